Context: an optimization exercise on an open-source flow, tuned for small area. The choices shown serve that exercise and are no tape-out recipe.
At most, simulation tests tie the RTL to the original design; equivalence was not proved.
Order is by start time. A run may have started before the one above it ended, and the first run may already hold edits.
The series may have gaps, and a smaller design here may also do less where the tests do not look.
Only the layout flow was run in runs 4 to 6, 10 and 11; the RTL was not checked for function there.

### design/flow/config.mk
export PLATFORM = sky130hd
export DESIGN_NAME = synthesizer
export DESIGN_NICKNAME = synthesizer
export VERILOG_FILES = /design/flow/design.v
export SDC_FILE = /design/flow/constraint.sdc
export NUM_CORES = 4
export LEC_CHECK = 0
export CAP_MARGIN = 20
export CORE_MARGIN = 2
export CORE_UTILIZATION = 40
export PLACE_DENSITY = 0.6
export SLEW_MARGIN = 20
### design/flow/run.sh
#!/bin/bash
# synth_recipe.tcl (not shown) runs the flow's synth.tcl, then flattens the netlist and writes it again
# the make line also repeats each setting of config.mk as NAME=value (left out here)
make -C /OpenROAD-flow-scripts/flow DESIGN_CONFIG=/design/flow/config.mk WORK_HOME=/design/flow/orfs CLKGATE_MAP_FILE= SYNTH_SCRIPT=/design/flow/synth_recipe.tcl finish
### design/flow/design.v
`timescale 1ns / 1ps
module display(freq, anode, segOut);
    input [11:0] freq;
    output [3:0] anode;      
    output [6:0] segOut;     
    wire [3:0] anode;
    reg [6:0] segOut;
    assign anode = 4'b1110;
    always @(*) begin
        case (freq)                      
            523 : segOut = 7'b1000110;  
            494 : segOut = 7'b0000011;  
            440 : segOut = 7'b0001000;  
            392 : segOut = 7'b0010000;  
            349 : segOut = 7'b0001110;  
            330 : segOut = 7'b0000110;  
            294 : segOut = 7'b0100001;  
            262 : segOut = 7'b1000110;  
            247 : segOut = 7'b0000011;  
            220 : segOut = 7'b0001000;  
            196 : segOut = 7'b0010000;  
            175 : segOut = 7'b0001110;  
            165 : segOut = 7'b0000110;  
            147 : segOut = 7'b0100001;  
            131 : segOut = 7'b1000110;  
            default : segOut = 7'b0111111;
        endcase
    end
endmodule
`timescale 1ns / 1ps
module osc_square(freq, clk, rst, sig);
    input [11:0] freq;
    input clk;           
    input rst;
    output [15:0] sig;   
    reg [15:0] sig;
    reg [31:0] cycleCount;       
    reg [31:0] sigHalfPeriod;
    always @(posedge clk)
    begin
        if (rst) begin
            sig <= 16'b0000111111111111;
            cycleCount <= 0;
        end
        else if (cycleCount >= sigHalfPeriod) begin
            sig <= ~sig;
            cycleCount <= 0;
        end
        else begin
            cycleCount <= cycleCount + 1;
        end
    end
    always @(*)
    begin
        sigHalfPeriod = 1000000 / (freq * 2);
    end
endmodule
`timescale 1ns / 1ps
module osc_tri_saw(freq, clk, rst, sig_saw, sig_tri);
    input [11:0] freq;
    input clk;   
    input rst;
    output [15:0] sig_saw;
    output [15:0] sig_tri;
    reg [15:0] sig_saw;
    reg [15:0] sig_tri;
    reg [15:0] sig_temp;
    reg [31:0] cycleCount;   
    reg [31:0] sigPeriod;
    wire [15:0] amplitude = 16'b0001111111111111;
    reg [15:0] X;
    reg [35:0] AmulC;
    reg [31:0] cc;
    always @(posedge clk)
    begin
        if (rst) begin
            sig_saw <= 16'b0000000000000000;
            sig_tri <= 16'b0000000000000000;
            cycleCount <= 0;
        end
        else begin
            cc = cycleCount;
            if (cc >= sigPeriod) begin
                cc = 0;
            end
            if ((cc << 1) < sigPeriod) begin
                X = 0;
            end
            else begin
                X = amplitude;
            end
            AmulC = amplitude * cc;
            sig_temp = (AmulC / sigPeriod) - X;
            sig_saw <= sig_temp;
            if (sig_temp[15] == 1) begin
                sig_temp = ~sig_temp + 1;
            end
            sig_temp = sig_temp - (amplitude >> 2);
            sig_tri <= sig_temp << 2;
            cycleCount <= cc + 1;
        end
    end
    always @(*)
    begin
        sigPeriod = 1000000 / freq;
    end
endmodule
`timescale 1ns / 1ps
module osc_sine(freq, clk, rst, sin);
    input [11:0] freq;
    input clk;           
    input rst;
    output [15:0] sin;   
    reg [15:0] sin;
    integer sin_curr;
    integer cos_curr;
    integer sin_last;
    integer cos_last;
    integer denom;
    always @(posedge clk)
    begin
        if (rst) begin
            sin <= 0;
            sin_last <= 0;
            cos_last <= 32'b00111111111111110000000000000000;
            denom <= 159154 / 440;
        end
        else begin
            sin_curr = (cos_last / denom);
            sin_curr = sin_last + sin_curr;
            cos_curr = (sin_last / denom);
            cos_curr = cos_last - cos_curr;
            sin <= sin_curr[31:16];
            if (sin_curr[31] == 0 && sin_last[31] == 1) begin
                sin_last <= 0;
                cos_last <= 32'b00111111111111110000000000000000;
                denom <= 159154 / freq;
            end
            else begin
                sin_last <= sin_curr;
                cos_last <= cos_curr;
            end
        end
    end
endmodule
`timescale 1ns / 1ps
module sig_adder(clk, rst, sw, sig_square, sig_saw, sig_tri, sig_sine, sig);
    input clk;                   
    input rst;
    input [4:0] sw;              
    input [15:0] sig_square;
    input [15:0] sig_saw;
    input [15:0] sig_tri;
    input [15:0] sig_sine;
    output reg [15:0] sig;       
    reg [15:0] sig_temp;
    reg [15:0] sig_noise;
    reg [15:0] noise_next;
    always @(posedge clk)
    begin
        if (rst) begin
            sig <= 0;
            sig_noise <= 773;
        end
        else begin
            sig_temp = 0;
            noise_next = sig_noise;
            if (sw[0] == 1) begin
                sig_temp = sig_temp + sig_square;
            end
            if (sw[1] == 1) begin
                sig_temp = sig_temp + sig_saw;
            end
            if (sw[2] == 1) begin
                sig_temp = sig_temp + sig_tri;
            end
            if (sw[3] == 1) begin
                sig_temp = sig_temp + sig_sine;
            end
            if (sw[4] == 1) begin
                noise_next = { sig_noise[14:0], sig_noise[15] ^ sig_noise[14] ^ sig_noise[12] ^ sig_noise[3] };
                sig_temp = sig_temp + noise_next;
            end
            sig_noise <= noise_next;
            sig <= sig_temp;
        end
    end
endmodule
`timescale 1ns / 1ps
module synthesizer(clk, rst, sw, freq, sig, seg);
    input clk;           
    input rst;           
    input [4:0] sw;      
    input [11:0] freq;   
    output [15:0] sig;   
    output [6:0] seg;    
    wire [15:0] sig_square;  
    wire [15:0] sig_saw;     
    wire [15:0] sig_tri;     
    wire [15:0] sig_sine;    
    display disp_ (
        .freq   (freq),
        .segOut (seg),
        .anode  ()
    );
    osc_square squosc_ (
        .freq   (freq),
        .clk    (clk),
        .rst    (rst),
        .sig    (sig_square)
    );
    osc_tri_saw trisawsc_ (
        .freq   (freq),
        .clk    (clk),
        .rst    (rst),
        .sig_saw    (sig_saw),
        .sig_tri    (sig_tri)
    );
    osc_sine sinesc_ (
        .freq   (freq),
        .clk    (clk),
        .rst    (rst),
        .sin    (sig_sine)
    );
    sig_adder sigadd_ (
        .sw (sw),
        .sig_saw    (sig_saw),
        .sig_tri    (sig_tri),
        .sig_square (sig_square),
        .sig_sine   (sig_sine),
        .clk    (clk),
        .rst    (rst),
        .sig    (sig)
    );
endmodule
### design/flow/constraint.sdc
create_clock -name core_clock -period 500.0 [get_ports {clk}]
set_input_delay 100.0000 -clock core_clock [delete_from_list [all_inputs] [get_ports {clk}]]
set_output_delay 100.0000 -clock core_clock [all_outputs]
set_load 0.01 [all_outputs]
==> results of run 1 <==
[sequential cells by signal, summed over array words and instances (netlist names)]
register              count
trisawsc_.cycleCount     32
trisawsc_.sig_saw        16
squosc_.cycleCount       32
sinesc_.denom            32
sigadd_.sig_noise        16
sigadd_.sig              16
sinesc_.cos_last         32
sinesc_.sin              16
trisawsc_.sig_tri        14
sinesc_.sin_last         32
squosc_.sig              16
[layout make-up]
type,count,area share [%]
Clock inverter,19,0.146
Tap cell,5220,3.91
Clock buffer,49,0.624
Antenna cell,4,0.00600
Sequential cell,254,3.05
Multi-Input combinational cell,20100,88.1
Inverter,1110,2.52
Timing Repair Buffer,330,1.59
[stage by stage]
step	hold slack (ns)	instances	util, %
2_1_floorplan	0.437	22100	-
3_3_place_gp	0.464	27000	42.1
3_5_place_dp	0.472	27000	42.1
4_1_cts	0.482	27000	42.5
5_1_grt	0.488	27000	42.5
6_report	0.487	27000	42.5
[cells by family after synthesis]
family / count (synthesis) / synth area share (%)
AOI/OAI and AO/OA: 6980 / 30.1
xor gates and xnor gates: 1114 / 6.22
adders and majority gates: 3018 / 24.9
buffers and inverters: 1759 / 4.39
DFF: 254 / 3.21
muxes: 850 / 5.94
other: 1 / 0.00237
and+or+nand+nor: 8097 / 25.2
[placed cells by master, fill, tap and decap left out, types with 483 or more instances in the layout]
master,count
xnor2_1,701
o31ai_1,839
a21oi_1,1454
nand2_1,1583
inv_1,1052
nor2_1,2148
mux2_2,675
nor3_1,1621
o21a_1,1624
nand2b_1,483
a21o_1,547
ha_1,2791
o21ai_0,1031
[layer usage]
layer	vias up	global-route usage, %	part of all wire, %
li1	82000	-	-
met1	75800	33.3	47
met2	3502	41.9	45
met3	671	1.56	4.0
met4	0	8.65	4.0
met5	-	0	0
==> key figures, run 1 <==
Clocking
  – Clock Path Buffers: 3
  – Clk slew on worst S/H paths: 0.06 ns
  – Setup Fix Bufs, Post-CTS: 0
  – Clock Sinks: about 250
  – Clock latency (worst-skew pair): 0.67 ns
  – CTS resizes: 0
  – Root buf cell: clkbuf_16
  – TritonCTS Buffers: 38
  – Hold buffer count at cts: 0
  – TritonCTS clock tree: done
  – H-tree levels: 2

Routing
  – Detailed-router iteration count before antenna repair: 6
  – Average wire per standard cell: 19.2 µm
  – Via-to-Cell Ratio: ~6.0
  – Routed Wire Length: 520 mm
  – Routed Antenna Nets: 0
  – DR iter-0 viols: 10900
  – DRC: 0
  – DR vias: between 150k and 200k

Place
  – Placed cell areas: roughly 170000 µm²
  – Global placement routability congestion: 0.946
  – Post-DP HPWL: 419 mm
  – Dpl ws: 155.81 ns
  – Port buffer count: 41

Run
  – Maxcap violations: 0

Hold path
  – Hold_sp: squosc_.cycleCount[0]
  – Worst hold path type: register to register
  – Worst Hold Depth: 1
  – Hold Path End: squosc_.cycleCount[0]

Setup path
  – Crit Path Max Fanout: between 50 and 60
  – Delay-heaviest family, CP: compound AO/OA/AOI/OAI gates
  – Slowest stage delay, CP: around 0.85 ns
  – CP Buf/Inv Count: 67
  – Critical path endpoint: trisawsc_.sig_tri[15]
  – R2r setup slk: roughly 350 ns
  – Levels on crit path: between 900 and 1000
  – Worst Reg2Reg Path Length in Cells: between 700 and 800
  – Worst Path Required: roughly 500 ns
  – Slowest-stage cell, CP: o211ai_1
  – Type of origin of the critical path: input port
  – CP most frequent cell: o21a_1
  – Worst reg2reg endpoint: trisawsc_.sig_tri[15]
  – Worst Path Arrival: 347.96 ns
  – RR Startpoint: trisawsc_.cycleCount[1]
  – Critical path class: input port to register
  – Worst setup EP type: register
  – Critical path origin: freq[11]

Floorplan
  – IO Count: 42
  – DIE WIDTH: around 630 µm
  – Die Footprint: 401000 µm²
  – Die height: 633 µm
  – Core region area: roughly 400000 µm²
  – # rows: between 200 and 250
  – Initial Utilization: around two fifths

Timing
  – Final TNS setup: 0 ns
  – RSZ-0062 raised after global routing: false
  – Hold Vio Cnt, Final: 0
  – Final worst path period share: around 69%
  – Setup ws final: between 150 and 200 ns
  – Worst slew margin: about 25%
  – Final min period: roughly 350 ns
  – Peak Freq: ~2.9 MHz
  – Final Skew: ~0.040 ns
  – Final setup viols: 0
  – Final slew viol count: 0
  – Worst-Margin Slew: about 1.1 ns

Synth
  – Ys flop type: dfxtp_1
  – Post-synth top cells: ha_1, nor2_1, nor3_1
  – Mean Syn Cell Area: 7.17 µm²
  – Yosys reg bits: between 200 and 300
  – Synthesized Nets: between 20000 and 30000
  – Post-synth cell types: ~170
  – EDFF count, synth: 0
  – Register area share after synthesis: 3.21%
  – Post-Syn Area: around 160000 µm²
  – Synth area leader: ha_1
  – Yosys warns: 5
  – Post-synth top area share: between 20% and 30%
  – Synth Instances: 22100
  – Fraction of registers with async set or reset after synthesis: 0%
  – Ranking of synthesized cells by area: ha_1, o21a_1, nor3_1, nor2_1, mux2_2
  – Count leader, synth: ha_1

GRT
  – Initial antenna violation count: 7
  – Largest net degree at the start of global routing: 64
  – Global-route wire length before repair: between 800 and 900 mm
  – GRT Overall Usage: between 20 and 25%
  – Grt ovf: 0
  – Vias in the first global route: 150000

Final layout
  – Reg area: 5090 µm²
  – Nets: around 25000
  – Fin area: between 150000 and 200000 µm²
  – Share of layout cells above drive strength 1: around 7.8%
  – Multi-input logic area: approximately 150000 µm²
  – Fillcell total: around 41000
  – Area grow syn2layout: 5.50%

Outcome
  – Outcome: no timing/DRC/antenna violations
Power of run 1 is not shown: the default activity estimate is doubtful for this run.
==> run 2: changes to the inputs <==
==> design/flow/design.v (replaced) <==
`timescale 1ns / 1ps
module note_key(freq, key);
    input [11:0] freq;
    output [4:0] key;
    assign key = {freq[5:3], freq[1:0]};
endmodule
module display(freq, segOut);
    input [11:0] freq;
    output reg [6:0] segOut;
    wire [4:0] key;
    note_key nk (.freq(freq), .key(key));
    always @(*) begin
        case (key)
            5'b00111, 5'b00011, 5'b00010 : segOut = 7'b1000110;  
            5'b10110, 5'b11011           : segOut = 7'b0000011;  
            5'b11100, 5'b01100           : segOut = 7'b0001000;  
            5'b00100, 5'b00000           : segOut = 7'b0010000;  
            5'b01101, 5'b10111           : segOut = 7'b0001110;  
            5'b00110, 5'b10001           : segOut = 7'b0000110;  
            5'b10010, 5'b01011           : segOut = 7'b0100001;  
            default                      : segOut = 7'b0111111;
        endcase
    end
endmodule
module note_consts(key, period, half, denom, denom_m1);
    input [4:0] key;
    output reg [12:0] period;
    output reg [11:0] half;
    output reg [10:0] denom;
    output [10:0] denom_m1;
    assign denom_m1 = denom - 1'b1;
    always @(*) begin
        case (key)
            5'b00011 : begin period = 7633; half = 3816; denom = 1214; end  
            5'b01011 : begin period = 6802; half = 3401; denom = 1082; end  
            5'b10001 : begin period = 6060; half = 3030; denom =  964; end  
            5'b10111 : begin period = 5714; half = 2857; denom =  909; end  
            5'b00000 : begin period = 5102; half = 2551; denom =  812; end  
            5'b01100 : begin period = 4545; half = 2272; denom =  723; end  
            5'b11011 : begin period = 4048; half = 2024; denom =  644; end  
            5'b00010 : begin period = 3816; half = 1908; denom =  607; end  
            5'b10010 : begin period = 3401; half = 1700; denom =  541; end  
            5'b00110 : begin period = 3030; half = 1515; denom =  482; end  
            5'b01101 : begin period = 2865; half = 1432; denom =  456; end  
            5'b00100 : begin period = 2551; half = 1275; denom =  406; end  
            5'b11100 : begin period = 2272; half = 1136; denom =  361; end  
            5'b10110 : begin period = 2024; half = 1012; denom =  322; end  
            default  : begin period = 1912; half =  956; denom =  304; end  
        endcase
    end
endmodule
`timescale 1ns / 1ps
module osc_square(freq, clk, rst, sq);
    input [11:0] freq;
    input clk;
    input rst;
    output reg sq;           
    reg [11:0] cycleCount;
    wire [4:0] key;
    wire [11:0] half;
    note_key nk (.freq(freq), .key(key));
    note_consts nc (.key(key), .period(), .half(half), .denom(), .denom_m1());
    wire reached;            
    add_rc #(12) cmp (.a(cycleCount), .b(~half), .ci(1'b1), .s(), .co(reached));
    wire [11:0] cnt1;
    inc_rc #(12) inc (.a(cycleCount), .ci(1'b1), .s(cnt1), .co());
    always @(posedge clk) begin
        if (rst) begin
            sq <= 1'b1;
            cycleCount <= 0;
        end else if (reached) begin
            sq <= ~sq;
            cycleCount <= 0;
        end else begin
            cycleCount <= cnt1;
        end
    end
endmodule
`timescale 1ns / 1ps
module osc_tri_saw(freq, clk, rst, sig_saw, sig_tri, valid);
    input [11:0] freq;
    input clk;
    input rst;
    output [15:0] sig_saw;
    output [15:0] sig_tri;
    output valid;
    reg [12:0] cc;
    reg [4:0] ckey;
    wire [4:0] key;
    wire [12:0] pnow, period;
    note_key nk (.freq(freq), .key(key));
    note_consts ncn (.key(key), .period(pnow), .half(), .denom(), .denom_m1());
    note_consts ncc (.key(ckey), .period(period), .half(), .denom(), .denom_m1());
    wire [12:0] cnext;
    wire wrap;
    inc_rc #(13) inc (.a(cc), .ci(1'b1), .s(cnext), .co());
    add_rc #(13) cmp (.a(cnext), .b(~pnow), .ci(1'b1), .s(), .co(wrap));
    always @(posedge clk) begin
        if (rst) begin
            cc <= 13'h1fff;
        end else begin
            cc <= wrap ? 13'd0 : cnext;
        end
        ckey <= key;
    end
    assign valid = ~&cc;
    wire [12:0] cinv = ~cc;
    wire [12:0] hi, lo;
    wire nz;
    inc_rc #(13) neg (.a(cinv), .ci(1'b1), .s(lo), .co());      
    add_rc #(13) dec (.a(cc), .b(13'h1fff), .ci(1'b0), .s(hi), .co(nz));   
    wire [12:0] np = ~period;
    wire [12:0] r [0:13];
    wire [12:0] q;
    assign r[13] = nz ? hi : 13'd0;
    genvar i;
    generate
        for (i = 12; i >= 0; i = i - 1) begin : st_
            div_step #(14, 13) ds (.a({r[i+1], lo[i]}), .nb({1'b1, np}), .q(q[i]), .r(r[i]));
        end
    endgenerate
    wire X;
    add_rc #(14) cmpx (.a({cc, 1'b0}), .b({1'b1, np}), .ci(1'b1), .s(), .co(X));
    wire [12:0] q1;
    inc_rc #(13) incq (.a(q), .ci(1'b1), .s(q1), .co());
    assign sig_saw = X ? {3'b111, q1} : {3'b000, q};
    wire [12:0] mag = q ^ {13{X}};
    wire [13:0] t;
    add_rc #(14) tadd (.a({1'b0, mag}), .b(14'h3801), .ci(1'b0), .s(t), .co());
    assign sig_tri = {t, 2'b00};
endmodule
`timescale 1ns / 1ps
module osc_sine(freq, clk, rst, sin);
    input [11:0] freq;
    input clk;
    input rst;
    output [15:0] sin;
    reg [31:0] s, c;
    reg [4:0] dkey;
    reg restart;
    wire [4:0] key;
    wire [10:0] d, dm1;
    note_key nk (.freq(freq), .key(key));
    note_consts nc (.key(dkey), .period(), .half(), .denom(d), .denom_m1(dm1));
    wire [31:0] se = restart ? 32'd0 : s;
    wire [31:0] ce = restart ? 32'h3FFF0000 : c;
    wire ss = se[31];
    wire cs = ce[31];
    wire [30:0] ys = se[30:0] ^ {31{ss}};
    wire [30:0] yc = ce[30:0] ^ {31{cs}};
    wire [21:0] qs, qc;
    wire es, ec;
    sdiv dvs (.y(ys), .d(d), .dm1(dm1), .q(qs), .e(es));
    sdiv dvc (.y(yc), .d(d), .dm1(dm1), .q(qc), .e(ec));
    wire sci = cs & ~ec;
    wire cci = ~ss | es;
    wire [31:0] sn, cn;
    add_rc #(32) adds (.a(se), .b({{10{cs}}, qc ^ {22{cs}}}), .ci(sci), .s(sn), .co());
    add_rc #(32) addc (.a(ce), .b({{10{~ss}}, qs ^ {22{~ss}}}), .ci(cci), .s(cn), .co());
    wire crossing = ~sn[31] & ss;
    always @(posedge clk) begin
        if (rst) begin
            s[31:16] <= 16'd0;
            restart <= 1'b1;
            dkey <= 5'b11100;    
        end else begin
            s[31:16] <= sn[31:16];
            restart <= crossing;
            if (crossing) dkey <= key;
        end
        s[15:0] <= sn[15:0];
        c <= cn;
    end
    assign sin = s[31:16];
endmodule
module sdiv(y, d, dm1, q, e);
    input [30:0] y;
    input [10:0] d, dm1;
    output [21:0] q;
    output e;
    wire [10:0] r [0:22];
    assign r[22] = {2'b00, y[30:22]};
    genvar i;
    generate
        for (i = 21; i >= 0; i = i - 1) begin : st_
            div_step #(12, 11) ds (.a({r[i+1], y[i]}), .nb({1'b1, ~d}), .q(q[i]), .r(r[i]));
        end
    endgenerate
    assign e = (r[0] == dm1);
endmodule
`timescale 1ns / 1ps
module sig_adder(clk, rst, sw, sq, sig_saw, sig_tri, saw_valid, sig_sine, sig);
    input clk;
    input rst;
    input [4:0] sw;
    input sq;
    input [15:0] sig_saw;
    input [15:0] sig_tri;
    input saw_valid;
    input [15:0] sig_sine;
    output reg [15:0] sig;
    reg [15:0] sig_noise;
    wire [15:0] noise_next = { sig_noise[14:0], sig_noise[15] ^ sig_noise[14] ^ sig_noise[12] ^ sig_noise[3] };
    wire [15:0] a = sw[0] ? (sq ? 16'h0FFF : 16'hF000) : 16'd0;
    wire [15:0] b = (sw[1] & saw_valid) ? sig_saw : 16'd0;
    wire [15:0] c = (sw[2] & saw_valid) ? sig_tri : 16'd0;
    wire [15:0] d = sw[3] ? sig_sine : 16'd0;
    wire [15:0] e = sw[4] ? noise_next : 16'd0;
    wire [15:0] s1 = a ^ b ^ c;
    wire [15:0] c1 = {(a[14:0] & b[14:0]) | (a[14:0] & c[14:0]) | (b[14:0] & c[14:0]), 1'b0};
    wire [15:0] s2 = s1 ^ c1 ^ d;
    wire [15:0] c2 = {(s1[14:0] & c1[14:0]) | (s1[14:0] & d[14:0]) | (c1[14:0] & d[14:0]), 1'b0};
    wire [15:0] s3 = s2 ^ c2 ^ e;
    wire [15:0] c3 = {(s2[14:0] & c2[14:0]) | (s2[14:0] & e[14:0]) | (c2[14:0] & e[14:0]), 1'b0};
    wire [15:0] sum;
    add_rc #(16) fin (.a(s3), .b(c3), .ci(1'b0), .s(sum), .co());
    always @(posedge clk) begin
        if (rst) begin
            sig <= 0;
            sig_noise <= 773;
        end else begin
            sig <= sum;
            if (sw[4]) sig_noise <= noise_next;
        end
    end
endmodule
`timescale 1ns / 1ps
module synthesizer(clk, rst, sw, freq, sig, seg);
    input clk;           
    input rst;           
    input [4:0] sw;      
    input [11:0] freq;   
    output [15:0] sig;   
    output [6:0] seg;    
    wire sq;
    wire [15:0] sig_saw, sig_tri, sig_sine;
    wire saw_valid;
    display disp_ (.freq(freq), .segOut(seg));
    osc_square squosc_ (.freq(freq), .clk(clk), .rst(rst), .sq(sq));
    osc_tri_saw trisawsc_ (.freq(freq), .clk(clk), .rst(rst),
                           .sig_saw(sig_saw), .sig_tri(sig_tri), .valid(saw_valid));
    osc_sine sinesc_ (.freq(freq), .clk(clk), .rst(rst), .sin(sig_sine));
    sig_adder sigadd_ (.clk(clk), .rst(rst), .sw(sw), .sq(sq), .sig_saw(sig_saw),
                       .sig_tri(sig_tri), .saw_valid(saw_valid), .sig_sine(sig_sine), .sig(sig));
endmodule
module add_rc #(parameter W = 8) (a, b, ci, s, co);
    input [W-1:0] a, b;
    input ci;
    output [W-1:0] s;
    output co;
    wire [W:0] c;
    assign c[0] = ci;
    genvar i;
    generate
        for (i = 0; i < W; i = i + 1) begin : bit_
            assign s[i] = a[i] ^ b[i] ^ c[i];
            assign c[i+1] = (a[i] & b[i]) | (c[i] & (a[i] ^ b[i]));
        end
    endgenerate
    assign co = c[W];
endmodule
module inc_rc #(parameter W = 8) (a, ci, s, co);
    input [W-1:0] a;
    input ci;
    output [W-1:0] s;
    output co;
    wire [W:0] c;
    assign c[0] = ci;
    genvar i;
    generate
        for (i = 0; i < W; i = i + 1) begin : bit_
            assign s[i] = a[i] ^ c[i];
            assign c[i+1] = a[i] & c[i];
        end
    endgenerate
    assign co = c[W];
endmodule
module div_step #(parameter W = 8, parameter R = 8) (a, nb, q, r);
    input [W-1:0] a, nb;
    output q;
    output [R-1:0] r;
    wire [W-1:0] d;
    add_rc #(W) sub (.a(a), .b(nb), .ci(1'b1), .s(d), .co(q));
    assign r = q ? d[R-1:0] : a[R-1:0];
endmodule
==> run 2 against run 1 <==
Fmax up 72%; design area fell by 78%; register-to-register slack improved by 21 ns; critical endpoint is now seg[4]; sequential share of layout area is 5.2 points higher; first-iteration DRC count is 90% lower; largest cell class unchanged; synthesized cell count down 85%; wire length is 85% lower; cell count fell by 83%; synthesized area down 78%; utilization up 0.52 points; worst hold slack lost 0.021 ns; still clean.
==> key figures, run 2 <==
Outcome
  – Outcome: no timing/DRC/antenna violations (unchanged)

Synth
  – Count leader, synth: fa_1 (was ha_1)
  – Post-synth top area share: 40.0% (was 22.1%)
  – Yosys reg bits: 152 (was 254)
  – Mean Syn Cell Area: 10.3 µm² (was 7.17 µm²)
  – Ranking of synthesized cells by area: fa_1, mux2_2, dfxtp_1, ha_1, nand2_1 (was ha_1, o21a_1, nor3_1, nor2_1, mux2_2)
  – EDFF count, synth: 0 (unchanged)
  – Synthesized Nets: 4276 (was 25100)
  – Post-synth top cells: fa_1, mux2_2, nand2_1 (was ha_1, nor2_1, nor3_1)
  – Post-Syn Area: 34900 µm² (was 158000 µm²)
  – Register area share after synthesis: 8.72% (was 3.21%)
  – Yosys warns: 7 (was 5)
  – Ys flop type: dfxtp_1 (unchanged)
  – Post-synth cell types: 107 (was 167)
  – Synth Instances: 3379 (was 22100)
  – Synth area leader: fa_1 (was ha_1)
  – Fraction of registers with async set or reset after synthesis: 0% (unchanged)

GRT
  – Grt ovf: 0 (unchanged)
  – GRT Overall Usage: 18.5% (was 24.8%)
  – Largest net degree at the start of global routing: 66 (was 64)
  – Global-route wire length before repair: 136 mm (was 822 mm)
  – Vias in the first global route: 25700 (was 150000)
  – Initial antenna violation count: 0 (was 7)

Timing
  – Worst slew margin: 33.5% (was 25.0%)
  – Final slew viol count: 0 (unchanged)
  – Worst-Margin Slew: 0.998 ns (was 1.12 ns)
  – Final setup viols: 0 (unchanged)
  – Final TNS setup: 0 ns (unchanged)
  – Final min period: 202.44 ns (was 347.47 ns)
  – Hold Vio Cnt, Final: 0 (unchanged)
  – RSZ-0062 raised after global routing: false (unchanged)
  – Final Skew: 0.0146 ns (was 0.0402 ns)
  – Peak Freq: 4.94 MHz (was 2.88 MHz)
  – Final worst path period share: 40.5% (was 69.5%)

Final layout
  – Most frequent cells in the layout: fa_1, mux2_2, nand2_1 (was ha_1, nor2_1, o21a_1)
  – Largest regs: sinesc_.c: 32 flops, sinesc_.s: 32 flops
  – Area grow syn2layout: 6.72% (was 5.50%)
  – Nets: 4270 (was 24800)
  – Share of layout cells above drive strength 1: 17.0% (was 7.76%)
  – Ant diodes: 0 (was 4)
  – Fillcell total: 8331 (was 40900)
  – Most common cell after layout, fill and taps aside: fa_1 (was ha_1)

Routing
  – DR iter-0 viols: 1145 (was 10900)
  – DR vias: 24300 (was 162000)
  – Detailed-router iteration count before antenna repair: 5 (was 6)
  – Routed Antenna Nets: 0 (unchanged)
  – Average wire per standard cell: 17.3 µm (was 19.2 µm)
  – DRC: 0 (unchanged)
  – Routed Wire Length: 78.5 mm (was 520 mm)
  – Via-to-Cell Ratio: 5.36 (was 5.99)

Floorplan
  – DIE WIDTH: 299 µm (was 633 µm)
  – Initial Utilization: 40.3% (was 40.2%)
  – IO Count: 42 (unchanged)
  – Die Footprint: 89600 µm² (was 401000 µm²)
  – Core region area: 86600 µm² (was 393000 µm²)
  – Die height: 299 µm (was 633 µm)
  – # rows: 108 (was 230)

Place
  – Post-DP HPWL: 64.4 mm (was 419 mm)
  – Global placement routability congestion: 0.838 (was 0.946)
  – Port buffer count: 34 (was 41)

Clocking
  – TritonCTS clock tree: done (unchanged)
  – Clock Sinks: 152 (was 254)
  – H-tree levels: 4 (was 2)
  – Clk slew on worst S/H paths: 0.06 ns (about the same)
  – Clock Path Buffers: 2 (was 3)
  – Hold buffer count at cts: 0 (unchanged)
  – CTS resizes: 0 (unchanged)
  – TritonCTS Buffers: 17 (was 38)
  – Root buf cell: clkbuf_16 (unchanged)
  – Clock latency (worst-skew pair): 0.48 ns (was 0.67 ns)
  – Setup Fix Bufs, Post-CTS: 0 (unchanged)

Setup path
  – Worst Path Arrival: 102.44 ns (was 347.96 ns)
  – Slowest stage delay, CP: 0.62 ns (was 0.85 ns)
  – Critical path class: input port to output port (was input port to register)
  – Worst setup EP type: output port (was register)
  – Crit Path Max Fanout: 8 (was 57)
  – Slowest-stage cell, CP: clkdlybuf4s50_1 (was o211ai_1)
  – CP Cell Sequence: clkdlybuf4s50_1 > inv_1 > ha_1 > nand2_1 > and2_1 > nand2_1 > a31oi_1 > clkdlybuf4s50_1
  – Type of origin of the critical path: input port (unchanged)
  – Worst Path Required: 400.00 ns (was 500.49 ns)

Hold path
  – Worst hold path type: register to register (unchanged)

Run
  – Maxcap violations: 0 (unchanged)
## run 2: changes by cell type after synthesis, moves of 437 or more
cell	delta
ha_1	-2613
o21a_1	-1608
nand2_1	-1266
inv_1	-779
xnor2_1	-623
a21oi_1	-1373
nand2b_1	-437
o31ai_1	-827
o21ai_0	-960
a21o_1	-527
nor3_1	-1607
fa_1	+473
nor2_1	-1969
## run 2: final timing paths
kind	to	slack [ns]	start	cells after the start
worst max register to register	sinesc_.dvc.d[9]	369.54	sinesc_.c[31]	353
worst min register to register	squosc_.cycleCount[0]	0.47	squosc_.cycleCount[0]	1
worst min-delay path	squosc_.cycleCount[0]	0.47	squosc_.cycleCount[0]	1
worst max-delay path	seg[4]	297.56	freq[1]	8
## run 2: area by class of cell
| cell class | instances | area [µm²] | share of cell area, % |
|---|---|---|---|
| multi-input cells | 2791 | 30100 | 80.9 |
| well taps | 1155 | 1450 | 3.88 |
| inverters | 298 | 1120 | 3.01 |
| flip-flops and latches | 152 | 3060 | 8.22 |
| clock inverters | 14 | 126 | 0.339 |
| repair buffers | 113 | 928 | 2.49 |
| clock buffers | 18 | 439 | 1.18 |
## run 2: cell families (layout without fill, tap and decap cells)
| logic type | count (synthesis) | after routing | synth area share [%] |
|---|---|---|---|
| AO/OA/AOI/OAI | 508 | 508 | 10.8 |
| AND/OR/NAND/NOR | 816 | 816 | 11.1 |
| buffers and inverters | 436 | 443 | 5.02 |
| adder cells (fa/ha/maj) | 878 | 878 | 46.5 |
| XOR/XNOR | 159 | 159 | 4.01 |
| flip-flops | 152 | 152 | 8.72 |
| multiplexers | 430 | 430 | 13.8 |
## run 2: worst max-delay path, delay by kind of cell
family	cells	cell delay [ns]
buffers and inverters	3	1.42
and+or+nand+nor	3	0.45
adders and majority gates	1	0.35
AOI/OAI and AO/OA	1	0.22
## run 2: metal layers
metal / wire length (µm) / GRT usage [%] / part of all wire [%]
met2: 38300 / 31.1 / 49
met3: 1870 / 1.66 / 2.4
met5: 0 / 0 / 0
met1: 36900 / 26.0 / 47
met4: 1390 / 4.20 / 1.8
## run 2: per-stage QoR
step | hold WS, ns | instance area (µm²) | cells | utilization [%] | setup slack, ns
2_1_floorplan | 0.428 | 34900 | 3379 | - | 298.51
3_3_place_gp | 0.441 | 36700 | 4509 | 42.3 | 297.57
3_5_place_dp | 0.449 | 36700 | 4509 | 42.3 | 297.61
4_1_cts | 0.463 | 37200 | 4541 | 43.0 | 297.59
5_1_grt | 0.476 | 37200 | 4541 | 43.0 | 297.43
6_report | 0.466 | 37200 | 4541 | 43.0 | 297.56
Power of run 2 is not shown: default switching activity piles up to over one toggle a cycle in this logic, so the estimate is an artifact.
==> run 3: changes to the inputs <==
--- a/design/flow/design.v
+++ b/design/flow/design.v
@@ -6,48 +6,137 @@
 endmodule
 module display(freq, segOut);
     input [11:0] freq;
-    output reg [6:0] segOut;
+    output [6:0] segOut;
     wire [4:0] key;
     note_key nk (.freq(freq), .key(key));
-    always @(*) begin
-        case (key)
-            5'b00111, 5'b00011, 5'b00010 : segOut = 7'b1000110;  
-            5'b10110, 5'b11011           : segOut = 7'b0000011;  
-            5'b11100, 5'b01100           : segOut = 7'b0001000;  
-            5'b00100, 5'b00000           : segOut = 7'b0010000;  
-            5'b01101, 5'b10111           : segOut = 7'b0001110;  
-            5'b00110, 5'b10001           : segOut = 7'b0000110;  
-            5'b10010, 5'b01011           : segOut = 7'b0100001;  
-            default                      : segOut = 7'b0111111;
-        endcase
-    end
+    seg_table st (.key(key), .seg(segOut));
 endmodule
-module note_consts(key, period, half, denom, denom_m1);
+module seg_table(key, seg);
     input [4:0] key;
-    output reg [12:0] period;
-    output reg [11:0] half;
-    output reg [10:0] denom;
-    output [10:0] denom_m1;
-    assign denom_m1 = denom - 1'b1;
-    always @(*) begin
-        case (key)
-            5'b00011 : begin period = 7633; half = 3816; denom = 1214; end  
-            5'b01011 : begin period = 6802; half = 3401; denom = 1082; end  
-            5'b10001 : begin period = 6060; half = 3030; denom =  964; end  
-            5'b10111 : begin period = 5714; half = 2857; denom =  909; end  
-            5'b00000 : begin period = 5102; half = 2551; denom =  812; end  
-            5'b01100 : begin period = 4545; half = 2272; denom =  723; end  
-            5'b11011 : begin period = 4048; half = 2024; denom =  644; end  
-            5'b00010 : begin period = 3816; half = 1908; denom =  607; end  
-            5'b10010 : begin period = 3401; half = 1700; denom =  541; end  
-            5'b00110 : begin period = 3030; half = 1515; denom =  482; end  
-            5'b01101 : begin period = 2865; half = 1432; denom =  456; end  
-            5'b00100 : begin period = 2551; half = 1275; denom =  406; end  
-            5'b11100 : begin period = 2272; half = 1136; denom =  361; end  
-            5'b10110 : begin period = 2024; half = 1012; denom =  322; end  
-            default  : begin period = 1912; half =  956; denom =  304; end  
-        endcase
-    end
+    output [6:0] seg;
+    assign seg[0] = (key[1] & key[3]) | (~key[0] & ~key[3] & key[4]);
+    assign seg[1] = (key[0] & ~key[1]) | (key[1] & key[2]) | (key[1] & ~key[3] & ~key[4]) | (key[0] & key[4]);
+    assign seg[2] = (key[0] & ~key[1]) | (key[0] & key[2]) | (key[1] & ~key[3] & ~key[4]);
+    assign seg[3] = (key[0] & key[2] & key[4]) | (key[2] & key[3]);
+    assign seg[4] = (~key[0] & ~key[1] & ~key[3]);
+    assign seg[5] = (key[1] & key[3] & ~key[4]) | (~key[0] & ~key[2] & key[4]);
+    assign seg[6] = (key[1] & ~key[2] & ~key[3] & ~key[4]) | (key[0] & ~key[3] & ~key[4]);
+endmodule
+module half_table(key, half);
+    input [4:0] key;
+    output [11:0] half;
+    assign half[0] = (key[1] & key[3] & ~key[4]) | (key[0] & key[2] & key[4]) | (~key[1] & ~key[3] & ~key[4]) | (~key[0] & key[1] & key[2] & ~key[4]);
+    assign half[1] = (~key[0] & key[1] & key[2] & ~key[4]) | (~key[1] & ~key[3]);
+    assign half[2] = (~key[0] & ~key[2]) | (~key[0] & ~key[3] & key[4]) | (~key[1] & ~key[2]) | (key[0] & key[1] & key[2] & ~key[4]);
+    assign half[3] = (key[2] & ~key[3] & ~key[4]) | (key[0] & key[3]) | (key[0] & key[1]);
+    assign half[4] = (~key[0] & ~key[2] & ~key[4]) | (~key[0] & key[2] & key[4]) | (key[0] & key[2] & ~key[4]) | (~key[1] & ~key[3]);
+    assign half[5] = (~key[3] & ~key[4]) | (~key[0]) | (key[1] & key[4]);
+    assign half[6] = (~key[0] & key[2]) | (key[0] & ~key[2]) | (~key[0] & ~key[4]);
+    assign half[7] = (~key[0] & key[1] & key[2]) | (~key[1] & ~key[4]) | (key[0] & ~key[3] & ~key[4]) | (~key[2] & key[4]);
+    assign half[8] = (key[0] & ~key[1]) | (key[1] & key[3]) | (~key[0] & ~key[2] & ~key[4]) | (key[1] & key[2]);
+    assign half[9] = (key[1] & ~key[2] & ~key[3]) | (key[1] & key[4]) | (key[0] & ~key[3]);
+    assign half[10] = (key[3] & key[4]) | (key[0] & key[3]) | (~key[0] & key[2] & ~key[3] & ~key[4]) | (key[1] & ~key[2]);
+    assign half[11] = (key[0] & key[2] & key[4]) | (~key[1] & ~key[2]) | (~key[0] & key[3] & ~key[4]) | (key[0] & ~key[2] & ~key[4]);
+endmodule
+module period_table(key, period);
+    input [4:0] key;
+    output [12:0] period;
+    assign period[0] = (key[0] & ~key[2] & ~key[3] & ~key[4]) | (~key[1] & key[2] & ~key[4]) | (~key[0] & ~key[2] & key[4]);
+    assign period[1] = (key[1] & key[3] & ~key[4]) | (key[0] & key[2] & key[4]) | (~key[1] & ~key[3] & ~key[4]) | (~key[0] & key[1] & key[2] & ~key[4]);
+    assign period[2] = (~key[0] & key[1] & key[2] & ~key[4]) | (~key[1] & ~key[3]);
+    assign period[3] = (~key[0] & ~key[2]) | (~key[0] & ~key[3] & key[4]) | (~key[1] & ~key[2]) | (key[0] & key[1] & key[2] & ~key[4]);
+    assign period[4] = (key[2] & ~key[3] & ~key[4]) | (key[0] & key[3]) | (key[0] & key[1]);
+    assign period[5] = (~key[0] & ~key[2] & ~key[4]) | (~key[0] & key[2] & key[4]) | (key[0] & key[2] & ~key[4]) | (~key[1] & ~key[3]);
+    assign period[6] = (~key[3] & ~key[4]) | (~key[0]) | (key[1] & key[4]);
+    assign period[7] = (~key[0] & key[2]) | (key[0] & ~key[2]) | (~key[0] & ~key[4]);
+    assign period[8] = (~key[0] & key[1] & key[2]) | (~key[1] & ~key[4]) | (key[0] & ~key[3] & ~key[4]) | (~key[2] & key[4]);
+    assign period[9] = (key[0] & ~key[1]) | (key[1] & key[3]) | (~key[0] & ~key[2] & ~key[4]) | (key[1] & key[2]);
+    assign period[10] = (key[1] & ~key[2] & ~key[3]) | (key[1] & key[4]) | (key[0] & ~key[3]);
+    assign period[11] = (key[3] & key[4]) | (key[0] & key[3]) | (~key[0] & key[2] & ~key[3] & ~key[4]) | (key[1] & ~key[2]);
+    assign period[12] = (key[0] & key[2] & key[4]) | (~key[1] & ~key[2]) | (~key[0] & key[3] & ~key[4]) | (key[0] & ~key[2] & ~key[4]);
+endmodule
+module sine_consts(key, d, c1, c3, t1, t2, t3);
+    input [4:0] key;
+    output [10:0] d;
+    output [22:0] c1;
+    output [6:0] c3;
+    output [10:0] t1;
+    output [10:0] t2;
+    output [10:0] t3;
+    assign d[0] = (key[0] & key[2] & key[4]) | (~key[0] & key[3]) | (~key[0] & key[1] & ~key[2]);
+    assign d[1] = (~key[0] & key[1] & key[2]) | (~key[0] & key[2] & ~key[4]) | (key[1] & ~key[2] & ~key[4]);
+    assign d[2] = (~key[2] & ~key[3]) | (~key[1] & ~key[3]) | (key[0] & key[4]);
+    assign d[3] = (key[0] & key[2] & key[4]) | (key[0] & ~key[1] & key[2]) | (key[2] & key[3] & key[4]) | (~key[2] & ~key[4]) | (~key[0] & ~key[2]);
+    assign d[4] = (~key[0] & key[1] & ~key[2]) | (~key[0] & ~key[1] & key[2] & ~key[4]) | (key[0] & key[1] & ~key[4]);
+    assign d[5] = (key[2] & key[3] & key[4]) | (~key[1] & ~key[2] & ~key[4]) | (key[0] & ~key[2] & ~key[4]) | (key[1] & key[2] & ~key[4]);
+    assign d[6] = (key[0] & ~key[1]) | (~key[0] & key[1] & key[2]) | (key[2] & key[3]) | (~key[0] & key[1] & ~key[4]);
+    assign d[7] = (key[0] & ~key[1]) | (key[0] & key[4]) | (key[0] & ~key[2] & ~key[3]) | (~key[0] & key[2] & ~key[4]);
+    assign d[8] = (key[0] & ~key[1]) | (key[2] & key[4]) | (key[2] & ~key[3]) | (~key[1] & ~key[2]);
+    assign d[9] = (key[0] & key[4]) | (~key[0] & ~key[2]) | (~key[0] & key[3] & ~key[4]);
+    assign d[10] = (key[0] & ~key[2] & ~key[4]);
+    assign c1[0] = (key[1] & key[3]) | (key[3] & ~key[4]) | (~key[1] & ~key[2] & ~key[4]) | (key[0] & key[2] & ~key[4]);
+    assign c1[1] = (key[1] & key[3]) | (key[1] & key[4]) | (~key[1] & key[2] & ~key[3]);
+    assign c1[2] = (key[3] & key[4]) | (~key[1] & ~key[2]) | (~key[0] & key[3]) | (key[0] & ~key[3] & ~key[4]) | (~key[0] & key[4]);
+    assign c1[3] = (key[0] & ~key[1]) | (key[2] & key[4]) | (key[1] & ~key[2] & ~key[3] & ~key[4]) | (key[3] & key[4]) | (~key[0] & key[2] & ~key[3]);
+    assign c1[4] = (key[3] & key[4]) | (~key[0] & key[1] & key[2]) | (key[0] & ~key[4]) | (~key[2] & ~key[4]);
+    assign c1[5] = (~key[3] & key[4]) | (~key[1] & key[2] & ~key[4]) | (key[0]) | (key[1] & ~key[2]);
+    assign c1[6] = (key[2] & key[3]) | (key[1] & key[4]) | (~key[0] & key[1]);
+    assign c1[7] = (key[2] & key[4]) | (key[0] & ~key[2] & ~key[3]) | (~key[0] & key[3]);
+    assign c1[8] = (key[0] & key[2] & key[4]) | (~key[0] & ~key[2] & ~key[4]) | (key[0] & ~key[1] & key[2]) | (key[2] & key[3] & key[4]) | (~key[0] & key[1] & ~key[4]);
+    assign c1[9] = (key[0] & ~key[2] & ~key[3]) | (~key[1] & key[2] & ~key[3]);
+    assign c1[10] = (key[1] & ~key[4]) | (key[0] & key[2]) | (~key[1] & ~key[2]);
+    assign c1[11] = (key[0] & ~key[1]) | (~key[2] & ~key[3]) | (~key[0] & ~key[4]);
+    assign c1[12] = (key[1] & ~key[2] & ~key[3] & ~key[4]) | (key[0] & ~key[2] & key[4]) | (~key[0] & key[2] & ~key[3] & ~key[4]);
+    assign c1[13] = (key[3]) | (~key[0] & key[1] & key[2]) | (key[1] & ~key[4]) | (~key[1] & ~key[2]);
+    assign c1[14] = (key[0] & ~key[1]) | (key[2] & ~key[3] & ~key[4]) | (key[3] & key[4]) | (~key[0] & key[1]) | (key[0] & ~key[3] & ~key[4]);
+    assign c1[15] = (key[0] & ~key[1]) | (~key[0] & key[1] & key[2]) | (key[0] & key[2] & ~key[4]) | (~key[0] & key[3] & ~key[4]) | (~key[0] & key[1] & ~key[4]);
+    assign c1[16] = (key[3] & key[4]) | (key[0] & ~key[4]) | (key[1] & key[2] & ~key[4]);
+    assign c1[17] = (key[2] & ~key[3] & key[4]) | (key[3] & ~key[4]) | (~key[0] & key[1] & ~key[2]);
+    assign c1[18] = (~key[0] & ~key[2] & key[4]) | (~key[1] & ~key[2] & ~key[4]) | (~key[0] & key[3]) | (key[0] & key[1] & ~key[4]);
+    assign c1[19] = (key[3] & key[4]) | (key[1] & ~key[2]) | (~key[1] & key[2] & ~key[3]);
+    assign c1[20] = (~key[3] & key[4]) | (~key[2] & key[4]) | (~key[0] & ~key[2]) | (~key[0] & key[3] & ~key[4]) | (key[0] & key[1] & key[2]);
+    assign c1[21] = (key[0] & ~key[1] & key[2]) | (key[2] & ~key[3] & ~key[4]) | (~key[0] & key[2] & key[4]);
+    assign c1[22] = 1'b0;
+    assign c3[0] = (key[0] & ~key[1]) | (key[0] & key[2] & key[4]) | (~key[0] & key[1] & key[2] & ~key[4]);
+    assign c3[1] = (~key[0] & ~key[2] & key[4]) | (~key[1] & ~key[2] & ~key[4]) | (key[2] & key[3]) | (key[0] & key[2] & ~key[4]);
+    assign c3[2] = (~key[0] & key[1] & ~key[2]) | (key[3] & key[4]) | (key[0] & key[1] & key[2] & ~key[4]);
+    assign c3[3] = (key[0] & ~key[1] & ~key[4]) | (~key[0] & key[1] & key[2] & ~key[4]);
+    assign c3[4] = (key[2] & key[3] & key[4]) | (~key[1] & key[2] & ~key[3]);
+    assign c3[5] = (~key[0] & key[1] & key[2] & key[4]) | (key[0] & key[1] & key[2] & ~key[4]);
+    assign c3[6] = 1'b0;
+    assign t1[0] = (~key[0] & key[3] & ~key[4]);
+    assign t1[1] = (key[1] & key[3] & ~key[4]) | (key[0] & key[2] & key[4]) | (~key[0] & ~key[2] & key[4]);
+    assign t1[2] = (key[2] & key[4]) | (~key[0] & ~key[1] & ~key[3]) | (key[3] & key[4]);
+    assign t1[3] = (key[0] & ~key[1] & ~key[4]) | (key[1] & ~key[2] & ~key[3] & ~key[4]) | (key[0] & key[2] & key[4]);
+    assign t1[4] = (~key[2] & ~key[3] & key[4]) | (key[1] & ~key[4]) | (key[0] & key[2]);
+    assign t1[5] = (~key[0] & ~key[1] & ~key[3]) | (key[1] & ~key[2] & ~key[3]) | (key[0] & key[3] & ~key[4]);
+    assign t1[6] = (~key[1]) | (~key[0] & ~key[2]) | (~key[0] & ~key[4]) | (~key[2] & ~key[4]);
+    assign t1[7] = (key[3] & key[4]) | (~key[0] & key[2] & key[4]);
+    assign t1[8] = (key[0] & key[2] & ~key[3] & ~key[4]) | (~key[0] & ~key[1] & ~key[4]);
+    assign t1[9] = 1'b0;
+    assign t1[10] = 1'b0;
+    assign t2[0] = (key[1] & key[3]) | (~key[1] & ~key[2] & ~key[4]) | (key[0] & key[2]);
+    assign t2[1] = (key[0] & key[2] & key[4]) | (key[1] & ~key[2] & key[4]) | (~key[0] & key[1] & ~key[4]) | (~key[0] & key[3]);
+    assign t2[2] = (~key[0] & key[2] & ~key[4]) | (key[3] & key[4]) | (~key[0] & ~key[1]) | (key[0] & ~key[3] & ~key[4]);
+    assign t2[3] = (key[1] & ~key[2] & ~key[3] & ~key[4]) | (key[3] & key[4]) | (~key[0] & key[1] & key[2]);
+    assign t2[4] = (key[2] & key[4]) | (key[1] & key[3] & ~key[4]) | (~key[0] & key[2] & ~key[3]) | (~key[0] & key[1] & ~key[4]);
+    assign t2[5] = (key[0] & ~key[1]) | (key[0] & key[2] & key[4]) | (~key[2] & ~key[3] & key[4]) | (~key[1] & key[4]) | (key[0] & ~key[2] & ~key[4]) | (~key[1] & key[2] & ~key[3]);
+    assign t2[6] = (~key[0] & key[2]) | (~key[3] & key[4]) | (~key[1]) | (key[0] & ~key[2] & ~key[4]);
+    assign t2[7] = (~key[0] & key[2] & ~key[4]) | (~key[0] & ~key[2] & key[4]) | (key[2] & key[3]);
+    assign t2[8] = (~key[1] & ~key[2]) | (key[0] & key[1] & key[2]);
+    assign t2[9] = (key[1] & key[3] & key[4]) | (key[0] & ~key[2] & ~key[3] & ~key[4]) | (~key[0] & key[3] & ~key[4]);
+    assign t2[10] = 1'b0;
+    assign t3[0] = (key[0] & ~key[1]) | (key[3] & ~key[4]) | (~key[0] & key[1] & key[2]) | (key[2] & ~key[4]);
+    assign t3[1] = (~key[3] & key[4]) | (key[2] & key[3] & ~key[4]) | (~key[0] & key[1]);
+    assign t3[2] = (key[1] & key[3]) | (~key[0] & ~key[2]) | (~key[0] & key[3] & ~key[4]) | (key[0] & key[4]);
+    assign t3[3] = (key[0] & ~key[2] & ~key[3]) | (~key[0] & key[1] & key[2] & ~key[4]) | (key[3] & key[4]) | (~key[0] & key[3]);
+    assign t3[4] = (key[0] & ~key[2] & ~key[3]) | (key[3] & ~key[4]) | (~key[0] & key[2] & ~key[3]);
+    assign t3[5] = (~key[1] & key[4]) | (~key[0] & key[4]) | (~key[0] & key[1] & ~key[2]);
+    assign t3[6] = (key[1] & ~key[2] & ~key[3] & ~key[4]) | (key[0] & ~key[3] & ~key[4]) | (~key[0] & key[3] & ~key[4]);
+    assign t3[7] = (key[0] & ~key[3] & key[4]) | (key[1] & ~key[2] & ~key[3]) | (key[0] & key[3] & ~key[4]);
+    assign t3[8] = (key[1] & key[3] & ~key[4]) | (key[0] & key[2] & key[4]) | (key[2] & key[3] & key[4]) | (~key[0] & ~key[2] & key[4]) | (~key[0] & key[1] & ~key[4]);
+    assign t3[9] = (key[0] & ~key[2] & ~key[4]) | (~key[0] & key[3] & ~key[4]);
+    assign t3[10] = 1'b0;
 endmodule
 `timescale 1ns / 1ps
 module osc_square(freq, clk, rst, sq);
@@ -59,7 +148,7 @@
     wire [4:0] key;
     wire [11:0] half;
     note_key nk (.freq(freq), .key(key));
-    note_consts nc (.key(key), .period(), .half(half), .denom(), .denom_m1());
+    half_table ht (.key(key), .half(half));
     wire reached;            
     add_rc #(12) cmp (.a(cycleCount), .b(~half), .ci(1'b1), .s(), .co(reached));
     wire [11:0] cnt1;
@@ -89,8 +178,8 @@
     wire [4:0] key;
     wire [12:0] pnow, period;
     note_key nk (.freq(freq), .key(key));
-    note_consts ncn (.key(key), .period(pnow), .half(), .denom(), .denom_m1());
-    note_consts ncc (.key(ckey), .period(period), .half(), .denom(), .denom_m1());
+    period_table ptn (.key(key), .period(pnow));
+    period_table ptc (.key(ckey), .period(period));
     wire [12:0] cnext;
     wire wrap;
     inc_rc #(13) inc (.a(cc), .ci(1'b1), .s(cnext), .co());
@@ -135,59 +224,95 @@
     input clk;
     input rst;
     output [15:0] sin;
-    reg [31:0] s, c;
+    reg [31:0] s;
+    reg [22:0] C1;
+    reg [14:0] S2;
+    reg [6:0] S3, C3;
+    reg [10:0] r1, r2, r3, t1, t2, t3;
     reg [4:0] dkey;
     reg restart;
     wire [4:0] key;
-    wire [10:0] d, dm1;
     note_key nk (.freq(freq), .key(key));
-    note_consts nc (.key(dkey), .period(), .half(), .denom(d), .denom_m1(dm1));
-    wire [31:0] se = restart ? 32'd0 : s;
-    wire [31:0] ce = restart ? 32'h3FFF0000 : c;
-    wire ss = se[31];
-    wire cs = ce[31];
-    wire [30:0] ys = se[30:0] ^ {31{ss}};
-    wire [30:0] yc = ce[30:0] ^ {31{cs}};
-    wire [21:0] qs, qc;
-    wire es, ec;
-    sdiv dvs (.y(ys), .d(d), .dm1(dm1), .q(qs), .e(es));
-    sdiv dvc (.y(yc), .d(d), .dm1(dm1), .q(qc), .e(ec));
-    wire sci = cs & ~ec;
-    wire cci = ~ss | es;
-    wire [31:0] sn, cn;
-    add_rc #(32) adds (.a(se), .b({{10{cs}}, qc ^ {22{cs}}}), .ci(sci), .s(sn), .co());
-    add_rc #(32) addc (.a(ce), .b({{10{~ss}}, qs ^ {22{~ss}}}), .ci(cci), .s(cn), .co());
-    wire crossing = ~sn[31] & ss;
+    wire [10:0] d;
+    wire [22:0] C1_0;
+    wire [6:0] C3_0;
+    wire [10:0] t1_0, t2_0, t3_0;
+    sine_consts sc (.key(dkey), .d(d), .c1(C1_0), .c3(C3_0), .t1(t1_0), .t2(t2_0), .t3(t3_0));
+    wire [31:0] se  = restart ? 32'd0 : s;
+    wire [14:0] S2e = restart ? 15'd0 : S2;
+    wire [6:0]  S3e = restart ? 7'd0  : S3;
+    wire [10:0] r1e = restart ? 11'd0 : r1;
+    wire [10:0] r2e = restart ? 11'd0 : r2;
+    wire [10:0] r3e = restart ? 11'd0 : r3;
+    wire [22:0] C1e = restart ? C1_0 : C1;
+    wire [6:0]  C3e = restart ? C3_0 : C3;
+    wire [10:0] t1e = restart ? t1_0 : t1;
+    wire [10:0] t2e = restart ? t2_0 : t2;
+    wire [10:0] t3e = restart ? t3_0 : t3;
+    wire [11:0] d12 = {1'b0, d};
+    wire sneg = se[31];
+    wire cneg = C3e[6];
+    wire S3neg = S3e[6];
+    wire dc = cneg & (|t1e);
+    wire ds = sneg & (|r1e);
+    wire [31:0] Sn;
+    add_rc #(32) a_s (.a(se), .b({{9{C1e[22]}}, C1e}), .ci(dc), .s(Sn), .co());
+    wire [11:0] U1, M1;
+    wire g1, g2;
+    add_rc #(11) a_u1 (.a(r1e), .b(t2e), .ci(dc), .s(U1[10:0]), .co(U1[11]));
+    add_rc #(12) a_m1 (.a(U1), .b(~d12), .ci(1'b1), .s(M1), .co(g1));
+    wire [10:0] r1n = g1 ? M1[10:0] : U1[10:0];
+    wire [11:0] U2, M2;
+    add_rc #(11) a_u2 (.a(r2e), .b(t3e), .ci(g1), .s(U2[10:0]), .co(U2[11]));
+    add_rc #(12) a_m2 (.a(U2), .b(~d12), .ci(1'b1), .s(M2), .co(g2));
+    wire [10:0] r2n = g2 ? M2[10:0] : U2[10:0];
+    wire [14:0] S2n;
+    add_rc #(15) a_s2 (.a(S2e), .b({{8{C3e[6]}}, C3e}), .ci(g2), .s(S2n), .co());
+    wire [11:0] V, AV;
+    add_rc #(12) a_v (.a({1'b0, r3e}), .b({{5{C3e[6]}}, C3e}), .ci(g2), .s(V), .co());
+    add_rc #(12) a_av (.a(V), .b(d12 ^ {12{~cneg}}), .ci(~cneg), .s(AV), .co());
+    wire uv = cneg ? V[11] : ~AV[11];
+    wire [10:0] r3n = uv ? AV[10:0] : V[10:0];
+    wire [6:0] S3n;
+    add_rc #(7) a_s3 (.a(S3e), .b({7{uv & cneg}}), .ci(uv & ~cneg), .s(S3n), .co());
+    wire [11:0] B1;
+    wire nb1, nb2;
+    add_rc #(12) a_b1 (.a({1'b0, t1e}), .b(~{1'b0, r2e}), .ci(~ds), .s(B1), .co(nb1));
+    wire [10:0] B1d;
+    add_rc #(11) a_b1d (.a(B1[10:0]), .b(d), .ci(1'b0), .s(B1d), .co());
+    wire [10:0] t1n = nb1 ? B1[10:0] : B1d;
+    wire [22:0] C1n;
+    add_rc #(23) a_c1 (.a(C1e), .b(~{{8{S2e[14]}}, S2e}), .ci(nb1), .s(C1n), .co());
+    wire [11:0] B2;
+    add_rc #(12) a_b2 (.a({1'b0, t2e}), .b(~{1'b0, r3e}), .ci(nb1), .s(B2), .co(nb2));
+    wire [10:0] B2d;
+    add_rc #(11) a_b2d (.a(B2[10:0]), .b(d), .ci(1'b0), .s(B2d), .co());
+    wire [10:0] t2n = nb2 ? B2[10:0] : B2d;
+    wire [11:0] W, AW;
+    add_rc #(12) a_w (.a({1'b0, t3e}), .b(~{{5{S3e[6]}}, S3e}), .ci(nb2), .s(W), .co());
+    add_rc #(12) a_aw (.a(W), .b(d12 ^ {12{S3neg}}), .ci(S3neg), .s(AW), .co());
+    wire uw = S3neg ? ~AW[11] : W[11];
+    wire [10:0] t3n = uw ? AW[10:0] : W[10:0];
+    wire [6:0] C3n;
+    add_rc #(7) a_c3 (.a(C3e), .b({7{uw & ~S3neg}}), .ci(uw & S3neg), .s(C3n), .co());
+    wire crossing = ~Sn[31] & sneg;
     always @(posedge clk) begin
         if (rst) begin
             s[31:16] <= 16'd0;
             restart <= 1'b1;
             dkey <= 5'b11100;    
         end else begin
-            s[31:16] <= sn[31:16];
+            s[31:16] <= Sn[31:16];
             restart <= crossing;
             if (crossing) dkey <= key;
         end
-        s[15:0] <= sn[15:0];
-        c <= cn;
+        s[15:0] <= Sn[15:0];
+        C1 <= C1n; S2 <= S2n; S3 <= S3n; C3 <= C3n;
+        r1 <= r1n; r2 <= r2n; r3 <= r3n;
+        t1 <= t1n; t2 <= t2n; t3 <= t3n;
     end
     assign sin = s[31:16];
 endmodule
-module sdiv(y, d, dm1, q, e);
-    input [30:0] y;
-    input [10:0] d, dm1;
-    output [21:0] q;
-    output e;
-    wire [10:0] r [0:22];
-    assign r[22] = {2'b00, y[30:22]};
-    genvar i;
-    generate
-        for (i = 21; i >= 0; i = i - 1) begin : st_
-            div_step #(12, 11) ds (.a({r[i+1], y[i]}), .nb({1'b1, ~d}), .q(q[i]), .r(r[i]));
-        end
-    endgenerate
-    assign e = (r[0] == dm1);
-endmodule
 `timescale 1ns / 1ps
 module sig_adder(clk, rst, sw, sq, sig_saw, sig_tri, saw_valid, sig_sine, sig);
     input clk;
==> run 3 against run 2 <==
First-iteration DRC count decreased by 3.8%; critical path depth fell by 2; clock skew grew 0.015 ns; design area down 32%; largest cell class unchanged; synthesized cell count is 30% lower; critical endpoint is now seg[5]; non-clock buffer count down 39; cell count shrank 30%; still clean.
==> key figures, run 3 <==
Final layout
  – Fillcell total: 5494 (was 8331)
  – Max FFs per register: 32
  – Layout Utilization: 44.1% (was 43.0%)
  – Nets: 2934 (was 4270)
  – Most common cell after layout, fill and taps aside: fa_1 (unchanged)
  – Ant diodes: 0 (unchanged)
  – Area grow syn2layout: 9.19% (was 6.72%)
  – Largest Register: sinesc_.s
  – Largest regs: sinesc_.s: 32 flops, sinesc_.C1: 23 flops (was sinesc_.c: 32 flops, sinesc_.s: 32 flops)
  – Share of layout cells above drive strength 1: 10.1% (was 17.0%)
  – Most frequent cells in the layout: fa_1, inv_1, nand2_1 (was fa_1, mux2_2, nand2_1)

GRT
  – GRT Overall Usage: 19.4% (was 18.5%)
  – Global-route wire length before repair: 93.5 mm (was 136 mm)
  – Grt ovf: 0 (unchanged)
  – Largest net degree at the start of global routing: 77 (was 66)
  – Vias in the first global route: 17400 (was 25700)
  – Initial antenna violation count: 2 (was 0)

Routing
  – Detailed-router iteration count before antenna repair: 5 (unchanged)
  – Routed Wire Length: 54.9 mm (was 78.5 mm)
  – DRC: 0 (unchanged)
  – DR iter-0 viols: 1102 (was 1145)
  – Routed Antenna Nets: 0 (unchanged)
  – DR vias: 16300 (was 24300)
  – Average wire per standard cell: 17.4 µm (was 17.3 µm)
  – Via-to-Cell Ratio: 5.16 (was 5.36)

Synth
  – Post-Syn Area: 23300 µm² (was 34900 µm²)
  – Post-synth top cells: fa_1, inv_1, nand2_1 (was fa_1, mux2_2, nand2_1)
  – Yosys reg bits: 219 (was 152)
  – Post-synth cell types: 93 (was 107)
  – Ys flop type: dfxtp_1 (unchanged)
  – EDFF count, synth: 0 (unchanged)
  – Synth Instances: 2379 (was 3379)
  – Register area share after synthesis: 18.8% (was 8.72%)
  – Count leader, synth: fa_1 (unchanged)
  – Mean Syn Cell Area: 9.78 µm² (was 10.3 µm²)
  – Ranking of synthesized cells by area: fa_1, dfxtp_1, ha_1, mux2_2, inv_1 (was fa_1, mux2_2, dfxtp_1, ha_1, nand2_1)
  – Fraction of registers with async set or reset after synthesis: 0% (unchanged)
  – Synthesized Nets: 2933 (was 4276)
  – Synth area leader: fa_1 (unchanged)
  – Post-synth top area share: 34.5% (was 40.0%)
  – Yosys warns: 4 (was 7)

Clocking
  – Setup Fix Bufs, Post-CTS: 0 (unchanged)
  – CTS resizes: 0 (unchanged)
  – Hold buffer count at cts: 0 (unchanged)
  – Clk slew on worst S/H paths: 0.06 ns (about the same)
  – H-tree levels: 1 (was 4)
  – Clock latency (worst-skew pair): 0.58 ns (was 0.48 ns)
  – Clock Path Buffers: 3 (was 2)
  – Root buf cell: clkbuf_16 (unchanged)
  – TritonCTS clock tree: done (unchanged)
  – TritonCTS Buffers: 29 (was 17)
  – Clock Sinks: 219 (was 152)

Place
  – Dpl ws: 297.92 ns (was 297.61 ns)
  – Port buffer count: 34 (unchanged)
  – Global placement routability congestion: 0.871 (was 0.838)
  – Post-DP HPWL: 43.5 mm (was 64.4 mm)

Timing
  – Final TNS setup: 0 ns (unchanged)
  – Worst-Margin Slew: 1.02 ns (was 0.998 ns)
  – Final slew viol count: 0 (unchanged)
  – RSZ-0062 raised after global routing: false (unchanged)
  – Worst slew margin: 30.5% (was 33.5%)
  – Hold Vio Cnt, Final: 0 (unchanged)
  – Final setup viols: 0 (unchanged)
  – Final min period: 202.12 ns (was 202.44 ns)
  – Final worst path period share: 40.4% (was 40.5%)
  – Final Skew: 0.0294 ns (was 0.0146 ns)
  – Setup ws final: 297.89 ns (was 297.56 ns)
  – Peak Freq: 4.95 MHz (was 4.94 MHz)

Floorplan
  – IO Count: 42 (unchanged)
  – # rows: 88 (was 108)
  – Core region area: 57600 µm² (was 86600 µm²)
  – Die height: 245 µm (was 299 µm)
  – Initial Utilization: 40.4% (was 40.3%)
  – DIE WIDTH: 245 µm (was 299 µm)
  – Die Footprint: 60100 µm² (was 89600 µm²)

Setup path
  – Type of origin of the critical path: input port (unchanged)
  – Critical path class: input port to output port (unchanged)
  – Worst setup EP type: output port (unchanged)
  – Worst Path Required: 400.00 ns (about the same)
  – Crit Path Max Fanout: 13 (was 8)
  – Worst Path Arrival: 102.11 ns (was 102.44 ns)

Hold path
  – Worst hold path type: register to register (unchanged)

Run
  – Maxcap violations: 0 (unchanged)

Outcome
  – Outcome: no timing/DRC/antenna violations (unchanged)
## run 3: cell types whose count changed after synthesis, sizes merged, moves of 33 or more
cell / change
buf: -33
mux2: -251
mux2i: -39
a21oi: +33
dfxtp: +67
nand2: -97
inv: +34
ha: -47
fa: -296
xor2: -65
## run 3: final timing paths
kind / start / endpoint / slack (ns) / cells past startpoint
hold reg to reg: sigadd_.sig_noise[5] / sigadd_.sig_noise[5] / 0.46 / 2
hold / removal: sigadd_.sig_noise[5] / sigadd_.sig_noise[5] / 0.46 / 2
setup reg to reg: trisawsc_.cc[0] / sigadd_.sig[15] / 420.15 / 271
setup / recovery: freq[0] / seg[5] / 297.89 / 6
## run 3: layout make-up
cell class	instances	area [µm²]	area share [%]
clock inverter	12	130	0.512
multi-input combinational	1721	17200	67.7
tap	765	957	3.77
clock buffer	40	827	3.25
sequential	219	4390	17.3
inverter	335	1260	4.97
timing repair buffer	74	636	2.50
## run 3: critical path: stages
cell	delay [ns]
clkdlybuf4s50_1	0.69
inv_1	0.36
ha_1	0.31
nand2_1	0.08
o31ai_1	0.09
clkdlybuf4s50_1	0.58
## run 3: routing by layer
layer / wire length [µm] / global-route usage [%]
met2: 26900 / 33.1
met4: 1470 / 5.43
met3: 2280 / 2.54
met1: 24200 / 25.8
met5: 25 / 0
## run 3: through the flow
stage,cells,hold WS [ns],area (µm²)
floorplan,2379,0.426,23300
detailed placement,3114,0.455,24500
CTS,3166,0.463,25400
global placement,3114,0.441,24400
global route,3166,0.478,25400
finish,3166,0.462,25400
## run 3: cell families after synthesis
group	synth area share, %
buffers and inverters	7.23
AND/OR/NAND/NOR	12.3
AO/OA/AOI/OAI	10.9
flip-flops	18.8
XOR/XNOR	2.45
multiplexers	6.63
adder cells (fa/ha/maj)	41.7
Power of run 3 is left out for the same reason.
==> run 4: changes to the inputs <==
--- a/design/flow/design.v
+++ b/design/flow/design.v
@@ -166,12 +166,12 @@
     end
 endmodule
 `timescale 1ns / 1ps
-module osc_tri_saw(freq, clk, rst, sig_saw, sig_tri, valid);
+module osc_tri_saw(freq, clk, rst, q, X, valid);
     input [11:0] freq;
     input clk;
     input rst;
-    output [15:0] sig_saw;
-    output [15:0] sig_tri;
+    output [12:0] q;
+    output X;
     output valid;
     reg [12:0] cc;
     reg [4:0] ckey;
@@ -193,30 +193,19 @@
         ckey <= key;
     end
     assign valid = ~&cc;
-    wire [12:0] cinv = ~cc;
-    wire [12:0] hi, lo;
-    wire nz;
-    inc_rc #(13) neg (.a(cinv), .ci(1'b1), .s(lo), .co());      
-    add_rc #(13) dec (.a(cc), .b(13'h1fff), .ci(1'b0), .s(hi), .co(nz));   
+    wire [12:0] lo;
+    wire z;
+    inc_rc #(13) neg (.a(~cc), .ci(1'b1), .s(lo), .co(z));
     wire [12:0] np = ~period;
     wire [12:0] r [0:13];
-    wire [12:0] q;
-    assign r[13] = nz ? hi : 13'd0;
+    assign r[13] = ~lo & {13{~z}};
     genvar i;
     generate
         for (i = 12; i >= 0; i = i - 1) begin : st_
             div_step #(14, 13) ds (.a({r[i+1], lo[i]}), .nb({1'b1, np}), .q(q[i]), .r(r[i]));
         end
     endgenerate
-    wire X;
     add_rc #(14) cmpx (.a({cc, 1'b0}), .b({1'b1, np}), .ci(1'b1), .s(), .co(X));
-    wire [12:0] q1;
-    inc_rc #(13) incq (.a(q), .ci(1'b1), .s(q1), .co());
-    assign sig_saw = X ? {3'b111, q1} : {3'b000, q};
-    wire [12:0] mag = q ^ {13{X}};
-    wire [13:0] t;
-    add_rc #(14) tadd (.a({1'b0, mag}), .b(14'h3801), .ci(1'b0), .s(t), .co());
-    assign sig_tri = {t, 2'b00};
 endmodule
 `timescale 1ns / 1ps
 module osc_sine(freq, clk, rst, sin);
@@ -314,21 +303,25 @@
     assign sin = s[31:16];
 endmodule
 `timescale 1ns / 1ps
-module sig_adder(clk, rst, sw, sq, sig_saw, sig_tri, saw_valid, sig_sine, sig);
+module sig_adder(clk, rst, sw, sq, q, X, saw_valid, sig_sine, sig);
     input clk;
     input rst;
     input [4:0] sw;
     input sq;
-    input [15:0] sig_saw;
-    input [15:0] sig_tri;
+    input [12:0] q;
+    input X;
     input saw_valid;
     input [15:0] sig_sine;
     output reg [15:0] sig;
     reg [15:0] sig_noise;
     wire [15:0] noise_next = { sig_noise[14:0], sig_noise[15] ^ sig_noise[14] ^ sig_noise[12] ^ sig_noise[3] };
-    wire [15:0] a = sw[0] ? (sq ? 16'h0FFF : 16'hF000) : 16'd0;
-    wire [15:0] b = (sw[1] & saw_valid) ? sig_saw : 16'd0;
-    wire [15:0] c = (sw[2] & saw_valid) ? sig_tri : 16'd0;
+    wire v1 = sw[1] & saw_valid;
+    wire v2 = sw[2] & saw_valid;
+    wire xb = X & v1;
+    wire [15:0] a = {{3{xb}}, q & {13{v1}}};
+    wire [15:0] b = {1'b0, (q ^ {13{X}}) & {13{v2}}, 2'b00};
+    wire [15:0] c = v2 ? (sw[0] ? (sq ? 16'hF003 : 16'hD004) : 16'hE004)
+                       : (sw[0] ? (sq ? 16'h0FFF : 16'hF000) : 16'h0000);
     wire [15:0] d = sw[3] ? sig_sine : 16'd0;
     wire [15:0] e = sw[4] ? noise_next : 16'd0;
     wire [15:0] s1 = a ^ b ^ c;
@@ -338,7 +331,7 @@
     wire [15:0] s3 = s2 ^ c2 ^ e;
     wire [15:0] c3 = {(s2[14:0] & c2[14:0]) | (s2[14:0] & e[14:0]) | (c2[14:0] & e[14:0]), 1'b0};
     wire [15:0] sum;
-    add_rc #(16) fin (.a(s3), .b(c3), .ci(1'b0), .s(sum), .co());
+    add_rc #(16) fin (.a(s3), .b(c3), .ci(xb), .s(sum), .co());
     always @(posedge clk) begin
         if (rst) begin
             sig <= 0;
@@ -358,15 +351,16 @@
     output [15:0] sig;   
     output [6:0] seg;    
     wire sq;
-    wire [15:0] sig_saw, sig_tri, sig_sine;
-    wire saw_valid;
+    wire [12:0] saw_q;
+    wire saw_x, saw_valid;
+    wire [15:0] sig_sine;
     display disp_ (.freq(freq), .segOut(seg));
     osc_square squosc_ (.freq(freq), .clk(clk), .rst(rst), .sq(sq));
     osc_tri_saw trisawsc_ (.freq(freq), .clk(clk), .rst(rst),
-                           .sig_saw(sig_saw), .sig_tri(sig_tri), .valid(saw_valid));
+                           .q(saw_q), .X(saw_x), .valid(saw_valid));
     osc_sine sinesc_ (.freq(freq), .clk(clk), .rst(rst), .sin(sig_sine));
-    sig_adder sigadd_ (.clk(clk), .rst(rst), .sw(sw), .sq(sq), .sig_saw(sig_saw),
-                       .sig_tri(sig_tri), .saw_valid(saw_valid), .sig_sine(sig_sine), .sig(sig));
+    sig_adder sigadd_ (.clk(clk), .rst(rst), .sw(sw), .sq(sq), .q(saw_q),
+                       .X(saw_x), .saw_valid(saw_valid), .sig_sine(sig_sine), .sig(sig));
 endmodule
 module add_rc #(parameter W = 8) (a, b, ci, s, co);
     input [W-1:0] a, b;
==> design/flow/config.mk (replaced) <==
export PLATFORM = sky130hd
export DESIGN_NAME = synthesizer
export DESIGN_NICKNAME = synthesizer
export VERILOG_FILES = /design/flow/design.v
export SDC_FILE = /design/flow/constraint.sdc
export NUM_CORES = 4
export LEC_CHECK = 0
export CAP_MARGIN = 5
export CORE_MARGIN = 2
export CORE_UTILIZATION = 60
export CTS_BUF_LIST = sky130_fd_sc_hd__clkbuf_4 sky130_fd_sc_hd__clkbuf_8
export PLACE_DENSITY = 0.75
export SLEW_MARGIN = 5
==> run 4 against run 3 <==
Setup slack worse by 0.15 ns; clock skew rose by 0.024 ns; sequential cell count unchanged; global-route usage up 8.9 points; synthesized area decreased by 2.5%; cell count fell by 9.8%; still clean; critical endpoint unchanged; critical path depth did not move.
==> key figures, run 4 <==
Routing
  – DR iter-0 viols: 920 (was 1102)
  – Detailed-router iteration count before antenna repair: 5 (unchanged)
  – DRC: 0 (unchanged)
  – Routed Wire Length: 51.2 mm (was 54.9 mm)
  – DR vias: 16000 (was 16300)
  – Average wire per standard cell: 17.9 µm (was 17.4 µm)
  – Via-to-Cell Ratio: 5.60 (was 5.16)
  – Routed Antenna Nets: 0 (unchanged)

Synth
  – Yosys warns: 4 (unchanged)
  – Synth Instances: 2306 (was 2379)
  – Post-synth top area share: 35.5% (was 34.5%)
  – Post-synth top cells: fa_1, inv_1, dfxtp_1 (was fa_1, inv_1, nand2_1)
  – EDFF count, synth: 0 (unchanged)
  – Ranking of synthesized cells by area: fa_1, dfxtp_1, ha_1, mux2_2, inv_1 (unchanged)
  – Synthesized Nets: 2840 (was 2933)
  – Post-Syn Area: 22700 µm² (was 23300 µm²)
  – Register area share after synthesis: 19.3% (was 18.8%)
  – Fraction of registers with async set or reset after synthesis: 0% (unchanged)
  – Post-synth cell types: 80 (was 93)
  – Yosys reg bits: 219 (unchanged)
  – Synth area leader: fa_1 (unchanged)
  – Count leader, synth: fa_1 (unchanged)
  – Ys flop type: dfxtp_1 (unchanged)
  – Mean Syn Cell Area: 9.84 µm² (was 9.78 µm²)

Setup path
  – Critical path class: input port to output port (unchanged)
  – Worst Path Required: 400.00 ns (about the same)
  – Worst Path Arrival: 102.27 ns (was 102.11 ns)
  – Type of origin of the critical path: input port (unchanged)
  – Worst setup EP type: output port (unchanged)
  – Crit Path Max Fanout: 12 (was 13)

Final layout
  – Max FFs per register: 32 (unchanged)
  – Most frequent cells in the layout: fa_1, inv_1, dfxtp_1 (was fa_1, inv_1, nand2_1)
  – Largest Register: sinesc_.s (unchanged)
  – Share of layout cells above drive strength 1: 11.2% (was 10.1%)
  – Largest regs: sinesc_.s: 32 flops, sinesc_.C1: 23 flops (unchanged)
  – Area grow syn2layout: 7.44% (was 9.19%)
  – Fillcell total: 3064 (was 5494)
  – Nets: 2847 (was 2934)
  – Post-route insts no fill: 2855 (was 3166)
  – Most common cell after layout, fill and taps aside: fa_1 (unchanged)
  – Ant diodes: 0 (unchanged)

Clocking
  – H-tree levels: 2 (was 1)
  – Clk slew on worst S/H paths: 0.06 ns (about the same)
  – Root buf cell: clkbuf_8 (was clkbuf_16)
  – TritonCTS clock tree: done (unchanged)
  – Hold buffer count at cts: 0 (unchanged)
  – CTS resizes: 0 (unchanged)
  – Clock latency (worst-skew pair): 0.62 ns (was 0.58 ns)
  – Clock Path Buffers: 3 (unchanged)
  – Clock Sinks: 219 (unchanged)
  – TritonCTS Buffers: 41 (was 29)
  – Setup Fix Bufs, Post-CTS: 0 (unchanged)

Outcome
  – Outcome: no timing/DRC/antenna violations (unchanged)

Timing
  – Final Skew: 0.0534 ns (was 0.0294 ns)
  – Peak Freq: 4.94 MHz (was 4.95 MHz)
  – Final setup viols: 0 (unchanged)
  – Final min period: 202.27 ns (was 202.12 ns)
  – Final worst path period share: 40.5% (was 40.4%)
  – Worst slew margin: 19.9% (was 30.5%)
  – Final slew viol count: 0 (unchanged)
  – Worst-Margin Slew: 1.19 ns (was 1.02 ns)
  – Hold Vio Cnt, Final: 0 (unchanged)
  – Final TNS setup: 0 ns (unchanged)
  – RSZ-0062 raised after global routing: false (unchanged)

Floorplan
  – IO Count: 42 (unchanged)
  – DIE WIDTH: 199 µm (was 245 µm)
  – Core region area: 37500 µm² (was 57600 µm²)
  – Die height: 199 µm (was 245 µm)
  – Die Footprint: 39400 µm² (was 60100 µm²)
  – # rows: 71 (was 88)
  – Initial Utilization: 60.6% (was 40.4%)

Place
  – DP Cell Count: 2781 (was 3114)
  – Global placement routability congestion: 0.916 (was 0.871)
  – Post-DP HPWL: 40.3 mm (was 43.5 mm)
  – Port buffer count: 34 (unchanged)

Hold path
  – Worst hold path type: register to register (unchanged)

GRT
  – Vias in the first global route: 17100 (was 17400)
  – Initial antenna violation count: 0 (was 2)
  – Largest net degree at the start of global routing: 69 (was 77)
  – GRT Overall Usage: 28.2% (was 19.4%)
  – Grt ovf: 0 (unchanged)
  – Global-route wire length before repair: 87.4 mm (was 93.5 mm)

Run
  – Maxcap violations: 0 (unchanged)
[run 4: cell count changes in the layout (fill, tap and decap cells not counted), moves of 12 or more]
cell / previous run / this run
a21o_1: 41 / 24
clkbuf_16: 29 / 0
clkbuf_4: 0 / 13
clkbuf_8: 6 / 53
ha_1: 134 / 112
nor2_1: 174 / 154
o21a_1: 17 / 29
o21ai_0: 56 / 69
[run 4: cells by family after synthesis]
logic type               Yosys count  share of synthesized area (%)
flip-flops                       219                           19.3
adder cells (fa/ha/maj)          515                           41.7
XOR/XNOR                          63                           2.43
multiplexers                     146                           7.26
buffers and inverters            431                           7.25
AO/OA/AOI/OAI                    363                           10.4
AND/OR/NAND/NOR                  569                           11.6
[run 4: worst paths after layout]
kind | from | to | slack, ns | depth (start not counted)
hold reg to reg | sigadd_.sig_noise[9] | sigadd_.sig_noise[9] | 0.47 | 1
setup reg to reg | trisawsc_.cc[0] | sigadd_.sig[15] | 419.84 | 266
hold / removal | sigadd_.sig_noise[9] | sigadd_.sig_noise[9] | 0.47 | 1
setup / recovery | freq[0] | seg[5] | 297.73 | 6
[run 4: worst max-delay path, stage by stage]
cell and delay [ns]:
clkdlybuf4s50_1 0.77, clkinv_1 0.40, ha_1 0.37, nand2_1 0.11
o31ai_1 0.11, clkdlybuf4s50_1 0.51
[run 4: metrics by stage]
stage	hold slack [ns]	util (%)	setup slack, ns	area [µm²]
after floorplan	0.432	-	299.04	22700
after global placement	0.443	62.7	297.82	23500
after detailed placement	0.450	62.7	297.81	23500
after CTS	0.467	65.1	297.80	24400
after global routing	0.495	65.1	297.63	24400
final	0.466	65.1	297.73	24400
[run 4: layout make-up]
type / count / area [µm²] / share of cell area [%]
flip-flops and latches: 219 / 4390 / 18.0
clock inverters: 8 / 50.0 / 0.205
well taps: 511 / 639 / 2.62
repair buffers: 65 / 568 / 2.33
inverters: 330 / 1240 / 5.08
clock buffers: 66 / 827 / 3.39
multi-input cells: 1656 / 16700 / 68.4
[run 4: metal layers]
layer	global-route usage, %	part of all wire (%)
met1	37.3	42
met2	47.6	49
met3	3.70	5.1
met4	10.9	3.7
met5	0	0
Power of run 4 is left out for the same reason.
==> run 5: changes to the inputs <==
--- a/design/flow/design.v
+++ b/design/flow/design.v
@@ -55,12 +55,30 @@
     assign period[11] = (key[3] & key[4]) | (key[0] & key[3]) | (~key[0] & key[2] & ~key[3] & ~key[4]) | (key[1] & ~key[2]);
     assign period[12] = (key[0] & key[2] & key[4]) | (~key[1] & ~key[2]) | (~key[0] & key[3] & ~key[4]) | (key[0] & ~key[2] & ~key[4]);
 endmodule
-module sine_consts(key, d, c1, c3, t1, t2, t3);
+module negperiod_table(key, negperiod);
+    input [4:0] key;
+    output [12:0] negperiod;
+    assign negperiod[0] = (key[0] & ~key[2] & ~key[3] & ~key[4]) | (~key[1] & key[2] & ~key[4]) | (~key[0] & ~key[2] & key[4]);
+    assign negperiod[1] = (key[0] & key[2] & key[4]) | (~key[0] & ~key[2] & key[4]) | (key[3] & ~key[4]) | (~key[0] & key[1] & key[2] & ~key[4]) | (~key[1] & ~key[2] & ~key[4]) | (key[0] & ~key[2] & ~key[4]);
+    assign negperiod[2] = (key[0] & ~key[2] & ~key[3]) | (key[0] & key[2] & key[4]) | (~key[0] & ~key[2] & key[4]) | (key[3] & ~key[4]);
+    assign negperiod[3] = (key[2] & ~key[3]) | (key[3] & ~key[4]) | (key[1] & ~key[4]);
+    assign negperiod[4] = (~key[0] & ~key[2]) | (~key[0] & ~key[3] & key[4]) | (~key[0] & key[3] & ~key[4]) | (~key[2] & key[4]);
+    assign negperiod[5] = (key[0] & key[1] & ~key[2]) | (key[0] & key[2] & key[4]) | (~key[0] & ~key[2] & key[4]) | (~key[0] & key[1] & key[2] & ~key[4]) | (~key[0] & key[3]);
+    assign negperiod[6] = (key[0] & ~key[1]) | (key[1] & key[3] & ~key[4]);
+    assign negperiod[7] = (~key[0] & ~key[2] & key[4]) | (key[0] & key[2]);
+    assign negperiod[8] = (key[1] & key[3] & ~key[4]) | (key[0] & key[2] & key[4]) | (key[2] & key[3] & key[4]) | (~key[0] & key[1] & ~key[2] & ~key[4]);
+    assign negperiod[9] = (key[0] & ~key[2] & ~key[3] & ~key[4]) | (~key[0] & ~key[2] & key[4]) | (~key[0] & ~key[1] & key[2]);
+    assign negperiod[10] = (~key[0] & key[2] & ~key[4]) | (key[3] & ~key[4]) | (~key[0] & ~key[1]);
+    assign negperiod[11] = (~key[1] & ~key[2]) | (key[2] & ~key[3] & key[4]) | (~key[0] & key[3] & ~key[4]) | (key[0] & key[1] & key[2]);
+    assign negperiod[12] = (key[0] & ~key[1] & ~key[4]) | (key[2] & ~key[3] & ~key[4]) | (key[3] & key[4]) | (~key[0] & key[1]);
+endmodule
+module sine_consts(key, d, negd, c1, nc3, nt1, t2, t3);
     input [4:0] key;
     output [10:0] d;
+    output [10:0] negd;
     output [22:0] c1;
-    output [6:0] c3;
-    output [10:0] t1;
+    output [6:0] nc3;
+    output [10:0] nt1;
     output [10:0] t2;
     output [10:0] t3;
     assign d[0] = (key[0] & key[2] & key[4]) | (~key[0] & key[3]) | (~key[0] & key[1] & ~key[2]);
@@ -74,6 +92,17 @@
     assign d[8] = (key[0] & ~key[1]) | (key[2] & key[4]) | (key[2] & ~key[3]) | (~key[1] & ~key[2]);
     assign d[9] = (key[0] & key[4]) | (~key[0] & ~key[2]) | (~key[0] & key[3] & ~key[4]);
     assign d[10] = (key[0] & ~key[2] & ~key[4]);
+    assign negd[0] = (key[0] & key[2] & key[4]) | (~key[0] & key[3]) | (~key[0] & key[1] & ~key[2]);
+    assign negd[1] = (key[2] & key[4]) | (~key[0] & key[4]) | (~key[0] & key[2] & ~key[3]) | (key[0] & ~key[2] & ~key[4]);
+    assign negd[2] = (key[1] & key[3]) | (~key[0] & key[1] & key[2]) | (~key[1] & ~key[2]) | (~key[0] & key[3]);
+    assign negd[3] = (~key[1] & key[2] & ~key[4]) | (~key[0] & key[1] & key[2]) | (key[0] & ~key[2] & key[4]);
+    assign negd[4] = (key[0] & ~key[1]) | (key[3] & key[4]) | (~key[1] & ~key[2]) | (key[1] & key[2]);
+    assign negd[5] = (~key[3] & key[4]) | (~key[2] & key[4]) | (~key[1] & key[2] & ~key[4]) | (~key[0] & key[1] & ~key[2]);
+    assign negd[6] = (~key[0] & ~key[1] & ~key[3]) | (~key[0] & ~key[2] & key[4]) | (key[0] & key[1]);
+    assign negd[7] = (key[1] & key[3] & ~key[4]) | (~key[0] & ~key[2]) | (~key[0] & key[4]) | (key[0] & key[1] & key[2] & ~key[4]);
+    assign negd[8] = (~key[0] & key[3] & ~key[4]) | (key[1] & ~key[2]);
+    assign negd[9] = (key[2] & ~key[3] & ~key[4]) | (key[0] & ~key[4]) | (~key[0] & key[2] & key[4]);
+    assign negd[10] = (key[2]) | (~key[0]) | (key[4]);
     assign c1[0] = (key[1] & key[3]) | (key[3] & ~key[4]) | (~key[1] & ~key[2] & ~key[4]) | (key[0] & key[2] & ~key[4]);
     assign c1[1] = (key[1] & key[3]) | (key[1] & key[4]) | (~key[1] & key[2] & ~key[3]);
     assign c1[2] = (key[3] & key[4]) | (~key[1] & ~key[2]) | (~key[0] & key[3]) | (key[0] & ~key[3] & ~key[4]) | (~key[0] & key[4]);
@@ -97,24 +126,24 @@
     assign c1[20] = (~key[3] & key[4]) | (~key[2] & key[4]) | (~key[0] & ~key[2]) | (~key[0] & key[3] & ~key[4]) | (key[0] & key[1] & key[2]);
     assign c1[21] = (key[0] & ~key[1] & key[2]) | (key[2] & ~key[3] & ~key[4]) | (~key[0] & key[2] & key[4]);
     assign c1[22] = 1'b0;
-    assign c3[0] = (key[0] & ~key[1]) | (key[0] & key[2] & key[4]) | (~key[0] & key[1] & key[2] & ~key[4]);
-    assign c3[1] = (~key[0] & ~key[2] & key[4]) | (~key[1] & ~key[2] & ~key[4]) | (key[2] & key[3]) | (key[0] & key[2] & ~key[4]);
-    assign c3[2] = (~key[0] & key[1] & ~key[2]) | (key[3] & key[4]) | (key[0] & key[1] & key[2] & ~key[4]);
-    assign c3[3] = (key[0] & ~key[1] & ~key[4]) | (~key[0] & key[1] & key[2] & ~key[4]);
-    assign c3[4] = (key[2] & key[3] & key[4]) | (~key[1] & key[2] & ~key[3]);
-    assign c3[5] = (~key[0] & key[1] & key[2] & key[4]) | (key[0] & key[1] & key[2] & ~key[4]);
-    assign c3[6] = 1'b0;
-    assign t1[0] = (~key[0] & key[3] & ~key[4]);
-    assign t1[1] = (key[1] & key[3] & ~key[4]) | (key[0] & key[2] & key[4]) | (~key[0] & ~key[2] & key[4]);
-    assign t1[2] = (key[2] & key[4]) | (~key[0] & ~key[1] & ~key[3]) | (key[3] & key[4]);
-    assign t1[3] = (key[0] & ~key[1] & ~key[4]) | (key[1] & ~key[2] & ~key[3] & ~key[4]) | (key[0] & key[2] & key[4]);
-    assign t1[4] = (~key[2] & ~key[3] & key[4]) | (key[1] & ~key[4]) | (key[0] & key[2]);
-    assign t1[5] = (~key[0] & ~key[1] & ~key[3]) | (key[1] & ~key[2] & ~key[3]) | (key[0] & key[3] & ~key[4]);
-    assign t1[6] = (~key[1]) | (~key[0] & ~key[2]) | (~key[0] & ~key[4]) | (~key[2] & ~key[4]);
-    assign t1[7] = (key[3] & key[4]) | (~key[0] & key[2] & key[4]);
-    assign t1[8] = (key[0] & key[2] & ~key[3] & ~key[4]) | (~key[0] & ~key[1] & ~key[4]);
-    assign t1[9] = 1'b0;
-    assign t1[10] = 1'b0;
+    assign nc3[0] = (~key[0] & ~key[1]) | (~key[0] & key[4]) | (key[0] & key[1] & ~key[4]) | (key[1] & ~key[2]);
+    assign nc3[1] = (key[1] & ~key[2] & ~key[4]) | (~key[0] & key[2] & ~key[3]) | (key[0] & key[4]);
+    assign nc3[2] = (~key[0] & key[1] & key[2]) | (~key[1] & ~key[4]) | (key[0] & ~key[3] & key[4]) | (key[0] & ~key[2] & ~key[4]);
+    assign nc3[3] = (key[4]) | (key[0] & key[1]) | (~key[2]) | (~key[0] & ~key[1]);
+    assign nc3[4] = (key[1]) | (key[3] & ~key[4]) | (~key[2]);
+    assign nc3[5] = (key[3]) | (~key[2]) | (~key[0] & ~key[4]) | (key[0] & key[4]);
+    assign nc3[6] = 1'b1;
+    assign nt1[0] = (~key[3]) | (key[4]) | (key[0]);
+    assign nt1[1] = (~key[0] & key[2]) | (~key[3] & ~key[4]) | (key[3] & key[4]) | (~key[1]);
+    assign nt1[2] = (key[3] & ~key[4]) | (~key[2] & ~key[3] & key[4]) | (key[1] & ~key[4]);
+    assign nt1[3] = (~key[0] & key[2]) | (key[1] & key[3]) | (key[2] & ~key[3] & ~key[4]) | (~key[0] & ~key[1]) | (~key[2] & key[4]);
+    assign nt1[4] = (key[3] & key[4]) | (~key[0] & key[2] & key[4]) | (~key[0] & ~key[1]);
+    assign nt1[5] = (~key[0] & key[3]) | (key[1] & key[2]) | (key[0] & key[4]);
+    assign nt1[6] = (key[0] & key[3] & key[4]) | (key[2] & ~key[3] & key[4]) | (key[0] & key[1] & key[2]);
+    assign nt1[7] = (~key[0] & ~key[2]) | (~key[4]) | (key[0] & ~key[3]);
+    assign nt1[8] = (key[0] & ~key[1]) | (key[4]) | (~key[0] & key[1]) | (key[0] & ~key[2]);
+    assign nt1[9] = 1'b1;
+    assign nt1[10] = 1'b1;
     assign t2[0] = (key[1] & key[3]) | (~key[1] & ~key[2] & ~key[4]) | (key[0] & key[2]);
     assign t2[1] = (key[0] & key[2] & key[4]) | (key[1] & ~key[2] & key[4]) | (~key[0] & key[1] & ~key[4]) | (~key[0] & key[3]);
     assign t2[2] = (~key[0] & key[2] & ~key[4]) | (key[3] & key[4]) | (~key[0] & ~key[1]) | (key[0] & ~key[3] & ~key[4]);
@@ -150,7 +179,7 @@
     note_key nk (.freq(freq), .key(key));
     half_table ht (.key(key), .half(half));
     wire reached;            
-    add_rc #(12) cmp (.a(cycleCount), .b(~half), .ci(1'b1), .s(), .co(reached));
+    ge_rc #(12) cmp (.a(cycleCount), .b(half), .ge(reached));
     wire [11:0] cnt1;
     inc_rc #(12) inc (.a(cycleCount), .ci(1'b1), .s(cnt1), .co());
     always @(posedge clk) begin
@@ -176,14 +205,14 @@
     reg [12:0] cc;
     reg [4:0] ckey;
     wire [4:0] key;
-    wire [12:0] pnow, period;
+    wire [12:0] pnow, np;
     note_key nk (.freq(freq), .key(key));
     period_table ptn (.key(key), .period(pnow));
-    period_table ptc (.key(ckey), .period(period));
+    negperiod_table ptc (.key(ckey), .negperiod(np));    
     wire [12:0] cnext;
     wire wrap;
     inc_rc #(13) inc (.a(cc), .ci(1'b1), .s(cnext), .co());
-    add_rc #(13) cmp (.a(cnext), .b(~pnow), .ci(1'b1), .s(), .co(wrap));
+    ge_rc #(13) cmp (.a(cnext), .b(pnow), .ge(wrap));
     always @(posedge clk) begin
         if (rst) begin
             cc <= 13'h1fff;
@@ -196,7 +225,6 @@
     wire [12:0] lo;
     wire z;
     inc_rc #(13) neg (.a(~cc), .ci(1'b1), .s(lo), .co(z));
-    wire [12:0] np = ~period;
     wire [12:0] r [0:13];
     assign r[13] = ~lo & {13{~z}};
     genvar i;
@@ -205,7 +233,7 @@
             div_step #(14, 13) ds (.a({r[i+1], lo[i]}), .nb({1'b1, np}), .q(q[i]), .r(r[i]));
         end
     endgenerate
-    add_rc #(14) cmpx (.a({cc, 1'b0}), .b({1'b1, np}), .ci(1'b1), .s(), .co(X));
+    carry_rc #(14) cmpx (.a({cc, 1'b0}), .b({1'b1, np}), .ci(1'b0), .co(X));
 endmodule
 `timescale 1ns / 1ps
 module osc_sine(freq, clk, rst, sin);
@@ -215,75 +243,76 @@
     output [15:0] sin;
     reg [31:0] s;
     reg [22:0] C1;
-    reg [14:0] S2;
-    reg [6:0] S3, C3;
-    reg [10:0] r1, r2, r3, t1, t2, t3;
+    reg [14:0] nS2;
+    reg [6:0] nS3, nC3;
+    reg [10:0] r1, r2, nr3, nt1, t2, t3;
     reg [4:0] dkey;
     reg restart;
     wire [4:0] key;
     note_key nk (.freq(freq), .key(key));
-    wire [10:0] d;
+    wire [10:0] d, negd;
     wire [22:0] C1_0;
-    wire [6:0] C3_0;
-    wire [10:0] t1_0, t2_0, t3_0;
-    sine_consts sc (.key(dkey), .d(d), .c1(C1_0), .c3(C3_0), .t1(t1_0), .t2(t2_0), .t3(t3_0));
-    wire [31:0] se  = restart ? 32'd0 : s;
-    wire [14:0] S2e = restart ? 15'd0 : S2;
-    wire [6:0]  S3e = restart ? 7'd0  : S3;
-    wire [10:0] r1e = restart ? 11'd0 : r1;
-    wire [10:0] r2e = restart ? 11'd0 : r2;
-    wire [10:0] r3e = restart ? 11'd0 : r3;
-    wire [22:0] C1e = restart ? C1_0 : C1;
-    wire [6:0]  C3e = restart ? C3_0 : C3;
-    wire [10:0] t1e = restart ? t1_0 : t1;
-    wire [10:0] t2e = restart ? t2_0 : t2;
-    wire [10:0] t3e = restart ? t3_0 : t3;
+    wire [6:0] nC3_0;
+    wire [10:0] nt1_0, t2_0, t3_0;
+    sine_consts sc (.key(dkey), .d(d), .negd(negd), .c1(C1_0), .nc3(nC3_0),
+                    .nt1(nt1_0), .t2(t2_0), .t3(t3_0));
+    wire [31:0] se   = restart ? 32'd0 : s;
+    wire [14:0] nS2e = restart ? 15'h7fff : nS2;
+    wire [6:0]  nS3e = restart ? 7'h7f : nS3;
+    wire [10:0] r1e  = restart ? 11'd0 : r1;
+    wire [10:0] r2e  = restart ? 11'd0 : r2;
+    wire [10:0] nr3e = restart ? 11'h7ff : nr3;
+    wire [22:0] C1e  = restart ? C1_0 : C1;
+    wire [6:0]  nC3e = restart ? nC3_0 : nC3;
+    wire [10:0] nt1e = restart ? nt1_0 : nt1;
+    wire [10:0] t2e  = restart ? t2_0 : t2;
+    wire [10:0] t3e  = restart ? t3_0 : t3;
     wire [11:0] d12 = {1'b0, d};
+    wire [11:0] negd12 = {1'b1, negd};       
     wire sneg = se[31];
-    wire cneg = C3e[6];
-    wire S3neg = S3e[6];
-    wire dc = cneg & (|t1e);
+    wire cneg = ~nC3e[6];
+    wire S3neg = ~nS3e[6];
+    wire dc = cneg & ~(&nt1e);
     wire ds = sneg & (|r1e);
     wire [31:0] Sn;
     add_rc #(32) a_s (.a(se), .b({{9{C1e[22]}}, C1e}), .ci(dc), .s(Sn), .co());
-    wire [11:0] U1, M1;
+    wire [11:0] U1, M1, U2, M2;
     wire g1, g2;
     add_rc #(11) a_u1 (.a(r1e), .b(t2e), .ci(dc), .s(U1[10:0]), .co(U1[11]));
-    add_rc #(12) a_m1 (.a(U1), .b(~d12), .ci(1'b1), .s(M1), .co(g1));
+    add_rc #(12) a_m1 (.a(U1), .b(negd12), .ci(1'b0), .s(M1), .co(g1));
     wire [10:0] r1n = g1 ? M1[10:0] : U1[10:0];
-    wire [11:0] U2, M2;
     add_rc #(11) a_u2 (.a(r2e), .b(t3e), .ci(g1), .s(U2[10:0]), .co(U2[11]));
-    add_rc #(12) a_m2 (.a(U2), .b(~d12), .ci(1'b1), .s(M2), .co(g2));
+    add_rc #(12) a_m2 (.a(U2), .b(negd12), .ci(1'b0), .s(M2), .co(g2));
     wire [10:0] r2n = g2 ? M2[10:0] : U2[10:0];
-    wire [14:0] S2n;
-    add_rc #(15) a_s2 (.a(S2e), .b({{8{C3e[6]}}, C3e}), .ci(g2), .s(S2n), .co());
-    wire [11:0] V, AV;
-    add_rc #(12) a_v (.a({1'b0, r3e}), .b({{5{C3e[6]}}, C3e}), .ci(g2), .s(V), .co());
-    add_rc #(12) a_av (.a(V), .b(d12 ^ {12{~cneg}}), .ci(~cneg), .s(AV), .co());
-    wire uv = cneg ? V[11] : ~AV[11];
-    wire [10:0] r3n = uv ? AV[10:0] : V[10:0];
-    wire [6:0] S3n;
-    add_rc #(7) a_s3 (.a(S3e), .b({7{uv & cneg}}), .ci(uv & ~cneg), .s(S3n), .co());
-    wire [11:0] B1;
-    wire nb1, nb2;
-    add_rc #(12) a_b1 (.a({1'b0, t1e}), .b(~{1'b0, r2e}), .ci(~ds), .s(B1), .co(nb1));
-    wire [10:0] B1d;
-    add_rc #(11) a_b1d (.a(B1[10:0]), .b(d), .ci(1'b0), .s(B1d), .co());
-    wire [10:0] t1n = nb1 ? B1[10:0] : B1d;
+    wire [14:0] nS2n;
+    add_rc #(15) a_s2 (.a(nS2e), .b({{8{nC3e[6]}}, nC3e}), .ci(~g2), .s(nS2n), .co());
+    wire [11:0] nV, AV;
+    add_rc #(12) a_v (.a({1'b1, nr3e}), .b({{5{nC3e[6]}}, nC3e}), .ci(~g2), .s(nV), .co());
+    add_rc #(12) a_av (.a(nV), .b(d12 ^ {12{cneg}}), .ci(cneg), .s(AV), .co());
+    wire uv = cneg ? ~nV[11] : AV[11];
+    wire [10:0] nr3n = uv ? AV[10:0] : nV[10:0];
+    wire [6:0] nS3n;
+    add_rc #(7) a_s3 (.a(nS3e), .b({7{uv & ~cneg}}), .ci(uv & cneg), .s(nS3n), .co());
+    wire [11:0] X1, B2;
+    add_rc #(12) a_b1 (.a({1'b1, nt1e}), .b({1'b0, r2e}), .ci(ds), .s(X1), .co());
+    wire b1 = ~X1[11];
+    wire [10:0] X1d;
+    add_rc #(11) a_b1d (.a(X1[10:0]), .b(negd), .ci(1'b0), .s(X1d), .co());
+    wire [10:0] nt1n = b1 ? X1d : X1[10:0];
     wire [22:0] C1n;
-    add_rc #(23) a_c1 (.a(C1e), .b(~{{8{S2e[14]}}, S2e}), .ci(nb1), .s(C1n), .co());
-    wire [11:0] B2;
-    add_rc #(12) a_b2 (.a({1'b0, t2e}), .b(~{1'b0, r3e}), .ci(nb1), .s(B2), .co(nb2));
+    add_rc #(23) a_c1 (.a(C1e), .b({{8{nS2e[14]}}, nS2e}), .ci(~b1), .s(C1n), .co());
+    add_rc #(12) a_b2 (.a({1'b0, t2e}), .b({1'b1, nr3e}), .ci(~b1), .s(B2), .co());
+    wire b2 = B2[11];
     wire [10:0] B2d;
     add_rc #(11) a_b2d (.a(B2[10:0]), .b(d), .ci(1'b0), .s(B2d), .co());
-    wire [10:0] t2n = nb2 ? B2[10:0] : B2d;
+    wire [10:0] t2n = b2 ? B2d : B2[10:0];
     wire [11:0] W, AW;
-    add_rc #(12) a_w (.a({1'b0, t3e}), .b(~{{5{S3e[6]}}, S3e}), .ci(nb2), .s(W), .co());
+    add_rc #(12) a_w (.a({1'b0, t3e}), .b({{5{nS3e[6]}}, nS3e}), .ci(~b2), .s(W), .co());
     add_rc #(12) a_aw (.a(W), .b(d12 ^ {12{S3neg}}), .ci(S3neg), .s(AW), .co());
     wire uw = S3neg ? ~AW[11] : W[11];
     wire [10:0] t3n = uw ? AW[10:0] : W[10:0];
-    wire [6:0] C3n;
-    add_rc #(7) a_c3 (.a(C3e), .b({7{uw & ~S3neg}}), .ci(uw & S3neg), .s(C3n), .co());
+    wire [6:0] nC3n;
+    add_rc #(7) a_c3 (.a(nC3e), .b({7{uw & S3neg}}), .ci(uw & ~S3neg), .s(nC3n), .co());
     wire crossing = ~Sn[31] & sneg;
     always @(posedge clk) begin
         if (rst) begin
@@ -296,9 +325,9 @@
             if (crossing) dkey <= key;
         end
         s[15:0] <= Sn[15:0];
-        C1 <= C1n; S2 <= S2n; S3 <= S3n; C3 <= C3n;
-        r1 <= r1n; r2 <= r2n; r3 <= r3n;
-        t1 <= t1n; t2 <= t2n; t3 <= t3n;
+        C1 <= C1n; nS2 <= nS2n; nS3 <= nS3n; nC3 <= nC3n;
+        r1 <= r1n; r2 <= r2n; nr3 <= nr3n;
+        nt1 <= nt1n; t2 <= t2n; t3 <= t3n;
     end
     assign sin = s[31:16];
 endmodule
@@ -394,11 +423,38 @@
     endgenerate
     assign co = c[W];
 endmodule
+module carry_rc #(parameter W = 8) (a, b, ci, co);
+    input [W-1:0] a, b;
+    input ci;
+    output co;
+    wire [W:0] c;
+    assign c[0] = ci;
+    genvar i;
+    generate
+        for (i = 0; i < W; i = i + 1) begin : bit_
+            assign c[i+1] = (a[i] & b[i]) | (a[i] & c[i]) | (b[i] & c[i]);
+        end
+    endgenerate
+    assign co = c[W];
+endmodule
+module ge_rc #(parameter W = 8) (a, b, ge);
+    input [W-1:0] a, b;
+    output ge;
+    wire [W:0] c;
+    assign c[0] = 1'b1;
+    genvar i;
+    generate
+        for (i = 0; i < W; i = i + 1) begin : bit_
+            assign c[i+1] = (a[i] & ~b[i]) | (a[i] & c[i]) | (~b[i] & c[i]);
+        end
+    endgenerate
+    assign ge = c[W];
+endmodule
 module div_step #(parameter W = 8, parameter R = 8) (a, nb, q, r);
     input [W-1:0] a, nb;
     output q;
     output [R-1:0] r;
     wire [W-1:0] d;
-    add_rc #(W) sub (.a(a), .b(nb), .ci(1'b1), .s(d), .co(q));
+    add_rc #(W) sub (.a(a), .b(nb), .ci(1'b0), .s(d), .co(q));
     assign r = q ? d[R-1:0] : a[R-1:0];
 endmodule
--- a/design/flow/config.mk
+++ b/design/flow/config.mk
@@ -8,6 +8,8 @@
 export CAP_MARGIN = 5
 export CORE_MARGIN = 2
 export CORE_UTILIZATION = 60
-export CTS_BUF_LIST = sky130_fd_sc_hd__clkbuf_4 sky130_fd_sc_hd__clkbuf_8
+export CTS_BUF_LIST = sky130_fd_sc_hd__clkbuf_16
+export CTS_CLUSTER_DIAMETER = 60
+export CTS_CLUSTER_SIZE = 35
 export PLACE_DENSITY = 0.75
 export SLEW_MARGIN = 5
==> run 5 against run 4 <==
Count of clock-buffer cells in the layout fell by 43; first-iteration DRC count rose by 13%; highest routed layer unchanged; still clean; utilization rose by 0.12 points; sequential share of layout area rose by 0.31 points; global-route usage barely moved; die area fell by 0.94%; clock skew fell by 0.011 ns; non-clock buffer count did not move.
==> key figures, run 5 <==
Routing
  – Routed Antenna Nets: 0 (unchanged)
  – DR vias: 15900 (was 16000)
  – Via-to-Cell Ratio: 5.75 (was 5.60)
  – Detailed-router iteration count before antenna repair: 5 (unchanged)
  – Routed Wire Length: 52.1 mm (was 51.2 mm)
  – DRC: 0 (unchanged)
  – DR iter-0 viols: 1035 (was 920)
  – Average wire per standard cell: 18.8 µm (was 17.9 µm)

GRT
  – Initial antenna violation count: 0 (unchanged)
  – Vias in the first global route: 16900 (was 17100)
  – Global-route wire length before repair: 86.6 mm (was 87.4 mm)
  – Grt ovf: 0 (unchanged)
  – Largest net degree at the start of global routing: 71 (was 69)
  – GRT Overall Usage: 28.3% (was 28.2%)

Floorplan
  – # rows: 70 (was 71)
  – Die height: 198 µm (was 199 µm)
  – IO Count: 42 (unchanged)
  – Die Footprint: 39000 µm² (was 39400 µm²)
  – Initial Utilization: 61.1% (was 60.6%)
  – Core region area: 36800 µm² (was 37500 µm²)
  – DIE WIDTH: 198 µm (was 199 µm)

Clocking
  – CTS resizes: 0 (unchanged)
  – Setup Fix Bufs, Post-CTS: 0 (unchanged)
  – Root buf cell: clkbuf_16 (was clkbuf_8)
  – Clock Sinks: 219 (unchanged)
  – Clock latency (worst-skew pair): 0.55 ns (was 0.62 ns)
  – Clock Path Buffers: 3 (unchanged)
  – Clk slew on worst S/H paths: 0.06 ns (about the same)
  – H-tree levels: 1 (was 2)
  – TritonCTS Buffers: 23 (was 41)
  – TritonCTS clock tree: done (unchanged)
  – Hold buffer count at cts: 0 (unchanged)

Synth
  – Post-synth top cells: fa_1, inv_1, nand2_1 (was fa_1, inv_1, dfxtp_1)
  – Register area share after synthesis: 19.5% (was 19.3%)
  – Yosys warns: 4 (unchanged)
  – Yosys reg bits: 219 (unchanged)
  – Synthesized Nets: 2792 (was 2840)
  – Post-synth cell types: 86 (was 80)
  – Synth Instances: 2297 (was 2306)
  – EDFF count, synth: 0 (unchanged)
  – Fraction of registers with async set or reset after synthesis: 0% (unchanged)
  – Mean Syn Cell Area: 9.79 µm² (was 9.84 µm²)
  – Synth area leader: fa_1 (unchanged)
  – Ranking of synthesized cells by area: fa_1, dfxtp_1, mux2_2, inv_1, nand2_1 (was fa_1, dfxtp_1, ha_1, mux2_2, inv_1)
  – Count leader, synth: fa_1 (unchanged)
  – Post-Syn Area: 22500 µm² (was 22700 µm²)
  – Post-synth top area share: 35.9% (was 35.5%)
  – Ys flop type: dfxtp_1 (unchanged)

Timing
  – Worst-Margin Slew: 1.17 ns (was 1.19 ns)
  – Worst slew margin: 20.1% (was 19.9%)
  – Hold_ws: 0.462 ns (was 0.466 ns)
  – RSZ-0062 raised after global routing: false (unchanged)
  – Final worst path period share: 40.4% (was 40.5%)
  – Final min period: 202.08 ns (was 202.27 ns)
  – Final TNS setup: 0 ns (unchanged)
  – Peak Freq: 4.95 MHz (was 4.94 MHz)
  – Final slew viol count: 0 (unchanged)
  – Hold Vio Cnt, Final: 0 (unchanged)
  – Final Skew: 0.0423 ns (was 0.0534 ns)
  – Final setup viols: 0 (unchanged)

Final layout
  – Max FFs per register: 32 (unchanged)
  – Area grow syn2layout: 6.64% (was 7.44%)
  – Most common cell after layout, fill and taps aside: fa_1 (unchanged)
  – Share of layout cells above drive strength 1: 10.3% (was 11.2%)
  – Fillcell total: 2960 (was 3064)
  – Nets: 2779 (was 2847)
  – Reg area: 4390 µm² (unchanged)
  – Most frequent cells in the layout: fa_1, inv_1, nand2_1 (was fa_1, inv_1, dfxtp_1)
  – Largest Register: sinesc_.s (unchanged)
  – Fin area: 24000 µm² (was 24400 µm²)
  – Multi-input logic area: 16600 µm² (was 16700 µm²)
  – Largest regs: sinesc_.s: 32 flops, sinesc_.C1: 23 flops (unchanged)
  – Ant diodes: 0 (unchanged)

Setup path
  – Slowest-stage cell, CP: clkdlybuf4s50_1 (unchanged)
  – Worst setup EP type: output port (unchanged)
  – RR Startpoint: trisawsc_.cc[0] (unchanged)
  – Worst Path Required: 400.00 ns (about the same)
  – CP Cell Sequence: clkdlybuf4s50_1 > inv_1 > ha_1 > nand2_1 > o31ai_1 > clkdlybuf4s50_1 (was clkdlybuf4s50_1 > clkinv_1 > ha_1 > nand2_1 > o31ai_1 > clkdlybuf4s50_1)
  – R2r setup slk: 419.30 ns (was 419.84 ns)
  – Slowest stage delay, CP: 0.82 ns (was 0.77 ns)
  – Critical path class: input port to output port (unchanged)
  – Type of origin of the critical path: input port (unchanged)
  – Worst Reg2Reg Path Length in Cells: 255 (was 266)
  – CP Buf/Inv Count: 3 (unchanged)
  – Delay-heaviest family, CP: buffers and inverters (unchanged)
  – Crit Path Max Fanout: 15 (was 12)
  – CP most frequent cell: clkdlybuf4s50_1 (unchanged)
  – Worst reg2reg endpoint: sigadd_.sig[15] (unchanged)
  – Worst Path Arrival: 102.08 ns (was 102.27 ns)

Hold path
  – Hold Path End: squosc_.cycleCount[0] (was sigadd_.sig_noise[9])
  – Hold_sp: squosc_.cycleCount[0] (was sigadd_.sig_noise[9])
  – Worst Hold Depth: 1 (unchanged)
  – Worst hold path type: register to register (unchanged)

Run
  – Maxcap violations: 0 (unchanged)

Place
  – Post-DP HPWL: 41.1 mm (was 40.3 mm)
  – Placed cell areas: 23200 µm² (was 23500 µm²)
  – Global placement routability congestion: 0.958 (was 0.916)
  – Port buffer count: 34 (unchanged)

Outcome
  – Outcome: no timing/DRC/antenna violations (unchanged)
run 5: how the worst max path moves through the flow:
stage / cells after the start / endpoint / from / slack, ns
finish: 6 / seg[5] / freq[0] / 297.92
global route: 6 / seg[5] / freq[0] / 297.81
CTS: 6 / seg[5] / freq[0] / 297.93
detailed placement: 6 / seg[5] / freq[0] / 297.93
global placement: 6 / seg[5] / freq[0] / 297.92
floorplan: 4 / seg[1] / freq[5] / 299.23
run 5: cells by family (layout without fill, tap and decap cells):
group / after synthesis / after routing / synth area share [%]
xor+xnor: 63 / 63 / 2.45
buf+inv: 389 / 393 / 6.69
mux: 149 / 149 / 7.33
simple gates: 643 / 643 / 13.2
compound gates: 338 / 338 / 9.97
flops: 219 / 219 / 19.5
fa+ha+maj: 496 / 496 / 40.9
run 5: routing by layer:
metal	up-vias	GRT usage [%]	share of wire, %	routed length, µm
met5	-	0	0	0
met4	0	12.2	4.6	2380
met3	133	3.65	5.2	2700
met2	433	49.0	50	26100
met1	7963	35.7	40	20900
li1	7396	-	-	-
run 5: area by class of cell:
class,count,share of cell area [%]
Inverter,286,4.48
Multi-Input combinational cell,1689,69.2
Sequential cell,219,18.3
Timing Repair Buffer,65,2.37
Tap cell,468,2.44
Clock inverter,19,0.793
Clock buffer,23,2.40
run 5: metrics by stage:
stage / cells / utilization [%] / setup slack, ns
finish: 2769 / 65.2 / 297.92
global route: 2769 / 65.2 / 297.81
CTS: 2769 / 65.2 / 297.93
detailed placement: 2727 / 63.1 / 297.93
global placement: 2727 / 63.1 / 297.92
floorplan: 2297 / - / 299.23
Power of run 5 is left out for the same reason.
==> run 6: changes to the inputs <==
--- a/design/flow/config.mk
+++ b/design/flow/config.mk
@@ -9,7 +9,7 @@
 export CORE_MARGIN = 2
 export CORE_UTILIZATION = 60
 export CTS_BUF_LIST = sky130_fd_sc_hd__clkbuf_16
-export CTS_CLUSTER_DIAMETER = 60
-export CTS_CLUSTER_SIZE = 35
+export CTS_CLUSTER_DIAMETER = 100
+export CTS_CLUSTER_SIZE = 28
 export PLACE_DENSITY = 0.75
 export SLEW_MARGIN = 5
==> run 6 against run 5 <==
Register-to-register slack about the same; still clean on timing, DRC and antenna; sequential share of layout area up 0.27 points; largest cell class unchanged; critical path type unchanged; sequential cell count is the same; utilization is 0.95 points lower; first-iteration DRC count grew 0.87%; setup slack lost 0.025 ns; clock skew shrank 0.0060 ns; critical path depth stayed put; synthesized area stayed put; count of clock-buffer cells in the layout down 10; global-route usage decreased by 0.22 points; critical endpoint unchanged.
==> key figures, run 6 <==
Synth
  – Post-synth top cells: fa_1, inv_1, nand2_1 (unchanged)
  – Yosys warns: 4 (unchanged)
  – Ys flop type: dfxtp_1 (unchanged)
  – Ranking of synthesized cells by area: fa_1, dfxtp_1, mux2_2, inv_1, nand2_1 (unchanged)
  – Synthesized Nets: 2792 (unchanged)
  – Post-Syn Area: 22500 µm² (unchanged)
  – Register area share after synthesis: 19.5% (unchanged)
  – Post-synth cell types: 86 (unchanged)
  – Count leader, synth: fa_1 (unchanged)
  – Yosys reg bits: 219 (unchanged)
  – Fraction of registers with async set or reset after synthesis: 0% (unchanged)
  – Mean Syn Cell Area: 9.79 µm² (unchanged)
  – Post-synth top area share: 35.9% (unchanged)
  – EDFF count, synth: 0 (unchanged)
  – Synth Instances: 2297 (unchanged)
  – Synth area leader: fa_1 (unchanged)

Clocking
  – TritonCTS Buffers: 13 (was 23)
  – Clock latency (worst-skew pair): 0.54 ns (was 0.55 ns)
  – Hold buffer count at cts: 0 (unchanged)
  – H-tree levels: 1 (unchanged)
  – TritonCTS clock tree: done (unchanged)
  – Setup Fix Bufs, Post-CTS: 0 (unchanged)
  – Clock Sinks: 219 (unchanged)
  – Root buf cell: clkbuf_16 (unchanged)
  – CTS resizes: 0 (unchanged)
  – Clock Path Buffers: 3 (unchanged)
  – Clk slew on worst S/H paths: 0.12 ns (was 0.06 ns)

Final layout
  – Fin area: 23600 µm² (was 24000 µm²)
  – Share of layout cells above drive strength 1: 9.52% (was 10.3%)
  – Nets: 2769 (was 2779)
  – Largest Register: sinesc_.s (unchanged)
  – Max FFs per register: 32 (unchanged)
  – Area grow syn2layout: 5.09% (was 6.64%)
  – Ant diodes: 0 (unchanged)
  – Largest regs: sinesc_.s: 32 flops, sinesc_.C1: 23 flops (unchanged)
  – Fillcell total: 3035 (was 2960)
  – Most common cell after layout, fill and taps aside: fa_1 (unchanged)
  – Most frequent cells in the layout: fa_1, inv_1, nand2_1 (unchanged)

Floorplan
  – IO Count: 42 (unchanged)
  – Die Footprint: 39000 µm² (unchanged)
  – Die height: 198 µm (unchanged)
  – Initial Utilization: 61.1% (unchanged)
  – DIE WIDTH: 198 µm (unchanged)
  – Core region area: 36800 µm² (unchanged)
  – # rows: 70 (unchanged)

Setup path
  – Critical path origin: freq[0] (unchanged)
  – Crit Path Max Fanout: 15 (unchanged)
  – Type of origin of the critical path: input port (unchanged)
  – Worst Reg2Reg Path Length in Cells: 255 (unchanged)
  – Worst setup EP type: output port (unchanged)
  – Worst Path Required: 400.00 ns (about the same)
  – RR Startpoint: trisawsc_.cc[0] (unchanged)
  – Worst Path Arrival: 102.11 ns (was 102.08 ns)
  – Critical path class: input port to output port (unchanged)
  – R2r setup slk: 419.30 ns (about the same)
  – Worst reg2reg endpoint: sigadd_.sig[15] (unchanged)
  – Critical path endpoint: seg[5] (unchanged)

Run
  – Maxcap violations: 0 (unchanged)

Timing
  – Peak Freq: 4.95 MHz (about the same)
  – RSZ-0062 raised after global routing: false (unchanged)
  – Hold Vio Cnt, Final: 0 (unchanged)
  – Final slew viol count: 0 (unchanged)
  – Final Skew: 0.0363 ns (was 0.0423 ns)
  – Final setup viols: 0 (unchanged)
  – Final worst path period share: 40.4% (about the same)
  – Final min period: 202.11 ns (was 202.08 ns)
  – Worst slew margin: 12.2% (was 20.1%)
  – Final TNS setup: 0 ns (unchanged)
  – Worst-Margin Slew: 1.28 ns (was 1.17 ns)

Place
  – Placed cell areas: 23200 µm² (unchanged)
  – Port buffer count: 34 (unchanged)
  – Post-DP HPWL: 41.1 mm (unchanged)
  – Global placement routability congestion: 0.958 (unchanged)

Routing
  – Via-to-Cell Ratio: 5.75 (about the same)
  – DR vias: 15800 (was 15900)
  – Detailed-router iteration count before antenna repair: 5 (unchanged)
  – Routed Antenna Nets: 0 (unchanged)
  – DRC: 0 (unchanged)
  – Routed Wire Length: 51.4 mm (was 52.1 mm)
  – DR iter-0 viols: 1044 (was 1035)
  – Average wire per standard cell: 18.7 µm (was 18.8 µm)

GRT
  – Grt ovf: 0 (unchanged)
  – GRT Overall Usage: 28.0% (was 28.3%)
  – Vias in the first global route: 16600 (was 16900)
  – Initial antenna violation count: 0 (unchanged)
  – Global-route wire length before repair: 85.8 mm (was 86.6 mm)
  – Largest net degree at the start of global routing: 71 (unchanged)

Hold path
  – Hold_sp: squosc_.cycleCount[0] (unchanged)
  – Worst hold path type: register to register (unchanged)

Outcome
  – Outcome: no timing/DRC/antenna violations (unchanged)
-- run 6: cell types whose count changed in the layout (fill, tap and decap cells not counted), moves of 2 or more --
cell	previous run	this run
clkinv_4	4	0
clkinv_1	6	4
inv_8	3	0
inv_6	4	2
clkbuf_16	23	13
-- run 6: how the worst min path moves through the flow --
stage	endpoint	slack [ns]	depth (start not counted)
6_report	squosc_.cycleCount[0]	0.47	1
3_5_place_dp	sigadd_.sig_noise[8]	0.45	1
2_1_floorplan	squosc_.cycleCount[0]	0.42	1
3_3_place_gp	sigadd_.sig_noise[9]	0.44	1
5_1_grt	sigadd_.sig_noise[0]	0.50	1
4_1_cts	sigadd_.sig_noise[1]	0.47	2
-- run 6: cells by family after synthesis --
| group | share of synthesized area [%] |
|---|---|
| flops | 19.5 |
| fa+ha+maj | 40.9 |
| xor+xnor | 2.45 |
| compound gates | 9.97 |
| simple gates | 13.2 |
| buf+inv | 6.69 |
| mux | 7.33 |
-- run 6: area by class of cell --
type                    count  area, µm²  area share (%)
clock buffers              13        325            1.38
clock inverters             7       91.3           0.387
inverters                 286       1070            4.54
multi-input cells        1689      16600            70.2
flip-flops and latches    219       4390            18.6
well taps                 468        586            2.48
repair buffers             65        568            2.40
-- run 6: per-stage QoR --
step / hold slack, ns / setup WS [ns] / cells / util (%)
6_report: 0.471 / 297.90 / 2747 / 64.2
3_5_place_dp: 0.449 / 297.93 / 2727 / 63.1
2_1_floorplan: 0.421 / 299.23 / 2297 / -
3_3_place_gp: 0.444 / 297.92 / 2727 / 63.1
4_1_cts: 0.474 / 297.93 / 2747 / 64.2
5_1_grt: 0.503 / 297.81 / 2747 / 64.2
-- run 6: critical path, stage by stage --
cell	delay, ns
clkdlybuf4s50_1	0.84
inv_1	0.27
ha_1	0.32
nand2_1	0.08
o31ai_1	0.08
clkdlybuf4s50_1	0.51
-- run 6: routing by layer --
metal | routed length, µm | track usage (%) | part of all wire, % | vias up
met5 | 0 | 0 | 0 | -
met4 | 2460 | 11.6 | 4.8 | 0
met3 | 2580 | 3.52 | 5.0 | 120
met2 | 25600 | 48.3 | 50 | 445
met1 | 20800 | 35.9 | 40 | 7875
li1 | - | - | - | 7350
Power of run 6 is left out for the same reason.
==> run 7: changes to the inputs <==
--- a/design/flow/design.v
+++ b/design/flow/design.v
@@ -72,15 +72,10 @@
     assign negperiod[11] = (~key[1] & ~key[2]) | (key[2] & ~key[3] & key[4]) | (~key[0] & key[3] & ~key[4]) | (key[0] & key[1] & key[2]);
     assign negperiod[12] = (key[0] & ~key[1] & ~key[4]) | (key[2] & ~key[3] & ~key[4]) | (key[3] & key[4]) | (~key[0] & key[1]);
 endmodule
-module sine_consts(key, d, negd, c1, nc3, nt1, t2, t3);
+module sine_d(key, d, negd);
     input [4:0] key;
     output [10:0] d;
     output [10:0] negd;
-    output [22:0] c1;
-    output [6:0] nc3;
-    output [10:0] nt1;
-    output [10:0] t2;
-    output [10:0] t3;
     assign d[0] = (key[0] & key[2] & key[4]) | (~key[0] & key[3]) | (~key[0] & key[1] & ~key[2]);
     assign d[1] = (~key[0] & key[1] & key[2]) | (~key[0] & key[2] & ~key[4]) | (key[1] & ~key[2] & ~key[4]);
     assign d[2] = (~key[2] & ~key[3]) | (~key[1] & ~key[3]) | (key[0] & key[4]);
@@ -103,6 +98,14 @@
     assign negd[8] = (~key[0] & key[3] & ~key[4]) | (key[1] & ~key[2]);
     assign negd[9] = (key[2] & ~key[3] & ~key[4]) | (key[0] & ~key[4]) | (~key[0] & key[2] & key[4]);
     assign negd[10] = (key[2]) | (~key[0]) | (key[4]);
+endmodule
+module sine_c0(key, c1, nc3, nt1, t2, t3);
+    input [4:0] key;
+    output [22:0] c1;
+    output [6:0] nc3;
+    output [10:0] nt1;
+    output [10:0] t2;
+    output [10:0] t3;
     assign c1[0] = (key[1] & key[3]) | (key[3] & ~key[4]) | (~key[1] & ~key[2] & ~key[4]) | (key[0] & key[2] & ~key[4]);
     assign c1[1] = (key[1] & key[3]) | (key[1] & key[4]) | (~key[1] & key[2] & ~key[3]);
     assign c1[2] = (key[3] & key[4]) | (~key[1] & ~key[2]) | (~key[0] & key[3]) | (key[0] & ~key[3] & ~key[4]) | (~key[0] & key[4]);
@@ -250,23 +253,24 @@
     reg restart;
     wire [4:0] key;
     note_key nk (.freq(freq), .key(key));
+    wire [4:0] lkey = rst ? 5'b11100 : key;
     wire [10:0] d, negd;
+    sine_d sd (.key(dkey), .d(d), .negd(negd));
     wire [22:0] C1_0;
     wire [6:0] nC3_0;
     wire [10:0] nt1_0, t2_0, t3_0;
-    sine_consts sc (.key(dkey), .d(d), .negd(negd), .c1(C1_0), .nc3(nC3_0),
-                    .nt1(nt1_0), .t2(t2_0), .t3(t3_0));
-    wire [31:0] se   = restart ? 32'd0 : s;
-    wire [14:0] nS2e = restart ? 15'h7fff : nS2;
-    wire [6:0]  nS3e = restart ? 7'h7f : nS3;
-    wire [10:0] r1e  = restart ? 11'd0 : r1;
-    wire [10:0] r2e  = restart ? 11'd0 : r2;
-    wire [10:0] nr3e = restart ? 11'h7ff : nr3;
-    wire [22:0] C1e  = restart ? C1_0 : C1;
-    wire [6:0]  nC3e = restart ? nC3_0 : nC3;
-    wire [10:0] nt1e = restart ? nt1_0 : nt1;
-    wire [10:0] t2e  = restart ? t2_0 : t2;
-    wire [10:0] t3e  = restart ? t3_0 : t3;
+    sine_c0 sc (.key(lkey), .c1(C1_0), .nc3(nC3_0), .nt1(nt1_0), .t2(t2_0), .t3(t3_0));
+    wire [31:0] se   = {restart ? 16'd0 : s[31:16], s[15:0]};
+    wire [14:0] nS2e = nS2;
+    wire [6:0]  nS3e = nS3;
+    wire [10:0] r1e  = r1;
+    wire [10:0] r2e  = r2;
+    wire [10:0] nr3e = nr3;
+    wire [22:0] C1e  = C1;
+    wire [6:0]  nC3e = nC3;
+    wire [10:0] nt1e = nt1;
+    wire [10:0] t2e  = t2;
+    wire [10:0] t3e  = t3;
     wire [11:0] d12 = {1'b0, d};
     wire [11:0] negd12 = {1'b1, negd};       
     wire sneg = se[31];
@@ -314,20 +318,27 @@
     wire [6:0] nC3n;
     add_rc #(7) a_c3 (.a(nC3e), .b({7{uw & S3neg}}), .ci(uw & ~S3neg), .s(nC3n), .co());
     wire crossing = ~Sn[31] & sneg;
+    wire load = rst | crossing;
     always @(posedge clk) begin
         if (rst) begin
             s[31:16] <= 16'd0;
             restart <= 1'b1;
-            dkey <= 5'b11100;    
         end else begin
             s[31:16] <= Sn[31:16];
             restart <= crossing;
-            if (crossing) dkey <= key;
         end
-        s[15:0] <= Sn[15:0];
-        C1 <= C1n; nS2 <= nS2n; nS3 <= nS3n; nC3 <= nC3n;
-        r1 <= r1n; r2 <= r2n; nr3 <= nr3n;
-        nt1 <= nt1n; t2 <= t2n; t3 <= t3n;
+        if (load) begin
+            dkey <= lkey;
+            s[15:0] <= 16'd0;
+            C1 <= C1_0; nS2 <= 15'h7fff; nS3 <= 7'h7f; nC3 <= nC3_0;
+            r1 <= 11'd0; r2 <= 11'd0; nr3 <= 11'h7ff;
+            nt1 <= nt1_0; t2 <= t2_0; t3 <= t3_0;
+        end else begin
+            s[15:0] <= Sn[15:0];
+            C1 <= C1n; nS2 <= nS2n; nS3 <= nS3n; nC3 <= nC3n;
+            r1 <= r1n; r2 <= r2n; nr3 <= nr3n;
+            nt1 <= nt1n; t2 <= t2n; t3 <= t3n;
+        end
     end
     assign sin = s[31:16];
 endmodule
==> run 7 against run 6 <==
Setup slack worse by 0.34 ns; via count up 0.60%; largest cell class unchanged; synthesized area about the same; worst hold slack about the same; still clean on timing, DRC and antenna.
==> key figures, run 7 <==
Place
  – Dpl ws: 297.64 ns (was 297.93 ns)
  – Global placement routability congestion: 0.927 (was 0.958)
  – DP Cell Count: 2693 (was 2727)
  – Port buffer count: 34 (unchanged)
  – Post-DP HPWL: 42.5 mm (was 41.1 mm)

Synth
  – Post-synth top cells: fa_1, inv_1, dfxtp_1 (was fa_1, inv_1, nand2_1)
  – Ranking of synthesized cells by area: fa_1, dfxtp_1, inv_1, mux2_2, ha_1 (was fa_1, dfxtp_1, mux2_2, inv_1, nand2_1)
  – Ys flop type: dfxtp_1 (unchanged)
  – Count leader, synth: fa_1 (unchanged)
  – Post-synth top area share: 35.9% (about the same)
  – Post-Syn Area: 22500 µm² (about the same)
  – Register area share after synthesis: 19.7% (was 19.5%)
  – Post-synth cell types: 91 (was 86)
  – Synth area leader: fa_1 (unchanged)
  – Yosys reg bits: 219 (unchanged)
  – Synthesized Nets: 2770 (was 2792)
  – Yosys warns: 4 (unchanged)
  – Fraction of registers with async set or reset after synthesis: 0% (unchanged)
  – Mean Syn Cell Area: 9.88 µm² (was 9.79 µm²)
  – EDFF count, synth: 5 (was 0)
  – Synth Instances: 2275 (was 2297)

Timing
  – Hold Vio Cnt, Final: 0 (unchanged)
  – Final setup viols: 0 (unchanged)
  – Final min period: 202.44 ns (was 202.11 ns)
  – Final TNS setup: 0 ns (unchanged)
  – Final slew viol count: 0 (unchanged)
  – Peak Freq: 4.94 MHz (was 4.95 MHz)
  – RSZ-0062 raised after global routing: false (unchanged)
  – Setup ws final: 297.56 ns (was 297.90 ns)
  – Worst-Margin Slew: 1.18 ns (was 1.28 ns)
  – Final Skew: 0.0426 ns (was 0.0363 ns)
  – Final worst path period share: 40.5% (was 40.4%)
  – Worst slew margin: 20.7% (was 12.2%)

Clocking
  – Clk slew on worst S/H paths: 0.09 ns (was 0.12 ns)
  – Clock latency (worst-skew pair): 0.51 ns (was 0.54 ns)
  – CTS resizes: 0 (unchanged)
  – H-tree levels: 1 (unchanged)
  – TritonCTS Buffers: 12 (was 13)
  – TritonCTS clock tree: done (unchanged)
  – Setup Fix Bufs, Post-CTS: 0 (unchanged)
  – Root buf cell: clkbuf_16 (unchanged)
  – Hold buffer count at cts: 0 (unchanged)
  – Clock Path Buffers: 3 (unchanged)
  – Clock Sinks: 219 (unchanged)

Setup path
  – Delay-heaviest family, CP: buffers and inverters (unchanged)
  – Worst Path Required: 400.00 ns (about the same)
  – Crit Path Max Fanout: 47 (was 15)
  – Type of origin of the critical path: input port (unchanged)
  – CP Cell Sequence: clkdlybuf4s50_1 > buf_4 > inv_1 > ha_1 > nand2_1 > o21ai_0 > clkdlybuf4s50_1 (was clkdlybuf4s50_1 > inv_1 > ha_1 > nand2_1 > o31ai_1 > clkdlybuf4s50_1)
  – CP most frequent cell: clkdlybuf4s50_1 (unchanged)
  – CP Buf/Inv Count: 4 (was 3)
  – Worst setup EP type: output port (unchanged)
  – Slowest-stage cell, CP: clkdlybuf4s50_1 (unchanged)
  – Critical path class: input port to output port (unchanged)
  – Slowest stage delay, CP: 0.54 ns (was 0.84 ns)
  – Worst Path Arrival: 102.44 ns (was 102.11 ns)

Final layout
  – Ant diodes: 0 (unchanged)
  – Post-route insts no fill: 2711 (was 2747)
  – Area grow syn2layout: 4.59% (was 5.09%)
  – Most common cell after layout, fill and taps aside: fa_1 (unchanged)
  – Share of layout cells above drive strength 1: 7.89% (was 9.52%)
  – Most frequent cells in the layout: fa_1, inv_1, dfxtp_1 (was fa_1, inv_1, nand2_1)
  – Largest regs: sinesc_.s: 32 flops, sinesc_.C1: 23 flops (unchanged)
  – Largest Register: sinesc_.s (unchanged)
  – Max FFs per register: 32 (unchanged)
  – Nets: 2734 (was 2769)

Routing
  – Average wire per standard cell: 19.9 µm (was 18.7 µm)
  – Via-to-Cell Ratio: 5.86 (was 5.75)
  – DR vias: 15900 (was 15800)
  – Detailed-router iteration count before antenna repair: 5 (unchanged)
  – Routed Wire Length: 53.9 mm (was 51.4 mm)
  – Routed Antenna Nets: 0 (unchanged)
  – DR iter-0 viols: 1198 (was 1044)
  – DRC: 0 (unchanged)

Floorplan
  – Die height: 198 µm (about the same)
  – DIE WIDTH: 198 µm (about the same)
  – Core region area: 36800 µm² (unchanged)
  – # rows: 70 (unchanged)
  – Initial Utilization: 61.1% (about the same)
  – Die Footprint: 39000 µm² (about the same)
  – IO Count: 42 (unchanged)

Hold path
  – Worst hold path type: register to register (unchanged)

GRT
  – Vias in the first global route: 16800 (was 16600)
  – Initial antenna violation count: 0 (unchanged)
  – GRT Overall Usage: 29.3% (was 28.0%)
  – Largest net degree at the start of global routing: 92 (was 71)
  – Grt ovf: 0 (unchanged)
  – Met3 Usage GRT: 2.87% (was 3.52%)
  – Grt met1 use: 38.8% (was 35.9%)
  – M2 GR Usage: 50.3% (was 48.3%)
  – Global-route wire length before repair: 89.8 mm (was 85.8 mm)
  – Most used routing layer: met2 (unchanged)

Run
  – Maxcap violations: 0 (unchanged)

Outcome
  – Outcome: no timing/DRC/antenna violations (unchanged)
## run 7: layout make-up
type / instances / area, µm²
fillers: 2999 / 13300
clock inverters: 6 / 65.1
repair buffers: 64 / 563
flip-flops and latches: 219 / 4430
clock buffers: 12 / 300
multi-input cells: 1658 / 16500
well taps: 468 / 586
inverters: 284 / 1070
## run 7: worst register-to-register path: cells and delay by family (launching register included)
family          cells  cell delay [ns]
fa+ha+maj         174            63.50
mux                13             3.16
compound gates     24             4.95
buf+inv            30             2.48
flops               1             0.46
simple gates       15             3.54
xor+xnor            3             0.56
## run 7: path summary, 6_finish.rpt
kind	from	to	slack, ns	depth (start not counted)
worst min-delay path	sigadd_.sig_noise[8]	sigadd_.sig_noise[8]	0.47	1
worst max-delay path	freq[0]	seg[5]	297.56	7
worst max register to register	trisawsc_.cc[0]	sigadd_.sig[15]	421.25	259
worst min register to register	sigadd_.sig_noise[8]	sigadd_.sig_noise[8]	0.47	1
## run 7: routing by layer
| metal | up-vias | routed length (µm) |
|---|---|---|
| li1 | 7322 | - |
| met1 | 8013 | 22300 |
| met2 | 435 | 26700 |
| met3 | 115 | 2410 |
| met4 | 0 | 2400 |
| met5 | - | 0 |
## run 7: kinds of logic after synthesis
family / count (synthesis) / share of synthesized area [%]
AND/OR/NAND/NOR: 598 / 12.7
buffers and inverters: 398 / 6.93
adder cells (fa/ha/maj): 496 / 40.9
AO/OA/AOI/OAI: 372 / 10.9
multiplexers: 131 / 6.44
flip-flops: 219 / 19.7
XOR/XNOR: 61 / 2.38
## run 7: per-stage QoR
stage                     utilization, %  cell area (µm²)  hold WS, ns
after CTS                           63.9            23500        0.472
final                               63.9            23500        0.472
after floorplan                        -            22500        0.426
after global routing                63.9            23500        0.503
after detailed placement            62.9            23100        0.452
after global placement              62.9            23100        0.441
Power of run 7 is left out for the same reason.
==> run 8: changes to the inputs <==
--- a/design/flow/design.v
+++ b/design/flow/design.v
@@ -355,15 +355,20 @@
     output reg [15:0] sig;
     reg [15:0] sig_noise;
     wire [15:0] noise_next = { sig_noise[14:0], sig_noise[15] ^ sig_noise[14] ^ sig_noise[12] ^ sig_noise[3] };
-    wire v1 = sw[1] & saw_valid;
-    wire v2 = sw[2] & saw_valid;
+    wire on = ~rst;
+    wire v0 = sw[0] & on;
+    wire v1 = sw[1] & saw_valid & on;
+    wire v2 = sw[2] & saw_valid & on;
+    wire v3 = sw[3] & on;
+    wire v4 = sw[4] & on;
     wire xb = X & v1;
-    wire [15:0] a = {{3{xb}}, q & {13{v1}}};
+    wire [15:0] a = {3'b000, q & {13{v1}}};
     wire [15:0] b = {1'b0, (q ^ {13{X}}) & {13{v2}}, 2'b00};
-    wire [15:0] c = v2 ? (sw[0] ? (sq ? 16'hF003 : 16'hD004) : 16'hE004)
-                       : (sw[0] ? (sq ? 16'h0FFF : 16'hF000) : 16'h0000);
-    wire [15:0] d = sw[3] ? sig_sine : 16'd0;
-    wire [15:0] e = sw[4] ? noise_next : 16'd0;
+    wire [15:0] c0 = v2 ? (v0 ? (sq ? 16'hF003 : 16'hD004) : 16'hE004)
+                        : (v0 ? (sq ? 16'h0FFF : 16'hF000) : 16'h0000);
+    wire [15:0] c = {c0[15:13] + {3{xb}}, c0[12:0]};
+    wire [15:0] d = v3 ? sig_sine : 16'd0;
+    wire [15:0] e = v4 ? noise_next : 16'd0;
     wire [15:0] s1 = a ^ b ^ c;
     wire [15:0] c1 = {(a[14:0] & b[14:0]) | (a[14:0] & c[14:0]) | (b[14:0] & c[14:0]), 1'b0};
     wire [15:0] s2 = s1 ^ c1 ^ d;
@@ -373,13 +378,9 @@
     wire [15:0] sum;
     add_rc #(16) fin (.a(s3), .b(c3), .ci(xb), .s(sum), .co());
     always @(posedge clk) begin
-        if (rst) begin
-            sig <= 0;
-            sig_noise <= 773;
-        end else begin
-            sig <= sum;
-            if (sw[4]) sig_noise <= noise_next;
-        end
+        sig <= sum;
+        if (rst) sig_noise <= 773;
+        else if (sw[4]) sig_noise <= noise_next;
     end
 endmodule
 `timescale 1ns / 1ps
==> design/flow/flow/run.sh (new file) <==
#!/bin/bash
bash standard.sh > standard.log 2>&1
==> design/flow/standard.sh (new file) <==
#!/bin/bash
# synth_recipe.tcl (not shown) runs the flow's synth.tcl, then flattens the netlist and writes it again
# the make line also repeats each setting of config.mk as NAME=value (left out here)
make -C /OpenROAD-flow-scripts/flow DESIGN_CONFIG=/design/flow/config.mk WORK_HOME=/design/flow/orfs CLKGATE_MAP_FILE= SYNTH_SCRIPT=/design/flow/synth_recipe.tcl "${@:-finish}"
removed: design/flow/run.sh
==> run 8 against run 7 <==
Global-route usage decreased by 0.49 points; worst hold slack improved by 0.028 ns; register-to-register slack improved by 2.3 ns; count of clock-buffer cells in the layout increased by 1; clock skew increased by 0.024 ns; first-iteration DRC count decreased by 17%; sequential share of layout area decreased by 0.062 points; critical endpoint unchanged.
==> key figures, run 8 <==
GRT
  – Global-route wire length before repair: 88.2 mm (was 89.8 mm)
  – Initial antenna violation count: 1 (was 0)
  – GRT Overall Usage: 28.9% (was 29.3%)
  – Grt ovf: 0 (unchanged)
  – Largest net degree at the start of global routing: 67 (was 92)
  – Vias in the first global route: 16800 (about the same)

Clocking
  – CTS resizes: 0 (unchanged)
  – Root buf cell: clkbuf_16 (unchanged)
  – Clock Sinks: 219 (unchanged)
  – Clock latency (worst-skew pair): 0.52 ns (was 0.51 ns)
  – H-tree levels: 1 (unchanged)
  – Clock Path Buffers: 3 (unchanged)
  – Hold buffer count at cts: 0 (unchanged)
  – TritonCTS Buffers: 13 (was 12)
  – Setup Fix Bufs, Post-CTS: 0 (unchanged)
  – TritonCTS clock tree: done (unchanged)
  – Clk slew on worst S/H paths: 0.10 ns (was 0.09 ns)

Synth
  – Mean Syn Cell Area: 9.96 µm² (was 9.88 µm²)
  – Post-synth top cells: fa_1, inv_1, dfxtp_1 (unchanged)
  – Synthesized Nets: 2745 (was 2770)
  – Synth area leader: fa_1 (unchanged)
  – Yosys reg bits: 219 (unchanged)
  – Fraction of registers with async set or reset after synthesis: 0% (unchanged)
  – Ranking of synthesized cells by area: fa_1, dfxtp_1, inv_1, ha_1, mux2_2 (was fa_1, dfxtp_1, inv_1, mux2_2, ha_1)
  – Post-synth top area share: 35.8% (was 35.9%)
  – Post-synth cell types: 102 (was 91)
  – Ys flop type: dfxtp_1 (unchanged)
  – Post-Syn Area: 22400 µm² (was 22500 µm²)
  – EDFF count, synth: 5 (unchanged)
  – Count leader, synth: fa_1 (unchanged)
  – Synth Instances: 2249 (was 2275)
  – Yosys warns: 4 (unchanged)
  – Register area share after synthesis: 19.8% (was 19.7%)

Setup path
  – Type of origin of the critical path: input port (unchanged)
  – RR Startpoint: trisawsc_.cc[0] (unchanged)
  – Worst Path Arrival: 102.33 ns (was 102.44 ns)
  – Crit Path Max Fanout: 33 (was 47)
  – Critical path class: input port to output port (unchanged)
  – Worst setup EP type: output port (unchanged)
  – Worst Path Required: 400.00 ns (about the same)
  – Critical path origin: freq[0] (unchanged)
  – R2r setup slk: 423.59 ns (was 421.25 ns)

Floorplan
  – DIE WIDTH: 197 µm (was 198 µm)
  – # rows: 70 (unchanged)
  – Core region area: 36700 µm² (was 36800 µm²)
  – IO Count: 42 (unchanged)
  – Die Footprint: 38900 µm² (was 39000 µm²)
  – Die height: 197 µm (was 198 µm)
  – Initial Utilization: 61.0% (was 61.1%)

Timing
  – Final setup viols: 0 (unchanged)
  – Hold Vio Cnt, Final: 0 (unchanged)
  – RSZ-0062 raised after global routing: false (unchanged)
  – Final TNS setup: 0 ns (unchanged)
  – Final slew viol count: 0 (unchanged)
  – Final min period: 202.33 ns (was 202.44 ns)
  – Final worst path period share: 40.5% (about the same)
  – Final Skew: 0.0668 ns (was 0.0426 ns)
  – Worst slew margin: 23.4% (was 20.7%)
  – Peak Freq: 4.94 MHz (about the same)
  – Setup ws final: 297.67 ns (was 297.56 ns)
  – Worst-Margin Slew: 1.14 ns (was 1.18 ns)

Final layout
  – Most common cell after layout, fill and taps aside: fa_1 (unchanged)
  – Most frequent cells in the layout: fa_1, inv_1, dfxtp_1 (unchanged)
  – Nets: 2724 (was 2734)
  – Max FFs per register: 32 (unchanged)
  – Largest regs: sinesc_.s: 32 flops, sinesc_.C1: 23 flops (unchanged)
  – Largest Register: sinesc_.s (unchanged)
  – Fillcell total: 3016 (was 2999)
  – Share of layout cells above drive strength 1: 7.62% (was 7.89%)
  – Area grow syn2layout: 5.25% (was 4.59%)
  – Post-route insts no fill: 2701 (was 2711)

Run
  – Maxcap violations: 0 (unchanged)

Place
  – DP Cell Count: 2681 (was 2693)
  – Global placement routability congestion: 0.938 (was 0.927)
  – Port buffer count: 34 (unchanged)
  – Post-DP HPWL: 42.6 mm (was 42.5 mm)
  – Dpl ws: 297.73 ns (was 297.64 ns)

Routing
  – Average wire per standard cell: 19.6 µm (was 19.9 µm)
  – DR iter-0 viols: 995 (was 1198)
  – DRC: 0 (unchanged)
  – Detailed-router iteration count before antenna repair: 7 (was 5)
  – Via-to-Cell Ratio: 5.83 (was 5.86)
  – Routed Wire Length: 53.0 mm (was 53.9 mm)
  – DR vias: 15700 (was 15900)
  – Routed Antenna Nets: 0 (unchanged)

Outcome
  – Outcome: no timing/DRC/antenna violations (unchanged)

Hold path
  – Worst hold path type: register to register (unchanged)
  – Hold_sp: sigadd_.sig_noise[7] (was sigadd_.sig_noise[8])
==> run 8: per-stage QoR <==
stage	hold slack, ns	util (%)	instance area, µm²
floorplan	0.431	-	22400
global placement	0.473	63.1	23200
detailed placement	0.480	63.1	23200
CTS	0.500	64.2	23600
global route	0.522	64.3	23600
finish	0.499	64.3	23600
==> run 8: kinds of logic after synthesis <==
| family | after synthesis | synth area share, % |
|---|---|---|
| AO/OA/AOI/OAI | 359 | 11.3 |
| XOR/XNOR | 61 | 2.38 |
| adder cells (fa/ha/maj) | 480 | 40.2 |
| buffers and inverters | 388 | 6.69 |
| flip-flops | 219 | 19.8 |
| multiplexers | 142 | 6.94 |
| AND/OR/NAND/NOR | 600 | 12.7 |
==> run 8: worst max-delay path, stage by stage <==
cell and delay (ns):
clkdlybuf4s50_1 0.46, buf_4 0.35, inv_1 0.33, ha_1 0.36, nand2_1 0.08, o21ai_0 0.18
clkdlybuf4s50_1 0.54
==> run 8: layout make-up <==
| class | instances | area, µm² | area share [%] |
|---|---|---|---|
| Multi-Input combinational cell | 1642 | 16500 | 69.9 |
| Sequential cell | 219 | 4430 | 18.8 |
| Inverter | 279 | 1050 | 4.44 |
| Timing Repair Buffer | 73 | 626 | 2.65 |
| Tap cell | 468 | 586 | 2.48 |
| Clock buffer | 13 | 325 | 1.38 |
| Clock inverter | 6 | 81.3 | 0.345 |
| Antenna cell | 1 | 2.50 | 0.0106 |
==> run 8: worst paths after layout <==
| kind | endpoint | depth (start not counted) |
|---|---|---|
| max reg2reg | sigadd_.sig[15] | 252 |
| min | sigadd_.sig_noise[8] | 1 |
| max | seg[5] | 7 |
| min reg2reg | sigadd_.sig_noise[8] | 1 |
==> run 8: layer usage <==
layer | track usage (%) | part of all wire, %
met5 | 0 | 0
met4 | 9.58 | 3.7
met3 | 3.04 | 4.1
met2 | 52.2 | 52
met1 | 36.2 | 40
Power of run 8 is left out for the same reason.
==> run 9: changes to the inputs <==
==> design/flow/flow/run.sh (replaced) <==
#!/bin/bash
# Standard synthesis, then inverters pushed across full adders (flow/fapol.py:
# a full adder with all inputs and outputs inverted is the same adder), then
# the standard layout from the modified netlist.
set -euo pipefail
R=orfs/results/sky130hd/synthesizer/base
bash standard.sh synth > synth.log 2>&1
cp $R/1_2_yosys.v yosys_netlist_orig.v
python3 flow/fapol.py yosys_netlist_orig.v $R/1_2_yosys.v > fapol.log 2>&1
rm -f $R/1_synth.odb $R/1_synth.sdc
touch $R/1_2_yosys.v
bash standard.sh finish > layout.log 2>&1
==> design/flow/flow/fapol.py (new file) <==
#!/usr/bin/env python3
"""Inverter pushing across full adders in a mapped sky130 netlist.

A full adder is self-dual: FA(~a, ~b, ~c) = (~sum, ~cout). Each fa cell
may therefore be "flipped" (fed inverted inputs, giving inverted outputs)
without changing the function. This chooses flips that minimise the number
of nets needing an inverted copy, then rewires the netlist with one shared
inverter per such net. Registers and all other cells are kept as they are.

usage: fapol.py IN.v OUT.v
"""
import re, sys
from collections import defaultdict

src = open(sys.argv[1]).read()
cell_re = re.compile(r'^(\s*)(sky130_fd_sc_hd__\w+)\s+(\S+)\s*\((.*?)\);\n', re.S | re.M)
pin_re = re.compile(r'\.(\w+)\(([^()]*)\)')
OUTS = {'X', 'Y', 'Q', 'Q_N', 'SUM', 'COUT', 'HI', 'LO'}

cells = []
for m in cell_re.finditer(src):
    pins = [(p, n.strip()) for p, n in pin_re.findall(m.group(4))]
    cells.append(dict(type=m.group(2), name=m.group(3), pins=pins, span=m.span()))

mod = re.search(r'module\s+(\w+)\((.*?)\);', src, re.S)
port_nets = set()
for m in re.finditer(r'^\s*output\s+(\[(\d+):(\d+)\]\s*)?(\S+);', src, re.M):
    if m.group(1):
        for i in range(int(m.group(3)), int(m.group(2)) + 1):
            port_nets.add('%s[%d]' % (m.group(4), i))
    else:
        port_nets.add(m.group(4))

def is_inv(c): return re.match(r'sky130_fd_sc_hd__inv_\d+$', c['type']) is not None
def is_fa(c): return c['type'] == 'sky130_fd_sc_hd__fa_1' or re.match(r'sky130_fd_sc_hd__fa_\d+$', c['type'])

driver = {}
for i, c in enumerate(cells):
    for p, n in c['pins']:
        if p in OUTS: driver[n] = (i, p)

# removable inverters: output not a port net
removable = set(i for i, c in enumerate(cells) if is_inv(c) and dict(c['pins'])['Y'] not in port_nets)

memo = {}
def root(n):
    if n in memo: return memo[n]
    d = driver.get(n)
    if d and d[0] in removable:
        r, q = root(dict(cells[d[0]]['pins'])['A'])
        res = (r, q ^ 1)
    else:
        res = (n, 0)
    memo[n] = res
    return res

fas = [i for i, c in enumerate(cells) if is_fa(c)]
fixed = set()
for i in fas:
    for p, n in cells[i]['pins']:
        if p in OUTS and n in port_nets: fixed.add(i)
fa_of_root = {}
for i in fas:
    for p, n in cells[i]['pins']:
        if p in OUTS: fa_of_root[n] = i

# consumers: (cell index, pin, root, parity)
cons = []
for i, c in enumerate(cells):
    if i in removable: continue
    for p, n in c['pins']:
        if p in OUTS: continue
        r, q = root(n)
        cons.append((i, p, r, q))
by_root = defaultdict(list)
for k, (i, p, r, q) in enumerate(cons): by_root[r].append(k)
fa_cons = defaultdict(list)
for k, (i, p, r, q) in enumerate(cons):
    if i in fa_of_root.values() and is_fa(cells[i]): fa_cons[i].append(k)

flip = defaultdict(int)
def pol(r):
    f = fa_of_root.get(r)
    return flip[f] if f is not None else 0
def need(k):
    i, p, r, q = cons[k]
    return q ^ (flip[i] if is_fa(cells[i]) else 0)
def root_cost(r):
    pr = pol(r)
    return 1 if any(need(k) != pr for k in by_root[r]) else 0

def fa_roots(i):
    rs = set()
    for p, n in cells[i]['pins']:
        if p in OUTS: rs.add(n)
        else: rs.add(root(n)[0])
    return rs

total0 = sum(root_cost(r) for r in by_root)
improved = True
it = 0
while improved and it < 50:
    improved = False; it += 1
    for i in fas:
        if i in fixed: continue
        rs = fa_roots(i)
        before = sum(root_cost(r) for r in rs)
        flip[i] ^= 1
        after = sum(root_cost(r) for r in rs)
        if after < before: improved = True
        else: flip[i] ^= 1
# annealing over single flips and over flips of whole runs of adders
# linked by their carries, to get out of local minima
import random
random.seed(1)
nxt = {}
for i in fas:
    co = dict(cells[i]['pins'])['COUT']
    for k in by_root.get(co, []):
        j = cons[k][0]
        if is_fa(cells[j]) and cons[k][1] == 'CIN': nxt[i] = j
groups = []
for i in fas:
    g = [i]; j = i
    for _ in range(40):
        j = nxt.get(j)
        if j is None or j in g: break
        g.append(j); groups.append(list(g))
groups += [[i] for i in fas]
cur = sum(root_cost(r) for r in by_root)
best = cur; bestflip = dict(flip)
T = 1.0
for step in range(200000):
    g = random.choice(groups)
    if any(i in fixed for i in g): continue
    rs = set()
    for i in g: rs |= fa_roots(i)
    before = sum(root_cost(r) for r in rs)
    for i in g: flip[i] ^= 1
    after = sum(root_cost(r) for r in rs)
    dlt = after - before
    if dlt <= 0 or random.random() < pow(2.718, -dlt / T):
        cur += dlt
        if cur < best: best = cur; bestflip = dict(flip)
    else:
        for i in g: flip[i] ^= 1
    T = max(0.05, 1.0 - step / 150000.0)
flip = defaultdict(int, bestflip)
total1 = sum(root_cost(r) for r in by_root)
old_inv = len(removable)
sys.stderr.write("inverters: %d removable before; nets needing inverted copy: %d -> %d; flipped %d of %d fa\n"
                 % (old_inv, total0, total1, sum(flip[i] for i in fas), len(fas)))

# rebuild
newpins = {i: list(c['pins']) for i, c in enumerate(cells)}
inv_net = {}
newcells = []
newwires = []
k = 0
for idx, (i, p, r, q) in enumerate(cons):
    pass
for kk, (i, p, r, q) in enumerate(cons):
    want = need(kk)
    if want == pol(r):
        net = r
    else:
        if r not in inv_net:
            nm = '_fapol_n%d_' % len(inv_net)
            inv_net[r] = nm
            newwires.append(nm)
            newcells.append('  sky130_fd_sc_hd__inv_1 _fapol_i%d_ (\n    .A(%s),\n    .Y(%s)\n  );\n' % (len(inv_net) - 1, r if not r.startswith('\\') else r + ' ', nm))
        net = inv_net[r]
    pins = newpins[i]
    for j, (pp, nn) in enumerate(pins):
        if pp == p and not isinstance(nn, tuple):
            pins[j] = (pp, (net,))
            break

def fmt(n):
    return n + ' ' if n.startswith('\\') else n
out = []
pos = 0
for i, c in enumerate(cells):
    s, e = c['span']
    out.append(src[pos:s]); pos = e
    if i in removable: continue
    body = ',\n'.join('    .%s(%s)' % (p, fmt(n[0]) if isinstance(n, tuple) else fmt(n)) for p, n in newpins[i])
    out.append('  %s %s (\n%s\n  );\n' % (c['type'], c['name'], body))
rest = src[pos:]
ei = rest.rfind('endmodule')
out.append(rest[:ei])
out.extend(newcells)
out.append(rest[ei:])
res = ''.join(out)
# declare new wires after the module header
hdr_end = res.index(';', res.index('module ')) + 1
res = res[:hdr_end] + '\n' + ''.join('  wire %s;\n' % w for w in newwires) + res[hdr_end:]
open(sys.argv[2], 'w').write(res)
sys.stderr.write("inverters now: %d\n" % len(newcells))
==> run 9 against run 8 <==
Still clean; count of clock-buffer cells in the layout stayed put; utilization is 0.58 points lower; critical path depth is 1 lower; cell count is 3.5% lower; clock skew is 0.049 ns lower; global-route usage is 0.083 points higher; wire length is 1.0% lower; setup slack worse by 0.082 ns; synthesized area is 1.6% lower; critical path type unchanged; largest cell class unchanged.
==> key figures, run 9 <==
Floorplan
  – # rows: 70 (unchanged)
  – IO Count: 42 (unchanged)
  – Die Footprint: 38300 µm² (was 38900 µm²)
  – Initial Utilization: 60.5% (was 61.0%)
  – Core region area: 36400 µm² (was 36700 µm²)
  – DIE WIDTH: 196 µm (was 197 µm)
  – Die height: 196 µm (was 197 µm)

Clocking
  – Clock latency (worst-skew pair): 0.49 ns (was 0.52 ns)
  – TritonCTS Buffers: 12 (was 13)
  – Hold buffer count at cts: 0 (unchanged)
  – TritonCTS clock tree: done (unchanged)
  – H-tree levels: 1 (unchanged)
  – Root buf cell: clkbuf_16 (unchanged)
  – Clock Sinks: 219 (unchanged)
  – Clock Path Buffers: 3 (unchanged)
  – CTS resizes: 0 (unchanged)
  – Setup Fix Bufs, Post-CTS: 0 (unchanged)
  – Clk slew on worst S/H paths: 0.09 ns (was 0.10 ns)

Routing
  – Routed Antenna Nets: 0 (unchanged)
  – Detailed-router iteration count before antenna repair: 6 (was 7)
  – DR vias: 15600 (was 15700)
  – DR iter-0 viols: 1202 (was 995)
  – DRC: 0 (unchanged)
  – Average wire per standard cell: 20.1 µm (was 19.6 µm)
  – Routed Wire Length: 52.4 mm (was 53.0 mm)
  – Via-to-Cell Ratio: 5.97 (was 5.83)

Setup path
  – Crit Path Max Fanout: 35 (was 33)
  – Worst Path Required: 400.00 ns (about the same)
  – Critical path class: input port to output port (unchanged)
  – Type of origin of the critical path: input port (unchanged)
  – Worst setup EP type: output port (unchanged)
  – Worst Path Arrival: 102.41 ns (was 102.33 ns)

Final layout
  – Nets: 2630 (was 2724)
  – Ant diodes: 0 (was 1)
  – Share of layout cells above drive strength 1: 7.86% (was 7.62%)
  – Fillcell total: 2909 (was 3016)
  – Largest Register: sinesc_.s (unchanged)
  – Largest regs: sinesc_.s: 32 flops, sinesc_.C1: 23 flops (unchanged)
  – Max FFs per register: 32 (unchanged)
  – Area grow syn2layout: 5.21% (was 5.25%)
  – Most common cell after layout, fill and taps aside: fa_1 (unchanged)
  – Multi-input logic area: 16500 µm² (unchanged)
  – Most frequent cells in the layout: fa_1, dfxtp_1, nor2_1 (was fa_1, inv_1, dfxtp_1)
  – Layout Utilization: 63.7% (was 64.3%)
  – Reg area: 4430 µm² (unchanged)

GRT
  – GRT Overall Usage: 28.9% (about the same)
  – Vias in the first global route: 16400 (was 16800)
  – Grt met1 use: 38.6% (was 36.2%)
  – M2 GR Usage: 50.9% (was 52.2%)
  – Met3 Usage GRT: 2.58% (was 3.04%)
  – Grt ovf: 0 (unchanged)
  – Most used routing layer: met2 (unchanged)
  – Global-route wire length before repair: 87.8 mm (was 88.2 mm)
  – Initial antenna violation count: 0 (was 1)
  – Largest net degree at the start of global routing: 67 (unchanged)

Synth
  – Synth Instances: 2155 (was 2249)
  – Synthesized Nets: 2651 (was 2745)
  – Post-Syn Area: 22000 µm² (was 22400 µm²)
  – Yosys warns: 4 (unchanged)
  – Mean Syn Cell Area: 10.2 µm² (was 9.96 µm²)

Timing
  – RSZ-0062 raised after global routing: false (unchanged)
  – Peak Freq: 4.94 MHz (about the same)
  – Final setup viols: 0 (unchanged)
  – Worst slew margin: 26.9% (was 23.4%)
  – Hold Vio Cnt, Final: 0 (unchanged)
  – Final TNS setup: 0 ns (unchanged)
  – Worst-Margin Slew: 1.09 ns (was 1.14 ns)
  – Final slew viol count: 0 (unchanged)
  – Final worst path period share: 40.5% (about the same)
  – Final Skew: 0.0183 ns (was 0.0668 ns)
  – Final min period: 202.41 ns (was 202.33 ns)

Run
  – Maxcap violations: 0 (unchanged)

Place
  – Port buffer count: 34 (unchanged)
  – Post-DP HPWL: 42.1 mm (was 42.6 mm)
  – Global placement routability congestion: 0.948 (was 0.938)

Outcome
  – Outcome: no timing/DRC/antenna violations (unchanged)

Hold path
  – Worst hold path type: register to register (unchanged)
[run 9: final timing paths]
path / startpoint / to / slack, ns / cells past startpoint
hold / removal: sigadd_.sig_noise[8] / sigadd_.sig_noise[9] / 0.52 / 1
hold reg to reg: sigadd_.sig_noise[8] / sigadd_.sig_noise[9] / 0.52 / 1
setup reg to reg: trisawsc_.cc[0] / sigadd_.sig[15] / 423.70 / 246
setup / recovery: freq[1] / seg[6] / 297.59 / 6
[run 9: layout make-up]
type                    instances  share of cell area [%]
clock buffers                  13                    1.40
repair buffers                 74                    2.73
flip-flops and latches        219                    19.1
inverters                     185                    2.99
clock inverters                 5                   0.210
multi-input cells            1642                    71.0
well taps                     468                    2.52
[run 9: per-stage QoR]
step                      hold WS (ns)  area (µm²)  instances  setup slack, ns
after floorplan                  0.431       22000       2155           298.69
after global placement           0.472       22800       2588           297.68
after detailed placement         0.479       22800       2588           297.63
after CTS                        0.511       23200       2606           297.62
after global routing             0.530       23200       2606           297.57
final                            0.515       23200       2606           297.59
[run 9: critical path, stage by stage]
cell and delay (ns):
clkdlybuf4s50_1 0.45, buf_4 0.34, nor2b_1 0.54, nor2_1 0.17
nor3_1 0.29, clkdlybuf4s50_1 0.60
[run 9: metal layers]
metal | part of all wire, % | routed length [µm]
met2 | 51 | 26500
met4 | 3.5 | 1850
met1 | 42 | 21800
met5 | 0 | 0
met3 | 4.3 | 2270
Power of run 9 is left out for the same reason.
==> run 10: changes to the inputs <==
--- a/design/flow/design.v
+++ b/design/flow/design.v
@@ -178,9 +178,10 @@
     output reg sq;           
     reg [11:0] cycleCount;
     wire [4:0] key;
-    wire [11:0] half;
+    wire [12:0] period;
     note_key nk (.freq(freq), .key(key));
-    half_table ht (.key(key), .half(half));
+    period_table pt (.key(key), .period(period));
+    wire [11:0] half = period[12:1];
     wire reached;            
     ge_rc #(12) cmp (.a(cycleCount), .b(half), .ge(reached));
     wire [11:0] cnt1;
--- a/design/flow/flow/run.sh
+++ b/design/flow/flow/run.sh
@@ -9,4 +9,4 @@
 python3 flow/fapol.py yosys_netlist_orig.v $R/1_2_yosys.v > fapol.log 2>&1
 rm -f $R/1_synth.odb $R/1_synth.sdc
 touch $R/1_2_yosys.v
-bash standard.sh finish > layout.log 2>&1
+bash standard.sh "BUFFER_PORTS_ARGS=-buffer_cell sky130_fd_sc_hd__buf_1" finish > layout.log 2>&1
==> run 10 against run 9 <==
First-iteration DRC count up 13%; critical endpoint is now seg[5]; highest routed layer unchanged; cell count up 1.6%; non-clock buffer count down 3; critical path type unchanged; largest cell class unchanged.
==> key figures, run 10 <==
Timing
  – Final setup viols: 0 (unchanged)
  – RSZ-0062 raised after global routing: false (unchanged)
  – Final Skew: 0.0603 ns (was 0.0183 ns)
  – Peak Freq: 4.96 MHz (was 4.94 MHz)
  – Hold Vio Cnt, Final: 0 (unchanged)
  – Final TNS setup: 0 ns (unchanged)
  – Final slew viol count: 0 (unchanged)
  – Worst-Margin Slew: 1.13 ns (was 1.09 ns)
  – Worst slew margin: 24.9% (was 26.9%)
  – Final min period: 201.49 ns (was 202.41 ns)
  – Final worst path period share: 40.3% (was 40.5%)

Setup path
  – Critical path class: input port to output port (unchanged)
  – CP most frequent cell: buf_1 (was clkdlybuf4s50_1)
  – Slowest stage delay, CP: 0.35 ns (was 0.60 ns)
  – RR Startpoint: trisawsc_.cc[0] (unchanged)
  – Worst Path Arrival: 101.49 ns (was 102.41 ns)
  – CP Cell Sequence: buf_1 > buf_4 > inv_1 > ha_1 > nand2_1 > o21ai_0 > buf_1 (was clkdlybuf4s50_1 > buf_4 > nor2b_1 > nor2_1 > nor3_1 > clkdlybuf4s50_1)
  – Worst Path Required: 400.00 ns (about the same)
  – Worst setup EP type: output port (unchanged)
  – Slowest-stage cell, CP: ha_1 (was clkdlybuf4s50_1)
  – R2r setup slk: 422.39 ns (was 423.70 ns)
  – Crit Path Max Fanout: 31 (was 35)
  – Type of origin of the critical path: input port (unchanged)
  – Critical path origin: freq[0] (was freq[1])

Place
  – Post-DP HPWL: 42.2 mm (was 42.1 mm)
  – Port buffer count: 34 (unchanged)
  – Global placement routability congestion: 0.933 (was 0.948)

GRT
  – Grt ovf: 0 (unchanged)
  – Initial antenna violation count: 0 (unchanged)
  – Largest net degree at the start of global routing: 66 (was 67)
  – Global-route wire length before repair: 88.9 mm (was 87.8 mm)
  – GRT Overall Usage: 29.2% (was 28.9%)
  – Vias in the first global route: 16800 (was 16400)

Final layout
  – Max FFs per register: 32 (unchanged)
  – Most frequent cells in the layout: fa_1, dfxtp_1, nand2_1 (was fa_1, dfxtp_1, nor2_1)
  – Share of layout cells above drive strength 1: 7.11% (was 7.86%)
  – Largest Register: sinesc_.s (unchanged)
  – Largest regs: sinesc_.s: 32 flops, sinesc_.C1: 23 flops (unchanged)
  – Layout Utilization: 63.2% (was 63.7%)
  – Ant diodes: 0 (unchanged)
  – Most common cell after layout, fill and taps aside: fa_1 (unchanged)
  – Area grow syn2layout: 4.14% (was 5.21%)
  – Nets: 2671 (was 2630)

Synth
  – Synthesized Nets: 2697 (was 2651)
  – Yosys warns: 4 (unchanged)
  – Mean Syn Cell Area: 10.1 µm² (was 10.2 µm²)
  – Synth Instances: 2201 (was 2155)
  – Post-Syn Area: 22200 µm² (was 22000 µm²)

Hold path
  – Worst hold path type: register to register (unchanged)
  – Hold_sp: sigadd_.sig_noise[8] (unchanged)

Clocking
  – TritonCTS Buffers: 12 (unchanged)
  – H-tree levels: 1 (unchanged)
  – Clock Path Buffers: 3 (unchanged)
  – Hold buffer count at cts: 0 (unchanged)
  – TritonCTS clock tree: done (unchanged)
  – CTS resizes: 0 (unchanged)
  – Clock Sinks: 219 (unchanged)
  – Setup Fix Bufs, Post-CTS: 0 (unchanged)
  – Clk slew on worst S/H paths: 0.10 ns (was 0.09 ns)
  – Root buf cell: clkbuf_16 (unchanged)
  – Clock latency (worst-skew pair): 0.52 ns (was 0.49 ns)

Floorplan
  – # rows: 70 (unchanged)
  – IO Count: 42 (unchanged)
  – Die Footprint: 38500 µm² (was 38300 µm²)
  – DIE WIDTH: 196 µm (about the same)
  – Die height: 196 µm (about the same)
  – Core region area: 36500 µm² (was 36400 µm²)
  – Initial Utilization: 60.7% (was 60.5%)

Run
  – Maxcap violations: 0 (unchanged)

Routing
  – Via-to-Cell Ratio: 6.01 (was 5.97)
  – Average wire per standard cell: 19.9 µm (was 20.1 µm)
  – Routed Antenna Nets: 0 (unchanged)
  – DRC: 0 (unchanged)
  – DR vias: 15900 (was 15600)
  – DR iter-0 viols: 1359 (was 1202)
  – Routed Wire Length: 52.8 mm (was 52.4 mm)
  – Detailed-router iteration count before antenna repair: 6 (unchanged)

Outcome
  – Outcome: no timing/DRC/antenna violations (unchanged)
[run 10: critical path, delay by kind of cell]
kind	cells	cell delay [ns]
compound gates	1	0.15
fa+ha+maj	1	0.35
buf+inv	4	0.89
simple gates	1	0.08
[run 10: path summary, 6_finish.rpt]
path	cells past startpoint	to
max	7	seg[5]
min	1	sigadd_.sig_noise[9]
max reg2reg	256	sigadd_.sig[15]
min reg2reg	1	sigadd_.sig_noise[9]
[run 10: metal layers]
layer | up-vias | track usage (%) | part of all wire, %
li1 | 7235 | - | -
met4 | 0 | 7.10 | 2.6
met1 | 8121 | 39.3 | 42
met2 | 461 | 51.4 | 51
met3 | 97 | 2.82 | 4.8
met5 | - | 0 | 0
[run 10: final cells by class]
| cell class | count | area [µm²] |
|---|---|---|
| sequential | 219 | 4430 |
| clock buffer | 12 | 300 |
| fill | 3042 | 13400 |
| timing repair buffer | 71 | 410 |
| tap | 468 | 586 |
| multi-input combinational | 1673 | 16500 |
| inverter | 198 | 743 |
| clock inverter | 7 | 87.6 |
[run 10: metrics by stage]
| stage | area (µm²) | std cells | setup slack, ns | hold slack (ns) |
|---|---|---|---|---|
| floorplan | 22200 | 2201 | 298.39 | 0.433 |
| global placement | 22700 | 2629 | 298.56 | 0.467 |
| detailed placement | 22700 | 2629 | 298.56 | 0.469 |
| CTS | 23100 | 2648 | 298.55 | 0.493 |
| global route | 23100 | 2648 | 298.40 | 0.518 |
| finish | 23100 | 2648 | 298.51 | 0.497 |
Power of run 10 is left out for the same reason.
==> run 11: changes to the inputs <==
--- a/design/flow/config.mk
+++ b/design/flow/config.mk
@@ -11,5 +11,6 @@
 export CTS_BUF_LIST = sky130_fd_sc_hd__clkbuf_16
 export CTS_CLUSTER_DIAMETER = 100
 export CTS_CLUSTER_SIZE = 28
+export GPL_TIMING_DRIVEN = 0
 export PLACE_DENSITY = 0.75
 export SLEW_MARGIN = 5
==> run 11 against run 10 <==
Still clean; count of clock-buffer cells in the layout rose by 1; via count rose by 3.8%; setup slack got worse by 1.5 ns; utilization rose by 0.52 points; design area rose by 0.83%; sequential share of layout area fell by 0.16 points; fmax fell by 0.72%; critical path type unchanged.
==> key figures, run 11 <==
Outcome
  – Outcome: no timing/DRC/antenna violations (unchanged)

GRT
  – Initial antenna violation count: 0 (unchanged)
  – GRT Overall Usage: 33.7% (was 29.2%)
  – Vias in the first global route: 17400 (was 16800)
  – Grt ovf: 0 (unchanged)
  – Largest net degree at the start of global routing: 29 (was 66)
  – Global-route wire length before repair: 98.8 mm (was 88.9 mm)

Setup path
  – Worst setup EP type: output port (unchanged)
  – Crit Path Max Fanout: 10 (was 31)
  – Worst Path Required: 400.00 ns (about the same)
  – Critical path class: input port to output port (unchanged)
  – Worst Path Arrival: 102.95 ns (was 101.49 ns)
  – Worst Reg2Reg Path Length in Cells: 262 (was 256)
  – Type of origin of the critical path: input port (unchanged)

Routing
  – Routed Antenna Nets: 0 (unchanged)
  – Average wire per standard cell: 22.5 µm (was 19.9 µm)
  – Routed Wire Length: 61.4 mm (was 52.8 mm)
  – DRC: 0 (unchanged)
  – Via-to-Cell Ratio: 6.07 (was 6.01)
  – DR iter-0 viols: 1344 (was 1359)
  – DR vias: 16500 (was 15900)
  – Detailed-router iteration count before antenna repair: 6 (unchanged)

Timing
  – Hold Vio Cnt, Final: 0 (unchanged)
  – Hold_ws: 0.519 ns (was 0.497 ns)
  – Final setup viols: 0 (unchanged)
  – Final min period: 202.95 ns (was 201.49 ns)
  – Final slew viol count: 0 (unchanged)
  – Peak Freq: 4.93 MHz (was 4.96 MHz)
  – Worst-Margin Slew: 1.30 ns (was 1.13 ns)
  – Final TNS setup: 0 ns (unchanged)
  – Setup ws final: 297.05 ns (was 298.51 ns)
  – Final worst path period share: 40.6% (was 40.3%)
  – RSZ-0062 raised after global routing: false (unchanged)
  – Worst slew margin: 12.5% (was 24.9%)
  – Final Skew: 0.0161 ns (was 0.0603 ns)

Final layout
  – Share of layout cells above drive strength 1: 5.99% (was 7.11%)
  – Most frequent cells in the layout: fa_1, dfxtp_1, nand2_1 (unchanged)
  – Max FFs per register: 32 (unchanged)
  – Multi-input logic area: 16500 µm² (unchanged)
  – Fillcell total: 3046 (was 3042)
  – Most common cell after layout, fill and taps aside: fa_1 (unchanged)
  – Reg area: 4430 µm² (unchanged)
  – Area grow syn2layout: 5.00% (was 4.14%)
  – Ant diodes: 0 (unchanged)
  – Nets: 2748 (was 2671)
  – Post-route insts no fill: 2723 (was 2648)
  – Largest Register: sinesc_.s (unchanged)
  – Largest regs: sinesc_.s: 32 flops, sinesc_.C1: 23 flops (unchanged)

Clocking
  – Hold buffer count at cts: 0 (unchanged)
  – TritonCTS clock tree: done (unchanged)
  – Clock Sinks: 219 (unchanged)
  – TritonCTS Buffers: 12 (unchanged)
  – CTS resizes: 0 (unchanged)
  – Clk slew on worst S/H paths: 0.11 ns (was 0.10 ns)
  – Clock latency (worst-skew pair): 0.50 ns (was 0.52 ns)
  – Root buf cell: clkbuf_16 (unchanged)
  – Setup Fix Bufs, Post-CTS: 0 (unchanged)
  – Clock Path Buffers: 3 (unchanged)
  – H-tree levels: 1 (unchanged)

Floorplan
  – Die height: 196 µm (unchanged)
  – Die Footprint: 38500 µm² (unchanged)
  – Initial Utilization: 60.7% (unchanged)
  – IO Count: 42 (unchanged)
  – Core region area: 36500 µm² (unchanged)
  – DIE WIDTH: 196 µm (unchanged)
  – # rows: 70 (unchanged)

Place
  – Post-DP HPWL: 50.1 mm (was 42.2 mm)
  – Port buffer count: 34 (unchanged)
  – DP Cell Count: 2705 (was 2629)
  – Global placement routability congestion: 0.991 (was 0.933)
  – Dpl ws: 297.23 ns (was 298.56 ns)

Hold path
  – Worst hold path type: register to register (unchanged)
  – Worst Hold Depth: 1 (unchanged)

Synth
  – Synthesized Nets: 2697 (unchanged)
  – Synth Instances: 2201 (unchanged)
  – Post-Syn Area: 22200 µm² (unchanged)
  – Yosys warns: 4 (unchanged)
  – Mean Syn Cell Area: 10.1 µm² (unchanged)

Run
  – Maxcap violations: 0 (unchanged)
run 11: path summary, 6_finish.rpt:
kind	end	slack (ns)	from
worst max-delay path	seg[5]	297.05	freq[5]
worst min-delay path	squosc_.cycleCount[0]	0.52	squosc_.cycleCount[0]
worst max register to register	sigadd_.sig[15]	420.52	trisawsc_.cc[0]
worst min register to register	squosc_.cycleCount[0]	0.52	squosc_.cycleCount[0]
run 11: layout make-up:
type                       instances  share of cell area (%)
clock inverter                     4                   0.177
multi-input combinational       1673                    71.0
inverter                         198                    3.19
tap                              468                    2.52
buffer                           111                    2.04
sequential                       219                    19.1
clock buffer                      13                    1.40
timing repair buffer              37                   0.635
run 11: metrics by stage:
step           utilization (%)  cell area (µm²)
2_1_floorplan                -            22200
3_3_place_gp              62.6            22900
3_5_place_dp              62.7            22900
4_1_cts                   63.7            23300
5_1_grt                   63.7            23300
6_report                  63.7            23300
run 11: critical path, stage by stage:
cell      delay [ns]
buf_1           0.23
clkbuf_1        0.36
clkbuf_1        0.39
buf_1           0.52
clkbuf_1        0.52
buf_1           0.47
o21ai_0         0.27
buf_1           0.18
run 11: routing by layer:
layer / track usage, % / part of all wire, %
met1: 44.2 / 41
met4: 15.2 / 5.3
met2: 56.4 / 48
met5: 0 / 0
met3: 4.35 / 6.2
Power of run 11 is left out for the same reason.
==> run 12: changes to the inputs <==
==> design/flow/design.v (replaced) <==
`timescale 1ns / 1ps
module note_key(freq, key);
    input [11:0] freq;
    output [3:0] key;
    note_enc e (.k({freq[5:3], freq[1:0]}), .code(key));
endmodule
module note_440(code);
    output [3:0] code;
    assign code = 4'd2;
endmodule
module display(freq, segOut);
    input [11:0] freq;
    output [6:0] segOut;
    wire [3:0] key;
    note_key nk (.freq(freq), .key(key));
    seg_table st (.key(key), .seg(segOut));
endmodule
module note_enc(k, code);
    input [4:0] k;
    output [3:0] code;
    assign code[0] = (~k[0] & ~k[1] & ~k[4]) | (k[0] & ~k[3] & ~k[4]) | (~k[2] & k[4]);
    assign code[1] = (k[0] & ~k[1]) | (k[3] & ~k[4]) | (k[0] & ~k[4]) | (~k[0] & k[2] & k[4]);
    assign code[2] = (k[0] & ~k[1]) | (k[2] & ~k[3]) | (~k[1] & ~k[2]);
    assign code[3] = (k[0] & k[3]) | (~k[1] & ~k[2] & ~k[4]) | (k[0] & k[1]);
endmodule
module seg_table(key, seg);
    input [3:0] key;
    output [6:0] seg;
    assign seg[0] = (~key[0] & ~key[2] & key[3]) | (key[0] & ~key[1] & ~key[2]) | (~key[0] & key[1] & key[2] & ~key[3]);
    assign seg[1] = (~key[0] & ~key[1]) | (key[0] & ~key[2] & key[3]) | (key[1] & key[2]);
    assign seg[2] = (~key[0] & ~key[1]) | (~key[0] & key[2] & key[3]) | (key[0] & key[1] & key[3]) | (key[0] & key[1] & key[2]);
    assign seg[3] = (~key[0] & key[2] & key[3]) | (key[1] & ~key[2] & ~key[3]);
    assign seg[4] = (key[0] & ~key[1] & key[2]);
    assign seg[5] = (key[0] & ~key[1] & ~key[2] & ~key[3]) | (~key[0] & ~key[2] & key[3]);
    assign seg[6] = (~key[0] & ~key[1] & ~key[2]) | (key[0] & key[1] & key[3]);
endmodule
module period_table(key, period);
    input [3:0] key;
    output [12:0] period;
    assign period[0] = (key[0] & key[1] & ~key[2]) | (key[0] & ~key[1] & ~key[3]) | (~key[0] & key[1] & key[2] & key[3]);
    assign period[1] = (~key[1] & key[2]) | (~key[0] & ~key[2] & key[3]);
    assign period[2] = (key[0] & ~key[1] & key[2]) | (~key[1] & key[2] & ~key[3]) | (key[0] & key[2] & ~key[3]);
    assign period[3] = (~key[1] & ~key[2] & ~key[3]) | (key[0] & key[2] & key[3]) | (key[1] & key[2] & ~key[3]);
    assign period[4] = (~key[2] & key[3]) | (key[1] & key[3]) | (~key[0] & key[3]) | (~key[1] & key[2] & ~key[3]);
    assign period[5] = (~key[0] & ~key[2] & ~key[3]) | (key[0] & key[2]) | (key[1] & key[2]);
    assign period[6] = (key[0] & ~key[2]) | (~key[1]) | (key[0] & key[3]) | (~key[0] & ~key[3]);
    assign period[7] = (~key[0] & ~key[2]) | (key[2] & ~key[3]) | (key[1] & ~key[2]) | (key[0] & ~key[1] & key[3]);
    assign period[8] = (key[2] & ~key[3]) | (key[0]) | (key[1] & key[2]);
    assign period[9] = (~key[0] & ~key[1]) | (~key[0] & key[3]) | (key[1] & key[2]) | (~key[1] & key[3]);
    assign period[10] = (~key[0] & ~key[1] & key[3]) | (key[0] & key[1] & key[3]) | (key[1] & key[2] & ~key[3]) | (~key[1] & ~key[2]);
    assign period[11] = (~key[2] & key[3]) | (~key[0] & ~key[2]) | (~key[1] & ~key[3]) | (~key[0] & key[1] & key[3]);
    assign period[12] = (~key[1] & key[2] & key[3]) | (key[0] & key[1] & ~key[3]) | (key[1] & ~key[2] & key[3]);
endmodule
module negperiod_table(key, negperiod);
    input [3:0] key;
    output [12:0] negperiod;
    assign negperiod[0] = (key[0] & key[1] & ~key[2]) | (key[0] & ~key[1] & ~key[3]) | (~key[0] & key[1] & key[2] & key[3]);
    assign negperiod[1] = (key[0] & key[1] & ~key[2]) | (key[0] & ~key[2] & ~key[3]) | (~key[1] & key[2] & key[3]) | (~key[0] & ~key[1] & key[2]) | (~key[0] & key[3]);
    assign negperiod[2] = (key[0] & key[1] & ~key[2]) | (key[0] & ~key[2] & ~key[3]) | (key[0] & key[1] & ~key[3]) | (~key[0] & key[3]);
    assign negperiod[3] = (~key[0] & ~key[1]) | (~key[0] & key[2]) | (key[0] & key[1] & ~key[2]) | (key[1] & key[3]) | (~key[1] & key[2] & ~key[3]);
    assign negperiod[4] = (key[0] & ~key[2] & ~key[3]) | (key[1] & key[2] & ~key[3]) | (~key[1] & ~key[2]) | (key[0] & ~key[1] & key[3]);
    assign negperiod[5] = (key[1] & ~key[2]) | (~key[0] & ~key[1] & key[2]) | (key[0] & ~key[2]);
    assign negperiod[6] = (key[0] & key[1] & key[2] & ~key[3]) | (~key[0] & key[1] & key[3]);
    assign negperiod[7] = (key[0] & ~key[1] & ~key[2] & ~key[3]) | (~key[0] & ~key[1] & key[3]) | (key[1] & key[2] & key[3]);
    assign negperiod[8] = (~key[0] & ~key[1] & key[3]) | (~key[0] & ~key[2]);
    assign negperiod[9] = (key[0] & key[1] & ~key[2]) | (key[0] & ~key[1] & ~key[3]) | (key[1] & ~key[2] & ~key[3]);
    assign negperiod[10] = (key[1] & ~key[2] & ~key[3]) | (key[0] & ~key[1] & key[2]) | (~key[0] & key[1] & key[3]) | (~key[1] & key[2] & ~key[3]);
    assign negperiod[11] = (~key[1] & key[2] & key[3]) | (key[0] & key[1] & ~key[3]) | (key[0] & key[2] & key[3]) | (key[1] & key[2] & ~key[3]);
    assign negperiod[12] = (~key[1] & ~key[3]) | (key[1] & key[2] & key[3]) | (~key[1] & ~key[2]) | (~key[0] & ~key[3]);
endmodule
module sine_d(key, d, negd);
    input [3:0] key;
    output [10:0] d;
    output [10:0] negd;
    assign d[0] = (~key[2] & ~key[3]) | (~key[0] & ~key[1] & key[3]);
    assign d[1] = (key[0] & key[1] & ~key[2]) | (~key[0] & ~key[1] & ~key[3]) | (~key[1] & key[2] & ~key[3]) | (~key[0] & ~key[2] & key[3]) | (~key[0] & key[2] & ~key[3]);
    assign d[2] = (~key[1] & key[3]) | (~key[1] & ~key[2]) | (key[0] & ~key[2] & key[3]) | (key[0] & key[2] & ~key[3]);
    assign d[3] = (~key[1] & ~key[2] & ~key[3]) | (~key[1] & key[2] & key[3]) | (~key[0] & ~key[2]) | (~key[0] & key[3]) | (key[1] & ~key[2] & key[3]);
    assign d[4] = (~key[1] & ~key[2] & ~key[3]) | (key[0] & key[1] & ~key[2]) | (key[1] & ~key[2] & key[3]) | (key[0] & ~key[1] & ~key[3]) | (key[0] & key[1] & key[3]);
    assign d[5] = (~key[0] & ~key[1] & key[2] & ~key[3]) | (key[0] & key[2] & key[3]) | (key[1] & ~key[2] & key[3]) | (~key[0] & key[1] & ~key[2]);
    assign d[6] = (~key[0] & key[1] & key[2]) | (key[1] & ~key[3]) | (~key[0] & ~key[3]);
    assign d[7] = (key[0] & key[1] & ~key[3]) | (key[0] & ~key[2] & key[3]) | (~key[0] & key[2] & key[3]) | (~key[1] & key[2] & ~key[3]);
    assign d[8] = (key[2]) | (~key[0] & key[1] & ~key[3]);
    assign d[9] = (~key[1] & ~key[2]) | (key[0] & key[1] & ~key[3]) | (~key[1] & key[3]);
    assign d[10] = (key[1] & ~key[2] & key[3]);
    assign negd[0] = (~key[2] & ~key[3]) | (~key[0] & ~key[1] & key[3]);
    assign negd[1] = (~key[0] & key[1] & ~key[3]) | (key[1] & ~key[2] & key[3]) | (key[0] & ~key[1] & ~key[3]) | (~key[0] & ~key[1] & key[2]);
    assign negd[2] = (key[0] & ~key[1] & key[3]) | (~key[0] & ~key[2] & key[3]) | (key[1] & ~key[3]) | (~key[0] & key[2] & ~key[3]);
    assign negd[3] = (key[2] & ~key[3]) | (~key[0] & key[1] & key[2]) | (key[0] & key[1] & ~key[3]) | (~key[1] & ~key[2] & key[3]);
    assign negd[4] = (~key[0] & key[2]) | (~key[0] & key[1] & ~key[3]) | (key[1] & key[2]) | (~key[1] & key[3]);
    assign negd[5] = (~key[1] & ~key[2]) | (~key[0] & ~key[1] & key[3]) | (~key[0] & key[1] & key[2]) | (key[0] & ~key[3]);
    assign negd[6] = (key[0] & ~key[1]) | (~key[2] & key[3]) | (~key[1] & key[3]) | (key[0] & key[3]);
    assign negd[7] = (~key[1] & ~key[2] & ~key[3]) | (key[0] & key[2] & key[3]) | (~key[0] & key[1] & ~key[3]) | (~key[0] & ~key[2]);
    assign negd[8] = (~key[2] & key[3]) | (~key[1] & ~key[2]) | (key[0] & ~key[2]);
    assign negd[9] = (key[1] & key[3]) | (~key[0] & key[1]) | (~key[1] & key[2] & ~key[3]);
    assign negd[10] = (~key[1]) | (~key[3]) | (key[2]);
endmodule
module sine_c0(key, c1, nc3, nt1, t2, t3);
    input [3:0] key;
    output [22:0] c1;
    output [6:0] nc3;
    output [10:0] nt1;
    output [10:0] t2;
    output [10:0] t3;
    assign c1[0] = (~key[0] & key[1] & key[3]) | (~key[1] & ~key[2] & key[3]) | (key[0] & key[2] & key[3]) | (key[0] & key[1] & ~key[2] & ~key[3]);
    assign c1[1] = (~key[0] & ~key[1] & key[3]) | (~key[0] & key[1] & key[2] & ~key[3]) | (~key[0] & ~key[2] & key[3]) | (key[0] & ~key[1] & ~key[2]) | (key[0] & ~key[1] & ~key[3]);
    assign c1[2] = (key[0] & ~key[2]) | (key[0] & key[3]) | (key[1] & ~key[3]);
    assign c1[3] = (~key[0] & key[2]) | (key[2] & ~key[3]) | (key[0] & ~key[2] & key[3]) | (~key[0] & ~key[3]);
    assign c1[4] = (key[1] & key[3]) | (key[0] & key[3]) | (~key[0] & ~key[3]);
    assign c1[5] = (key[1] & key[3]) | (~key[1] & ~key[2]) | (~key[0] & key[3]) | (key[0] & ~key[3]) | (key[1] & key[2]);
    assign c1[6] = (~key[0] & key[2]) | (~key[2] & ~key[3]) | (~key[1] & ~key[2]);
    assign c1[7] = (key[0] & key[1] & ~key[2]) | (key[1] & ~key[3]) | (~key[0] & ~key[1] & key[3]);
    assign c1[8] = (~key[0] & ~key[1]) | (~key[0] & ~key[2] & ~key[3]) | (~key[1] & key[2] & key[3]) | (~key[0] & key[2] & key[3]);
    assign c1[9] = (key[0] & key[2] & ~key[3]) | (key[0] & key[1] & ~key[2] & key[3]);
    assign c1[10] = (~key[0] & ~key[1]) | (key[2] & key[3]) | (key[1] & key[3]) | (key[0] & key[1] & key[2]);
    assign c1[11] = (key[0] & key[1] & ~key[2]) | (~key[1] & ~key[3]) | (key[0] & ~key[1] & key[2]) | (key[0] & ~key[3]) | (~key[0] & key[1] & key[2] & key[3]);
    assign c1[12] = (~key[0] & ~key[1] & ~key[3]) | (key[0] & ~key[2] & key[3]) | (key[0] & key[2] & ~key[3]);
    assign c1[13] = (key[0] & key[3]) | (key[1]) | (~key[0] & ~key[3]);
    assign c1[14] = (~key[1] & ~key[3]) | (key[1] & key[2]) | (key[0] & ~key[2] & key[3]) | (~key[0] & ~key[3]);
    assign c1[15] = (~key[0] & ~key[1] & ~key[3]) | (key[0] & key[1] & ~key[3]) | (key[1] & key[2]);
    assign c1[16] = (~key[2] & key[3]) | (~key[0] & ~key[1] & key[2] & ~key[3]) | (key[1] & key[3]) | (~key[0] & key[1] & ~key[2]);
    assign c1[17] = (~key[1] & ~key[2] & ~key[3]) | (key[0] & ~key[2] & ~key[3]) | (~key[0] & key[3]) | (~key[0] & key[1] & key[2]);
    assign c1[18] = (key[1] & ~key[2]) | (key[0] & ~key[2] & ~key[3]) | (key[0] & key[2] & key[3]);
    assign c1[19] = (~key[2] & key[3]) | (~key[0] & ~key[2]) | (key[0] & ~key[1] & ~key[3]);
    assign c1[20] = (key[0] & ~key[2] & ~key[3]) | (key[0] & key[2] & key[3]) | (key[1] & key[2] & ~key[3]) | (~key[1] & ~key[2]) | (~key[1] & key[3]);
    assign c1[21] = (~key[0] & key[1] & ~key[3]) | (key[1] & key[2] & key[3]) | (~key[1] & key[2] & ~key[3]);
    assign c1[22] = 1'b0;
    assign nc3[0] = (key[0] & ~key[1]) | (~key[0] & key[1] & ~key[3]) | (~key[2]) | (key[0] & key[3]);
    assign nc3[1] = (~key[0] & ~key[1]) | (~key[2] & key[3]) | (key[2] & ~key[3]);
    assign nc3[2] = (key[0] & key[1] & ~key[2]) | (~key[0] & key[3]) | (key[2] & ~key[3]) | (~key[1] & key[2]);
    assign nc3[3] = (key[1] & ~key[3]) | (key[0]) | (~key[1] & key[3]) | (~key[2]);
    assign nc3[4] = (~key[0] & ~key[1]) | (key[0] & ~key[2]) | (key[1] & key[2]) | (key[3]);
    assign nc3[5] = (~key[1]) | (key[0] & ~key[3]) | (~key[0] & key[3]) | (~key[2]);
    assign nc3[6] = 1'b1;
    assign nt1[0] = (key[3]) | (~key[1]) | (key[2]) | (~key[0]);
    assign nt1[1] = (key[2] & ~key[3]) | (key[0] & key[3]) | (~key[0] & ~key[3]) | (key[0] & key[1]) | (key[1] & key[2]);
    assign nt1[2] = (~key[1] & ~key[2] & ~key[3]) | (key[1] & key[3]) | (~key[0] & ~key[1] & ~key[3]) | (key[0] & key[1]);
    assign nt1[3] = (key[0] & ~key[1]) | (key[2] & ~key[3]) | (key[0] & key[2]) | (~key[0] & ~key[2] & key[3]) | (key[1] & ~key[3]);
    assign nt1[4] = (~key[0] & key[1] & ~key[3]) | (key[0] & ~key[1] & key[2]) | (key[1] & ~key[2] & ~key[3]) | (~key[1] & ~key[2] & key[3]);
    assign nt1[5] = (~key[0] & ~key[1] & key[2]) | (~key[1] & ~key[2] & key[3]) | (key[0] & key[1] & key[2]) | (key[1] & ~key[3]);
    assign nt1[6] = (key[0] & key[1] & key[2] & key[3]) | (~key[0] & ~key[1] & key[3]) | (~key[1] & ~key[2] & key[3]) | (~key[0] & key[1] & key[2] & ~key[3]);
    assign nt1[7] = (key[1] & key[3]) | (~key[1] & key[2]) | (~key[0] & ~key[1]) | (key[0] & ~key[3]);
    assign nt1[8] = (key[1] & key[2] & ~key[3]) | (~key[2] & key[3]) | (~key[0]) | (~key[1] & ~key[2]);
    assign nt1[9] = 1'b1;
    assign nt1[10] = 1'b1;
    assign t2[0] = (~key[1] & key[3]) | (key[2] & key[3]) | (~key[0] & key[3]);
    assign t2[1] = (~key[0] & ~key[1]) | (~key[2] & ~key[3]) | (~key[1] & ~key[2]);
    assign t2[2] = (key[1] & ~key[2] & ~key[3]) | (key[0] & key[3]) | (~key[1] & key[2] & ~key[3]);
    assign t2[3] = (~key[0] & ~key[3]) | (key[0] & ~key[2] & key[3]);
    assign t2[4] = (~key[0] & ~key[1]) | (~key[1] & key[2] & ~key[3]) | (~key[0] & ~key[2]) | (~key[0] & ~key[3]);
    assign t2[5] = (key[0] & key[2] & ~key[3]) | (~key[0] & key[3]) | (key[1] & ~key[2] & key[3]) | (key[0] & ~key[1] & ~key[3]) | (~key[0] & key[1] & ~key[2]);
    assign t2[6] = (~key[0] & key[2]) | (~key[1] & key[2]) | (key[1] & ~key[2]) | (key[0] & ~key[3]);
    assign t2[7] = (key[0] & ~key[1] & ~key[3]) | (key[1] & ~key[2] & ~key[3]) | (~key[1] & key[2] & ~key[3]) | (~key[0] & key[1] & key[2] & key[3]);
    assign t2[8] = (~key[1] & key[2] & key[3]) | (key[0] & key[1] & key[2]);
    assign t2[9] = (key[0] & key[1] & ~key[2]) | (key[0] & ~key[2] & key[3]);
    assign t2[10] = 1'b0;
    assign t3[0] = (key[0] & key[1] & ~key[3]) | (key[2] & ~key[3]) | (~key[0] & key[1] & key[3]) | (key[1] & key[2]);
    assign t3[1] = (~key[1] & ~key[2] & ~key[3]) | (~key[0] & key[2]) | (key[0] & key[1] & ~key[3]);
    assign t3[2] = (key[0] & key[1] & ~key[3]) | (~key[0] & ~key[2] & key[3]) | (~key[1] & ~key[2]) | (~key[1] & key[3]);
    assign t3[3] = (~key[0] & ~key[1] & key[2] & ~key[3]) | (key[1] & ~key[2] & ~key[3]) | (key[0] & key[1] & ~key[3]) | (key[0] & ~key[2] & key[3]);
    assign t3[4] = (key[0] & key[1] & ~key[2]) | (key[2] & ~key[3]) | (~key[0] & key[1] & key[3]);
    assign t3[5] = (~key[1] & ~key[2] & ~key[3]) | (~key[0] & key[1] & ~key[3]) | (key[1] & key[2] & ~key[3]);
    assign t3[6] = (key[0] & key[1] & ~key[2]) | (key[0] & key[1] & key[3]) | (~key[0] & ~key[1] & ~key[2]);
    assign t3[7] = (~key[1] & ~key[2] & ~key[3]) | (~key[0] & key[3]) | (key[0] & key[1] & key[2] & ~key[3]) | (key[1] & ~key[2] & key[3]);
    assign t3[8] = (~key[1] & ~key[2] & ~key[3]) | (~key[0] & ~key[2]) | (~key[0] & ~key[1]);
    assign t3[9] = (~key[0] & ~key[2] & key[3]) | (key[0] & key[1] & ~key[2]);
    assign t3[10] = 1'b0;
endmodule
`timescale 1ns / 1ps
module osc_square(freq, clk, rst, sq);
    input [11:0] freq;
    input clk;
    input rst;
    output reg sq;           
    reg [11:0] cycleCount;
    wire [3:0] key;
    wire [12:0] period;
    note_key nk (.freq(freq), .key(key));
    period_table pt (.key(key), .period(period));
    wire [11:0] half = period[12:1];
    wire reached;            
    ge_rc #(12) cmp (.a(cycleCount), .b(half), .ge(reached));
    wire [11:0] cnt1;
    inc_rc #(12) inc (.a(cycleCount), .ci(1'b1), .s(cnt1), .co());
    always @(posedge clk) begin
        if (rst) begin
            sq <= 1'b1;
            cycleCount <= 0;
        end else if (reached) begin
            sq <= ~sq;
            cycleCount <= 0;
        end else begin
            cycleCount <= cnt1;
        end
    end
endmodule
`timescale 1ns / 1ps
module osc_tri_saw(freq, clk, rst, q, X, valid);
    input [11:0] freq;
    input clk;
    input rst;
    output [12:0] q;
    output X;
    output valid;
    reg [12:0] cc;
    reg [3:0] ckey;
    wire [3:0] key;
    wire [12:0] pnow, np;
    note_key nk (.freq(freq), .key(key));
    period_table ptn (.key(key), .period(pnow));
    negperiod_table ptc (.key(ckey), .negperiod(np));    
    wire [12:0] cnext;
    wire wrap;
    inc_rc #(13) inc (.a(cc), .ci(1'b1), .s(cnext), .co());
    ge_rc #(13) cmp (.a(cnext), .b(pnow), .ge(wrap));
    always @(posedge clk) begin
        if (rst) begin
            cc <= 13'h1fff;
        end else begin
            cc <= wrap ? 13'd0 : cnext;
        end
        ckey <= key;
    end
    assign valid = ~&cc;
    wire [12:0] lo;
    wire z;
    inc_rc #(13) neg (.a(~cc), .ci(1'b1), .s(lo), .co(z));
    wire [12:0] r [0:13];
    assign r[13] = ~lo & {13{~z}};
    genvar i;
    generate
        for (i = 12; i >= 0; i = i - 1) begin : st_
            div_step #(14, 13) ds (.a({r[i+1], lo[i]}), .nb({1'b1, np}), .q(q[i]), .r(r[i]));
        end
    endgenerate
    carry_rc #(14) cmpx (.a({cc, 1'b0}), .b({1'b1, np}), .ci(1'b0), .co(X));
endmodule
`timescale 1ns / 1ps
module osc_sine(freq, clk, rst, sin);
    input [11:0] freq;
    input clk;
    input rst;
    output [15:0] sin;
    reg [31:0] s;
    reg [22:0] C1;
    reg [14:0] nS2;
    reg [6:0] nS3, nC3;
    reg [10:0] r1, r2, nr3, nt1, t2, t3;
    reg [3:0] dkey;
    reg restart;
    wire [3:0] key;
    note_key nk (.freq(freq), .key(key));
    wire [3:0] k440;
    note_440 n440 (.code(k440));
    wire [3:0] lkey = rst ? k440 : key;
    wire [10:0] d, negd;
    sine_d sd (.key(dkey), .d(d), .negd(negd));
    wire [22:0] C1_0;
    wire [6:0] nC3_0;
    wire [10:0] nt1_0, t2_0, t3_0;
    sine_c0 sc (.key(lkey), .c1(C1_0), .nc3(nC3_0), .nt1(nt1_0), .t2(t2_0), .t3(t3_0));
    wire [31:0] se   = {restart ? 16'd0 : s[31:16], s[15:0]};
    wire [14:0] nS2e = nS2;
    wire [6:0]  nS3e = nS3;
    wire [10:0] r1e  = r1;
    wire [10:0] r2e  = r2;
    wire [10:0] nr3e = nr3;
    wire [22:0] C1e  = C1;
    wire [6:0]  nC3e = nC3;
    wire [10:0] nt1e = nt1;
    wire [10:0] t2e  = t2;
    wire [10:0] t3e  = t3;
    wire [11:0] d12 = {1'b0, d};
    wire [11:0] negd12 = {1'b1, negd};       
    wire sneg = se[31];
    wire cneg = ~nC3e[6];
    wire S3neg = ~nS3e[6];
    wire dc = cneg & ~(&nt1e);
    wire ds = sneg & (|r1e);
    wire [31:0] Sn;
    add_rc #(32) a_s (.a(se), .b({{9{C1e[22]}}, C1e}), .ci(dc), .s(Sn), .co());
    wire [11:0] U1, M1, U2, M2;
    wire g1, g2;
    add_rc #(11) a_u1 (.a(r1e), .b(t2e), .ci(dc), .s(U1[10:0]), .co(U1[11]));
    add_rc #(12) a_m1 (.a(U1), .b(negd12), .ci(1'b0), .s(M1), .co(g1));
    wire [10:0] r1n = g1 ? M1[10:0] : U1[10:0];
    add_rc #(11) a_u2 (.a(r2e), .b(t3e), .ci(g1), .s(U2[10:0]), .co(U2[11]));
    add_rc #(12) a_m2 (.a(U2), .b(negd12), .ci(1'b0), .s(M2), .co(g2));
    wire [10:0] r2n = g2 ? M2[10:0] : U2[10:0];
    wire [14:0] nS2n;
    add_rc #(15) a_s2 (.a(nS2e), .b({{8{nC3e[6]}}, nC3e}), .ci(~g2), .s(nS2n), .co());
    wire [11:0] nV, AV;
    add_rc #(12) a_v (.a({1'b1, nr3e}), .b({{5{nC3e[6]}}, nC3e}), .ci(~g2), .s(nV), .co());
    add_rc #(12) a_av (.a(nV), .b(d12 ^ {12{cneg}}), .ci(cneg), .s(AV), .co());
    wire uv = cneg ? ~nV[11] : AV[11];
    wire [10:0] nr3n = uv ? AV[10:0] : nV[10:0];
    wire [6:0] nS3n;
    add_rc #(7) a_s3 (.a(nS3e), .b({7{uv & ~cneg}}), .ci(uv & cneg), .s(nS3n), .co());
    wire [11:0] X1, B2;
    add_rc #(12) a_b1 (.a({1'b1, nt1e}), .b({1'b0, r2e}), .ci(ds), .s(X1), .co());
    wire b1 = ~X1[11];
    wire [10:0] X1d;
    add_rc #(11) a_b1d (.a(X1[10:0]), .b(negd), .ci(1'b0), .s(X1d), .co());
    wire [10:0] nt1n = b1 ? X1d : X1[10:0];
    wire [22:0] C1n;
    add_rc #(23) a_c1 (.a(C1e), .b({{8{nS2e[14]}}, nS2e}), .ci(~b1), .s(C1n), .co());
    add_rc #(12) a_b2 (.a({1'b0, t2e}), .b({1'b1, nr3e}), .ci(~b1), .s(B2), .co());
    wire b2 = B2[11];
    wire [10:0] B2d;
    add_rc #(11) a_b2d (.a(B2[10:0]), .b(d), .ci(1'b0), .s(B2d), .co());
    wire [10:0] t2n = b2 ? B2d : B2[10:0];
    wire [11:0] W, AW;
    add_rc #(12) a_w (.a({1'b0, t3e}), .b({{5{nS3e[6]}}, nS3e}), .ci(~b2), .s(W), .co());
    add_rc #(12) a_aw (.a(W), .b(d12 ^ {12{S3neg}}), .ci(S3neg), .s(AW), .co());
    wire uw = S3neg ? ~AW[11] : W[11];
    wire [10:0] t3n = uw ? AW[10:0] : W[10:0];
    wire [6:0] nC3n;
    add_rc #(7) a_c3 (.a(nC3e), .b({7{uw & S3neg}}), .ci(uw & ~S3neg), .s(nC3n), .co());
    wire crossing = ~Sn[31] & sneg;
    wire load = rst | crossing;
    always @(posedge clk) begin
        if (rst) begin
            s[31:16] <= 16'd0;
            restart <= 1'b1;
        end else begin
            s[31:16] <= Sn[31:16];
            restart <= crossing;
        end
        if (load) begin
            dkey <= lkey;
            s[15:0] <= 16'd0;
            C1 <= C1_0; nS2 <= 15'h7fff; nS3 <= 7'h7f; nC3 <= nC3_0;
            r1 <= 11'd0; r2 <= 11'd0; nr3 <= 11'h7ff;
            nt1 <= nt1_0; t2 <= t2_0; t3 <= t3_0;
        end else begin
            s[15:0] <= Sn[15:0];
            C1 <= C1n; nS2 <= nS2n; nS3 <= nS3n; nC3 <= nC3n;
            r1 <= r1n; r2 <= r2n; nr3 <= nr3n;
            nt1 <= nt1n; t2 <= t2n; t3 <= t3n;
        end
    end
    assign sin = s[31:16];
endmodule
`timescale 1ns / 1ps
module sig_adder(clk, rst, sw, sq, q, X, saw_valid, sig_sine, sig);
    input clk;
    input rst;
    input [4:0] sw;
    input sq;
    input [12:0] q;
    input X;
    input saw_valid;
    input [15:0] sig_sine;
    output reg [15:0] sig;
    reg [15:0] sig_noise;
    wire [15:0] noise_next = { sig_noise[14:0], sig_noise[15] ^ sig_noise[14] ^ sig_noise[12] ^ sig_noise[3] };
    wire on = ~rst;
    wire v0 = sw[0] & on;
    wire v1 = sw[1] & saw_valid & on;
    wire v2 = sw[2] & saw_valid & on;
    wire v3 = sw[3] & on;
    wire v4 = sw[4] & on;
    wire xb = X & v1;
    wire [15:0] a = {3'b000, q & {13{v1}}};
    wire [15:0] b = {1'b0, (q ^ {13{X}}) & {13{v2}}, 2'b00};
    wire [15:0] c0 = v2 ? (v0 ? (sq ? 16'hF003 : 16'hD004) : 16'hE004)
                        : (v0 ? (sq ? 16'h0FFF : 16'hF000) : 16'h0000);
    wire [15:0] c = {c0[15:13] + {3{xb}}, c0[12:0]};
    wire [15:0] d = v3 ? sig_sine : 16'd0;
    wire [15:0] e = v4 ? noise_next : 16'd0;
    wire [15:0] s1 = a ^ b ^ c;
    wire [15:0] c1 = {(a[14:0] & b[14:0]) | (a[14:0] & c[14:0]) | (b[14:0] & c[14:0]), 1'b0};
    wire [15:0] s2 = s1 ^ c1 ^ d;
    wire [15:0] c2 = {(s1[14:0] & c1[14:0]) | (s1[14:0] & d[14:0]) | (c1[14:0] & d[14:0]), 1'b0};
    wire [15:0] s3 = s2 ^ c2 ^ e;
    wire [15:0] c3 = {(s2[14:0] & c2[14:0]) | (s2[14:0] & e[14:0]) | (c2[14:0] & e[14:0]), 1'b0};
    wire [15:0] sum;
    add_rc #(16) fin (.a(s3), .b(c3), .ci(xb), .s(sum), .co());
    always @(posedge clk) begin
        sig <= sum;
        if (rst) sig_noise <= 773;
        else if (sw[4]) sig_noise <= noise_next;
    end
endmodule
`timescale 1ns / 1ps
module synthesizer(clk, rst, sw, freq, sig, seg);
    input clk;           
    input rst;           
    input [4:0] sw;      
    input [11:0] freq;   
    output [15:0] sig;   
    output [6:0] seg;    
    wire sq;
    wire [12:0] saw_q;
    wire saw_x, saw_valid;
    wire [15:0] sig_sine;
    display disp_ (.freq(freq), .segOut(seg));
    osc_square squosc_ (.freq(freq), .clk(clk), .rst(rst), .sq(sq));
    osc_tri_saw trisawsc_ (.freq(freq), .clk(clk), .rst(rst),
                           .q(saw_q), .X(saw_x), .valid(saw_valid));
    osc_sine sinesc_ (.freq(freq), .clk(clk), .rst(rst), .sin(sig_sine));
    sig_adder sigadd_ (.clk(clk), .rst(rst), .sw(sw), .sq(sq), .q(saw_q),
                       .X(saw_x), .saw_valid(saw_valid), .sig_sine(sig_sine), .sig(sig));
endmodule
module add_rc #(parameter W = 8) (a, b, ci, s, co);
    input [W-1:0] a, b;
    input ci;
    output [W-1:0] s;
    output co;
    wire [W:0] c;
    assign c[0] = ci;
    genvar i;
    generate
        for (i = 0; i < W; i = i + 1) begin : bit_
            assign s[i] = a[i] ^ b[i] ^ c[i];
            assign c[i+1] = (a[i] & b[i]) | (c[i] & (a[i] ^ b[i]));
        end
    endgenerate
    assign co = c[W];
endmodule
module inc_rc #(parameter W = 8) (a, ci, s, co);
    input [W-1:0] a;
    input ci;
    output [W-1:0] s;
    output co;
    wire [W:0] c;
    assign c[0] = ci;
    genvar i;
    generate
        for (i = 0; i < W; i = i + 1) begin : bit_
            assign s[i] = a[i] ^ c[i];
            assign c[i+1] = a[i] & c[i];
        end
    endgenerate
    assign co = c[W];
endmodule
module carry_rc #(parameter W = 8) (a, b, ci, co);
    input [W-1:0] a, b;
    input ci;
    output co;
    wire [W:0] c;
    assign c[0] = ci;
    genvar i;
    generate
        for (i = 0; i < W; i = i + 1) begin : bit_
            assign c[i+1] = (a[i] & b[i]) | (a[i] & c[i]) | (b[i] & c[i]);
        end
    endgenerate
    assign co = c[W];
endmodule
module ge_rc #(parameter W = 8) (a, b, ge);
    input [W-1:0] a, b;
    output ge;
    wire [W:0] c;
    assign c[0] = 1'b1;
    genvar i;
    generate
        for (i = 0; i < W; i = i + 1) begin : bit_
            assign c[i+1] = (a[i] & ~b[i]) | (a[i] & c[i]) | (~b[i] & c[i]);
        end
    endgenerate
    assign ge = c[W];
endmodule
module div_step #(parameter W = 8, parameter R = 8) (a, nb, q, r);
    input [W-1:0] a, nb;
    output q;
    output [R-1:0] r;
    wire [W-1:0] d;
    add_rc #(W) sub (.a(a), .b(nb), .ci(1'b0), .s(d), .co(q));
    assign r = q ? d[R-1:0] : a[R-1:0];
endmodule
--- a/design/flow/config.mk
+++ b/design/flow/config.mk
@@ -11,6 +11,5 @@
 export CTS_BUF_LIST = sky130_fd_sc_hd__clkbuf_16
 export CTS_CLUSTER_DIAMETER = 100
 export CTS_CLUSTER_SIZE = 28
-export GPL_TIMING_DRIVEN = 0
 export PLACE_DENSITY = 0.75
 export SLEW_MARGIN = 5
==> run 12 against run 11 <==
Wire length down 13%; register-to-register slack improved by 3.5 ns; critical path depth rose by 2; synthesized area down 0.20%; utilization shrank 0.47 points; sequential share of layout area about the same; sequential cell count down 2; non-clock buffer count is 76 lower.
==> key figures, run 12 <==
Final layout
  – Fillcell total: 2998 (was 3046)
  – Ant diodes: 0 (unchanged)
  – Most common cell after layout, fill and taps aside: fa_1 (unchanged)
  – Largest regs: sinesc_.s: 32 flops, sinesc_.C1: 23 flops (unchanged)
  – Most frequent cells in the layout: fa_1, dfxtp_1, inv_1 (was fa_1, dfxtp_1, nand2_1)
  – Area grow syn2layout: 4.19% (was 5.00%)
  – Fin area: 23000 µm² (was 23300 µm²)
  – Nets: 2660 (was 2748)
  – Largest Register: sinesc_.s (unchanged)
  – Max FFs per register: 32 (unchanged)
  – Share of layout cells above drive strength 1: 7.59% (was 5.99%)

Floorplan
  – Die height: 196 µm (about the same)
  – Core region area: 36400 µm² (was 36500 µm²)
  – IO Count: 42 (unchanged)
  – Die Footprint: 38400 µm² (was 38500 µm²)
  – # rows: 70 (unchanged)
  – DIE WIDTH: 196 µm (about the same)
  – Initial Utilization: 60.7% (about the same)

Clocking
  – Hold buffer count at cts: 0 (unchanged)
  – Clock Sinks: 217 (was 219)
  – Clk slew on worst S/H paths: 0.10 ns (was 0.11 ns)
  – CTS resizes: 0 (unchanged)
  – TritonCTS clock tree: done (unchanged)
  – H-tree levels: 1 (unchanged)
  – Clock Path Buffers: 3 (unchanged)
  – Root buf cell: clkbuf_16 (unchanged)
  – Clock latency (worst-skew pair): 0.52 ns (was 0.50 ns)
  – TritonCTS Buffers: 13 (was 12)
  – Setup Fix Bufs, Post-CTS: 0 (unchanged)

Run
  – Maxcap violations: 0 (unchanged)

Synth
  – Yosys warns: 4 (unchanged)
  – Synthesized Nets: 2684 (was 2697)
  – Synth Instances: 2192 (was 2201)
  – Mean Syn Cell Area: 10.1 µm² (about the same)
  – Post-Syn Area: 22100 µm² (was 22200 µm²)

Timing
  – Peak Freq: 4.92 MHz (was 4.93 MHz)
  – Final min period: 203.13 ns (was 202.95 ns)
  – Final Skew: 0.0596 ns (was 0.0161 ns)
  – Worst slew margin: 30.0% (was 12.5%)
  – Hold Vio Cnt, Final: 0 (unchanged)
  – Final setup viols: 0 (unchanged)
  – Final TNS setup: 0 ns (unchanged)
  – Worst-Margin Slew: 1.04 ns (was 1.30 ns)
  – Final worst path period share: 40.6% (about the same)
  – RSZ-0062 raised after global routing: false (unchanged)
  – Final slew viol count: 0 (unchanged)

Setup path
  – Worst setup EP type: output port (unchanged)
  – Critical path class: input port to output port (unchanged)
  – Type of origin of the critical path: input port (unchanged)
  – Worst Path Required: 400.00 ns (about the same)
  – Worst Path Arrival: 103.13 ns (was 102.95 ns)
  – Slowest stage delay, CP: 0.79 ns (was 0.52 ns)
  – CP Cell Sequence: buf_1 > nor2b_1 > o21a_1 > buf_4 > clkinv_1 > nor2_1 > nor2_1 > o21ai_0 > nand2_1 > buf_1 (was buf_1 > clkbuf_1 > clkbuf_1 > buf_1 > clkbuf_1 > buf_1 > o21ai_0 > buf_1)
  – Slowest-stage cell, CP: nor2_1 (was buf_1)
  – Crit Path Max Fanout: 32 (was 10)

Hold path
  – Worst hold path type: register to register (unchanged)

Place
  – Global placement routability congestion: 0.973 (was 0.991)
  – Port buffer count: 34 (unchanged)
  – Placed cell areas: 22600 µm² (was 22900 µm²)
  – Post-DP HPWL: 42.2 mm (was 50.1 mm)

Routing
  – Detailed-router iteration count before antenna repair: 5 (was 6)
  – Via-to-Cell Ratio: 6.01 (was 6.07)
  – DR iter-0 viols: 1211 (was 1344)
  – Routed Antenna Nets: 0 (unchanged)
  – DRC: 0 (unchanged)
  – Routed Wire Length: 53.2 mm (was 61.4 mm)
  – DR vias: 15900 (was 16500)
  – Average wire per standard cell: 20.2 µm (was 22.5 µm)

GRT
  – Initial antenna violation count: 1 (was 0)
  – GRT Overall Usage: 29.3% (was 33.7%)
  – Largest net degree at the start of global routing: 68 (was 29)
  – Global-route wire length before repair: 88.7 mm (was 98.8 mm)
  – Grt ovf: 0 (unchanged)
  – Vias in the first global route: 16700 (was 17400)

Outcome
  – Outcome: no timing/DRC/antenna violations (unchanged)
run 12: final cells by class:
class	instances	area [µm²]	share of cell area, %
Clock inverter	7	80.1	0.348
Timing Repair Buffer	72	417	1.81
Inverter	208	781	3.39
Tap cell	468	586	2.54
Multi-Input combinational cell	1656	16500	71.5
Sequential cell	217	4380	19.0
Clock buffer	13	325	1.41
run 12: critical path, delay by kind of cell:
kind,cells,cell delay [ns]
and+or+nand+nor,4,1.16
buffers and inverters,4,1.64
AOI/OAI and AO/OA,2,0.29
run 12: metal layers:
| layer | global-route usage (%) | up-vias | wire [µm] |
|---|---|---|---|
| met1 | 39.1 | 7998 | 22100 |
| met5 | 0 | - | 13 |
| li1 | - | 7217 | - |
| met2 | 50.0 | 535 | 26100 |
| met3 | 3.11 | 122 | 2890 |
| met4 | 10.7 | 2 | 2150 |
run 12: path summary, 6_finish.rpt:
check / start / to / slack (ns) / cells past startpoint
worst min-delay path: squosc_.cycleCount[0] / squosc_.cycleCount[0] / 0.49 / 1
worst min register to register: squosc_.cycleCount[0] / squosc_.cycleCount[0] / 0.49 / 1
worst max register to register: trisawsc_.cc[0] / sigadd_.sig[15] / 424.02 / 259
worst max-delay path: freq[3] / seg[2] / 296.87 / 10
run 12: through the flow:
| step | worst slack [ns] | hold slack, ns | std cells | util, % |
|---|---|---|---|---|
| final | 296.87 | 0.491 | 2641 | 63.2 |
| after floorplan | 298.33 | 0.432 | 2192 | - |
| after CTS | 297.03 | 0.496 | 2640 | 63.2 |
| after global routing | 296.65 | 0.532 | 2641 | 63.2 |
| after detailed placement | 297.04 | 0.465 | 2620 | 62.1 |
| after global placement | 297.09 | 0.456 | 2620 | 62.1 |
Power of run 12 is left out for the same reason.
==> run 13: changes to the inputs <==
--- a/design/flow/config.mk
+++ b/design/flow/config.mk
@@ -5,11 +5,11 @@
 export SDC_FILE = /design/flow/constraint.sdc
 export NUM_CORES = 4
 export LEC_CHECK = 0
-export CAP_MARGIN = 5
+export CAP_MARGIN = 0
 export CORE_MARGIN = 2
 export CORE_UTILIZATION = 60
 export CTS_BUF_LIST = sky130_fd_sc_hd__clkbuf_16
 export CTS_CLUSTER_DIAMETER = 100
 export CTS_CLUSTER_SIZE = 28
 export PLACE_DENSITY = 0.75
-export SLEW_MARGIN = 5
+export SLEW_MARGIN = 0
==> run 13 against run 12 <==
First-iteration DRC count is 0.58% higher; register-to-register slack worse by 0.07 ns; die area did not move; utilization is essentially flat; clock skew rose by 0.0050 ns; critical path type unchanged.
==> key figures, run 13 <==
Routing
  – Detailed-router iteration count before antenna repair: 5 (unchanged)
  – DR iter-0 viols: 1218 (was 1211)
  – DR vias: 15900 (about the same)
  – Average wire per standard cell: 20.1 µm (was 20.2 µm)
  – DRC: 0 (unchanged)
  – Routed Antenna Nets: 0 (unchanged)
  – Routed Wire Length: 53.1 mm (was 53.2 mm)
  – Via-to-Cell Ratio: 6.02 (was 6.01)

Final layout
  – Ant diodes: 0 (unchanged)
  – Largest Register: sinesc_.s (unchanged)
  – Multi-input logic area: 16500 µm² (unchanged)
  – Nets: 2659 (was 2660)
  – Fin area: 23000 µm² (about the same)
  – Share of layout cells above drive strength 1: 7.55% (was 7.59%)
  – Largest regs: sinesc_.s: 32 flops, sinesc_.C1: 23 flops (unchanged)
  – Reg area: 4380 µm² (unchanged)
  – Most frequent cells in the layout: fa_1, dfxtp_1, inv_1 (unchanged)
  – Max FFs per register: 32 (unchanged)
  – Layout Utilization: 63.2% (about the same)
  – Area grow syn2layout: 4.16% (was 4.19%)
  – Fillcell total: 2998 (unchanged)
  – Most common cell after layout, fill and taps aside: fa_1 (unchanged)

Timing
  – Final slew viol count: 0 (unchanged)
  – Final Skew: 0.0647 ns (was 0.0596 ns)
  – Hold Vio Cnt, Final: 0 (unchanged)
  – RSZ-0062 raised after global routing: false (unchanged)
  – Peak Freq: 4.92 MHz (about the same)
  – Final TNS setup: 0 ns (unchanged)
  – Final min period: 203.15 ns (was 203.13 ns)
  – Worst-Margin Slew: 1.27 ns (was 1.04 ns)
  – Final setup viols: 0 (unchanged)
  – Final worst path period share: 40.6% (about the same)
  – Worst slew margin: 14.5% (was 30.0%)

Setup path
  – Worst setup EP type: output port (unchanged)
  – Worst reg2reg endpoint: sigadd_.sig[15] (unchanged)
  – Critical path class: input port to output port (unchanged)
  – Type of origin of the critical path: input port (unchanged)
  – Worst Path Required: 400.00 ns (about the same)
  – Slowest stage delay, CP: 0.80 ns (was 0.79 ns)
  – Worst Reg2Reg Path Length in Cells: 259 (unchanged)
  – CP Buf/Inv Count: 4 (unchanged)
  – RR Startpoint: trisawsc_.cc[0] (unchanged)
  – Slowest-stage cell, CP: nor2_1 (unchanged)
  – R2r setup slk: 423.95 ns (was 424.02 ns)
  – Crit Path Max Fanout: 32 (unchanged)
  – Worst Path Arrival: 103.15 ns (was 103.13 ns)
  – CP Cell Sequence: buf_1 > nor2b_1 > o21a_1 > buf_4 > clkinv_1 > nor2_1 > nor2_1 > o21ai_0 > nand2_1 > buf_1 (unchanged)
  – Delay-heaviest family, CP: buffers and inverters (unchanged)

Floorplan
  – # rows: 70 (unchanged)
  – DIE WIDTH: 196 µm (unchanged)
  – Die height: 196 µm (unchanged)
  – IO Count: 42 (unchanged)
  – Initial Utilization: 60.7% (unchanged)
  – Core region area: 36400 µm² (unchanged)
  – Die Footprint: 38400 µm² (unchanged)

GRT
  – Vias in the first global route: 16700 (unchanged)
  – Grt met1 use: 39.1% (unchanged)
  – Grt ovf: 0 (unchanged)
  – Global-route wire length before repair: 88.7 mm (unchanged)
  – GRT Overall Usage: 29.3% (unchanged)
  – M2 GR Usage: 50.0% (unchanged)
  – Most used routing layer: met2 (unchanged)
  – Initial antenna violation count: 1 (unchanged)
  – Largest net degree at the start of global routing: 68 (unchanged)
  – Met3 Usage GRT: 3.11% (unchanged)

Synth
  – Mean Syn Cell Area: 10.1 µm² (unchanged)
  – Synthesized Nets: 2684 (unchanged)
  – Synth Instances: 2192 (unchanged)
  – Yosys warns: 4 (unchanged)
  – Post-Syn Area: 22100 µm² (unchanged)

Clocking
  – H-tree levels: 1 (unchanged)
  – TritonCTS Buffers: 13 (unchanged)
  – TritonCTS clock tree: done (unchanged)
  – Setup Fix Bufs, Post-CTS: 0 (unchanged)
  – CTS resizes: 0 (unchanged)
  – Clock latency (worst-skew pair): 0.53 ns (was 0.52 ns)
  – Clock Sinks: 217 (unchanged)
  – Hold buffer count at cts: 0 (unchanged)
  – Clock Path Buffers: 3 (unchanged)
  – Clk slew on worst S/H paths: 0.10 ns (about the same)
  – Root buf cell: clkbuf_16 (unchanged)

Place
  – Port buffer count: 34 (unchanged)
  – Post-DP HPWL: 42.2 mm (unchanged)
  – Placed cell areas: 22600 µm² (unchanged)
  – Global placement routability congestion: 0.973 (unchanged)

Hold path
  – Hold Path End: squosc_.cycleCount[0] (unchanged)
  – Hold_sp: squosc_.cycleCount[0] (unchanged)
  – Worst hold path type: register to register (unchanged)
  – Worst Hold Depth: 1 (unchanged)

Outcome
  – Outcome: no timing/DRC/antenna violations (unchanged)

Run
  – Maxcap violations: 0 (unchanged)
run 13: layout make-up:
cell class | instances | share of cell area [%]
Clock inverter | 7 | 0.348
Clock buffer | 13 | 1.41
Inverter | 208 | 3.39
Timing Repair Buffer | 71 | 1.78
Sequential cell | 217 | 19.0
Multi-Input combinational cell | 1656 | 71.5
Tap cell | 468 | 2.54
run 13: layer usage:
layer / up-vias / part of all wire (%)
met1: 8078 / 42
met3: 117 / 4.7
li1: 7228 / -
met5: - / 0.024
met4: 2 / 4.0
met2: 474 / 49
run 13: worst max-delay path by stage:
| stage | cells past startpoint | endpoint | startpoint | slack, ns |
|---|---|---|---|---|
| 2_1_floorplan | 9 | seg[2] | freq[4] | 298.33 |
| 3_3_place_gp | 10 | seg[2] | freq[3] | 297.09 |
| 3_5_place_dp | 10 | seg[2] | freq[3] | 297.04 |
| 4_1_cts | 10 | seg[2] | freq[3] | 297.03 |
| 5_1_grt | 10 | seg[2] | freq[3] | 296.65 |
| 6_report | 10 | seg[2] | freq[3] | 296.85 |
run 13: stage by stage:
| step | worst slack [ns] | hold slack (ns) | std cells |
|---|---|---|---|
| 2_1_floorplan | 298.33 | 0.432 | 2192 |
| 6_report | 296.85 | 0.490 | 2640 |
| 3_3_place_gp | 297.09 | 0.456 | 2620 |
| 4_1_cts | 297.03 | 0.496 | 2640 |
| 3_5_place_dp | 297.04 | 0.465 | 2620 |
| 5_1_grt | 296.65 | 0.532 | 2640 |
Power of run 13 is left out for the same reason.
==> run 14: changes to the inputs <==
==> design/flow/config.mk (replaced) <==
export PLATFORM = sky130hd
export DESIGN_NAME = synthesizer
export DESIGN_NICKNAME = synthesizer
export VERILOG_FILES = /design/flow/design.v
export SDC_FILE = /design/flow/constraint.sdc
export NUM_CORES = 4
export LEC_CHECK = 0
export CAP_MARGIN = 5
export CORE_MARGIN = 2
export CORE_UTILIZATION = 60
export CTS_BUF_LIST = sky130_fd_sc_hd__clkbuf_8
export CTS_CLUSTER_DIAMETER = 70
export CTS_CLUSTER_SIZE = 16
export PLACE_DENSITY = 0.75
export SLEW_MARGIN = 5
==> run 14 against run 13 <==
Non-clock buffer count is 1 higher; cell count is 0.30% higher; critical path depth stayed put; synthesized cell count stayed put; synthesized area stayed put; wire length is 0.11% lower; critical path type unchanged; fmax hardly changed; sequential share of layout area is 0.059 points higher; largest cell class unchanged; global-route usage hardly changed.
==> key figures, run 14 <==
Synth
  – Yosys warns: 4 (unchanged)
  – Post-Syn Area: 22100 µm² (unchanged)
  – Synth Instances: 2192 (unchanged)
  – Mean Syn Cell Area: 10.1 µm² (unchanged)
  – Synthesized Nets: 2684 (unchanged)

GRT
  – Initial antenna violation count: 1 (unchanged)
  – Global-route wire length before repair: 88.7 mm (about the same)
  – Largest net degree at the start of global routing: 68 (unchanged)
  – Vias in the first global route: 16700 (about the same)
  – GRT Overall Usage: 29.3% (about the same)
  – Grt ovf: 0 (unchanged)

Routing
  – DR vias: 15900 (about the same)
  – DRC: 0 (unchanged)
  – Routed Antenna Nets: 0 (unchanged)
  – DR iter-0 viols: 1230 (was 1218)
  – Detailed-router iteration count before antenna repair: 6 (was 5)
  – Routed Wire Length: 53.1 mm (about the same)
  – Average wire per standard cell: 20.0 µm (was 20.1 µm)
  – Via-to-Cell Ratio: 6.01 (was 6.02)

Timing
  – Worst slew margin: 28.9% (was 14.5%)
  – Final slew viol count: 0 (unchanged)
  – Final setup viols: 0 (unchanged)
  – Hold_ws: 0.492 ns (was 0.490 ns)
  – Final min period: 203.10 ns (was 203.15 ns)
  – Final TNS setup: 0 ns (unchanged)
  – RSZ-0062 raised after global routing: false (unchanged)
  – Hold Vio Cnt, Final: 0 (unchanged)
  – Final Skew: 0.0401 ns (was 0.0647 ns)
  – Final worst path period share: 40.6% (about the same)
  – Peak Freq: 4.92 MHz (about the same)
  – Worst-Margin Slew: 1.05 ns (was 1.27 ns)

Final layout
  – Area grow syn2layout: 3.84% (was 4.16%)
  – Most common cell after layout, fill and taps aside: fa_1 (unchanged)
  – Layout Utilization: 63.0% (was 63.2%)
  – Most frequent cells in the layout: fa_1, dfxtp_1, inv_1 (unchanged)
  – Ant diodes: 0 (unchanged)
  – Nets: 2666 (was 2659)
  – Max FFs per register: 32 (unchanged)
  – Largest Register: sinesc_.s (unchanged)
  – Largest regs: sinesc_.s: 32 flops, sinesc_.C1: 23 flops (unchanged)
  – Share of layout cells above drive strength 1: 7.89% (was 7.55%)

Clocking
  – Clock latency (worst-skew pair): 0.59 ns (was 0.53 ns)
  – Clock Sinks: 217 (unchanged)
  – TritonCTS clock tree: done (unchanged)
  – CTS resizes: 0 (unchanged)
  – TritonCTS Buffers: 19 (was 13)
  – Clock Path Buffers: 3 (unchanged)
  – Hold buffer count at cts: 0 (unchanged)
  – Setup Fix Bufs, Post-CTS: 0 (unchanged)
  – Clk slew on worst S/H paths: 0.10 ns (about the same)
  – Root buf cell: clkbuf_8 (was clkbuf_16)
  – H-tree levels: 1 (unchanged)

Floorplan
  – Die height: 196 µm (unchanged)
  – IO Count: 42 (unchanged)
  – DIE WIDTH: 196 µm (unchanged)
  – Initial Utilization: 60.7% (unchanged)
  – # rows: 70 (unchanged)
  – Core region area: 36400 µm² (unchanged)
  – Die Footprint: 38400 µm² (unchanged)

Setup path
  – Critical path class: input port to output port (unchanged)
  – Worst setup EP type: output port (unchanged)
  – Worst Path Required: 400.00 ns (about the same)
  – Crit Path Max Fanout: 32 (unchanged)
  – Type of origin of the critical path: input port (unchanged)
  – Worst Path Arrival: 103.10 ns (was 103.15 ns)
  – R2r setup slk: 424.04 ns (was 423.95 ns)

Outcome
  – Outcome: no timing/DRC/antenna violations (unchanged)

Place
  – Global placement routability congestion: 0.973 (unchanged)
  – Port buffer count: 34 (unchanged)
  – Post-DP HPWL: 42.2 mm (unchanged)

Run
  – Maxcap violations: 0 (unchanged)

Hold path
  – Worst hold path type: register to register (unchanged)
## run 14: stage by stage
| step | cells | area (µm²) | setup WS [ns] |
|---|---|---|---|
| final | 2648 | 23000 | 296.90 |
| after global routing | 2648 | 23000 | 296.63 |
| after CTS | 2647 | 23000 | 297.03 |
| after detailed placement | 2620 | 22600 | 297.04 |
| after global placement | 2620 | 22600 | 297.09 |
| after floorplan | 2192 | 22100 | 298.33 |
## run 14: path summary, 6_finish.rpt
kind | from | endpoint | cells after the start
setup / recovery | freq[3] | seg[2] | 10
hold / removal | squosc_.cycleCount[0] | squosc_.cycleCount[0] | 1
setup reg to reg | trisawsc_.cc[0] | sigadd_.sig[15] | 259
hold reg to reg | squosc_.cycleCount[0] | squosc_.cycleCount[0] | 1
## run 14: critical path: stages
cell      delay [ns]
buf_1           0.41
nor2b_1         0.20
o21a_1          0.12
buf_4           0.33
clkinv_1        0.72
nor2_1          0.79
nor2_1          0.07
o21ai_0         0.16
nand2_1         0.11
buf_1           0.16
## run 14: layout make-up
cell class,count,area (µm²)
clock inverter,8,65.1
clock buffer,19,262
fill,3011,13500
multi-input combinational,1656,16500
timing repair buffer,72,417
tap,468,586
inverter,208,781
sequential,217,4380
## run 14: per-layer routing
| layer | track usage, % | routed length, µm | up-vias | share of wire (%) |
|---|---|---|---|---|
| li1 | - | - | 7234 | - |
| met2 | 49.5 | 26000 | 504 | 49 |
| met4 | 11.0 | 2170 | 0 | 4.1 |
| met5 | 0 | 0 | - | 0 |
| met3 | 3.54 | 2900 | 130 | 5.5 |
| met1 | 39.0 | 22000 | 8042 | 41 |
Power of run 14 is left out for the same reason.
==> run 15: changes to the inputs <==
==> design/flow/config.mk (replaced) <==
export PLATFORM = sky130hd
export DESIGN_NAME = synthesizer
export DESIGN_NICKNAME = synthesizer
export VERILOG_FILES = /design/flow/design.v
export SDC_FILE = /design/flow/constraint.sdc
export NUM_CORES = 4
export LEC_CHECK = 0
export CAP_MARGIN = 5
export CORE_MARGIN = 2
export CORE_UTILIZATION = 75
export CTS_BUF_LIST = sky130_fd_sc_hd__clkbuf_16
export CTS_CLUSTER_DIAMETER = 100
export CTS_CLUSTER_SIZE = 28
export PLACE_DENSITY = 0.85
export SLEW_MARGIN = 5
==> run 15 against run 14 <==
Still clean on timing, DRC and antenna; utilization rose by 16 points; via count rose by 2.7%; global-route usage rose by 8.3 points; critical path depth did not move; synthesized cell count did not move; wire length rose by 4.0%; fmax barely moved; non-clock buffer count fell by 2; register-to-register slack got worse by 1.1 ns; count of clock-buffer cells in the layout fell by 7; cell count fell by 3.5%; sequential share of layout area rose by 0.067 points; critical endpoint unchanged.
==> key figures, run 15 <==
GRT
  – Initial antenna violation count: 1 (unchanged)
  – GRT Overall Usage: 37.6% (was 29.3%)
  – Vias in the first global route: 17300 (was 16700)
  – Global-route wire length before repair: 90.7 mm (was 88.7 mm)
  – Grt ovf: 0 (unchanged)
  – Largest net degree at the start of global routing: 71 (was 68)

Place
  – Global placement routability congestion: 1.01 (was 0.973)
  – Post-DP HPWL: 43.2 mm (was 42.2 mm)
  – Port buffer count: 34 (unchanged)

Clocking
  – CTS resizes: 0 (unchanged)
  – Clock Path Buffers: 3 (unchanged)
  – Root buf cell: clkbuf_16 (was clkbuf_8)
  – TritonCTS clock tree: done (unchanged)
  – H-tree levels: 1 (unchanged)
  – Clk slew on worst S/H paths: 0.09 ns (was 0.10 ns)
  – Clock latency (worst-skew pair): 0.51 ns (was 0.59 ns)
  – Clock Sinks: 217 (unchanged)
  – Setup Fix Bufs, Post-CTS: 0 (unchanged)
  – Hold buffer count at cts: 0 (unchanged)
  – TritonCTS Buffers: 12 (was 19)

Setup path
  – Worst Path Arrival: 103.07 ns (was 103.10 ns)
  – Crit Path Max Fanout: 32 (unchanged)
  – Slowest stage delay, CP: 0.76 ns (was 0.79 ns)
  – Slowest-stage cell, CP: nor2_1 (unchanged)
  – CP Cell Sequence: buf_1 > nor2b_1 > o21a_1 > buf_4 > clkinv_1 > nor2_1 > nor2_1 > o21ai_0 > nand2_1 > buf_1 (unchanged)
  – Type of origin of the critical path: input port (unchanged)
  – Worst Path Required: 400.00 ns (about the same)
  – Critical path class: input port to output port (unchanged)
  – Worst setup EP type: output port (unchanged)

Synth
  – Mean Syn Cell Area: 10.1 µm² (unchanged)
  – Yosys warns: 4 (unchanged)
  – Post-Syn Area: 22100 µm² (unchanged)
  – Synth Instances: 2192 (unchanged)
  – Synthesized Nets: 2684 (unchanged)

Floorplan
  – IO Count: 42 (unchanged)
  – # rows: 62 (was 70)
  – Initial Utilization: 76.6% (was 60.7%)
  – Die height: 176 µm (was 196 µm)
  – Core region area: 28900 µm² (was 36400 µm²)
  – DIE WIDTH: 176 µm (was 196 µm)
  – Die Footprint: 30900 µm² (was 38400 µm²)

Final layout
  – Largest Register: sinesc_.s (unchanged)
  – Most frequent cells in the layout: fa_1, dfxtp_1, inv_1 (unchanged)
  – Reg area: 4380 µm² (unchanged)
  – Area grow syn2layout: 3.47% (was 3.84%)
  – Layout Utilization: 79.3% (was 63.0%)
  – Max FFs per register: 32 (unchanged)
  – Nets: 2657 (was 2666)
  – Share of layout cells above drive strength 1: 7.47% (was 7.89%)
  – Fillcell total: 1917 (was 3011)
  – Largest regs: sinesc_.s: 32 flops, sinesc_.C1: 23 flops (unchanged)
  – Multi-input logic area: 16500 µm² (about the same)
  – Most common cell after layout, fill and taps aside: fa_1 (unchanged)

Timing
  – Final Skew: 0.0477 ns (was 0.0401 ns)
  – Final setup viols: 0 (unchanged)
  – Worst-Margin Slew: 1.21 ns (was 1.05 ns)
  – Worst slew margin: 19.2% (was 28.9%)
  – Hold Vio Cnt, Final: 0 (unchanged)
  – Final min period: 203.07 ns (was 203.10 ns)
  – Final worst path period share: 40.6% (about the same)
  – Final TNS setup: 0 ns (unchanged)
  – Peak Freq: 4.92 MHz (about the same)
  – Final slew viol count: 0 (unchanged)
  – RSZ-0062 raised after global routing: false (unchanged)

Routing
  – Routed Wire Length: 55.2 mm (was 53.1 mm)
  – Top Metal Used: met4 (unchanged)
  – Via-to-Cell Ratio: 6.40 (was 6.01)
  – Routed length on met3: 3.81 mm (was 2.90 mm)
  – DR vias: 16300 (was 15900)
  – DRT met1 WL: 20.5 mm (was 22.0 mm)
  – Routed Antenna Nets: 0 (unchanged)
  – DR iter-0 viols: 1603 (was 1230)
  – DRC: 0 (unchanged)
  – WL met2: 27.8 mm (was 26.0 mm)
  – Detailed-router iteration count before antenna repair: 7 (was 6)
  – Average wire per standard cell: 21.6 µm (was 20.0 µm)

Run
  – Maxcap violations: 0 (unchanged)

Hold path
  – Worst hold path type: register to register (unchanged)

Outcome
  – Outcome: no timing/DRC/antenna violations (unchanged)
==> run 15: final cells by class <==
type | count | area share [%]
multi-input combinational | 1656 | 72.0
sequential | 217 | 19.2
inverter | 208 | 3.41
tap | 384 | 2.10
timing repair buffer | 70 | 1.76
clock buffer | 12 | 1.31
clock inverter | 6 | 0.284
antenna | 1 | 0.0109
==> run 15: worst paths after layout <==
path	startpoint	end	slack, ns	depth (start not counted)
setup / recovery	freq[3]	seg[2]	296.93	10
hold / removal	sigadd_.sig_noise[1]	sigadd_.sig_noise[2]	0.51	1
setup reg to reg	trisawsc_.cc[0]	sigadd_.sig[15]	422.95	258
hold reg to reg	sigadd_.sig_noise[1]	sigadd_.sig_noise[2]	0.51	1
==> run 15: stage by stage <==
stage / hold WS, ns / cell area [µm²] / instances / worst slack [ns]
finish: 0.511 / 22900 / 2554 / 296.93
global route: 0.521 / 22900 / 2554 / 296.69
CTS: 0.510 / 22900 / 2553 / 297.06
detailed placement: 0.485 / 22500 / 2535 / 297.08
global placement: 0.452 / 22500 / 2535 / 297.14
floorplan: 0.432 / 22100 / 2192 / 298.33
==> run 15: routing by layer <==
metal  GRT usage, %  up-vias
met1           47.5     8192
li1               -     7210
met5              0        -
met2           65.1      749
met3           4.83      191
met4           17.5        0
==> run 15: critical path, delay by kind of cell <==
kind,cells,cell delay (ns)
compound gates,2,0.29
buf+inv,4,1.63
simple gates,4,1.13
Power of run 15 is left out for the same reason.
==> run 16: changes to the inputs <==
--- a/design/flow/config.mk
+++ b/design/flow/config.mk
@@ -8,8 +8,8 @@
 export CAP_MARGIN = 5
 export CORE_MARGIN = 2
 export CORE_UTILIZATION = 75
-export CTS_BUF_LIST = sky130_fd_sc_hd__clkbuf_16
-export CTS_CLUSTER_DIAMETER = 100
-export CTS_CLUSTER_SIZE = 28
+export CTS_BUF_LIST = sky130_fd_sc_hd__clkbuf_8
+export CTS_CLUSTER_DIAMETER = 70
+export CTS_CLUSTER_SIZE = 16
 export PLACE_DENSITY = 0.85
 export SLEW_MARGIN = 5
==> run 16 against run 15 <==
Largest cell class unchanged; die area stayed put; highest routed layer unchanged; synthesized cell count unchanged; first-iteration DRC count decreased by 2.7%; sequential share of layout area down 0.074 points; count of clock-buffer cells in the layout rose by 10; register-to-register slack worse by 0.02 ns.
==> key figures, run 16 <==
Outcome
  – Outcome: no timing/DRC/antenna violations (unchanged)

Timing
  – Final worst path period share: 40.6% (about the same)
  – Hold Vio Cnt, Final: 0 (unchanged)
  – Final TNS setup: 0 ns (unchanged)
  – Final min period: 203.08 ns (was 203.07 ns)
  – Final setup viols: 0 (unchanged)
  – Final Skew: 0.0758 ns (was 0.0477 ns)
  – RSZ-0062 raised after global routing: false (unchanged)
  – Peak Freq: 4.92 MHz (about the same)
  – Final slew viol count: 0 (unchanged)
  – Worst-Margin Slew: 1.23 ns (was 1.21 ns)
  – Worst slew margin: 15.6% (was 19.2%)

Final layout
  – Max FFs per register: 32 (unchanged)
  – Largest regs: sinesc_.s: 32 flops, sinesc_.C1: 23 flops (unchanged)
  – Area grow syn2layout: 3.88% (was 3.47%)
  – Multi-input logic area: 16500 µm² (unchanged)
  – Share of layout cells above drive strength 1: 8.19% (was 7.47%)
  – Largest Register: sinesc_.s (unchanged)
  – Most common cell after layout, fill and taps aside: fa_1 (unchanged)
  – Reg area: 4380 µm² (unchanged)
  – Most frequent cells in the layout: fa_1, dfxtp_1, inv_1 (unchanged)
  – Fillcell total: 1910 (was 1917)
  – Nets: 2667 (was 2657)

Setup path
  – Slowest stage delay, CP: 0.76 ns (about the same)
  – Worst Reg2Reg Path Length in Cells: 258 (unchanged)
  – Crit Path Max Fanout: 32 (unchanged)
  – R2r setup slk: 422.93 ns (was 422.95 ns)
  – Worst Path Required: 400.00 ns (about the same)
  – CP Cell Sequence: buf_1 > nor2b_1 > o21a_1 > buf_4 > clkinv_1 > nor2_1 > nor2_1 > o21ai_0 > nand2_1 > buf_1 (unchanged)
  – Slowest-stage cell, CP: nor2_1 (unchanged)
  – Worst setup EP type: output port (unchanged)
  – Type of origin of the critical path: input port (unchanged)
  – Critical path class: input port to output port (unchanged)
  – Worst Path Arrival: 103.07 ns (about the same)

Hold path
  – Worst hold path type: register to register (unchanged)
  – Worst Hold Depth: 1 (unchanged)

Clocking
  – Clock Path Buffers: 3 (unchanged)
  – TritonCTS clock tree: done (unchanged)
  – Clock latency (worst-skew pair): 0.61 ns (was 0.51 ns)
  – TritonCTS Buffers: 22 (was 12)
  – CTS resizes: 0 (unchanged)
  – Root buf cell: clkbuf_8 (was clkbuf_16)
  – Setup Fix Bufs, Post-CTS: 0 (unchanged)
  – Clk slew on worst S/H paths: 0.10 ns (was 0.09 ns)
  – Clock Sinks: 217 (unchanged)
  – H-tree levels: 1 (unchanged)
  – Hold buffer count at cts: 0 (unchanged)

Routing
  – Routed Antenna Nets: 0 (unchanged)
  – Average wire per standard cell: 21.2 µm (was 21.6 µm)
  – DRC: 0 (unchanged)
  – DR iter-0 viols: 1560 (was 1603)
  – Via-to-Cell Ratio: 6.36 (was 6.40)
  – Detailed-router iteration count before antenna repair: 8 (was 7)
  – DR vias: 16300 (about the same)
  – Routed Wire Length: 54.6 mm (was 55.2 mm)

GRT
  – Global-route wire length before repair: 89.9 mm (was 90.7 mm)
  – Vias in the first global route: 17300 (about the same)
  – GRT Overall Usage: 37.2% (was 37.6%)
  – Largest net degree at the start of global routing: 71 (unchanged)
  – Initial antenna violation count: 1 (unchanged)
  – Grt ovf: 0 (unchanged)

Place
  – Port buffer count: 34 (unchanged)
  – Global placement routability congestion: 1.01 (unchanged)
  – Post-DP HPWL: 43.2 mm (unchanged)

Synth
  – Synth Instances: 2192 (unchanged)
  – Synthesized Nets: 2684 (unchanged)
  – Mean Syn Cell Area: 10.1 µm² (unchanged)
  – Yosys warns: 4 (unchanged)
  – Post-Syn Area: 22100 µm² (unchanged)

Floorplan
  – IO Count: 42 (unchanged)
  – Die height: 176 µm (unchanged)
  – Die Footprint: 30900 µm² (unchanged)
  – # rows: 62 (unchanged)
  – DIE WIDTH: 176 µm (unchanged)
  – Core region area: 28900 µm² (unchanged)
  – Initial Utilization: 76.6% (unchanged)

Run
  – Maxcap violations: 0 (unchanged)
-- run 16: worst max-delay path, delay by kind of cell --
kind / cells / cell delay [ns]
AOI/OAI and AO/OA: 2 / 0.30
and+or+nand+nor: 4 / 1.13
buffers and inverters: 4 / 1.62
-- run 16: final timing paths --
check / startpoint / endpoint
worst max-delay path: freq[3] / seg[2]
worst max register to register: trisawsc_.cc[0] / sigadd_.sig[15]
worst min register to register: sigadd_.sig_noise[1] / sigadd_.sig_noise[2]
worst min-delay path: sigadd_.sig_noise[1] / sigadd_.sig_noise[2]
-- run 16: cell type report --
cell class | count | share of cell area (%)
multi-input cells | 1656 | 71.7
flip-flops and latches | 217 | 19.1
inverters | 208 | 3.40
well taps | 384 | 2.09
repair buffers | 70 | 1.75
clock buffers | 22 | 1.32
clock inverters | 12 | 0.659
diodes | 1 | 0.0109
-- run 16: per-layer routing --
layer,share of wire (%),wire [µm],up-vias,track usage [%]
li1,-,-,7226,-
met1,38,20600,8216,46.8
met2,50,27300,704,64.0
met3,6.6,3610,193,5.52
met4,5.7,3100,0,17.4
met5,0,0,-,0
-- run 16: metrics by stage --
stage | setup slack, ns | hold WS (ns) | util [%] | cells | instance area (µm²)
2_1_floorplan | 298.33 | 0.432 | - | 2192 | 22100
3_3_place_gp | 297.14 | 0.452 | 78.0 | 2535 | 22500
3_5_place_dp | 297.08 | 0.485 | 78.0 | 2535 | 22500
4_1_cts | 297.06 | 0.507 | 79.6 | 2569 | 23000
5_1_grt | 296.73 | 0.517 | 79.6 | 2570 | 23000
6_report | 296.93 | 0.511 | 79.6 | 2570 | 23000
Power of run 16 is left out for the same reason.

[separate check: timing with driven ports]
No port has a modelled driver above. Below, the same layouts with a new extraction and two added sets of constraints.
Step 1 assumes that a clkbuf_16 drives the clock port and a buf_2 every other input.
Step 2 moves the port delays by t, midway between the first and last clock arrival at a register: inputs arrive t later, outputs are due t later. That takes back most of the time a late clock gives input paths.
Three values: ideal ports, drivers, drivers and shift; two values: the first two.
run	t, ns	setup slack, ns	worst slew at a driven data input, ns	cell pins on the clock port's net
run 1	0.728	152.531 / 152.575 / 151.847	0.08	1
run 2	0.521	297.562 / 297.540 / 297.540	0.05	1
run 3	0.628	297.885 / 297.865 / 297.865	0.04	1
run 4	0.643	297.734 / 297.713 / 297.713	0.04	1
run 5	0.579	297.920 / 297.894 / 297.894	0.04	1
run 6	0.567	297.895 / 297.869 / 297.869	0.04	1
run 7	0.547	297.556 / 297.532 / 297.532	0.04	1
run 8	0.548	297.670 / 297.648 / 297.648	0.09	1
run 9	0.536	297.588 / 297.564 / 297.564	0.04	1
run 10	0.552	298.514 / 298.491 / 298.491	0.03	1
run 11	0.544	297.051 / 297.029 / 297.029	0.03	1
run 12	0.545	296.867 / 296.808 / 296.808	0.08	1
run 13	0.547	296.850 / 296.792 / 296.792	0.08	1
run 14	0.617	296.896 / 296.838 / 296.838	0.08	1
run 15	0.545	296.928 / 296.905 / 296.905	0.11	1
run 16	0.617	296.925 / 296.902 / 296.902	0.11	1
After both steps setup and hold are still met in every run listed. For run 1, which loses most, drivers alone change the setup slack by +0.044 ns; drivers and shift together by -0.684 ns.
